Background: an optimization exercise with open tools, aiming at a short achievable clock period and few clock cycles. Do not read the settings as production practice.
In this exercise RTL edits were held to simulation tests only and were not proved equivalent to the original.
Runs are listed by start time; runs that overlapped did not see each other's results, and the first one shown may already differ from the original design.
Not every run is shown, and edits may drop behaviour that the tests do not exercise.
Power and IR drop assume default switching activity.

--- design/flow/run.sh ---
#!/bin/bash
# synth_recipe.tcl (not shown) runs the flow's synth.tcl, then flattens the netlist and writes it again
# the make line also repeats each setting of config.mk as NAME=value (left out here)
make -C /OpenROAD-flow-scripts/flow DESIGN_CONFIG=/design/flow/config.mk WORK_HOME=/design/flow/orfs CLKGATE_MAP_FILE= SYNTH_SCRIPT=/design/flow/synth_recipe.tcl finish
--- design/flow/config.mk ---
export PLATFORM = sky130hd
export DESIGN_NAME = main
export DESIGN_NICKNAME = main
export VERILOG_FILES = /design/flow/design.v
export SDC_FILE = /design/flow/constraint.sdc
export NUM_CORES = 4
export LEC_CHECK = 0
export CAP_MARGIN = 20
export CORE_MARGIN = 2
export CORE_UTILIZATION = 40
export PLACE_DENSITY = 0.6
export SLEW_MARGIN = 20
--- design/flow/constraint.sdc ---
create_clock -name core_clock -period 10.0 [get_ports {clk}]
set_input_delay 2.0000 -clock core_clock [delete_from_list [all_inputs] [get_ports {clk}]]
set_output_delay 2.0000 -clock core_clock [all_outputs]
set_load 0.01 [all_outputs]
--- design/flow/design.v ---
module fetch_stage(
    input  wire        clk,
    input  wire        rst,
    input  wire        PCWrite,       
    input  wire        branch,        
    input  wire [31:0] branchPC,
    output wire [31:0] PC,
    output wire [31:0] imem_addr,
    input  wire [31:0] imem_rdata,
    output wire [31:0] instruction
);
    reg [31:0] out;
    always @(posedge clk) begin
        if (rst)
            out <= 32'd0;
        else if (branch)
            out <= branchPC;
        else if (PCWrite)
            out <= out + 32'd4;
    end
    assign PC          = out;
    assign imem_addr   = out;
    assign instruction = imem_rdata;
endmodule
module IFIDRegister (
    input  wire        clk,
    input  wire        rst,
    input  wire        IF_flush,
    input  wire        IFIDWrite,
    input  wire [31:0] PC,
    input  wire [31:0] instruction,
    output reg  [31:0] nextinst,
    output reg  [31:0] nextPC,
    output reg         nextvalid
);
    always @(posedge clk) begin
        if (rst || IF_flush) begin
            nextvalid <= 1'b0;
            nextinst  <= 32'h00000013;  
            nextPC    <= 32'd0;
        end else if (IFIDWrite) begin
            nextvalid <= 1'b1;
            nextinst  <= instruction;
            nextPC    <= PC;
        end
    end
endmodule
module register (
    input  wire        clk,
    input  wire        regWrite,
    input  wire [31:0] write_data,
    input  wire [4:0]  rd_data,
    input  wire [4:0]  rs1_data,
    input  wire [4:0]  rs2_data,
    output reg  [31:0] read_data1,
    output reg  [31:0] read_data2
);
    reg [31:0] registerf [1:31];
    always @(posedge clk) begin
        if (regWrite && rd_data != 5'd0)
            registerf[rd_data] <= write_data;
    end
    always @(*) begin
        if (rs1_data == 5'd0)
            read_data1 = 32'b0;
        else if (regWrite && rd_data == rs1_data)
            read_data1 = write_data;
        else
            read_data1 = registerf[rs1_data];
        if (rs2_data == 5'd0)
            read_data2 = 32'b0;
        else if (regWrite && rd_data == rs2_data)
            read_data2 = write_data;
        else
            read_data2 = registerf[rs2_data];
    end
endmodule
module decode_stage(
    input  wire        clk,
    input  wire [31:0] PC,
    input  wire [31:0] instruction,
    input  wire        valid,
    input  wire [31:0] MEMWB_WriteBack_val,
    input  wire        MEMWB_WriteBack,
    input  wire [4:0]  MEMWB_rd,
    input  wire        IDEX_MemoryRead,
    input  wire [4:0]  IDEX_rd,
    output wire [4:0]  IFID_rs1,
    output wire [4:0]  IFID_rs2,
    output reg  [4:0]  IFID_rd,
    output reg  [31:0] IFID_imm,
    output wire [31:0] IFID_read_data1,
    output wire [31:0] IFID_read_data2,
    output reg         WriteBack,
    output reg         MemoryRead,
    output reg         MemoryWrite,
    output reg  [3:0]  aluOP,
    output reg  [2:0]  aluOP_2,      
    output reg         AluSrc,       
    output reg  [1:0]  AsrcSel,      
    output reg         Branch,
    output reg         Jal,
    output reg         Jalr,
    output wire        HDU           
);
    wire [6:0] opcode = instruction[6:0];
    wire [2:0] func3  = instruction[14:12];
    wire [6:0] func7  = instruction[31:25];
    assign IFID_rs1 = instruction[19:15];
    assign IFID_rs2 = instruction[24:20];
    reg uses_rs1, uses_rs2;
    register u_register (
        .clk(clk),
        .regWrite(MEMWB_WriteBack),
        .write_data(MEMWB_WriteBack_val),
        .rd_data(MEMWB_rd),
        .rs1_data(IFID_rs1),
        .rs2_data(IFID_rs2),
        .read_data1(IFID_read_data1),
        .read_data2(IFID_read_data2)
    );
    always @(*) begin
        case (opcode)
            7'd35:         IFID_imm = {{20{instruction[31]}}, instruction[31:25], instruction[11:7]};
            7'd23, 7'd55:  IFID_imm = {instruction[31:12], 12'b0};
            7'd111:        IFID_imm = {{11{instruction[31]}}, instruction[31], instruction[19:12], instruction[20], instruction[30:21], 1'b0};
            7'd99:         IFID_imm = {{19{instruction[31]}}, instruction[31], instruction[7], instruction[30:25], instruction[11:8], 1'b0};
            default:       IFID_imm = {{20{instruction[31]}}, instruction[31:20]};
        endcase
    end
    always @(*) begin
        IFID_rd     = instruction[11:7];
        WriteBack   = 1'b0;
        MemoryRead  = 1'b0;
        MemoryWrite = 1'b0;
        aluOP       = 4'd2;
        aluOP_2     = func3;
        AluSrc      = 1'b0;
        AsrcSel     = 2'd0;
        Branch      = 1'b0;
        Jal         = 1'b0;
        Jalr        = 1'b0;
        uses_rs1    = 1'b0;
        uses_rs2    = 1'b0;
        case (opcode)
            7'd51, 7'd19: begin  
                case (func3)
                    3'd0: aluOP = (opcode == 7'd51 && func7[5]) ? 4'd3 : 4'd2;  
                    3'd1: aluOP = 4'd8;   
                    3'd2: aluOP = 4'd4;   
                    3'd3: aluOP = 4'd5;   
                    3'd4: aluOP = 4'd6;   
                    3'd5: aluOP = func7[5] ? 4'd9 : 4'd10;  
                    3'd6: aluOP = 4'd1;   
                    3'd7: aluOP = 4'd0;   
                endcase
                AluSrc    = (opcode == 7'd19);
                WriteBack = 1'b1;
                uses_rs1  = 1'b1;
                uses_rs2  = (opcode == 7'd51);
            end
            7'd3: begin  
                MemoryRead = 1'b1;
                WriteBack  = 1'b1;
                AluSrc     = 1'b1;
                uses_rs1   = 1'b1;
            end
            7'd35: begin  
                MemoryWrite = 1'b1;
                AluSrc      = 1'b1;
                uses_rs1    = 1'b1;
                uses_rs2    = 1'b1;
            end
            7'd103: begin  
                Jalr      = 1'b1;
                WriteBack = 1'b1;
                uses_rs1  = 1'b1;
            end
            7'd111: begin  
                Jal       = 1'b1;
                WriteBack = 1'b1;
            end
            7'd23: begin  
                AsrcSel   = 2'd1;
                AluSrc    = 1'b1;
                WriteBack = 1'b1;
            end
            7'd55: begin  
                AsrcSel   = 2'd2;
                AluSrc    = 1'b1;
                WriteBack = 1'b1;
            end
            7'd99: begin  
                Branch   = 1'b1;
                uses_rs1 = 1'b1;
                uses_rs2 = 1'b1;
            end
            default: ;
        endcase
        if (!valid) begin
            WriteBack   = 1'b0;
            MemoryRead  = 1'b0;
            MemoryWrite = 1'b0;
            Branch      = 1'b0;
            Jal         = 1'b0;
            Jalr        = 1'b0;
        end
    end
    assign HDU = valid && IDEX_MemoryRead && (IDEX_rd != 5'd0) &&
                 ((uses_rs1 && IDEX_rd == IFID_rs1) || (uses_rs2 && IDEX_rd == IFID_rs2));
endmodule
module IDEXRegister(
    input  wire        clk,
    input  wire        rst,
    input  wire        ID_flush,     
    input  wire [31:0] IFID_PC,
    input  wire [4:0]  IFID_rs1,
    input  wire [4:0]  IFID_rs2,
    input  wire [4:0]  IFID_rd,
    input  wire [31:0] IFID_imm,
    input  wire [31:0] IFID_read_data1,
    input  wire [31:0] IFID_read_data2,
    input  wire        IFID_WriteBack,
    input  wire        IFID_MemoryRead,
    input  wire        IFID_MemoryWrite,
    input  wire [2:0]  IFID_aluOP_2,
    input  wire [3:0]  IFID_aluOP,
    input  wire        IFID_AluSrc,
    input  wire [1:0]  IFID_AsrcSel,
    input  wire        IFID_Branch,
    input  wire        IFID_Jal,
    input  wire        IFID_Jalr,
    output reg  [31:0] IDEX_PC,
    output reg  [4:0]  IDEX_rs1,
    output reg  [4:0]  IDEX_rs2,
    output reg  [4:0]  IDEX_rd,
    output reg  [31:0] IDEX_imm,
    output reg  [31:0] IDEX_read_data1,
    output reg  [31:0] IDEX_read_data2,
    output reg         IDEX_WriteBack,
    output reg         IDEX_MemoryRead,
    output reg         IDEX_MemoryWrite,
    output reg  [2:0]  IDEX_aluOP_2,
    output reg  [3:0]  IDEX_aluOP,
    output reg         IDEX_AluSrc,
    output reg  [1:0]  IDEX_AsrcSel,
    output reg         IDEX_Branch,
    output reg         IDEX_Jal,
    output reg         IDEX_Jalr
);
    always @(posedge clk) begin
        if (rst || ID_flush) begin
            IDEX_WriteBack   <= 1'b0;
            IDEX_MemoryRead  <= 1'b0;
            IDEX_MemoryWrite <= 1'b0;
            IDEX_Branch      <= 1'b0;
            IDEX_Jal         <= 1'b0;
            IDEX_Jalr        <= 1'b0;
        end else begin
            IDEX_WriteBack   <= IFID_WriteBack;
            IDEX_MemoryRead  <= IFID_MemoryRead;
            IDEX_MemoryWrite <= IFID_MemoryWrite;
            IDEX_Branch      <= IFID_Branch;
            IDEX_Jal         <= IFID_Jal;
            IDEX_Jalr        <= IFID_Jalr;
        end
        IDEX_PC         <= IFID_PC;
        IDEX_rs1        <= IFID_rs1;
        IDEX_rs2        <= IFID_rs2;
        IDEX_rd         <= IFID_rd;
        IDEX_imm        <= IFID_imm;
        IDEX_read_data1 <= IFID_read_data1;
        IDEX_read_data2 <= IFID_read_data2;
        IDEX_aluOP      <= IFID_aluOP;
        IDEX_aluOP_2    <= IFID_aluOP_2;
        IDEX_AluSrc     <= IFID_AluSrc;
        IDEX_AsrcSel    <= IFID_AsrcSel;
    end
endmodule
module forwarding_unit(
    input  wire [4:0] IDEX_rs1,
    input  wire [4:0] IDEX_rs2,
    input  wire [4:0] EXMEM_rd,
    input  wire [4:0] MEMWB_rd,
    input  wire       EXMEM_WriteBack,
    input  wire       MEMWB_WriteBack,
    output reg  [1:0] forwardA,
    output reg  [1:0] forwardB
);
    always @(*) begin
        forwardA = 2'b00;
        forwardB = 2'b00;
        if (MEMWB_WriteBack && MEMWB_rd != 5'd0) begin
            if (MEMWB_rd == IDEX_rs1) forwardA = 2'b01;
            if (MEMWB_rd == IDEX_rs2) forwardB = 2'b01;
        end
        if (EXMEM_WriteBack && EXMEM_rd != 5'd0) begin
            if (EXMEM_rd == IDEX_rs1) forwardA = 2'b10;
            if (EXMEM_rd == IDEX_rs2) forwardB = 2'b10;
        end
    end
endmodule
module alu(
    input  wire [31:0] a,
    input  wire [31:0] b,
    input  wire [3:0]  aluOP,
    output reg  [31:0] c
);
    always @(*) begin
        case (aluOP)
            4'd0:  c = a & b;
            4'd1:  c = a | b;
            4'd2:  c = a + b;
            4'd3:  c = a - b;
            4'd4:  c = {31'b0, $signed(a) < $signed(b)};
            4'd5:  c = {31'b0, a < b};
            4'd6:  c = a ^ b;
            4'd8:  c = a << b[4:0];
            4'd9:  c = $signed(a) >>> b[4:0];
            4'd10: c = a >> b[4:0];
            default: c = 32'b0;
        endcase
    end
endmodule
module execution_stage(
    input  wire [31:0] IDEX_PC,
    input  wire [4:0]  IDEX_rs1,
    input  wire [4:0]  IDEX_rs2,
    input  wire [4:0]  EXMEM_rd,
    input  wire [4:0]  MEMWB_rd,
    input  wire [31:0] IDEX_imm,
    input  wire [31:0] IDEX_read_data1,
    input  wire [31:0] IDEX_read_data2,
    input  wire [31:0] EXMEM_AluRES,
    input  wire [31:0] MEMWB_WriteBack_Val,
    input  wire        EXMEM_WriteBack,
    input  wire        MEMWB_WriteBack,
    input  wire [2:0]  IDEX_aluOP_2,
    input  wire [3:0]  IDEX_aluOP,
    input  wire        IDEX_AluSrc,
    input  wire [1:0]  IDEX_AsrcSel,
    input  wire        IDEX_Branch,
    input  wire        IDEX_Jal,
    input  wire        IDEX_Jalr,
    output wire [31:0] c,           
    output wire [31:0] opB,         
    output wire        branch,      
    output wire [31:0] branchPC
);
    reg  [31:0] a, b;
    wire [1:0]  forwardA, forwardB;
    wire [31:0] aluA, aluB, aluC;
    reg         taken;
    forwarding_unit u_forwarding_unit(
        .IDEX_rs1(IDEX_rs1),
        .IDEX_rs2(IDEX_rs2),
        .EXMEM_rd(EXMEM_rd),
        .MEMWB_rd(MEMWB_rd),
        .EXMEM_WriteBack(EXMEM_WriteBack),
        .MEMWB_WriteBack(MEMWB_WriteBack),
        .forwardA(forwardA),
        .forwardB(forwardB)
    );
    always @(*) begin
        case (forwardA)
            2'b01:   a = MEMWB_WriteBack_Val;
            2'b10:   a = EXMEM_AluRES;
            default: a = IDEX_read_data1;
        endcase
        case (forwardB)
            2'b01:   b = MEMWB_WriteBack_Val;
            2'b10:   b = EXMEM_AluRES;
            default: b = IDEX_read_data2;
        endcase
    end
    assign aluA = (IDEX_AsrcSel == 2'd1) ? IDEX_PC :
                  (IDEX_AsrcSel == 2'd2) ? 32'd0 : a;
    assign aluB = IDEX_AluSrc ? IDEX_imm : b;
    assign opB  = b;
    alu u_alu(
        .a(aluA),
        .b(aluB),
        .aluOP(IDEX_aluOP),
        .c(aluC)
    );
    always @(*) begin
        case (IDEX_aluOP_2)
            3'd0:    taken = (a == b);                    
            3'd1:    taken = (a != b);                    
            3'd4:    taken = ($signed(a) <  $signed(b));  
            3'd5:    taken = ($signed(a) >= $signed(b));  
            3'd6:    taken = (a <  b);                    
            3'd7:    taken = (a >= b);                    
            default: taken = 1'b0;
        endcase
    end
    assign branch   = IDEX_Jal || IDEX_Jalr || (IDEX_Branch && taken);
    assign branchPC = IDEX_Jalr ? ((a + IDEX_imm) & 32'hFFFFFFFE) : (IDEX_PC + IDEX_imm);
    assign c        = (IDEX_Jal || IDEX_Jalr) ? (IDEX_PC + 32'd4) : aluC;
endmodule
module EXMEMRegister(
    input  wire        clk,
    input  wire        rst,
    input  wire [31:0] c,
    input  wire [31:0] opB,
    input  wire        IDEX_WriteBack,
    input  wire [2:0]  IDEX_AluOP_2,
    input  wire        IDEX_MemoryRead,
    input  wire        IDEX_MemoryWrite,
    input  wire [4:0]  IDEX_rd,
    output reg  [31:0] EXMEM_AluRES,
    output reg  [31:0] rs2,
    output reg         EXMEM_WriteBack,
    output reg         EXMEM_MemoryRead,
    output reg         EXMEM_MemoryWrite,
    output reg  [4:0]  EXMEM_rd,
    output reg  [2:0]  EXMEM_AluOP_2
);
    always @(posedge clk) begin
        if (rst) begin
            EXMEM_WriteBack   <= 1'b0;
            EXMEM_MemoryRead  <= 1'b0;
            EXMEM_MemoryWrite <= 1'b0;
        end else begin
            EXMEM_WriteBack   <= IDEX_WriteBack;
            EXMEM_MemoryRead  <= IDEX_MemoryRead;
            EXMEM_MemoryWrite <= IDEX_MemoryWrite;
        end
        EXMEM_AluRES  <= c;
        rs2           <= opB;
        EXMEM_rd      <= IDEX_rd;
        EXMEM_AluOP_2 <= IDEX_AluOP_2;
    end
endmodule
module memory_stage(
    input  wire [2:0]  aluOP_2,
    input  wire [31:0] EXMEM_AluRES,
    input  wire [31:0] rs2,
    input  wire        EXMEM_MemoryRead,
    input  wire        EXMEM_MemoryWrite,
    output wire [31:0] dmem_addr,
    output wire        dmem_re,
    output reg  [3:0]  dmem_wstrb,
    output reg  [31:0] dmem_wdata,
    input  wire [31:0] dmem_rdata,
    output reg  [31:0] EXMEM_LoadData
);
    wire [1:0]  off = EXMEM_AluRES[1:0];
    wire [31:0] sh  = dmem_rdata >> {off, 3'b000};
    assign dmem_addr = EXMEM_AluRES;
    assign dmem_re   = EXMEM_MemoryRead;
    always @(*) begin
        dmem_wstrb = 4'b0000;
        dmem_wdata = rs2;
        case (aluOP_2[1:0])
            2'd0: begin  
                dmem_wdata = {4{rs2[7:0]}};
                dmem_wstrb = 4'b0001 << off;
            end
            2'd1: begin  
                dmem_wdata = {2{rs2[15:0]}};
                dmem_wstrb = off[1] ? 4'b1100 : 4'b0011;
            end
            default: begin  
                dmem_wdata = rs2;
                dmem_wstrb = 4'b1111;
            end
        endcase
        if (!EXMEM_MemoryWrite)
            dmem_wstrb = 4'b0000;
    end
    always @(*) begin
        case (aluOP_2)
            3'd0:    EXMEM_LoadData = {{24{sh[7]}}, sh[7:0]};    
            3'd1:    EXMEM_LoadData = {{16{sh[15]}}, sh[15:0]};  
            3'd4:    EXMEM_LoadData = {24'b0, sh[7:0]};          
            3'd5:    EXMEM_LoadData = {16'b0, sh[15:0]};         
            default: EXMEM_LoadData = dmem_rdata;                
        endcase
    end
endmodule
module MEMWBRegister (
    input  wire        clk,
    input  wire        rst,
    input  wire [31:0] EXMEM_LoadData,
    input  wire [31:0] EXMEM_AluRES,
    input  wire [4:0]  EXMEM_rd,
    input  wire        EXMEM_WriteBack,
    input  wire        EXMEM_MemoryRead,
    output reg  [31:0] MEMWB_LoadData,
    output reg  [31:0] MEMWB_AluRES,
    output reg  [4:0]  MEMWB_rd,
    output reg         MEMWB_WriteBack,
    output reg         MEMWB_MemoryRead
);
    always @(posedge clk) begin
        if (rst)
            MEMWB_WriteBack <= 1'b0;
        else
            MEMWB_WriteBack <= EXMEM_WriteBack;
        MEMWB_LoadData   <= EXMEM_LoadData;
        MEMWB_AluRES     <= EXMEM_AluRES;
        MEMWB_rd         <= EXMEM_rd;
        MEMWB_MemoryRead <= EXMEM_MemoryRead;
    end
endmodule
module writeback_stage(
    input  wire [31:0] MEMWB_LoadData,
    input  wire [31:0] MEMWB_AluRES,
    input  wire        MEMWB_MemoryRead,
    output wire [31:0] MEMWB_WriteBack_Val
);
    assign MEMWB_WriteBack_Val = MEMWB_MemoryRead ? MEMWB_LoadData : MEMWB_AluRES;
endmodule
module main(
    input  wire        clk,
    input  wire        rst,
    output wire [31:0] imem_addr,
    input  wire [31:0] imem_rdata,
    output wire [31:0] dmem_addr,
    output wire        dmem_re,
    output wire [3:0]  dmem_wstrb,
    output wire [31:0] dmem_wdata,
    input  wire [31:0] dmem_rdata
);
    wire        branch, HDU;
    wire [31:0] branchPC, PC, instruction, nextinst, nextPC;
    wire        nextvalid;
    wire [4:0]  IFID_rs1, IFID_rs2, IFID_rd;
    wire [31:0] IFID_imm, IFID_read_data1, IFID_read_data2;
    wire        IFID_WriteBack, IFID_MemoryRead, IFID_MemoryWrite, IFID_AluSrc;
    wire        IFID_Branch, IFID_Jal, IFID_Jalr;
    wire [3:0]  IFID_aluOP;
    wire [2:0]  IFID_aluOP_2;
    wire [1:0]  IFID_AsrcSel;
    wire [31:0] IDEX_PC, IDEX_imm, IDEX_read_data1, IDEX_read_data2;
    wire [4:0]  IDEX_rs1, IDEX_rs2, IDEX_rd;
    wire        IDEX_WriteBack, IDEX_MemoryRead, IDEX_MemoryWrite, IDEX_AluSrc;
    wire        IDEX_Branch, IDEX_Jal, IDEX_Jalr;
    wire [3:0]  IDEX_aluOP;
    wire [2:0]  IDEX_aluOP_2;
    wire [1:0]  IDEX_AsrcSel;
    wire [31:0] c, opB;
    wire [31:0] EXMEM_AluRES, rs2, EXMEM_LoadData;
    wire        EXMEM_WriteBack, EXMEM_MemoryRead, EXMEM_MemoryWrite;
    wire [4:0]  EXMEM_rd;
    wire [2:0]  EXMEM_AluOP_2;
    wire [31:0] MEMWB_LoadData, MEMWB_AluRES, MEMWB_WriteBack_Val;
    wire [4:0]  MEMWB_rd;
    wire        MEMWB_WriteBack, MEMWB_MemoryRead;
    wire PCWrite   = ~HDU;
    wire IFIDWrite = ~HDU;
    wire IF_flush  = branch;
    wire ID_flush  = branch | HDU;
    fetch_stage u_fetch_stage(
        .clk(clk),
        .rst(rst),
        .PCWrite(PCWrite),
        .branch(branch),
        .branchPC(branchPC),
        .PC(PC),
        .imem_addr(imem_addr),
        .imem_rdata(imem_rdata),
        .instruction(instruction)
    );
    IFIDRegister u_IFIDRegister(
        .clk(clk),
        .rst(rst),
        .IF_flush(IF_flush),
        .IFIDWrite(IFIDWrite),
        .PC(PC),
        .instruction(instruction),
        .nextinst(nextinst),
        .nextPC(nextPC),
        .nextvalid(nextvalid)
    );
    decode_stage u_decode_stage(
        .clk(clk),
        .PC(nextPC),
        .instruction(nextinst),
        .valid(nextvalid),
        .MEMWB_WriteBack_val(MEMWB_WriteBack_Val),
        .MEMWB_WriteBack(MEMWB_WriteBack),
        .MEMWB_rd(MEMWB_rd),
        .IDEX_MemoryRead(IDEX_MemoryRead),
        .IDEX_rd(IDEX_rd),
        .IFID_rs1(IFID_rs1),
        .IFID_rs2(IFID_rs2),
        .IFID_rd(IFID_rd),
        .IFID_imm(IFID_imm),
        .IFID_read_data1(IFID_read_data1),
        .IFID_read_data2(IFID_read_data2),
        .WriteBack(IFID_WriteBack),
        .MemoryRead(IFID_MemoryRead),
        .MemoryWrite(IFID_MemoryWrite),
        .aluOP(IFID_aluOP),
        .aluOP_2(IFID_aluOP_2),
        .AluSrc(IFID_AluSrc),
        .AsrcSel(IFID_AsrcSel),
        .Branch(IFID_Branch),
        .Jal(IFID_Jal),
        .Jalr(IFID_Jalr),
        .HDU(HDU)
    );
    IDEXRegister u_IDEXRegister(
        .clk(clk),
        .rst(rst),
        .ID_flush(ID_flush),
        .IFID_PC(nextPC),
        .IFID_rs1(IFID_rs1),
        .IFID_rs2(IFID_rs2),
        .IFID_rd(IFID_rd),
        .IFID_imm(IFID_imm),
        .IFID_read_data1(IFID_read_data1),
        .IFID_read_data2(IFID_read_data2),
        .IFID_WriteBack(IFID_WriteBack),
        .IFID_MemoryRead(IFID_MemoryRead),
        .IFID_MemoryWrite(IFID_MemoryWrite),
        .IFID_aluOP_2(IFID_aluOP_2),
        .IFID_aluOP(IFID_aluOP),
        .IFID_AluSrc(IFID_AluSrc),
        .IFID_AsrcSel(IFID_AsrcSel),
        .IFID_Branch(IFID_Branch),
        .IFID_Jal(IFID_Jal),
        .IFID_Jalr(IFID_Jalr),
        .IDEX_PC(IDEX_PC),
        .IDEX_rs1(IDEX_rs1),
        .IDEX_rs2(IDEX_rs2),
        .IDEX_rd(IDEX_rd),
        .IDEX_imm(IDEX_imm),
        .IDEX_read_data1(IDEX_read_data1),
        .IDEX_read_data2(IDEX_read_data2),
        .IDEX_WriteBack(IDEX_WriteBack),
        .IDEX_MemoryRead(IDEX_MemoryRead),
        .IDEX_MemoryWrite(IDEX_MemoryWrite),
        .IDEX_aluOP_2(IDEX_aluOP_2),
        .IDEX_aluOP(IDEX_aluOP),
        .IDEX_AluSrc(IDEX_AluSrc),
        .IDEX_AsrcSel(IDEX_AsrcSel),
        .IDEX_Branch(IDEX_Branch),
        .IDEX_Jal(IDEX_Jal),
        .IDEX_Jalr(IDEX_Jalr)
    );
    execution_stage u_execution_stage(
        .IDEX_PC(IDEX_PC),
        .IDEX_rs1(IDEX_rs1),
        .IDEX_rs2(IDEX_rs2),
        .EXMEM_rd(EXMEM_rd),
        .MEMWB_rd(MEMWB_rd),
        .IDEX_imm(IDEX_imm),
        .IDEX_read_data1(IDEX_read_data1),
        .IDEX_read_data2(IDEX_read_data2),
        .EXMEM_AluRES(EXMEM_AluRES),
        .MEMWB_WriteBack_Val(MEMWB_WriteBack_Val),
        .EXMEM_WriteBack(EXMEM_WriteBack),
        .MEMWB_WriteBack(MEMWB_WriteBack),
        .IDEX_aluOP_2(IDEX_aluOP_2),
        .IDEX_aluOP(IDEX_aluOP),
        .IDEX_AluSrc(IDEX_AluSrc),
        .IDEX_AsrcSel(IDEX_AsrcSel),
        .IDEX_Branch(IDEX_Branch),
        .IDEX_Jal(IDEX_Jal),
        .IDEX_Jalr(IDEX_Jalr),
        .c(c),
        .opB(opB),
        .branch(branch),
        .branchPC(branchPC)
    );
    EXMEMRegister u_EXMEMRegister(
        .clk(clk),
        .rst(rst),
        .c(c),
        .opB(opB),
        .IDEX_WriteBack(IDEX_WriteBack),
        .IDEX_AluOP_2(IDEX_aluOP_2),
        .IDEX_MemoryRead(IDEX_MemoryRead),
        .IDEX_MemoryWrite(IDEX_MemoryWrite),
        .IDEX_rd(IDEX_rd),
        .EXMEM_AluRES(EXMEM_AluRES),
        .rs2(rs2),
        .EXMEM_WriteBack(EXMEM_WriteBack),
        .EXMEM_MemoryRead(EXMEM_MemoryRead),
        .EXMEM_MemoryWrite(EXMEM_MemoryWrite),
        .EXMEM_rd(EXMEM_rd),
        .EXMEM_AluOP_2(EXMEM_AluOP_2)
    );
    memory_stage u_memory_stage(
        .aluOP_2(EXMEM_AluOP_2),
        .EXMEM_AluRES(EXMEM_AluRES),
        .rs2(rs2),
        .EXMEM_MemoryRead(EXMEM_MemoryRead),
        .EXMEM_MemoryWrite(EXMEM_MemoryWrite),
        .dmem_addr(dmem_addr),
        .dmem_re(dmem_re),
        .dmem_wstrb(dmem_wstrb),
        .dmem_wdata(dmem_wdata),
        .dmem_rdata(dmem_rdata),
        .EXMEM_LoadData(EXMEM_LoadData)
    );
    MEMWBRegister u_MEMWBRegister(
        .clk(clk),
        .rst(rst),
        .EXMEM_LoadData(EXMEM_LoadData),
        .EXMEM_AluRES(EXMEM_AluRES),
        .EXMEM_rd(EXMEM_rd),
        .EXMEM_WriteBack(EXMEM_WriteBack),
        .EXMEM_MemoryRead(EXMEM_MemoryRead),
        .MEMWB_LoadData(MEMWB_LoadData),
        .MEMWB_AluRES(MEMWB_AluRES),
        .MEMWB_rd(MEMWB_rd),
        .MEMWB_WriteBack(MEMWB_WriteBack),
        .MEMWB_MemoryRead(MEMWB_MemoryRead)
    );
    writeback_stage u_writeback_stage(
        .MEMWB_LoadData(MEMWB_LoadData),
        .MEMWB_AluRES(MEMWB_AluRES),
        .MEMWB_MemoryRead(MEMWB_MemoryRead),
        .MEMWB_WriteBack_Val(MEMWB_WriteBack_Val)
    );
endmodule
==> impl_metrics.env, run 1 <==
export IMPL_via_per_inst=6.572
export IMPL_arrival_ns=8.72
export IMPL_yosys_top_cells_count="edfxtp_1 (992), a21oi_1 (520), mux4_2 (460), nand2_1 (426), dfxtp_1 (402)"
export IMPL_wl_mm=315.8
export IMPL_synth_flop_cell="edfxtp_1"
export IMPL_grt_max_degree=98
export IMPL_clock_sinks=1394
export IMPL_synth_cell_type_count=92
export IMPL_cts_buffers=150
export IMPL_status="timing/DRC/antenna clean"
export IMPL_slew_violations=0
export IMPL_portBuffers=166
export IMPL_cts_resized_gates=0
export IMPL_synth_area_top_cells="edfxtp_1 (39%), mux4_2 (14%), dfxtp_1 (11%), a21oi_1 (3.4%), mux2i_1 (3.3%)"
export IMPL_wl_per_cell_um=35.42
export IMPL_num_rows=159
export IMPL_worst_slack_ns=1.970
export IMPL_synth_area_leader_cell="edfxtp_1"
export IMPL_synth_compound_area_share_pct=14.28
export IMPL_crit_start="u_MEMWBRegister.MEMWB_rd[3]$_DFF_P_"
export IMPL_clock_path_buffers=3
export IMPL_r2r_slack_ns=1.97
export IMPL_yosys_area_share_simple_pct=7.945
export IMPL_synth_edf_count=992
export IMPL_powerDensity_mw_per_mm2=206.2
export IMPL_ir_drop_uv=139.0
export IMPL_synth_top_cell_area_share_pct=39.29
export IMPL_critical_path_class="flop to flop"
export IMPL_antenna_left=0
export IMPL_fp_dieH_um=439.4
export IMPL_nFillCells=16900
export IMPL_synth_most_common_cell="edfxtp_1"
export IMPL_worstHoldStart="u_IFIDRegister.nextPC[10]$_SDFFE_PP0N_"
export IMPL_start_util_pct=40.33
export IMPL_synthMuxAreaShare_pct=19.22
export IMPL_post_place_ws_ns=2.234
export IMPL_path_clk_slew_ns=0.06
export IMPL_cts_root_buf="clkbuf_16"
export IMPL_fin_crit_sh_pct=80.30
export IMPL_synth_top_family_by_area="multiplexers"
export IMPL_antenna_found_initial=13
export IMPL_grt_pass1_vias=56570
export IMPL_cts_setup_buffers=0
export IMPL_yosys_area_share_adder_pct=3.340
export IMPL_syn_inst=6263
export IMPL_required_ns=10.69
export IMPL_period_minus_slack_ns=8.030
export IMPL_ys_seq_area_share_pct=49.91
export IMPL_critPathMaxFanout=42
export IMPL_cap_violations=0
export IMPL_drc=0
export IMPL_place_hpwl_mm=215.1
export IMPL_grt_pass1_wl_mm=436.9
export IMPL_grt_setup_unrepaired="false"
export IMPL_num_vias=58590
export IMPL_reg2reg_from="u_MEMWBRegister.MEMWB_rd[3]$_DFF_P_"
export IMPL_tightest_slew_ns=1.264
export IMPL_finalHoldViolations=0
export IMPL_grtUsageTotal_pct=32.01
export IMPL_yosys_register_bits=1394
export IMPL_io_pins=167
export IMPL_syn_num_nets=6529
export IMPL_maxSlewHeadroom_pct=14.84
export IMPL_leakage_nw=29.34
export IMPL_grt_overflow=0
export IMPL_cts_tree="yes"
export IMPL_fin_nets=6551
export IMPL_endpoint_kind="flop"
export IMPL_avgSynthCellArea_sq_um=12.11
export IMPL_dr_first_iter_drc_count=7797
export IMPL_skew_ns=0.05867
export IMPL_fmax_mhz=124.5
export IMPL_setup_viol=0
export IMPL_syn2layout_area_growth_pct=12.82
export IMPL_dieWidth_um=439.4
export IMPL_async_flop_share_pct=0
export IMPL_netlist_area_sq_mm=0.07582
export IMPL_globalplace_congestion=1.106
export IMPL_cts_htree_levels=4
export IMPL_coreArea_sq_mm=0.1880
export IMPL_min_path_type="flop to flop"
export IMPL_dieArea_sq_mm=0.1930
export IMPL_yosysWarnings=11
export IMPL_yosys_area_share_xor_xnor_pct=1.744
export IMPL_cts_hold_buf=0
export IMPL_clock_latency_ns=0.84
export IMPL_start_kind="flop"
export IMPL_drtPass1Iterations=8
export IMPL_finalSetupTns_ns=0
export IMPL_layout_drive_gt1_share_pct=17.58
[cells by family after synthesis]
| logic type | after synthesis |
|---|---|
| mux | 861 |
| buf+inv | 684 |
| xor+xnor | 151 |
| simple gates | 1311 |
| compound gates | 1662 |
| flops | 1394 |
| fa+ha+maj | 200 |
[placed cells by master, fill, tap and decap left out, types with 62 or more instances in the layout]
cell             instances
edfxtp_1               992
a21oi_1                520
mux4_2                 460
nand2_1                422
dfxtp_1                386
nor2_1                 357
o21ai_0                292
mux2i_1                250
inv_1                  211
ha_1                   194
clkdlybuf4s50_1        166
buf_4                  163
clkbuf_16              151
mux2_2                 149
a221oi_1               120
xnor2_1                 98
nand3_1                 87
a21o_1                  80
nor3_1                  79
a22oi_1                 71
o211ai_1                71
a31oi_1                 62
[power by group]
| group | switching (mW) | internal, mW | leakage (nW) |
|---|---|---|---|
| Clock | 2.47 | 3.26 | 2.45 |
| Sequential | 0.513 | 7.03 | 12.3 |
| Combinational | 3.07 | 1.29 | 14.6 |
[registers in the layout, summed over array words and instances (netlist names), 2 cells and up]
| signal | count |
|---|---|
| u_IDEXRegister.IDEX_rs1 | 5 |
| u_EXMEMRegister.EXMEM_AluOP_2 | 3 |
| u_MEMWBRegister.MEMWB_AluRES | 32 |
| u_IDEXRegister.IDEX_rs2 | 5 |
| u_IFIDRegister.nextPC | 32 |
| u_IDEXRegister.IDEX_PC | 32 |
| u_IDEXRegister.IDEX_read_data1 | 32 |
| u_EXMEMRegister.EXMEM_rd | 5 |
| u_MEMWBRegister.MEMWB_rd | 5 |
| u_EXMEMRegister.rs2 | 32 |
| u_EXMEMRegister.EXMEM_AluRES | 32 |
| u_MEMWBRegister.MEMWB_LoadData | 32 |
| u_IDEXRegister.IDEX_rd | 5 |
| u_IDEXRegister.IDEX_read_data2 | 32 |
| u_IDEXRegister.IDEX_aluOP_2 | 3 |
| u_IDEXRegister.IDEX_imm | 32 |
| u_IDEXRegister.IDEX_AsrcSel | 2 |
| u_fetch_stage.out | 32 |
| u_IFIDRegister.nextinst | 32 |
| u_IDEXRegister.IDEX_aluOP | 4 |
| u_decode_stage.u_register.registerf | 992 |
[layer usage]
metal,wire (um),track usage (%),part of all wire [%]
met1,118500,40.46,38
met2,141300,48.96,45
met3,30650,7.308,9.7
met4,25200,21.75,8.0
met5,49,0,0.016
[final timing paths]
check	cells after the start	end
setup / recovery	18	u_IFIDRegister.nextinst[0]$_SDFFE_PP1N_
setup reg to reg	18	u_IFIDRegister.nextinst[0]$_SDFFE_PP1N_
hold reg to reg	0	u_IDEXRegister.IDEX_PC[10]$_DFF_P_
hold / removal	0	u_IDEXRegister.IDEX_PC[10]$_DFF_P_
[per-stage QoR]
step / total power, mW / instance area, sq um / hold WS [ns] / util, % / instances
3_3_place_gp: 11.83 / 80460 / 0.3356 / 42.80 / 8628
2_1_floorplan: 9.659 / 75820 / 0.3290 / - / 6263
6_report: 17.64 / 85540 / 0.3501 / 45.50 / 8915
4_1_cts: 17.52 / 85490 / 0.3507 / 45.47 / 8900
3_5_place_dp: 11.84 / 80460 / 0.3370 / 42.80 / 8628
5_1_grt: 18.07 / 85520 / 0.3538 / 45.49 / 8910
[layout make-up]
type,count,area [sq um],share of cell area (%)
antenna,15,37.54,0.04388
clock buffer,185,3948,4.615
clock inverter,87,1076,1.258
inverter,220,825.8,0.9654
multi-input combinational,4185,35660,41.69
sequential,1394,37880,44.29
tap,2495,3122,3.650
timing repair buffer,334,2985,3.490
[worst max-delay path: stages (launching register included)]
cell	delay [ns]
dfxtp_1	0.43
or3_1	0.57
o31ai_1	0.55
nor4_1	0.14
and3_1	0.23
ha_2	0.94
buf_4	0.48
a221oi_1	0.13
a21oi_1	0.26
ha_1	0.40
nand2_1	0.19
nor3_1	0.10
a2111o_1	0.41
a31oi_1	0.67
a2111oi_0	0.27
a31oi_1	0.32
a41o_1	0.74
nand4_1	0.57
or2_2	0.47
Testbench counts, summed over its fixed seeds: cycles 39,136.
==> inputs of run 2 (changes only) <==
==> design/flow/design.v (replaced) <==
module main(
    input  wire        clk,
    input  wire        rst,
    output wire [31:0] imem_addr,
    input  wire [31:0] imem_rdata,
    output wire [31:0] dmem_addr,
    output wire        dmem_re,
    output wire [3:0]  dmem_wstrb,
    output wire [31:0] dmem_wdata,
    input  wire [31:0] dmem_rdata
);
    reg  [31:0] pc;
    reg         d_valid;
    reg  [31:0] d_pc, d_inst, d_imm;
    reg         d_wb, d_mr, d_mw, d_br, d_jal, d_jalr, d_lui, d_urs1, d_urs2;
    reg         d_alusrc, d_pre;
    reg  [9:0]  d_aluop;    
    reg         e_wbe, e_mr, e_mw, e_jal, e_jalr;
    reg         e_teq, e_tne, e_tlt, e_tge, e_tltu, e_tgeu;
    reg  [4:0]  e_rd;
    reg  [2:0]  e_f3;
    reg  [31:0] e_rd1, e_rd2, e_imm, e_tgt, e_prev;
    reg         e_fam, e_faw, e_far, e_fbm, e_fbw, e_fbr;
    reg         e_bm, e_bw, e_br, e_bi;    
    reg  [9:0]  e_aluop;
    reg         e_pre;
    reg  [31:0] m_res, m_wdata;
    reg  [3:0]  m_wstrb;
    reg  [4:0]  m_rd;
    reg         m_wbe, m_mr;
    reg  [2:0]  m_f3;
    reg  [31:0] w_val;
    reg  [4:0]  w_rd;
    reg         w_wbe;
    reg  [31:0] rf [1:31];
    wire branch, hdu;
    wire [31:0] bpc;
    assign imem_addr = pc;
    wire [31:0] fi = imem_rdata;
    wire [6:0]  fop = fi[6:0];
    wire [2:0]  ff3 = fi[14:12];
    wire f_op    = (fop == 7'd51);
    wire f_opimm = (fop == 7'd19);
    wire f_load  = (fop == 7'd3);
    wire f_store = (fop == 7'd35);
    wire f_jalr  = (fop == 7'd103);
    wire f_jal   = (fop == 7'd111);
    wire f_auipc = (fop == 7'd23);
    wire f_lui   = (fop == 7'd55);
    wire f_br    = (fop == 7'd99);
    wire f_alu   = f_op | f_opimm;
    reg [31:0] f_imm;
    always @(*) begin
        if (f_store)              f_imm = {{20{fi[31]}}, fi[31:25], fi[11:7]};
        else if (f_auipc | f_lui) f_imm = {fi[31:12], 12'b0};
        else if (f_jal)           f_imm = {{11{fi[31]}}, fi[31], fi[19:12], fi[20], fi[30:21], 1'b0};
        else if (f_br)            f_imm = {{19{fi[31]}}, fi[31], fi[7], fi[30:25], fi[11:8], 1'b0};
        else                      f_imm = {{20{fi[31]}}, fi[31:20]};
    end
    reg [9:0] f_aluop;
    always @(*) begin
        f_aluop = 10'b0000000001;                       
        if (f_alu) begin
            case (ff3)
                3'd0: f_aluop = (f_op & fi[30]) ? 10'b0000000010 : 10'b0000000001;
                3'd1: f_aluop = 10'b0000000100;
                3'd2: f_aluop = 10'b0000001000;
                3'd3: f_aluop = 10'b0000010000;
                3'd4: f_aluop = 10'b0000100000;
                3'd5: f_aluop = fi[30] ? 10'b0010000000 : 10'b0001000000;
                3'd6: f_aluop = 10'b0100000000;
                3'd7: f_aluop = 10'b1000000000;
            endcase
        end
    end
    always @(posedge clk) begin
        if (rst)
            pc <= 32'd0;
        else if (branch)
            pc <= bpc;
        else if (!hdu)
            pc <= pc + 32'd4;
    end
    always @(posedge clk) begin
        if (rst || branch)
            d_valid <= 1'b0;
        else if (!hdu)
            d_valid <= 1'b1;
        if (!hdu) begin
            d_pc     <= pc;
            d_inst   <= fi;
            d_imm    <= f_imm;
            d_wb     <= f_alu | f_load | f_jalr | f_jal | f_auipc | f_lui;
            d_mr     <= f_load;
            d_mw     <= f_store;
            d_br     <= f_br;
            d_jal    <= f_jal;
            d_jalr   <= f_jalr;
            d_lui    <= f_lui;
            d_urs1   <= f_alu | f_load | f_store | f_jalr | f_br;
            d_urs2   <= f_op | f_store | f_br;
            d_alusrc <= f_opimm | f_load | f_store;
            d_pre    <= f_jal | f_jalr | f_auipc | f_lui;
            d_aluop  <= f_aluop;
        end
    end
    wire [4:0] rs1 = d_inst[19:15];
    wire [4:0] rs2 = d_inst[24:20];
    wire [4:0] rd  = d_inst[11:7];
    wire [2:0] f3  = d_inst[14:12];
    reg [31:0] rd1, rd2;
    always @(*) begin
        if (rs1 == 5'd0)                 rd1 = 32'd0;
        else if (w_wbe && w_rd == rs1)   rd1 = w_val;
        else                             rd1 = rf[rs1];
        if (rs2 == 5'd0)                 rd2 = 32'd0;
        else if (w_wbe && w_rd == rs2)   rd2 = w_val;
        else                             rd2 = rf[rs2];
    end
    wire [31:0] tgt = d_pc + d_imm;
    wire [31:0] pc4 = d_pc + 32'd4;
    wire [31:0] prev = (d_jal | d_jalr) ? pc4 : d_lui ? d_imm : tgt;
    assign hdu = d_valid && e_mr && (e_rd != 5'd0) &&
                 ((d_urs1 && e_rd == rs1) || (d_urs2 && e_rd == rs2));
    wire fam = !rst && e_wbe && e_rd == rs1;
    wire faw = !fam && !rst && m_wbe && m_rd == rs1;
    wire fbm = !rst && e_wbe && e_rd == rs2;
    wire fbw = !fbm && !rst && m_wbe && m_rd == rs2;
    wire kill = rst || branch || hdu;
    wire dv   = d_valid;
    always @(posedge clk) begin
        e_wbe  <= !kill && dv && d_wb && rd != 5'd0;
        e_mr   <= !kill && dv && d_mr;
        e_mw   <= !kill && dv && d_mw;
        e_jal  <= !kill && dv && d_jal;
        e_jalr <= !kill && dv && d_jalr;
        e_teq  <= !kill && dv && d_br && f3 == 3'd0;
        e_tne  <= !kill && dv && d_br && f3 == 3'd1;
        e_tlt  <= !kill && dv && d_br && f3 == 3'd4;
        e_tge  <= !kill && dv && d_br && f3 == 3'd5;
        e_tltu <= !kill && dv && d_br && f3 == 3'd6;
        e_tgeu <= !kill && dv && d_br && f3 == 3'd7;
        e_rd   <= rd;
        e_f3   <= f3;
        e_rd1  <= rd1;
        e_rd2  <= rd2;
        e_imm  <= d_imm;
        e_tgt  <= tgt;
        e_prev <= prev;
        e_fam  <= fam;
        e_faw  <= faw;
        e_far  <= !fam && !faw;
        e_fbm  <= fbm;
        e_fbw  <= fbw;
        e_fbr  <= !fbm && !fbw;
        e_bi   <= d_alusrc;
        e_bm   <= !d_alusrc && fbm;
        e_bw   <= !d_alusrc && fbw;
        e_br   <= !d_alusrc && !fbm && !fbw;
        e_aluop <= d_pre ? 10'd0 : d_aluop;
        e_pre  <= d_pre;
    end
    wire [31:0] a  = ({32{e_fam}} & m_res) | ({32{e_faw}} & w_val) | ({32{e_far}} & e_rd1);
    wire [31:0] b  = ({32{e_fbm}} & m_res) | ({32{e_fbw}} & w_val) | ({32{e_fbr}} & e_rd2);
    wire [31:0] ob = ({32{e_bm}} & m_res) | ({32{e_bw}} & w_val) | ({32{e_br}} & e_rd2) |
                     ({32{e_bi}} & e_imm);
    wire [31:0] sum  = a + ob;
    wire [31:0] diff = a - ob;
    wire        slt  = $signed(a) < $signed(ob);
    wire        sltu = a < ob;
    wire [31:0] sll  = a << ob[4:0];
    wire [31:0] srl  = a >> ob[4:0];
    wire [31:0] sra  = $signed(a) >>> ob[4:0];
    wire [31:0] c = ({32{e_aluop[0]}} & sum) |
                    ({32{e_aluop[1]}} & diff) |
                    ({32{e_aluop[2]}} & sll) |
                    {31'd0, e_aluop[3] & slt} |
                    {31'd0, e_aluop[4] & sltu} |
                    ({32{e_aluop[5]}} & (a ^ ob)) |
                    ({32{e_aluop[6]}} & srl) |
                    ({32{e_aluop[7]}} & sra) |
                    ({32{e_aluop[8]}} & (a | ob)) |
                    ({32{e_aluop[9]}} & (a & ob)) |
                    ({32{e_pre}} & e_prev);
    wire beq  = (a == b);
    wire blt  = $signed(a) < $signed(b);
    wire bltu = a < b;
    assign branch = e_jal | e_jalr |
                    (e_teq & beq) | (e_tne & ~beq) |
                    (e_tlt & blt) | (e_tge & ~blt) |
                    (e_tltu & bltu) | (e_tgeu & ~bltu);
    wire [31:0] jt = a + e_imm;
    assign bpc = e_jalr ? {jt[31:1], 1'b0} : e_tgt;
    always @(posedge clk) begin
        m_res   <= c;
        m_rd    <= e_rd;
        m_f3    <= e_f3;
        m_wbe   <= !rst && e_wbe;
        m_mr    <= !rst && e_mr;
        if (rst || !e_mw)
            m_wstrb <= 4'b0000;
        else case (e_f3[1:0])
            2'd0:    m_wstrb <= 4'b0001 << sum[1:0];
            2'd1:    m_wstrb <= sum[1] ? 4'b1100 : 4'b0011;
            default: m_wstrb <= 4'b1111;
        endcase
        case (e_f3[1:0])
            2'd0:    m_wdata <= {4{b[7:0]}};
            2'd1:    m_wdata <= {2{b[15:0]}};
            default: m_wdata <= b;
        endcase
    end
    assign dmem_addr  = m_res;
    assign dmem_re    = m_mr;
    assign dmem_wstrb = m_wstrb;
    assign dmem_wdata = m_wdata;
    wire [31:0] sh = dmem_rdata >> {m_res[1:0], 3'b000};
    reg  [31:0] ld;
    always @(*) begin
        case (m_f3)
            3'd0:    ld = {{24{sh[7]}}, sh[7:0]};
            3'd1:    ld = {{16{sh[15]}}, sh[15:0]};
            3'd4:    ld = {24'b0, sh[7:0]};
            3'd5:    ld = {16'b0, sh[15:0]};
            default: ld = dmem_rdata;
        endcase
    end
    always @(posedge clk) begin
        w_val <= m_mr ? ld : m_res;
        w_rd  <= m_rd;
        w_wbe <= !rst && m_wbe;
    end
    always @(posedge clk) begin
        if (w_wbe && w_rd != 5'd0)
            rf[w_rd] <= w_val;
    end
endmodule
==> design/flow/flow/run.sh (new file) <==
#!/bin/bash
set -euo pipefail
bash standard.sh SETUP_SLACK_MARGIN=6.8 finish > flow_orfs.log 2>&1
==> design/flow/standard.sh (new file) <==
#!/bin/bash
# synth_recipe.tcl (not shown) runs the flow's synth.tcl, then flattens the netlist and writes it again
# the make line also repeats each setting of config.mk as NAME=value (left out here)
make -C /OpenROAD-flow-scripts/flow DESIGN_CONFIG=/design/flow/config.mk WORK_HOME=/design/flow/orfs CLKGATE_MAP_FILE= SYNTH_SCRIPT=/design/flow/synth_recipe.tcl "${@:-finish}"
--- a/design/flow/config.mk
+++ b/design/flow/config.mk
@@ -5,6 +5,7 @@
 export SDC_FILE = /design/flow/constraint.sdc
 export NUM_CORES = 4
 export LEC_CHECK = 0
+export ABC_CLOCK_PERIOD_IN_PS = 3000
 export CAP_MARGIN = 20
 export CORE_MARGIN = 2
 export CORE_UTILIZATION = 40
removed: design/flow/run.sh
==> run 2 against run 1 <==
Still clean. Global-route usage up 1.6 points. Via count up 0.70%. Total power up 14%. Design area up 8.1%. Sequential share of layout area down 0.83 points. Critical endpoint is now m_res[27]$_DFF_P_. Largest cell class unchanged. Largest power group unchanged. Highest routed layer unchanged.
==> impl_metrics.env, run 2 <==
export IMPL_fmax_mhz=238.4
export IMPL_synth_top_cell_area_share_pct=43.75
export IMPL_final_cells=8917
export IMPL_synth_flop_cell="edfxtp_1"
export IMPL_netlist_area_sq_mm=0.07516
export IMPL_grt_setup_unrepaired="true"
export IMPL_finalSetupTns_ns=0
export IMPL_coreArea_sq_mm=0.1872
export IMPL_path_clk_slew_ns=0.06
export IMPL_synth_most_common_cell="edfxtp_1"
export IMPL_finalHoldViolations=0
export IMPL_via_per_inst=6.617
export IMPL_async_flop_share_pct=0
export IMPL_fin_nets=6541
export IMPL_dr_first_iter_drc_count=9394
export IMPL_syn_num_nets=6111
export IMPL_synth_area_leader_cell="edfxtp_1"
export IMPL_final_cell_mix="edfxtp_1 (1095), mux4_2 (449), buf_4 (369), a21oi_1 (366), nor2_1 (322)"
export IMPL_globalplace_congestion=1.022
export IMPL_ir_drop_uv=224.2
export IMPL_cts_tree="yes"
export IMPL_drc=0
export IMPL_syn2layout_area_growth_pct=23.05
export IMPL_avgSynthCellArea_sq_um=12.84
export IMPL_fp_dieH_um=437.5
export IMPL_grtUsageTotal_pct=33.58
export IMPL_antenna_found_initial=24
export IMPL_clock_path_buffers=3
export IMPL_yosysWarnings=1
export IMPL_skew_ns=0.06020
export IMPL_critical_path_class="flop to flop"
export IMPL_synth_cell_type_count=83
export IMPL_postLayoutCoreUtil_pct=49.40
export IMPL_top_register="rf"
export IMPL_antenna_left=0
export IMPL_wl_per_cell_um=37.15
export IMPL_synth_area_top_cells="edfxtp_1 (44%), mux4_2 (13%), dfxtp_1 (9.3%), mux2i_1 (3.9%), ha_1 (3.2%)"
export IMPL_num_vias=59010
export IMPL_worstRegToRegCells=16
export IMPL_wl_mm=331.3
export IMPL_crit_cells=16
export IMPL_yosys_top_cells_count="edfxtp_1 (1095), mux4_2 (449), a21oi_1 (431), nor2_1 (374), dfxtp_1 (349)"
export IMPL_whs_path_depth=0
export IMPL_clock_latency_ns=0.86
export IMPL_place_hpwl_mm=209.0
export IMPL_powerDensity_mw_per_mm2=217.1
export IMPL_drtPass1Iterations=13
export IMPL_synth_edf_count=1095
export IMPL_dieWidth_um=437.5
export IMPL_slowest_stage="or4_4"
export IMPL_total_power_mw=20.08
export IMPL_fin_crit_sh_pct=41.95
export IMPL_critPathBufInv=4
export IMPL_required_ns=10.74
export IMPL_nFillCells=16200
export IMPL_cts_hold_buf=0
export IMPL_crit_family="compound AO/OA/AOI/OAI gates"
export IMPL_crit_chain="buf_8 > a222oi_1 > buf_4 > clkinvlp_4 > ha_4 > or2_4 > or4_4 > o21ai_4 > a31oi_4 > a2111oi_4 > o31ai_4 > a21oi_2 > o31ai_4 > buf_4 > o211a_1 > o2111ai_1"
export IMPL_layout_drive_gt1_share_pct=30.90
export IMPL_io_pins=167
export IMPL_dieArea_sq_mm=0.1914
export IMPL_yosys_register_bits=1444
export IMPL_period_minus_slack_ns=4.195
export IMPL_clock_sinks=1444
export IMPL_syn_inst=5851
export IMPL_num_rows=159
export IMPL_postLayoutCellArea_sq_mm=0.09248
export IMPL_grt_max_degree=87
export IMPL_placed_cell_area_sq_mm=0.08038
export IMPL_start_util_pct=40.15
export IMPL_arrival_ns=4.94
export IMPL_slew_violations=0
export IMPL_ys_seq_area_share_pct=53.05
export IMPL_critPathMaxFanout=32
export IMPL_portBuffers=166
export IMPL_cpPeakStageDelay_ns=0.53
export IMPL_cts_buffers=155
export IMPL_endpoint_kind="flop"
export IMPL_multi_input_area_sq_mm=0.03601
export IMPL_tightest_slew_ns=1.257
export IMPL_leakage_nw=32.90
export IMPL_regArea_sq_mm=0.04019
export IMPL_maxSlewHeadroom_pct=16.19
export IMPL_layout_commonest_cell="edfxtp_1"
export IMPL_grt_pass1_wl_mm=449.5
export IMPL_start_kind="flop"
export IMPL_min_path_type="flop to flop"
export IMPL_largest_reg_flops=992
export IMPL_setup_viol=0
export IMPL_cts_htree_levels=4
export IMPL_grt_pass1_vias=56810
export IMPL_status="timing/DRC/antenna clean"
export IMPL_grt_overflow=0
export IMPL_dp_cells=8254
export IMPL_cts_root_buf="clkbuf_16"
export IMPL_cap_violations=0
==> run 2: cells by family (layout without fill, tap and decap cells) <==
group           after synthesis  after routing  synth area share, %
compound gates             1410           1411                12.36
simple gates               1232           1237                7.706
xor+xnor                    163            163                1.900
buf+inv                     571           1126                2.912
flops                      1444           1444                53.05
mux                         837            837                18.80
fa+ha+maj                   194            194                3.270
other cells                   0             10                    0
==> run 2: final timing paths <==
check / to / slack [ns] / startpoint
max: m_res[27]$_DFF_P_ / 5.80 / e_far$_DFF_P_
min: m_f3[2]$_DFF_P_ / 0.35 / e_f3[2]$_DFF_P_
max reg2reg: m_res[27]$_DFF_P_ / 5.80 / e_far$_DFF_P_
min reg2reg: m_f3[2]$_DFF_P_ / 0.35 / e_f3[2]$_DFF_P_
==> run 2: layout make-up <==
cell class / count / area share (%)
flip-flops and latches: 1444 / 43.46
well taps: 2495 / 3.376
repair buffers: 686 / 7.808
clock buffers: 201 / 4.526
clock inverters: 87 / 1.157
inverters: 152 / 0.7076
multi-input cells: 3842 / 38.94
diodes: 10 / 0.02706
==> run 2: metrics by stage <==
step / setup WS (ns) / hold WS, ns
6_report: 5.805 / 0.3510
3_5_place_dp: 4.419 / 0.3288
3_3_place_gp: 4.529 / 0.3187
5_1_grt: 5.757 / 0.3651
4_1_cts: 5.964 / 0.3609
2_1_floorplan: 6.117 / 0.3096
==> run 2: where the power goes <==
| part | leakage [nW] | switching, mW | internal [mW] |
|---|---|---|---|
| combinational | 17.3 | 3.42 | 2.30 |
| clock | 2.54 | 2.62 | 3.37 |
| sequential | 13.0 | 0.853 | 7.51 |
==> run 2: repair_timing <==
item / 4_1_cts / 5_1_grt
cloned: 24 / 10
gates resized for setup: 1143 / 173
endpoints found under the setup margin: 507 / 298
buffers inserted: 273 / 58
pin swaps: 158 / 92
==> run 2: routing by layer <==
metal | global-route usage, % | share of wire [%] | vias to the layer above
met5 | 0 | 0.022 | -
met2 | 48.97 | 43 | 4067
li1 | - | - | 23940
met4 | 18.85 | 6.6 | 12
met3 | 7.829 | 11 | 817
met1 | 46.05 | 40 | 30170
Testbench counts for the RTL of run 2, summed over its fixed seeds: cycles 39,136.
==> inputs of run 3 (changes only) <==
==> design/flow/run.sh (new file) <==
#!/bin/bash
# synth_recipe.tcl (not shown) runs the flow's synth.tcl, then flattens the netlist and writes it again
# the make line also repeats each setting of config.mk as NAME=value (left out here)
make -C /OpenROAD-flow-scripts/flow DESIGN_CONFIG=/design/flow/config.mk WORK_HOME=/design/flow/orfs CLKGATE_MAP_FILE= SYNTH_SCRIPT=/design/flow/synth_recipe.tcl finish
--- a/design/flow/config.mk
+++ b/design/flow/config.mk
@@ -10,4 +10,5 @@
 export CORE_MARGIN = 2
 export CORE_UTILIZATION = 40
 export PLACE_DENSITY = 0.6
+export SETUP_SLACK_MARGIN = 5
 export SLEW_MARGIN = 20
removed: design/flow/flow/run.sh
removed: design/flow/standard.sh
==> run 3 against run 2 <==
Fmax down 14%. Wire length down 6.5%. Sequential cell count unchanged. Design area down 7.2%. Critical path type unchanged.
==> impl_metrics.env, run 3 <==
export IMPL_cts_hold_buf=0
export IMPL_drc=0
export IMPL_grtUsageTotal_pct=31.62
export IMPL_maxSlewHeadroom_pct=12.36
export IMPL_grt_overflow=0
export IMPL_r2r_slack_ns=5.12
export IMPL_layout_drive_gt1_share_pct=18.33
export IMPL_setup_viol=0
export IMPL_synth_area_top_cells="edfxtp_1 (44%), mux4_2 (13%), dfxtp_1 (9.3%), mux2i_1 (3.9%), ha_1 (3.2%)"
export IMPL_critPathMaxFanout=49
export IMPL_ys_seq_area_share_pct=53.05
export IMPL_yosys_top_cells_count="edfxtp_1 (1095), mux4_2 (449), a21oi_1 (431), nor2_1 (374), dfxtp_1 (349)"
export IMPL_largest_reg_flops=992
export IMPL_synth_most_common_cell="edfxtp_1"
export IMPL_final_cells=8600
export IMPL_dieArea_sq_mm=0.1914
export IMPL_synth_edf_count=1095
export IMPL_slew_violations=0
export IMPL_endpoint_kind="flop"
export IMPL_cap_violations=0
export IMPL_arrival_ns=5.60
export IMPL_syn2layout_area_growth_pct=14.25
export IMPL_dr_first_iter_drc_count=8877
export IMPL_clock_sinks=1444
export IMPL_grt_pass1_vias=54180
export IMPL_clock_path_buffers=3
export IMPL_yosys_register_bits=1444
export IMPL_drtPass1Iterations=14
export IMPL_skew_ns=0.06949
export IMPL_whs_path_depth=0
export IMPL_start_kind="flop"
export IMPL_period_minus_slack_ns=4.884
export IMPL_synth_flop_cell="edfxtp_1"
export IMPL_globalplace_congestion=1.030
export IMPL_fmax_mhz=204.7
export IMPL_reg2reg_from="e_fam$_DFF_P_"
export IMPL_top_register="rf"
export IMPL_swShare_pct=33.67
export IMPL_min_path_type="flop to flop"
export IMPL_status="timing/DRC/antenna clean"
export IMPL_cts_htree_levels=4
export IMPL_critical_path_class="flop to flop"
export IMPL_tightest_slew_ns=1.315
export IMPL_netlist_area_sq_mm=0.07516
export IMPL_intPower_mw=12.40
export IMPL_num_vias=56680
export IMPL_ir_drop_uv=229.3
export IMPL_synth_cell_type_count=83
export IMPL_num_rows=159
export IMPL_clock_latency_ns=0.84
export IMPL_finalHoldViolations=0
export IMPL_start_util_pct=40.15
export IMPL_layout_commonest_cell="edfxtp_1"
export IMPL_portBuffers=166
export IMPL_syn_inst=5851
export IMPL_avgSynthCellArea_sq_um=12.84
export IMPL_p_seq_share_pct=44.2
export IMPL_rr_endpoint="pc[11]$_SDFFE_PP0P_"
export IMPL_yosysWarnings=1
export IMPL_io_pins=167
export IMPL_dieWidth_um=437.5
export IMPL_power_switching_mw=6.295
export IMPL_synth_area_leader_cell="edfxtp_1"
export IMPL_cts_buffers=155
export IMPL_leakage_nw=30.28
export IMPL_fp_dieH_um=437.5
export IMPL_min_to="m_f3[2]$_DFF_P_"
export IMPL_synth_top_cell_area_share_pct=43.75
export IMPL_wl_per_cell_um=36.03
export IMPL_fin_crit_sh_pct=48.84
export IMPL_clockPowerShare_pct=31.9
export IMPL_antenna_found_initial=24
export IMPL_grt_max_degree=110
export IMPL_required_ns=10.71
export IMPL_worstHoldStart="e_f3[2]$_DFF_P_"
export IMPL_finalSetupTns_ns=0
export IMPL_dp_cells=8280
export IMPL_async_flop_share_pct=0
export IMPL_grt_pass1_wl_mm=425.9
export IMPL_via_per_inst=6.590
export IMPL_powerDensity_mw_per_mm2=217.7
export IMPL_place_hpwl_mm=208.4
export IMPL_cts_tree="yes"
export IMPL_grt_setup_unrepaired="false"
export IMPL_antenna_left=0
export IMPL_wl_mm=309.9
export IMPL_path_clk_slew_ns=0.06
export IMPL_fin_nets=6227
export IMPL_cts_root_buf="clkbuf_16"
export IMPL_coreArea_sq_mm=0.1872
export IMPL_syn_num_nets=6111
export IMPL_worstRegToRegCells=16
export IMPL_final_cell_mix="edfxtp_1 (1095), mux4_2 (449), a21oi_1 (431), nor2_1 (342), dfxtp_1 (334)"
export IMPL_power_frac_comb_pct=23.9
run 3: cell counts after synthesis:
No cell type changed its count.
run 3: power by group through the flow:
stage                     Clock, mW  Sequential, mW  Combinational [mW]
after floorplan                   0            8.14                2.29
after global placement            0            8.32                4.29
after detailed placement          0            8.34                4.29
after CTS                      6.03            8.21                4.33
after global routing           6.24            8.27                4.69
final                          5.97            8.26                4.47
run 3: repair_timing:
item,in CTS,in global routing
pin swaps,13,2
setup endpoints to repair,55,56
cloned,0,0
gates resized for setup,18,24
setup buffers,19,6
run 3: cells by family after synthesis:
family          share of synthesized area [%]
flops                                   53.05
buf+inv                                 2.912
fa+ha+maj                               3.270
simple gates                            7.706
xor+xnor                                1.900
mux                                     18.80
compound gates                          12.36
run 3: layout make-up:
type / instances / area, sq um
tap: 2495 / 3122
multi-input combinational: 3836 / 33550
antenna: 11 / 27.53
inverter: 152 / 576.8
timing repair buffer: 378 / 3387
clock inverter: 79 / 960.9
clock buffer: 205 / 4354
fill: 16590 / 101300
sequential: 1444 / 39890
run 3: metal layers:
layer	vias to the layer above	part of all wire (%)	track usage [%]
li1	23280	-	-
met1	29020	40	44.26
met2	3705	43	45.64
met3	657	11	7.728
met4	10	5.8	15.96
met5	-	0.021	0
run 3: worst max-delay path by stage:
stage | startpoint | to | depth (start not counted)
floorplan | w_val[2]$_DFF_P_ | m_res[28]$_DFF_P_ | 19
global placement | w_val[26]$_DFF_P_ | pc[29]$_SDFFE_PP0P_ | 13
detailed placement | e_fam$_DFF_P_ | pc[29]$_SDFFE_PP0P_ | 14
CTS | w_val[2]$_DFF_P_ | m_res[28]$_DFF_P_ | 17
global route | e_fam$_DFF_P_ | pc[31]$_SDFFE_PP0P_ | 16
finish | e_fam$_DFF_P_ | pc[11]$_SDFFE_PP0P_ | 16
run 3: metrics by stage:
stage               worst slack [ns]  util [%]  power, mW  hold slack (ns)  cell area [sq um]
finish                         5.116     45.87      18.70           0.3276              85860
global route                   5.003     45.86      19.20           0.3330              85850
CTS                            5.014     45.78      18.57           0.3318              85700
detailed placement             4.049     42.82      12.63           0.3179              80170
global placement               4.452     42.82      12.62           0.3183              80160
floorplan                      5.115         -      10.43           0.3096              75160
run 3: worst max-delay path: stages, from the launching register on:
cell and delay [ns]:
dfxtp_1 0.30, buf_4 0.24, a222oi_1 0.71, buf_4 0.26, clkinvlp_4 0.18, ha_1 0.33, nand4_1 0.17, nor4_2 0.43
nand2_1 0.16, nor2_1 0.17, nor4b_4 0.41, mux2_2 0.39, o211ai_1 0.15, and2_2 0.26, buf_12 0.22, nor2_1 0.09
a311oi_1 0.23
==> inputs of run 4 (changes only) <==
--- a/design/flow/design.v
+++ b/design/flow/design.v
@@ -15,13 +15,13 @@
     reg         d_wb, d_mr, d_mw, d_br, d_jal, d_jalr, d_lui, d_urs1, d_urs2;
     reg         d_alusrc, d_pre;
     reg  [9:0]  d_aluop;    
+    reg         e_nb;      
     reg         e_wbe, e_mr, e_mw, e_jal, e_jalr;
-    reg         e_teq, e_tne, e_tlt, e_tge, e_tltu, e_tgeu;
+    reg         e_isbr, e_ceq, e_clt, e_cltu, e_cinv;
     reg  [4:0]  e_rd;
     reg  [2:0]  e_f3;
-    reg  [31:0] e_rd1, e_rd2, e_imm, e_tgt, e_prev;
-    reg         e_fam, e_faw, e_far, e_fbm, e_fbw, e_fbr;
-    reg         e_bm, e_bw, e_br, e_bi;    
+    reg  [31:0] e_imm, e_tgt, e_prev;
+    reg  [31:0] e_a, e_b, e_o;
     reg  [9:0]  e_aluop;
     reg         e_pre;
     reg  [31:0] m_res, m_wdata;
@@ -34,7 +34,7 @@
     reg         w_wbe;
     reg  [31:0] rf [1:31];
     wire branch, hdu;
-    wire [31:0] bpc;
+    wire [31:0] bpc, c, wbval;
     assign imem_addr = pc;
     wire [31:0] fi = imem_rdata;
     wire [6:0]  fop = fi[6:0];
@@ -73,14 +73,9 @@
             endcase
         end
     end
-    always @(posedge clk) begin
-        if (rst)
-            pc <= 32'd0;
-        else if (branch)
-            pc <= bpc;
-        else if (!hdu)
-            pc <= pc + 32'd4;
-    end
+    wire [31:0] pcs = pc + {29'd0, !hdu, 2'b00};
+    always @(posedge clk)
+        pc <= rst ? 32'd0 : branch ? bpc : pcs;
     always @(posedge clk) begin
         if (rst || branch)
             d_valid <= 1'b0;
@@ -120,50 +115,40 @@
     wire [31:0] tgt = d_pc + d_imm;
     wire [31:0] pc4 = d_pc + 32'd4;
     wire [31:0] prev = (d_jal | d_jalr) ? pc4 : d_lui ? d_imm : tgt;
-    assign hdu = d_valid && e_mr && (e_rd != 5'd0) &&
+    assign hdu = d_valid && e_mr && e_nb && (e_rd != 5'd0) &&
                  ((d_urs1 && e_rd == rs1) || (d_urs2 && e_rd == rs2));
-    wire fam = !rst && e_wbe && e_rd == rs1;
+    wire fam = !rst && e_wbe && e_nb && e_rd == rs1;
     wire faw = !fam && !rst && m_wbe && m_rd == rs1;
-    wire fbm = !rst && e_wbe && e_rd == rs2;
+    wire fbm = !rst && e_wbe && e_nb && e_rd == rs2;
     wire fbw = !fbm && !rst && m_wbe && m_rd == rs2;
-    wire kill = rst || branch || hdu;
+    wire kill = rst || hdu;
     wire dv   = d_valid;
     always @(posedge clk) begin
+        e_nb   <= !branch;
         e_wbe  <= !kill && dv && d_wb && rd != 5'd0;
         e_mr   <= !kill && dv && d_mr;
         e_mw   <= !kill && dv && d_mw;
         e_jal  <= !kill && dv && d_jal;
         e_jalr <= !kill && dv && d_jalr;
-        e_teq  <= !kill && dv && d_br && f3 == 3'd0;
-        e_tne  <= !kill && dv && d_br && f3 == 3'd1;
-        e_tlt  <= !kill && dv && d_br && f3 == 3'd4;
-        e_tge  <= !kill && dv && d_br && f3 == 3'd5;
-        e_tltu <= !kill && dv && d_br && f3 == 3'd6;
-        e_tgeu <= !kill && dv && d_br && f3 == 3'd7;
+        e_isbr <= !kill && dv && d_br && f3 != 3'd2 && f3 != 3'd3;
+        e_ceq  <= f3[2:1] == 2'd0;
+        e_clt  <= f3[2:1] == 2'd2;
+        e_cltu <= f3[2:1] == 2'd3;
+        e_cinv <= f3[0];
         e_rd   <= rd;
         e_f3   <= f3;
-        e_rd1  <= rd1;
-        e_rd2  <= rd2;
         e_imm  <= d_imm;
         e_tgt  <= tgt;
         e_prev <= prev;
-        e_fam  <= fam;
-        e_faw  <= faw;
-        e_far  <= !fam && !faw;
-        e_fbm  <= fbm;
-        e_fbw  <= fbw;
-        e_fbr  <= !fbm && !fbw;
-        e_bi   <= d_alusrc;
-        e_bm   <= !d_alusrc && fbm;
-        e_bw   <= !d_alusrc && fbw;
-        e_br   <= !d_alusrc && !fbm && !fbw;
+        e_a    <= fam ? c : faw ? wbval : rd1;
+        e_b    <= fbm ? c : fbw ? wbval : rd2;
+        e_o    <= (fbm && !d_alusrc) ? c : d_alusrc ? d_imm : fbw ? wbval : rd2;
         e_aluop <= d_pre ? 10'd0 : d_aluop;
         e_pre  <= d_pre;
     end
-    wire [31:0] a  = ({32{e_fam}} & m_res) | ({32{e_faw}} & w_val) | ({32{e_far}} & e_rd1);
-    wire [31:0] b  = ({32{e_fbm}} & m_res) | ({32{e_fbw}} & w_val) | ({32{e_fbr}} & e_rd2);
-    wire [31:0] ob = ({32{e_bm}} & m_res) | ({32{e_bw}} & w_val) | ({32{e_br}} & e_rd2) |
-                     ({32{e_bi}} & e_imm);
+    wire [31:0] a  = e_a;
+    wire [31:0] b  = e_b;
+    wire [31:0] ob = e_o;
     wire [31:0] sum  = a + ob;
     wire [31:0] diff = a - ob;
     wire        slt  = $signed(a) < $signed(ob);
@@ -171,7 +156,7 @@
     wire [31:0] sll  = a << ob[4:0];
     wire [31:0] srl  = a >> ob[4:0];
     wire [31:0] sra  = $signed(a) >>> ob[4:0];
-    wire [31:0] c = ({32{e_aluop[0]}} & sum) |
+    assign c = ({32{e_aluop[0]}} & sum) |
                     ({32{e_aluop[1]}} & diff) |
                     ({32{e_aluop[2]}} & sll) |
                     {31'd0, e_aluop[3] & slt} |
@@ -182,22 +167,24 @@
                     ({32{e_aluop[8]}} & (a | ob)) |
                     ({32{e_aluop[9]}} & (a & ob)) |
                     ({32{e_pre}} & e_prev);
-    wire beq  = (a == b);
-    wire blt  = $signed(a) < $signed(b);
-    wire bltu = a < b;
-    assign branch = e_jal | e_jalr |
-                    (e_teq & beq) | (e_tne & ~beq) |
-                    (e_tlt & blt) | (e_tge & ~blt) |
-                    (e_tltu & bltu) | (e_tgeu & ~bltu);
+    wire beq   = (a == b);
+    wire lt31  = a[30:0] < b[30:0];
+    wire samesg = a[31] == b[31];
+    wire blt   = samesg ? lt31 : a[31];
+    wire bltu  = samesg ? lt31 : b[31];
+    wire cmp   = (e_ceq & beq) | (e_clt & blt) | (e_cltu & bltu);
+    wire jj    = e_nb & (e_jal | e_jalr);
+    wire bb    = e_nb & e_isbr;
+    assign branch = jj | (bb & (cmp ^ e_cinv));
     wire [31:0] jt = a + e_imm;
     assign bpc = e_jalr ? {jt[31:1], 1'b0} : e_tgt;
     always @(posedge clk) begin
         m_res   <= c;
         m_rd    <= e_rd;
         m_f3    <= e_f3;
-        m_wbe   <= !rst && e_wbe;
-        m_mr    <= !rst && e_mr;
-        if (rst || !e_mw)
+        m_wbe   <= !rst && e_wbe && e_nb;
+        m_mr    <= !rst && e_mr && e_nb;
+        if (rst || !e_mw || !e_nb)
             m_wstrb <= 4'b0000;
         else case (e_f3[1:0])
             2'd0:    m_wstrb <= 4'b0001 << sum[1:0];
@@ -225,8 +212,9 @@
             default: ld = dmem_rdata;
         endcase
     end
-    always @(posedge clk) begin
-        w_val <= m_mr ? ld : m_res;
+    assign wbval = m_mr ? ld : m_res;
+    always @(posedge clk) begin
+        w_val <= wbval;
         w_rd  <= m_rd;
         w_wbe <= !rst && m_wbe;
     end
==> design/flow/flow/run.sh (new file) <==
#!/bin/bash
set -euo pipefail
bash standard.sh SETUP_SLACK_MARGIN=7 finish > flow_orfs.log 2>&1
==> design/flow/standard.sh (new file) <==
#!/bin/bash
# synth_recipe.tcl (not shown) runs the flow's synth.tcl, then flattens the netlist and writes it again
# the make line also repeats each setting of config.mk as NAME=value (left out here)
make -C /OpenROAD-flow-scripts/flow DESIGN_CONFIG=/design/flow/config.mk WORK_HOME=/design/flow/orfs CLKGATE_MAP_FILE= SYNTH_SCRIPT=/design/flow/synth_recipe.tcl "${@:-finish}"
==> design/flow/config.mk (replaced) <==
export PLATFORM = sky130hd
export DESIGN_NAME = main
export DESIGN_NICKNAME = main
export VERILOG_FILES = /design/flow/design.v
export SDC_FILE = /design/flow/constraint.sdc
export NUM_CORES = 4
export LEC_CHECK = 0
export CAP_MARGIN = 20
export CORE_MARGIN = 2
export CORE_UTILIZATION = 60
export PLACE_DENSITY = 0.7
export SLEW_MARGIN = 20
removed: design/flow/run.sh
==> run 4 against run 3 <==
Highest routed layer unchanged. Fmax is 25% higher. Clock skew decreased by 0.0035 ns. Die area shrank 32%. Largest cell class unchanged. Setup slack improved by 0.97 ns.
==> impl_metrics.env, run 4 <==
export IMPL_status="timing/DRC/antenna clean"
export IMPL_place_hpwl_mm=190.6
export IMPL_path_clk_slew_ns=0.06
export IMPL_num_vias=65290
export IMPL_critical_path_class="flop to flop"
export IMPL_total_power_mw=18.86
export IMPL_finalHoldViolations=0
export IMPL_slowest_stage="buf_4"
export IMPL_synth_area_top_cells="edfxtp_1 (43%), mux4_2 (17%), dfxtp_1 (10%), ha_1 (3.1%), mux2i_1 (3.1%)"
export IMPL_antenna_left=0
export IMPL_grt_pass1_wl_mm=475.1
export IMPL_arrival_ns=4.62
export IMPL_syn2layout_area_growth_pct=26.49
export IMPL_dr_first_iter_drc_count=13120
export IMPL_wl_per_cell_um=44.28
export IMPL_swShare_pct=32.92
export IMPL_powerDensity_mw_per_mm2=195.4
export IMPL_power_frac_comb_pct=24.2
export IMPL_async_flop_share_pct=0
export IMPL_drc=0
export IMPL_synth_flop_cell="edfxtp_1"
export IMPL_io_pins=167
export IMPL_final_cell_mix="edfxtp_1 (1095), mux4_2 (587), buf_4 (430), nor2_1 (369), nand2_1 (308)"
export IMPL_wl_mm=358.8
export IMPL_portBuffers=166
export IMPL_crit_family="multiplexers"
export IMPL_grt_pass1_vias=61110
export IMPL_grt_setup_unrepaired="true"
export IMPL_cpPeakStageDelay_ns=0.71
export IMPL_ys_seq_area_share_pct=53.07
export IMPL_largest_reg_flops=992
export IMPL_power_switching_mw=6.208
export IMPL_fp_dieH_um=360.6
export IMPL_grt_max_degree=65
export IMPL_critPathMaxFanout=40
export IMPL_slew_violations=0
export IMPL_cap_violations=0
export IMPL_required_ns=10.70
export IMPL_fin_crit_sh_pct=39.11
export IMPL_num_rows=130
export IMPL_skew_ns=0.06600
export IMPL_p_seq_share_pct=43.2
export IMPL_layout_commonest_cell="edfxtp_1"
export IMPL_min_path_type="flop to flop"
export IMPL_top_register="rf"
export IMPL_yosys_register_bits=1475
export IMPL_yosys_top_cells_count="edfxtp_1 (1095), mux4_2 (582), nor2_1 (468), dfxtp_1 (380), a21oi_1 (334)"
export IMPL_clock_latency_ns=0.84
export IMPL_dieArea_sq_mm=0.1300
export IMPL_syn_inst=5683
export IMPL_synth_edf_count=1095
export IMPL_finalSetupTns_ns=0
export IMPL_cts_root_buf="clkbuf_16"
export IMPL_grt_overflow=0
export IMPL_grtUsageTotal_pct=52.47
export IMPL_period_minus_slack_ns=3.911
export IMPL_avgSynthCellArea_sq_um=13.43
export IMPL_cts_tree="yes"
export IMPL_intPower_mw=12.65
export IMPL_fin_nets=6562
export IMPL_drtPass1Iterations=18
export IMPL_fmax_mhz=255.7
export IMPL_globalplace_congestion=1.115
export IMPL_critPathBufInv=1
export IMPL_tightest_slew_ns=1.212
export IMPL_layout_drive_gt1_share_pct=38.92
export IMPL_clock_path_buffers=3
export IMPL_start_util_pct=60.60
export IMPL_cts_htree_levels=4
export IMPL_endpoint_kind="flop"
export IMPL_dieWidth_um=360.6
export IMPL_antenna_found_initial=32
export IMPL_synth_area_leader_cell="edfxtp_1"
export IMPL_via_per_inst=8.060
export IMPL_clockPowerShare_pct=32.6
export IMPL_synth_cell_type_count=99
export IMPL_crit_chain="buf_4 > mux4_2 > mux2i_2 > a21oi_1 > a221o_1 > o21a_1 > mux2_4"
export IMPL_hold_ws_ns=0.3414
export IMPL_yosysWarnings=1
export IMPL_setup_viol=0
export IMPL_netlist_area_sq_mm=0.07630
export IMPL_ir_drop_uv=277.0
export IMPL_synth_top_cell_area_share_pct=43.10
export IMPL_coreArea_sq_mm=0.1259
export IMPL_start_kind="flop"
export IMPL_leakage_nw=34.72
export IMPL_clock_sinks=1475
export IMPL_maxSlewHeadroom_pct=19.12
export IMPL_cts_buffers=154
export IMPL_syn_num_nets=5945
export IMPL_synth_most_common_cell="edfxtp_1"
-- run 4: cell count changes in the layout (fill, tap and decap cells not counted), sizes merged, moves of 55 or more --
cell	delta
buf	+534
a211oi	+143
mux4	+139
clkdlybuf4s50	-127
nor2	+96
a21oi	-93
a22oi	-65
mux2i	-57
nor3	-55
-- run 4: cell type report --
type / instances / area, sq um
diodes: 23 / 57.56
multi-input cells: 3644 / 37910
inverters: 193 / 802.0
repair buffers: 832 / 9547
clock inverters: 77 / 937.1
well taps: 1650 / 2064
fillers: 7145 / 29380
clock buffers: 207 / 4302
flip-flops and latches: 1475 / 40900
-- run 4: final timing paths --
kind | from | endpoint | slack, ns | depth (start not counted)
min reg2reg | e_f3[2]$_DFF_P_ | m_f3[2]$_DFF_P_ | 0.34 | 0
max reg2reg | flop | e_o[14]$_DFF_P_ | 6.09 | 7
max | flop | e_o[14]$_DFF_P_ | 6.09 | 7
min | e_f3[2]$_DFF_P_ | m_f3[2]$_DFF_P_ | 0.34 | 0
-- run 4: kinds of logic after synthesis --
group / synth area share, %
buffers and inverters: 3.170
DFF: 53.07
muxes: 21.24
AOI/OAI and AO/OA: 10.81
and+or+nand+nor: 6.794
xor gates and xnor gates: 1.664
adders and majority gates: 3.254
-- run 4: worst reg2reg max path: stages, from the launching register on --
cell     delay [ns]
dfxtp_4        0.67
buf_4          0.74
mux4_2         0.48
mux2i_2        0.64
a21oi_1        0.45
a221o_1        0.43
o21a_1         0.12
mux2_4         0.26
-- run 4: layer usage --
metal	global-route usage [%]	share of wire, %
met5	0.5919	0.11
met4	37.33	10
met3	22.49	17
met2	73.97	41
met1	64.93	32
-- run 4: power by group through the flow --
stage | clock network (mW) | registers, mW | logic [mW]
global route | 6.29 | 8.13 | 4.65
global placement | 0 | 8.18 | 2.98
detailed placement | 0 | 8.19 | 2.99
finish | 6.14 | 8.15 | 4.57
floorplan | 0 | 7.85 | 1.81
CTS | 5.99 | 8.04 | 4.04
-- run 4: repair_timing --
item,in CTS,in global routing
buffers inserted,386,96
hold buffers,0,0
pin swaps,200,157
setup endpoints to repair,436,299
resized for setup,1543,319
cloned,58,4
-- run 4: stage by stage --
step	util (%)	instances	instance area, sq um	worst slack (ns)
global placement	63.65	7249	80130	4.440
detailed placement	63.66	7250	80150	4.359
floorplan	-	5683	77030	5.737
finish	76.66	8101	96510	6.089
CTS	74.84	7978	94220	6.582
global route	76.62	8079	96460	6.245
Testbench counts for the RTL of run 4, summed over its fixed seeds: cycles 39,136.
==> inputs of run 5 (changes only) <==
--- a/design/flow/config.mk
+++ b/design/flow/config.mk
@@ -7,6 +7,6 @@
 export LEC_CHECK = 0
 export CAP_MARGIN = 20
 export CORE_MARGIN = 2
-export CORE_UTILIZATION = 60
-export PLACE_DENSITY = 0.7
+export CORE_UTILIZATION = 40
+export PLACE_DENSITY = 0.6
 export SLEW_MARGIN = 20
==> run 5 against run 4 <==
Still clean on timing, DRC and antenna. Design area barely moved. Sequential cell count did not move. First-iteration DRC count fell by 46%. Register-to-register slack improved by 0.28 ns. Non-clock buffer count fell by 53. Hold slack improved by 0.031 ns. Synthesized cell count did not move. Synthesized area did not move. Clock power fell by 5.0%. Critical path depth rose by 9. Clock skew rose by 0.015 ns. Critical path type unchanged. Largest power group unchanged.
==> impl_metrics.env, run 5 <==
export IMPL_status="timing/DRC/antenna clean"
export IMPL_ir_drop_uv=152.7
export IMPL_start_kind="flop"
export IMPL_synth_flop_cell="edfxtp_1"
export IMPL_setup_viol=0
export IMPL_yosys_top_cells_count="edfxtp_1 (1095), mux4_2 (582), nor2_1 (468), dfxtp_1 (380), a21oi_1 (334)"
export IMPL_cap_violations=0
export IMPL_skew_ns=0.08099
export IMPL_fmax_mhz=275.1
export IMPL_hold_ws_ns=0.3719
export IMPL_grt_overflow=0
export IMPL_fin_nets=6512
export IMPL_period_minus_slack_ns=3.635
export IMPL_drtPass1Iterations=6
export IMPL_postLayoutCellArea_sq_mm=0.09653
export IMPL_clock_latency_ns=0.83
export IMPL_cts_root_buf="clkbuf_16"
export IMPL_syn2layout_area_growth_pct=26.51
export IMPL_drc=0
export IMPL_endpoint_kind="flop"
export IMPL_cts_htree_levels=4
export IMPL_slowest_stage="or4_4"
export IMPL_crit_family="simple AND/OR/NAND/NOR gates"
export IMPL_final_cells=8905
export IMPL_coreArea_sq_mm=0.1898
export IMPL_grt_max_degree=65
export IMPL_cts_tree="yes"
export IMPL_finalSetupTns_ns=0
export IMPL_maxSlewHeadroom_pct=21.84
export IMPL_largest_reg_flops=992
export IMPL_antenna_left=0
export IMPL_placed_cell_area_sq_mm=0.08121
export IMPL_wl_mm=313.7
export IMPL_critPathMaxFanout=4
export IMPL_synth_most_common_cell="edfxtp_1"
export IMPL_grt_use_met2_pct=49.50
export IMPL_synth_area_top_cells="edfxtp_1 (43%), mux4_2 (17%), dfxtp_1 (10%), ha_1 (3.1%), mux2i_1 (3.1%)"
export IMPL_required_ns=10.65
export IMPL_dieWidth_um=440.7
export IMPL_antenna_found_initial=19
export IMPL_yosys_register_bits=1475
export IMPL_layout_drive_gt1_share_pct=37.22
export IMPL_synth_top_cell_area_share_pct=43.10
export IMPL_avgSynthCellArea_sq_um=13.43
export IMPL_wl_per_cell_um=35.23
export IMPL_min_path_type="flop to flop"
export IMPL_dr_first_iter_drc_count=7032
export IMPL_critPathBufInv=4
export IMPL_powerDensity_mw_per_mm2=190.1
export IMPL_grt_pass1_vias=56020
export IMPL_cts_hold_buf=0
export IMPL_dieArea_sq_mm=0.1943
export IMPL_grt_setup_unrepaired="true"
export IMPL_gr_usage_met3_pct=7.398
export IMPL_cts_buffers=159
export IMPL_ys_seq_area_share_pct=53.07
export IMPL_yosysWarnings=1
export IMPL_synth_edf_count=1095
export IMPL_num_rows=160
export IMPL_finalHoldViolations=0
export IMPL_leakage_nw=34.24
export IMPL_fin_crit_sh_pct=36.35
export IMPL_slew_violations=0
export IMPL_dp_cells=8107
export IMPL_arrival_ns=4.28
export IMPL_via_per_inst=6.442
export IMPL_io_pins=167
export IMPL_tightest_slew_ns=1.171
export IMPL_nFillCells=15840
export IMPL_grt_pass1_wl_mm=431.4
export IMPL_num_vias=57360
export IMPL_r2r_slack_ns=6.36
export IMPL_synth_area_leader_cell="edfxtp_1"
export IMPL_critical_path_class="flop to flop"
export IMPL_top_usage_layer="met2"
export IMPL_globalplace_congestion=0.9900
export IMPL_crit_chain="buf_6 > buf_12 > ha_4 > inv_2 > fa_2 > and2b_1 > o21ai_2 > o211a_4 > nor4_4 > buf_4 > nor2_4 > o21ai_4 > a31oi_4 > mux2i_1 > or4_4 > mux2_4"
export IMPL_portBuffers=166
export IMPL_syn_num_nets=5945
export IMPL_place_hpwl_mm=184.5
export IMPL_grtUsageTotal_pct=31.69
export IMPL_synth_cell_type_count=99
export IMPL_final_cell_mix="edfxtp_1 (1095), mux4_2 (587), nor2_1 (385), buf_4 (382), nand2_1 (310)"
export IMPL_cpPeakStageDelay_ns=0.58
export IMPL_grt_use_met1_pct=38.70
export IMPL_layout_commonest_cell="edfxtp_1"
export IMPL_clock_sinks=1475
export IMPL_async_flop_share_pct=0
export IMPL_netlist_area_sq_mm=0.07630
export IMPL_fp_dieH_um=440.7
export IMPL_clock_path_buffers=3
export IMPL_syn_inst=5683
export IMPL_path_clk_slew_ns=0.06
export IMPL_top_register="rf"
export IMPL_start_util_pct=40.20
==> run 5: cell counts after synthesis <==
No cell type changed its count.
==> run 5: metal layers <==
layer  routed length, um  part of all wire, %
met3               30260                  9.6
met4               26900                  8.6
met5                  11               0.0035
met1              112700                   36
met2              143800                   46
==> run 5: cell families after synthesis <==
logic type	Yosys count	share of synthesized area (%)
DFF	1475	53.07
AOI/OAI and AO/OA	1255	10.81
and+or+nand+nor	1164	6.794
muxes	873	21.24
buffers and inverters	575	3.170
adders and majority gates	196	3.254
xor gates and xnor gates	145	1.664
==> run 5: final timing paths <==
check | start | end | cells after the start
worst max-delay path | e_a[0]$_DFF_P_ | e_a[28]$_DFF_P_ | 16
worst min-delay path | d_inst[8]$_DFFE_PN_ | e_rd[1]$_DFF_P_ | 0
worst max register to register | e_a[0]$_DFF_P_ | e_a[28]$_DFF_P_ | 16
worst min register to register | d_inst[8]$_DFFE_PN_ | e_rd[1]$_DFF_P_ | 0
==> run 5: worst register-to-register path: cells and delay by family, from the launching register on <==
| family | cells | cell delay (ns) |
|---|---|---|
| and+or+nand+nor | 4 | 1.01 |
| AOI/OAI and AO/OA | 4 | 0.68 |
| DFF | 1 | 0.37 |
| adders and majority gates | 2 | 0.52 |
| buffers and inverters | 4 | 0.43 |
| muxes | 2 | 0.47 |
==> run 5: metrics by stage <==
stage          setup slack, ns  util, %  power [mW]
3_5_place_dp             4.494    42.79       11.23
4_1_cts                  6.461    49.76       17.94
2_1_floorplan            5.737        -       9.661
5_1_grt                  6.288    50.84       18.80
6_report                 6.365    50.86       18.35
3_3_place_gp             4.486    42.78       11.20
==> run 5: report_power, final <==
part / total [mW] / internal, mW / switching, mW
logic: 4.36 / 1.89 / 2.47
registers: 8.17 / 7.36 / 0.809
clock network: 5.83 / 3.27 / 2.56
==> run 5: layout make-up <==
| cell class | count | area, sq um | share of cell area [%] |
|---|---|---|---|
| Timing Repair Buffer | 779 | 8999 | 9.323 |
| Inverter | 193 | 792.0 | 0.8205 |
| Multi-Input combinational cell | 3641 | 37560 | 38.91 |
| Antenna cell | 16 | 40.04 | 0.04148 |
| Timing Repair inverter | 1 | 5.005 | 0.005185 |
| Sequential cell | 1475 | 40900 | 42.37 |
| Clock inverter | 75 | 688.2 | 0.7129 |
| Tap cell | 2511 | 3142 | 3.255 |
| Clock buffer | 214 | 4408 | 4.567 |
==> run 5: what timing repair did <==
action,in CTS,in global routing
gates resized for setup,1411,292
pin swaps,171,145
setup buffers,341,89
cloned,60,2
setup endpoints to repair,388,339
==> inputs of run 6 (changes only) <==
--- a/design/flow/design.v
+++ b/design/flow/design.v
@@ -1,3 +1,47 @@
+module alu(
+    input  wire [31:0] a,
+    input  wire [31:0] b,
+    input  wire [9:0]  op,
+    input  wire        pre,
+    input  wire [31:0] prev,
+    output wire [31:0] c,
+    output wire [31:0] sum
+);
+    wire [31:0] diff = a - b;
+    wire        slt  = $signed(a) < $signed(b);
+    wire        sltu = a < b;
+    wire [31:0] sll  = a << b[4:0];
+    wire [31:0] srl  = a >> b[4:0];
+    wire [31:0] sra  = $signed(a) >>> b[4:0];
+    assign sum = a + b;
+    assign c = ({32{op[0]}} & sum) |
+               ({32{op[1]}} & diff) |
+               ({32{op[2]}} & sll) |
+               {31'd0, op[3] & slt} |
+               {31'd0, op[4] & sltu} |
+               ({32{op[5]}} & (a ^ b)) |
+               ({32{op[6]}} & srl) |
+               ({32{op[7]}} & sra) |
+               ({32{op[8]}} & (a | b)) |
+               ({32{op[9]}} & (a & b)) |
+               ({32{pre}} & prev);
+endmodule
+module branch_cmp(
+    input  wire [31:0] a,
+    input  wire [31:0] b,
+    input  wire        ceq,
+    input  wire        clt,
+    input  wire        cltu,
+    input  wire        inv,
+    output wire        cond
+);
+    wire beq    = (a == b);
+    wire lt31   = a[30:0] < b[30:0];
+    wire samesg = a[31] == b[31];
+    wire blt    = samesg ? lt31 : a[31];
+    wire bltu   = samesg ? lt31 : b[31];
+    assign cond = ((ceq & beq) | (clt & blt) | (cltu & bltu)) ^ inv;
+endmodule
 module main(
     input  wire        clk,
     input  wire        rst,
@@ -149,33 +193,14 @@
     wire [31:0] a  = e_a;
     wire [31:0] b  = e_b;
     wire [31:0] ob = e_o;
-    wire [31:0] sum  = a + ob;
-    wire [31:0] diff = a - ob;
-    wire        slt  = $signed(a) < $signed(ob);
-    wire        sltu = a < ob;
-    wire [31:0] sll  = a << ob[4:0];
-    wire [31:0] srl  = a >> ob[4:0];
-    wire [31:0] sra  = $signed(a) >>> ob[4:0];
-    assign c = ({32{e_aluop[0]}} & sum) |
-                    ({32{e_aluop[1]}} & diff) |
-                    ({32{e_aluop[2]}} & sll) |
-                    {31'd0, e_aluop[3] & slt} |
-                    {31'd0, e_aluop[4] & sltu} |
-                    ({32{e_aluop[5]}} & (a ^ ob)) |
-                    ({32{e_aluop[6]}} & srl) |
-                    ({32{e_aluop[7]}} & sra) |
-                    ({32{e_aluop[8]}} & (a | ob)) |
-                    ({32{e_aluop[9]}} & (a & ob)) |
-                    ({32{e_pre}} & e_prev);
-    wire beq   = (a == b);
-    wire lt31  = a[30:0] < b[30:0];
-    wire samesg = a[31] == b[31];
-    wire blt   = samesg ? lt31 : a[31];
-    wire bltu  = samesg ? lt31 : b[31];
-    wire cmp   = (e_ceq & beq) | (e_clt & blt) | (e_cltu & bltu);
+    wire [31:0] sum;
+    alu u_alu(.a(a), .b(ob), .op(e_aluop), .pre(e_pre), .prev(e_prev), .c(c), .sum(sum));
+    wire cond;
+    branch_cmp u_cmp(.a(a), .b(b), .ceq(e_ceq), .clt(e_clt), .cltu(e_cltu), .inv(e_cinv),
+                     .cond(cond));
     wire jj    = e_nb & (e_jal | e_jalr);
     wire bb    = e_nb & e_isbr;
-    assign branch = jj | (bb & (cmp ^ e_cinv));
+    assign branch = jj | (bb & cond);
     wire [31:0] jt = a + e_imm;
     assign bpc = e_jalr ? {jt[31:1], 1'b0} : e_tgt;
     always @(posedge clk) begin
--- a/design/flow/config.mk
+++ b/design/flow/config.mk
@@ -10,3 +10,4 @@
 export CORE_UTILIZATION = 40
 export PLACE_DENSITY = 0.6
 export SLEW_MARGIN = 20
+export SYNTH_HIERARCHICAL = 1
==> run 6 against run 5 <==
Via count is 2.1% lower. Total power grew 1.0%. Sequential share of layout area rose by 0.37 points. Largest cell class unchanged.
==> impl_metrics.env, run 6 <==
export IMPL_start_util_pct=40.30
export IMPL_path_clk_slew_ns=0.06
export IMPL_min_to="m_f3[2]$_DFF_P_"
export IMPL_dieArea_sq_mm=0.1927
export IMPL_syn_num_nets=5842
export IMPL_leakage_nw=34.25
export IMPL_yosysWarnings=7
export IMPL_drc=0
export IMPL_wl_mm=304.5
export IMPL_tightest_slew_ns=1.201
export IMPL_reg2reg_from="e_o[0]$_DFF_P_"
export IMPL_status="timing/DRC/antenna clean"
export IMPL_finalSetupTns_ns=0
export IMPL_final_cell_mix="edfxtp_1 (1095), mux4_2 (553), buf_4 (420), nand2_1 (325), nor2_1 (248)"
export IMPL_r2r_slack_ns=6.32
export IMPL_arrival_ns=4.36
export IMPL_dr_first_iter_drc_count=7106
export IMPL_cts_root_buf="clkbuf_16"
export IMPL_grt_pass1_wl_mm=419.6
export IMPL_maxSlewHeadroom_pct=19.68
export IMPL_top_register="rf"
export IMPL_netlist_area_sq_mm=0.07569
export IMPL_io_pins=167
export IMPL_wl_per_cell_um=34.63
export IMPL_largest_reg_flops=992
export IMPL_worstRegToRegCells=13
export IMPL_globalplace_congestion=1.030
export IMPL_grtUsageTotal_pct=30.87
export IMPL_postLayoutCoreUtil_pct=51.03
export IMPL_fin_nets=6421
export IMPL_antenna_found_initial=19
export IMPL_required_ns=10.68
export IMPL_skew_ns=0.06294
export IMPL_cts_tree="yes"
export IMPL_syn2layout_area_growth_pct=26.61
export IMPL_fp_dieH_um=439.0
export IMPL_nFillCells=15650
export IMPL_syn_inst=5580
export IMPL_num_rows=159
export IMPL_slew_violations=0
export IMPL_cts_buffers=159
export IMPL_worst_slack_ns=6.320
export IMPL_grt_pass1_vias=54760
export IMPL_critPathMaxFanout=6
export IMPL_place_hpwl_mm=181.8
export IMPL_grt_setup_unrepaired="true"
export IMPL_worstHoldStart="e_f3[2]$_DFF_P_"
export IMPL_endpoint_kind="flop"
export IMPL_powerDensity_mw_per_mm2=193.4
export IMPL_start_kind="flop"
export IMPL_period_minus_slack_ns=3.680
export IMPL_cts_htree_levels=4
export IMPL_grt_overflow=0
export IMPL_rr_endpoint="e_o[18]$_DFF_P_"
export IMPL_critical_path_class="flop to flop"
export IMPL_finalHoldViolations=0
export IMPL_avgSynthCellArea_sq_um=13.56
export IMPL_clock_latency_ns=0.83
export IMPL_num_vias=56150
export IMPL_ir_drop_uv=202.1
export IMPL_fin_crit_sh_pct=36.80
export IMPL_min_path_type="flop to flop"
export IMPL_via_per_inst=6.386
export IMPL_portBuffers=166
export IMPL_clock_sinks=1475
export IMPL_grt_max_degree=72
export IMPL_post_place_ws_ns=4.983
export IMPL_layout_commonest_cell="edfxtp_1"
export IMPL_fmax_mhz=271.8
export IMPL_coreArea_sq_mm=0.1878
export IMPL_dieWidth_um=439.0
export IMPL_drtPass1Iterations=6
export IMPL_whs_path_depth=0
export IMPL_layout_drive_gt1_share_pct=38.33
export IMPL_setup_viol=0
export IMPL_antenna_left=0
export IMPL_cap_violations=0
export IMPL_clock_path_buffers=3
[run 6: changes by cell type in the layout (fill, tap and decap cells not counted), sizes merged, moves of 19 or more]
cell,delta
a211oi,-32
a21oi,-68
a22oi,+32
mux2,+45
mux4,-36
nand2,+22
nor2,-149
nor3,-19
[run 6: what timing repair did]
item / CTS / global route
setup endpoints to repair: 414 / 381
setup buffers: 323 / 147
hold endpoints to repair: 0 / 0
pin swaps: 145 / 159
gates cloned: 40 / 6
resized for setup: 1407 / 297
hold buffers: 0 / 0
[run 6: metrics by stage]
step           cells  power (mW)  area [sq um]  hold slack (ns)
2_1_floorplan   5580       9.741         76580           0.3096
6_report        8793       18.54         95830           0.3285
3_3_place_gp    7974       11.27         80660           0.3115
5_1_grt         8787       19.00         95810           0.3462
4_1_cts         8629       18.04         93230           0.3286
3_5_place_dp    7976       11.29         80700           0.3224
[run 6: layer usage]
metal | global-route usage [%] | up-vias | part of all wire, %
li1 | - | 23220 | -
met1 | 37.31 | 28630 | 35
met2 | 49.47 | 3412 | 47
met3 | 6.388 | 883 | 9.4
met4 | 21.68 | 8 | 8.5
met5 | 0 | - | 0.013
[run 6: cell type report]
class,instances,area (sq um),area share (%)
Timing Repair inverter,2,16.27,0.01697
Antenna cell,10,25.02,0.02611
Inverter,191,800.8,0.8356
Sequential cell,1475,40950,42.74
Multi-Input combinational cell,3536,37000,38.61
Clock buffer,208,4298,4.485
Tap cell,2495,3122,3.258
Clock inverter,82,988.4,1.031
Timing Repair Buffer,794,8627,9.003
[run 6: how the worst max path moves through the flow]
stage	startpoint	to	slack [ns]	cells past startpoint
finish	e_o[0]$_DFF_P_	e_o[18]$_DFF_P_	6.32	13
global route	e_a[0]$_DFF_P_	e_o[30]$_DFF_P_	6.30	15
CTS	e_o[0]$_DFF_P_	e_o[28]$_DFF_P_	6.35	15
detailed placement	e_a[4]$_DFF_P_	pc[28]$_SDFF_PP0_	4.98	13
global placement	e_a[4]$_DFF_P_	pc[28]$_SDFF_PP0_	5.02	13
floorplan	d_inst[24]$_DFFE_PP_	pc[28]$_SDFF_PP0_	5.61	16
[run 6: worst max-delay path: stages (launching register included)]
cell and delay, ns:
dfxtp_4 0.37, buf_12 0.14, ha_4 0.16, fa_2 0.40
o21ba_4 0.21, or2_4 0.26, a21o_4 0.25, a31oi_4 0.24
or2_4 0.19, o221a_4 0.18, nor2_2 0.03, or4_4 0.56
mux2_4 0.29, mux2_4 0.27
[run 6: report_power, final]
group          total, mW  internal (mW)  switching [mW]  leakage, nW
sequential          8.26           7.40           0.856         13.3
combinational       4.28           1.89            2.39         18.4
clock               6.00           3.38            2.62         2.58
Testbench counts for the RTL of run 6, summed over its fixed seeds: cycles 39,136.
==> inputs of run 7 (changes only) <==
--- a/design/flow/design.v
+++ b/design/flow/design.v
@@ -69,6 +69,8 @@
     reg  [9:0]  e_aluop;
     reg         e_pre;
     reg  [31:0] m_res, m_wdata;
+    reg  [31:0] m_addr;    
+    reg         m_ld;      
     reg  [3:0]  m_wstrb;
     reg  [4:0]  m_rd;
     reg         m_wbe, m_mr;
@@ -166,6 +168,17 @@
     wire fbm = !rst && e_wbe && e_nb && e_rd == rs2;
     wire fbw = !fbm && !rst && m_wbe && m_rd == rs2;
     wire kill = rst || hdu;
+    wire fal = faw && m_ld;
+    wire fax = faw && !m_ld;
+    wire far = !fam && !faw;
+    wire fbl = fbw && m_ld;
+    wire fbx = fbw && !m_ld;
+    wire fbr = !fbm && !fbw;
+    wire oi  = d_alusrc;
+    wire om  = fbm && !d_alusrc;
+    wire ol  = fbl && !d_alusrc;
+    wire ox  = fbx && !d_alusrc;
+    wire orr = fbr && !d_alusrc;
     wire dv   = d_valid;
     always @(posedge clk) begin
         e_nb   <= !branch;
@@ -184,9 +197,10 @@
         e_imm  <= d_imm;
         e_tgt  <= tgt;
         e_prev <= prev;
-        e_a    <= fam ? c : faw ? wbval : rd1;
-        e_b    <= fbm ? c : fbw ? wbval : rd2;
-        e_o    <= (fbm && !d_alusrc) ? c : d_alusrc ? d_imm : fbw ? wbval : rd2;
+        e_a    <= ({32{fam}} & c) | ({32{fal}} & ld) | ({32{fax}} & m_res) | ({32{far}} & rd1);
+        e_b    <= ({32{fbm}} & c) | ({32{fbl}} & ld) | ({32{fbx}} & m_res) | ({32{fbr}} & rd2);
+        e_o    <= ({32{om}} & c) | ({32{ol}} & ld) | ({32{ox}} & m_res) | ({32{oi}} & d_imm) |
+                  ({32{orr}} & rd2);
         e_aluop <= d_pre ? 10'd0 : d_aluop;
         e_pre  <= d_pre;
     end
@@ -205,6 +219,8 @@
     assign bpc = e_jalr ? {jt[31:1], 1'b0} : e_tgt;
     always @(posedge clk) begin
         m_res   <= c;
+        m_addr  <= {32{e_mr | e_mw}} & c;
+        m_ld    <= e_mr;
         m_rd    <= e_rd;
         m_f3    <= e_f3;
         m_wbe   <= !rst && e_wbe && e_nb;
@@ -222,7 +238,7 @@
             default: m_wdata <= b;
         endcase
     end
-    assign dmem_addr  = m_res;
+    assign dmem_addr  = m_addr;
     assign dmem_re    = m_mr;
     assign dmem_wstrb = m_wstrb;
     assign dmem_wdata = m_wdata;
@@ -237,7 +253,7 @@
             default: ld = dmem_rdata;
         endcase
     end
-    assign wbval = m_mr ? ld : m_res;
+    assign wbval = m_ld ? ld : m_res;
     always @(posedge clk) begin
         w_val <= wbval;
         w_rd  <= m_rd;
==> run 7 against run 6 <==
Largest power group unchanged. Clock-buffer cell count decreased by 2. Sequential cell count increased by 33. Die area increased by 2.1%. Critical endpoint is now e_o[26]$_DFF_P_. Highest routed layer unchanged. Register-to-register slack improved by 0.07 ns. Synthesized cell count increased by 5.4%. Design area increased by 2.2%. Total power increased by 0.15%. Combinational power about the same. Sequential power about the same.
==> impl_metrics.env, run 7 <==
export IMPL_syn_inst=5884
export IMPL_clock_path_buffers=3
export IMPL_start_kind="flop"
export IMPL_drc=0
export IMPL_wl_mm=311.4
export IMPL_tightest_slew_ns=1.152
export IMPL_io_pins=167
export IMPL_grtUsageTotal_pct=30.79
export IMPL_grt_max_degree=66
export IMPL_antenna_left=0
export IMPL_path_clk_slew_ns=0.06
export IMPL_regArea_sq_mm=0.04156
export IMPL_critical_path_class="flop to flop"
export IMPL_avgSynthCellArea_sq_um=13.13
export IMPL_final_cell_mix="edfxtp_1 (1095), mux4_2 (561), buf_4 (399), nand2_1 (374), nor2_1 (316)"
export IMPL_leakage_nw=34.96
export IMPL_r2r_slack_ns=6.39
export IMPL_min_path_type="flop to flop"
export IMPL_skew_ns=0.07158
export IMPL_num_rows=161
export IMPL_setup_viol=0
export IMPL_cts_root_buf="clkbuf_16"
export IMPL_hold_ws_ns=0.3276
export IMPL_cts_tree="yes"
export IMPL_netlist_area_sq_mm=0.07726
export IMPL_cts_htree_levels=4
export IMPL_place_hpwl_mm=188.5
export IMPL_multi_input_area_sq_mm=0.03856
export IMPL_post_place_ws_ns=4.766
export IMPL_worst_slack_ns=6.388
export IMPL_drtPass1Iterations=6
export IMPL_antenna_found_initial=24
export IMPL_slew_violations=0
export IMPL_wl_per_cell_um=34.16
export IMPL_via_per_inst=6.404
export IMPL_postLayoutCellArea_sq_mm=0.09798
export IMPL_fin_nets=6707
export IMPL_period_minus_slack_ns=3.612
export IMPL_num_vias=58370
export IMPL_layout_drive_gt1_share_pct=37.67
export IMPL_status="timing/DRC/antenna clean"
export IMPL_dieArea_sq_mm=0.1967
export IMPL_maxSlewHeadroom_pct=23.07
export IMPL_top_register="rf"
export IMPL_largest_reg_flops=992
export IMPL_grt_overflow=0
export IMPL_grt_pass1_vias=56810
export IMPL_cts_buffers=160
export IMPL_fp_dieH_um=443.5
export IMPL_dr_first_iter_drc_count=7806
export IMPL_finalSetupTns_ns=0
export IMPL_fin_crit_sh_pct=36.12
export IMPL_portBuffers=166
export IMPL_endpoint_kind="flop"
export IMPL_nFillCells=16180
export IMPL_start_util_pct=40.20
export IMPL_layout_commonest_cell="edfxtp_1"
export IMPL_syn2layout_area_growth_pct=26.82
export IMPL_grt_pass1_wl_mm=431.8
export IMPL_required_ns=10.68
export IMPL_clock_sinks=1508
export IMPL_arrival_ns=4.29
export IMPL_cap_violations=0
export IMPL_syn_num_nets=6146
export IMPL_fmax_mhz=276.8
export IMPL_ir_drop_uv=135.8
export IMPL_critPathMaxFanout=7
export IMPL_dieWidth_um=443.5
export IMPL_postLayoutCoreUtil_pct=50.98
export IMPL_grt_setup_unrepaired="true"
export IMPL_cts_hold_buf=0
export IMPL_clock_latency_ns=0.83
export IMPL_placed_cell_area_sq_mm=0.08243
export IMPL_powerDensity_mw_per_mm2=189.5
export IMPL_globalplace_congestion=0.9844
export IMPL_coreArea_sq_mm=0.1922
export IMPL_finalHoldViolations=0
export IMPL_yosysWarnings=7
==> run 7: worst max-delay path, cell delays in order, from the launching register on <==
cell	delay (ns)
dfxtp_4	0.41
ha_4	0.19
fa_2	0.35
a21o_4	0.24
a211oi_4	0.30
o31ai_4	0.16
a211oi_4	0.32
o21ai_4	0.15
a31oi_4	0.28
buf_6	0.14
xnor2_1	0.05
a21oi_1	0.14
o21ai_1	0.12
buf_6	0.19
nand2_4	0.08
a21oi_2	0.05
a21oi_1	0.18
o211ai_1	0.14
==> run 7: path summary, 6_finish.rpt <==
kind              cells after the start              end             from
setup / recovery                     17  e_o[26]$_DFF_P_   e_o[0]$_DFF_P_
hold / removal                        0  m_f3[2]$_DFF_P_  e_f3[2]$_DFF_P_
setup reg to reg                     17  e_o[26]$_DFF_P_   e_o[0]$_DFF_P_
hold reg to reg                       0  m_f3[2]$_DFF_P_  e_f3[2]$_DFF_P_
==> run 7: what timing repair did <==
action                     4_1_cts  5_1_grt
hold endpoints to repair         0        0
setup buffers                  348      117
gates cloned                    45        7
setup endpoints to repair      487      342
pin swaps                      172      185
resized for setup             1444      400
==> run 7: cell type report <==
class	count	area share [%]
diodes	16	0.04086
repair buffers	792	8.836
clock buffers	206	4.486
multi-input cells	3797	39.36
flip-flops and latches	1508	42.42
clock inverters	84	0.8211
inverters	183	0.7918
repair inverters	3	0.02299
well taps	2526	3.226
==> run 7: layer usage <==
metal	GRT usage, %	share of wire [%]	wire length (um)	up-vias
met5	0	0.016	49	-
met4	19.72	7.4	23120	10
met3	6.184	9.3	28840	883
met2	48.56	47	145000	3581
met1	38.79	37	114300	29730
li1	-	-	-	24170
==> run 7: where the power goes <==
group          switching [mW]  internal (mW)  leakage, nW
clock network            2.60           3.36         2.53
registers               0.779           7.51         13.6
logic                    2.45           1.86         18.8
==> run 7: stage by stage <==
step	power, mW	instances
2_1_floorplan	9.912	5884
3_3_place_gp	11.30	8292
4_1_cts	18.07	8975
5_1_grt	19.06	9107
3_5_place_dp	11.32	8292
6_report	18.57	9115
Testbench counts for the RTL of run 7, summed over its fixed seeds: cycles 39,136.
==> inputs of run 8 (changes only) <==
--- a/design/flow/design.v
+++ b/design/flow/design.v
@@ -4,8 +4,11 @@
     input  wire [9:0]  op,
     input  wire        pre,
     input  wire [31:0] prev,
+    input  wire        s_a, s_b, s_o, s_m,
+    input  wire [31:0] r_a, r_b, r_o,
     output wire [31:0] c,
-    output wire [31:0] sum
+    output wire [31:0] sum,
+    output wire [31:0] n_a, n_b, n_o, n_m
 );
     wire [31:0] diff = a - b;
     wire        slt  = $signed(a) < $signed(b);
@@ -25,22 +28,38 @@
                ({32{op[8]}} & (a | b)) |
                ({32{op[9]}} & (a & b)) |
                ({32{pre}} & prev);
+    assign n_a = ({32{s_a}} & c) | r_a;
+    assign n_b = ({32{s_b}} & c) | r_b;
+    assign n_o = ({32{s_o}} & c) | r_o;
+    assign n_m = {32{s_m}} & c;
 endmodule
-module branch_cmp(
+module branch_unit(
+    input  wire        rst,
     input  wire [31:0] a,
     input  wire [31:0] b,
     input  wire        ceq,
     input  wire        clt,
     input  wire        cltu,
     input  wire        inv,
-    output wire        cond
+    input  wire        jj,
+    input  wire        bb,
+    input  wire        jalr,
+    input  wire [31:0] imm,
+    input  wire [31:0] tgt,
+    input  wire [31:0] pcs,
+    output wire        branch,
+    output wire [31:0] pc_next
 );
     wire beq    = (a == b);
     wire lt31   = a[30:0] < b[30:0];
     wire samesg = a[31] == b[31];
     wire blt    = samesg ? lt31 : a[31];
     wire bltu   = samesg ? lt31 : b[31];
-    assign cond = ((ceq & beq) | (clt & blt) | (cltu & bltu)) ^ inv;
+    wire cond   = ((ceq & beq) | (clt & blt) | (cltu & bltu)) ^ inv;
+    assign branch = jj | (bb & cond);
+    wire [31:0] jt  = a + imm;
+    wire [31:0] bpc = jalr ? {jt[31:1], 1'b0} : tgt;
+    assign pc_next = rst ? 32'd0 : branch ? bpc : pcs;
 endmodule
 module main(
     input  wire        clk,
@@ -80,7 +99,7 @@
     reg         w_wbe;
     reg  [31:0] rf [1:31];
     wire branch, hdu;
-    wire [31:0] bpc, c, wbval;
+    wire [31:0] pc_next, c, wbval;
     assign imem_addr = pc;
     wire [31:0] fi = imem_rdata;
     wire [6:0]  fop = fi[6:0];
@@ -121,7 +140,7 @@
     end
     wire [31:0] pcs = pc + {29'd0, !hdu, 2'b00};
     always @(posedge clk)
-        pc <= rst ? 32'd0 : branch ? bpc : pcs;
+        pc <= pc_next;
     always @(posedge clk) begin
         if (rst || branch)
             d_valid <= 1'b0;
@@ -180,6 +199,10 @@
     wire ox  = fbx && !d_alusrc;
     wire orr = fbr && !d_alusrc;
     wire dv   = d_valid;
+    wire [31:0] r_a = ({32{fal}} & ld) | ({32{fax}} & m_res) | ({32{far}} & rd1);
+    wire [31:0] r_b = ({32{fbl}} & ld) | ({32{fbx}} & m_res) | ({32{fbr}} & rd2);
+    wire [31:0] r_o = ({32{ol}} & ld) | ({32{ox}} & m_res) | ({32{oi}} & d_imm) |
+                      ({32{orr}} & rd2);
     always @(posedge clk) begin
         e_nb   <= !branch;
         e_wbe  <= !kill && dv && d_wb && rd != 5'd0;
@@ -197,29 +220,28 @@
         e_imm  <= d_imm;
         e_tgt  <= tgt;
         e_prev <= prev;
-        e_a    <= ({32{fam}} & c) | ({32{fal}} & ld) | ({32{fax}} & m_res) | ({32{far}} & rd1);
-        e_b    <= ({32{fbm}} & c) | ({32{fbl}} & ld) | ({32{fbx}} & m_res) | ({32{fbr}} & rd2);
-        e_o    <= ({32{om}} & c) | ({32{ol}} & ld) | ({32{ox}} & m_res) | ({32{oi}} & d_imm) |
-                  ({32{orr}} & rd2);
+        e_a    <= n_a;
+        e_b    <= n_b;
+        e_o    <= n_o;
         e_aluop <= d_pre ? 10'd0 : d_aluop;
         e_pre  <= d_pre;
     end
     wire [31:0] a  = e_a;
     wire [31:0] b  = e_b;
     wire [31:0] ob = e_o;
-    wire [31:0] sum;
-    alu u_alu(.a(a), .b(ob), .op(e_aluop), .pre(e_pre), .prev(e_prev), .c(c), .sum(sum));
-    wire cond;
-    branch_cmp u_cmp(.a(a), .b(b), .ceq(e_ceq), .clt(e_clt), .cltu(e_cltu), .inv(e_cinv),
-                     .cond(cond));
+    wire [31:0] sum, n_a, n_b, n_o, n_m;
+    alu u_alu(.a(a), .b(ob), .op(e_aluop), .pre(e_pre), .prev(e_prev),
+              .s_a(fam), .s_b(fbm), .s_o(om), .s_m(e_mr | e_mw),
+              .r_a(r_a), .r_b(r_b), .r_o(r_o),
+              .c(c), .sum(sum), .n_a(n_a), .n_b(n_b), .n_o(n_o), .n_m(n_m));
     wire jj    = e_nb & (e_jal | e_jalr);
     wire bb    = e_nb & e_isbr;
-    assign branch = jj | (bb & cond);
-    wire [31:0] jt = a + e_imm;
-    assign bpc = e_jalr ? {jt[31:1], 1'b0} : e_tgt;
+    branch_unit u_br(.rst(rst), .a(a), .b(b), .ceq(e_ceq), .clt(e_clt), .cltu(e_cltu),
+                     .inv(e_cinv), .jj(jj), .bb(bb), .jalr(e_jalr), .imm(e_imm), .tgt(e_tgt),
+                     .pcs(pcs), .branch(branch), .pc_next(pc_next));
     always @(posedge clk) begin
         m_res   <= c;
-        m_addr  <= {32{e_mr | e_mw}} & c;
+        m_addr  <= n_m;
         m_ld    <= e_mr;
         m_rd    <= e_rd;
         m_f3    <= e_f3;
==> run 8 against run 7 <==
Wire length rose by 4.5%. Hold slack lost 0.016 ns. Fmax increased by 6.2%. Synthesized cell count rose by 0.29%. First-iteration DRC count is 0.64% lower. Design area grew 1.2%. Still clean. Final cell count grew 0.76%. Largest cell class unchanged. Setup slack better by 0.21 ns.
==> impl_metrics.env, run 8 <==
export IMPL_cts_buffers=162
export IMPL_layout_commonest_cell="edfxtp_1"
export IMPL_crit_family="flip-flops"
export IMPL_wl_per_cell_um=35.43
export IMPL_critPathBufInv=1
export IMPL_netlist_area_sq_mm=0.07821
export IMPL_via_per_inst=6.465
export IMPL_critical_path_class="flop to primary output"
export IMPL_period_minus_slack_ns=3.402
export IMPL_slew_violations=0
export IMPL_final_cell_mix="edfxtp_1 (1095), mux4_2 (530), buf_4 (434), nor2_1 (303), nand2_1 (298)"
export IMPL_syn_inst=5901
export IMPL_avgSynthCellArea_sq_um=13.25
export IMPL_worstRegToRegCells=14
export IMPL_portBuffers=166
export IMPL_dieWidth_um=446.2
export IMPL_num_vias=59380
export IMPL_place_hpwl_mm=190.9
export IMPL_crit_cells=1
export IMPL_clock_path_buffers=3
export IMPL_maxSlewHeadroom_pct=22.01
export IMPL_crit_end="dmem_addr[25]"
export IMPL_cts_htree_levels=4
export IMPL_crit_chain="buf_6"
export IMPL_top_register="rf"
export IMPL_slowest_stage="dfxtp_4"
export IMPL_required_ns=8.00
export IMPL_syn_num_nets=6163
export IMPL_skew_ns=0.07887
export IMPL_powerDensity_mw_per_mm2=187.5
export IMPL_hold_ws_ns=0.3118
export IMPL_fin_nets=6761
export IMPL_cpPeakStageDelay_ns=0.46
export IMPL_cts_tree="yes"
export IMPL_globalplace_congestion=1.012
export IMPL_routed_top_layer="met5"
export IMPL_status="timing/DRC/antenna clean"
export IMPL_fin_crit_sh_pct=34.02
export IMPL_arrival_ns=1.40
export IMPL_start_kind="flop"
export IMPL_grt_overflow=0
export IMPL_grtUsageTotal_pct=31.50
export IMPL_postLayoutCellArea_sq_mm=0.09918
export IMPL_dr_first_iter_drc_count=7756
export IMPL_coreArea_sq_mm=0.1946
export IMPL_wl_met1_mm=115.0
export IMPL_tightest_slew_ns=1.168
export IMPL_placed_cell_area_sq_mm=0.08312
export IMPL_io_pins=167
export IMPL_r2r_slack_ns=6.67
export IMPL_setup_viol=0
export IMPL_drc=0
export IMPL_critPathMaxFanout=1
export IMPL_yosysWarnings=7
export IMPL_ir_drop_uv=142.1
export IMPL_grt_pass1_wl_mm=441.5
export IMPL_clock_latency_ns=0.84
export IMPL_wl_mm=325.4
export IMPL_clock_sinks=1508
export IMPL_path_clk_slew_ns=0.07
export IMPL_fmax_mhz=293.9
export IMPL_wl_met3_mm=31.77
export IMPL_crit_start="m_addr[25]$_DFF_P_"
export IMPL_grt_max_degree=68
export IMPL_fp_dieH_um=446.2
export IMPL_num_rows=162
export IMPL_endpoint_kind="primary output"
export IMPL_finalSetupTns_ns=0
export IMPL_layout_drive_gt1_share_pct=36.62
export IMPL_min_path_type="flop to flop"
export IMPL_grt_pass1_vias=57430
export IMPL_dieArea_sq_mm=0.1991
export IMPL_largest_reg_flops=992
export IMPL_cts_root_buf="clkbuf_16"
export IMPL_cap_violations=0
export IMPL_post_place_ws_ns=4.967
export IMPL_reg2reg_from="e_a[5]$_DFF_P_"
export IMPL_leakage_nw=36.05
export IMPL_antenna_left=0
export IMPL_rr_endpoint="m_addr[30]$_DFF_P_"
export IMPL_grt_setup_unrepaired="true"
export IMPL_met2_length_mm=150.8
export IMPL_worst_slack_ns=6.598
export IMPL_total_power_mw=18.59
export IMPL_drtPass1Iterations=6
export IMPL_finalHoldViolations=0
export IMPL_syn2layout_area_growth_pct=26.81
export IMPL_antenna_found_initial=19
export IMPL_start_util_pct=40.19
run 8: layout make-up:
type | count | area [sq um]
sequential | 1508 | 41510
inverter | 195 | 827.0
fill | 16280 | 95410
timing repair inverter | 5 | 40.04
clock buffer | 209 | 4378
timing repair buffer | 835 | 9557
clock inverter | 89 | 947.2
tap | 2542 | 3181
antenna | 9 | 22.52
multi-input combinational | 3792 | 38710
run 8: what timing repair did:
action                     in CTS  in global routing
setup buffers                 315                154
gates resized for setup      1360                371
cloned                         51                 17
hold buffers                    0                  0
pin swaps                     174                202
setup endpoints to repair     489                344
run 8: through the flow:
step	util, %	std cells
floorplan	-	5901
global placement	42.71	8340
detailed placement	42.72	8340
CTS	49.22	9004
global route	50.96	9176
finish	50.97	9184
run 8: worst min-delay path by stage:
stage	from	endpoint	slack, ns	depth (start not counted)
floorplan	e_f3[2]$_DFF_P_	m_f3[2]$_DFF_P_	0.31	0
global placement	d_inst[12]$_DFFE_PP_	e_f3[0]$_DFF_P_	0.33	0
detailed placement	d_inst[12]$_DFFE_PP_	e_f3[0]$_DFF_P_	0.33	0
CTS	e_f3[2]$_DFF_P_	m_f3[2]$_DFF_P_	0.30	0
global route	e_f3[2]$_DFF_P_	m_f3[2]$_DFF_P_	0.32	0
finish	e_f3[2]$_DFF_P_	m_f3[2]$_DFF_P_	0.31	0
run 8: layer usage:
layer / GRT usage (%) / vias to the layer above
met5: 0 / -
met3: 7.102 / 964
li1: - / 24410
met4: 21.75 / 16
met1: 38.05 / 30340
met2: 50.19 / 3648
run 8: report_power, final:
part / switching [mW] / internal [mW] / total (mW)
clock: 2.67 / 3.38 / 6.05
sequential: 0.711 / 7.51 / 8.22
combinational: 2.52 / 1.81 / 4.33
total: 5.90 / 12.7 / 18.6
Testbench counts for the RTL of run 8, summed over its fixed seeds: cycles 39,136.
==> inputs of run 9 (changes only) <==
--- a/design/flow/config.mk
+++ b/design/flow/config.mk
@@ -7,7 +7,7 @@
 export LEC_CHECK = 0
 export CAP_MARGIN = 20
 export CORE_MARGIN = 2
-export CORE_UTILIZATION = 40
-export PLACE_DENSITY = 0.6
+export CORE_UTILIZATION = 50
+export PLACE_DENSITY = 0.62
 export SLEW_MARGIN = 20
 export SYNTH_HIERARCHICAL = 1
==> run 9 against run 8 <==
Total power grew 0.68%. Wire length shrank 1.7%. Fmax grew 1.4%. Sequential power grew 0.6%. Die area shrank 20%. Sequential cell count is the same. Final cell count shrank 4.8%. Sequential share of layout area shrank 0.11 points. First-iteration DRC count grew 7.1%. Highest routed layer unchanged.
==> impl_metrics.env, run 9 <==
export IMPL_slew_violations=0
export IMPL_clock_sinks=1508
export IMPL_finalSetupTns_ns=0
export IMPL_grt_pass1_vias=57100
export IMPL_cts_htree_levels=4
export IMPL_grt_overflow=0
export IMPL_reg2reg_from="e_o[0]$_DFF_P_"
export IMPL_globalplace_congestion=1.002
export IMPL_drc=0
export IMPL_worst_slack_ns=6.645
export IMPL_coreArea_sq_mm=0.1558
export IMPL_post_place_ws_ns=4.647
export IMPL_io_pins=167
export IMPL_cts_root_buf="clkbuf_16"
export IMPL_skew_ns=0.05994
export IMPL_final_cell_mix="edfxtp_1 (1095), mux4_2 (530), buf_4 (461), nor2_1 (305), nand2_1 (292)"
export IMPL_drtPass1Iterations=9
export IMPL_num_vias=60030
export IMPL_fp_dieH_um=399.5
export IMPL_fin_nets=6809
export IMPL_finalHoldViolations=0
export IMPL_layout_commonest_cell="edfxtp_1"
export IMPL_path_clk_slew_ns=0.06
export IMPL_crit_chain="buf_6 > mux4_2 > nand2b_4 > and2_4 > o31ai_4 > buf_12 > buf_16 > o22ai_4 > o22ai_2 > mux2_4 > a21o_1"
export IMPL_cts_hold_buf=0
export IMPL_status="timing/DRC/antenna clean"
export IMPL_clock_latency_ns=0.82
export IMPL_largest_reg_flops=992
export IMPL_tightest_slew_ns=1.166
export IMPL_cts_tree="yes"
export IMPL_syn_num_nets=6163
export IMPL_grt_use_met1_pct=47.75
export IMPL_avgSynthCellArea_sq_um=13.25
export IMPL_netlist_area_sq_mm=0.07821
export IMPL_antenna_left=0
export IMPL_grt_use_met2_pct=60.87
export IMPL_place_hpwl_mm=186.7
export IMPL_antenna_found_initial=15
export IMPL_yosysWarnings=7
export IMPL_leakage_nw=36.47
export IMPL_start_util_pct=50.18
export IMPL_crit_start="dmem_rdata[31]"
export IMPL_maxSlewHeadroom_pct=22.16
export IMPL_wl_per_cell_um=36.59
export IMPL_fmax_mhz=298.1
export IMPL_fin_crit_sh_pct=33.55
export IMPL_gr_usage_met3_pct=9.692
export IMPL_syn2layout_area_growth_pct=27.13
export IMPL_syn_inst=5901
export IMPL_dr_first_iter_drc_count=8308
export IMPL_grtUsageTotal_pct=38.74
export IMPL_setup_viol=0
export IMPL_endpoint_kind="flop"
export IMPL_top_usage_layer="met2"
export IMPL_critical_path_class="primary input to flop"
export IMPL_wl_mm=319.8
export IMPL_clock_path_buffers=3
export IMPL_via_per_inst=6.867
export IMPL_slowest_stage="mux4_2"
export IMPL_top_register="rf"
export IMPL_total_power_mw=18.72
export IMPL_grt_setup_unrepaired="true"
export IMPL_start_kind="primary input"
export IMPL_r2r_slack_ns=6.71
export IMPL_cap_violations=0
export IMPL_dieWidth_um=399.5
export IMPL_arrival_ns=4.02
export IMPL_cts_buffers=160
export IMPL_cpPeakStageDelay_ns=0.51
export IMPL_num_rows=145
export IMPL_worstHoldStart="e_f3[2]$_DFF_P_"
export IMPL_grt_max_degree=65
export IMPL_postLayoutCoreUtil_pct=63.80
export IMPL_dieArea_sq_mm=0.1596
export IMPL_required_ns=10.66
export IMPL_ir_drop_uv=195.8
export IMPL_portBuffers=166
export IMPL_min_path_type="flop to flop"
export IMPL_critPathMaxFanout=8
export IMPL_hold_ws_ns=0.3283
export IMPL_period_minus_slack_ns=3.355
export IMPL_grt_pass1_wl_mm=432.1
export IMPL_powerDensity_mw_per_mm2=188.3
export IMPL_layout_drive_gt1_share_pct=38.24
==> run 9: repair_timing <==
item / CTS / global route
resized for setup: 1412 / 398
setup buffers: 338 / 185
cloned: 51 / 18
pin swaps: 203 / 222
setup endpoints to repair: 431 / 366
==> run 9: through the flow <==
stage               instances  instance area, sq um
CTS                      8531                 95740
global placement         7850                 82480
floorplan                5901                 78880
finish                   8742                 99430
global route             8736                 99410
detailed placement       7850                 82500
==> run 9: per-layer routing <==
layer	share of wire (%)	wire length, um	vias up
li1	-	-	24510
met1	35	111600	30370
met2	46	146900	4049
met3	11	35340	1095
met4	8.1	25940	6
met5	0.013	40	-
==> run 9: area by class of cell <==
type / instances / area (sq um)
clock inverters: 81 / 832.0
repair inverters: 6 / 50.05
inverters: 195 / 829.5
diodes: 7 / 17.52
multi-input cells: 3791 / 38990
well taps: 2058 / 2575
fillers: 11370 / 56410
clock buffers: 211 / 4400
repair buffers: 885 / 10230
flip-flops and latches: 1508 / 41510
==> run 9: critical path, delay by kind of cell <==
family | cells | cell delay, ns
multiplexers | 2 | 0.81
AO/OA/AOI/OAI | 4 | 0.49
buffers and inverters | 3 | 0.45
AND/OR/NAND/NOR | 2 | 0.25
==> run 9: final timing paths <==
check	endpoint	depth (start not counted)
max	e_o[16]$_DFF_P_	11
min	m_f3[2]$_DFF_P_	0
max reg2reg	m_addr[30]$_DFF_P_	14
min reg2reg	m_f3[2]$_DFF_P_	0
==> run 9: power breakdown <==
group          switching (mW)  leakage, nW  internal [mW]
Combinational            2.56         20.3           1.94
Sequential              0.755         13.6           7.51
Clock                    2.58         2.56           3.38
Total                    5.89         36.5           12.8
==> inputs of run 10 (changes only) <==
--- a/design/flow/design.v
+++ b/design/flow/design.v
@@ -94,6 +94,8 @@
     reg  [4:0]  m_rd;
     reg         m_wbe, m_mr;
     reg  [2:0]  m_f3;
+    reg         m_l00, m_l01, m_l02, m_l03, m_l11, m_l12, m_l13, m_lw, m_byte;
+    reg         m_sb0, m_sb1, m_sb2, m_sb3;
     reg  [31:0] w_val;
     reg  [4:0]  w_rd;
     reg         w_wbe;
@@ -245,6 +247,19 @@
         m_ld    <= e_mr;
         m_rd    <= e_rd;
         m_f3    <= e_f3;
+        m_l00   <= e_f3[1] || sum[1:0] == 2'd0;
+        m_l01   <= !e_f3[1] && sum[1:0] == 2'd1;
+        m_l02   <= !e_f3[1] && sum[1:0] == 2'd2;
+        m_l03   <= !e_f3[1] && sum[1:0] == 2'd3;
+        m_l11   <= e_f3[1] || (e_f3[1:0] == 2'd1 && sum[1:0] == 2'd0);
+        m_l12   <= e_f3[1:0] == 2'd1 && sum[1:0] == 2'd1;
+        m_l13   <= e_f3[1:0] == 2'd1 && sum[1:0] == 2'd2;
+        m_lw    <= e_f3[1];
+        m_byte  <= e_f3[1:0] == 2'd0;
+        m_sb0   <= e_f3[2:0] == 3'd0 && sum[1:0] == 2'd0;
+        m_sb1   <= (e_f3[2:0] == 3'd0 && sum[1:0] == 2'd1) || (e_f3[2:0] == 3'd1 && sum[1:0] == 2'd0);
+        m_sb2   <= (e_f3[2:0] == 3'd0 && sum[1:0] == 2'd2) || (e_f3[2:0] == 3'd1 && sum[1:0] == 2'd1);
+        m_sb3   <= (e_f3[2:0] == 3'd0 && sum[1:0] == 2'd3) || (e_f3[2:0] == 3'd1 && sum[1:0] == 2'd2);
         m_wbe   <= !rst && e_wbe && e_nb;
         m_mr    <= !rst && e_mr && e_nb;
         if (rst || !e_mw || !e_nb)
@@ -264,17 +279,14 @@
     assign dmem_re    = m_mr;
     assign dmem_wstrb = m_wstrb;
     assign dmem_wdata = m_wdata;
-    wire [31:0] sh = dmem_rdata >> {m_res[1:0], 3'b000};
-    reg  [31:0] ld;
-    always @(*) begin
-        case (m_f3)
-            3'd0:    ld = {{24{sh[7]}}, sh[7:0]};
-            3'd1:    ld = {{16{sh[15]}}, sh[15:0]};
-            3'd4:    ld = {24'b0, sh[7:0]};
-            3'd5:    ld = {16'b0, sh[15:0]};
-            default: ld = dmem_rdata;
-        endcase
-    end
+    wire [31:0] r = dmem_rdata;
+    wire sgn = (m_sb0 & r[7]) | (m_sb1 & r[15]) | (m_sb2 & r[23]) | (m_sb3 & r[31]);
+    wire [31:0] ld;
+    assign ld[7:0]   = ({8{m_l00}} & r[7:0]) | ({8{m_l01}} & r[15:8]) |
+                       ({8{m_l02}} & r[23:16]) | ({8{m_l03}} & r[31:24]);
+    assign ld[15:8]  = ({8{m_l11}} & r[15:8]) | ({8{m_l12}} & r[23:16]) |
+                       ({8{m_l13}} & r[31:24]) | {8{m_byte & sgn}};
+    assign ld[31:16] = ({16{m_lw}} & r[31:16]) | {16{sgn}};
     assign wbval = m_ld ? ld : m_res;
     always @(posedge clk) begin
         w_val <= wbval;
--- a/design/flow/config.mk
+++ b/design/flow/config.mk
@@ -7,7 +7,7 @@
 export LEC_CHECK = 0
 export CAP_MARGIN = 20
 export CORE_MARGIN = 2
-export CORE_UTILIZATION = 50
-export PLACE_DENSITY = 0.62
+export CORE_UTILIZATION = 40
+export PLACE_DENSITY = 0.6
 export SLEW_MARGIN = 20
 export SYNTH_HIERARCHICAL = 1
==> run 10 against run 9 <==
Final cell count rose by 6.7%. Sequential power barely moved. Synthesized cell count rose by 1.4%. Fmax fell by 0.62%. Largest power group unchanged. Critical path depth rose by 1. Still clean on timing, DRC and antenna. Critical path type is now flop to flop.
==> impl_metrics.env, run 10 <==
export IMPL_syn_inst=5981
export IMPL_netlist_area_sq_mm=0.07845
export IMPL_avgSynthCellArea_sq_um=13.12
export IMPL_num_vias=60630
export IMPL_maxSlewHeadroom_pct=21.24
export IMPL_fin_nets=6819
export IMPL_skew_ns=0.05546
export IMPL_start_util_pct=40.23
export IMPL_place_hpwl_mm=189.4
export IMPL_cts_hold_buf=0
export IMPL_ir_drop_uv=152.0
export IMPL_setup_viol=0
export IMPL_clock_path_buffers=3
export IMPL_dp_cells=8497
export IMPL_drtPass1Iterations=7
export IMPL_min_path_type="flop to flop"
export IMPL_fin_crit_sh_pct=33.76
export IMPL_cts_root_buf="clkbuf_16"
export IMPL_period_minus_slack_ns=3.376
export IMPL_endpoint_kind="flop"
export IMPL_layout_drive_gt1_share_pct=35.81
export IMPL_powerDensity_mw_per_mm2=187.5
export IMPL_critical_path_class="flop to flop"
export IMPL_grt_pass1_vias=57690
export IMPL_required_ns=10.71
export IMPL_critPathMaxFanout=16
export IMPL_cap_violations=0
export IMPL_cts_htree_levels=4
export IMPL_coreArea_sq_mm=0.1950
export IMPL_postLayoutCoreUtil_pct=51.10
export IMPL_grt_setup_unrepaired="true"
export IMPL_antenna_found_initial=21
export IMPL_leakage_nw=36.27
export IMPL_drc=0
export IMPL_gr_usage_met3_pct=6.951
export IMPL_grtUsageTotal_pct=31.45
export IMPL_status="timing/DRC/antenna clean"
export IMPL_final_cell_mix="edfxtp_1 (1095), mux4_2 (515), buf_4 (418), nand2_1 (355), nor2_1 (335)"
export IMPL_path_clk_slew_ns=0.06
export IMPL_via_per_inst=6.498
export IMPL_largest_reg_flops=992
export IMPL_grt_overflow=0
export IMPL_yosysWarnings=7
export IMPL_final_cells=9331
export IMPL_finalSetupTns_ns=0
export IMPL_grt_use_met2_pct=50.16
export IMPL_dieArea_sq_mm=0.1997
export IMPL_antenna_left=0
export IMPL_wl_mm=327.1
export IMPL_cpPeakStageDelay_ns=0.44
export IMPL_start_kind="flop"
export IMPL_post_place_ws_ns=4.952
export IMPL_grt_use_met1_pct=38.97
export IMPL_io_pins=167
export IMPL_fmax_mhz=296.2
export IMPL_slowest_stage="nand2b_1"
export IMPL_crit_family="simple AND/OR/NAND/NOR gates"
export IMPL_grt_pass1_wl_mm=443.3
export IMPL_critPathBufInv=3
export IMPL_slew_violations=0
export IMPL_hold_ws_ns=0.3283
export IMPL_globalplace_congestion=1.025
export IMPL_syn_num_nets=6243
export IMPL_cts_tree="yes"
export IMPL_dr_first_iter_drc_count=8623
export IMPL_clock_latency_ns=0.84
export IMPL_cts_buffers=161
export IMPL_num_rows=162
export IMPL_dieWidth_um=446.9
export IMPL_fp_dieH_um=446.9
export IMPL_arrival_ns=4.09
export IMPL_portBuffers=166
export IMPL_grt_max_degree=65
export IMPL_top_usage_layer="met2"
export IMPL_finalHoldViolations=0
export IMPL_tightest_slew_ns=1.180
export IMPL_crit_chain="buf_12 > buf_4 > buf_4 > nand2b_1 > nor2_1 > nand3_1 > nand3_1 > a221oi_2 > o21ai_1 > a211o_1 > a221o_2 > and2_4"
export IMPL_syn2layout_area_growth_pct=27.01
export IMPL_worst_slack_ns=6.624
export IMPL_top_register="rf"
export IMPL_nFillCells=16450
export IMPL_layout_commonest_cell="edfxtp_1"
export IMPL_wl_per_cell_um=35.06
export IMPL_clock_sinks=1518
run 10: worst reg2reg max path: stages, from the launching register on:
cell,delay [ns]
dfxtp_4,0.36
buf_12,0.14
buf_4,0.21
buf_4,0.27
nand2b_1,0.45
nor2_1,0.25
nand3_1,0.21
nand3_1,0.11
a221oi_2,0.24
o21ai_1,0.13
a211o_1,0.28
a221o_2,0.41
and2_4,0.22
run 10: layout make-up:
type | count | area [sq um] | area share [%]
antenna | 18 | 45.04 | 0.04521
timing repair buffer | 822 | 9713 | 9.748
inverter | 199 | 820.8 | 0.8238
sequential | 1518 | 41760 | 41.91
clock buffer | 203 | 4443 | 4.459
multi-input combinational | 3852 | 38640 | 38.78
tap | 2624 | 3283 | 3.295
timing repair inverter | 3 | 26.28 | 0.02637
clock inverter | 92 | 904.6 | 0.9079
run 10: path summary, 6_finish.rpt:
kind / from / end / slack [ns] / cells after the start
worst max-delay path: e_o[3]$_DFF_P_ / m_addr[30]$_DFF_P_ / 6.62 / 12
worst min-delay path: d_inst[12]$_DFFE_PP_ / e_f3[0]$_DFF_P_ / 0.33 / 0
worst max register to register: e_o[3]$_DFF_P_ / m_addr[30]$_DFF_P_ / 6.62 / 12
worst min register to register: d_inst[12]$_DFFE_PP_ / e_f3[0]$_DFF_P_ / 0.33 / 0
run 10: what timing repair did:
action / in CTS / in global routing
gates resized for setup: 1355 / 384
cloned: 52 / 26
hold endpoints to repair: 0 / 0
setup buffers: 289 / 154
endpoints found under the setup margin: 580 / 309
pin swaps: 209 / 212
run 10: report_power, final:
group	internal [mW]	leakage [nW]	total, mW	switching, mW
Sequential	7.55	13.7	8.24	0.684
Combinational	1.81	20.0	4.36	2.55
Clock	3.44	2.61	6.08	2.64
Total	12.8	36.3	18.7	5.88
run 10: routing by layer:
layer | share of wire, % | vias to the layer above
met5 | 0.040 | -
met4 | 7.7 | 18
met3 | 11 | 994
met2 | 47 | 4130
met1 | 35 | 30820
li1 | - | 24670
run 10: metrics by stage:
stage,power [mW],area [sq um]
2_1_floorplan,10.01,79000
3_3_place_gp,11.39,83390
3_5_place_dp,11.40,83390
4_1_cts,18.13,96060
5_1_grt,19.16,99590
6_report,18.68,99640
Testbench counts for the RTL of run 10, summed over its fixed seeds: cycles 39,136.
==> inputs of run 11 (changes only) <==
--- a/design/flow/design.v
+++ b/design/flow/design.v
@@ -232,6 +232,7 @@
     wire [31:0] b  = e_b;
     wire [31:0] ob = e_o;
     wire [31:0] sum, n_a, n_b, n_o, n_m;
+    wire [31:0] agu = a + e_imm;
     alu u_alu(.a(a), .b(ob), .op(e_aluop), .pre(e_pre), .prev(e_prev),
               .s_a(fam), .s_b(fbm), .s_o(om), .s_m(e_mr | e_mw),
               .r_a(r_a), .r_b(r_b), .r_o(r_o),
@@ -243,7 +244,7 @@
                      .pcs(pcs), .branch(branch), .pc_next(pc_next));
     always @(posedge clk) begin
         m_res   <= c;
-        m_addr  <= n_m;
+        m_addr  <= {32{e_mr | e_mw}} & agu;
         m_ld    <= e_mr;
         m_rd    <= e_rd;
         m_f3    <= e_f3;
==> design/flow/flow/run.sh (replaced) <==
#!/bin/bash
set -euo pipefail
bash standard.sh SETUP_SLACK_MARGIN=7 place > flow_place.log 2>&1
PLACE_ODB="$PWD/orfs/results/$FLOW_PLATFORM/main/base/3_place.odb" \
  openroad -no_init -exit flow/move_out_ffs.tcl > flow_move.log 2>&1
bash standard.sh SETUP_SLACK_MARGIN=7 finish > flow_orfs.log 2>&1
==> design/flow/flow/move_out_ffs.tcl (new file) <==
# Place each flip-flop that drives a data-port output (through its output
# buffer) next to that buffer, then legalize. The flip-flop's Q wire to the
# pin is then short; its D input has slack to spare.
set odb $::env(PLACE_ODB)
read_db $odb
set block [ord::get_db_block]
set moved 0
foreach bterm [$block getBTerms] {
  if {[$bterm getIoType] != "OUTPUT"} { continue }
  set name [$bterm getName]
  if {![string match "dmem_*" $name]} { continue }
  set net [$bterm getNet]
  set buf ""
  foreach it [$net getITerms] { if {[$it isOutputSignal]} { set buf [$it getInst] } }
  if {$buf == ""} { continue }
  set innet ""
  foreach it [$buf getITerms] { if {[$it isInputSignal]} { set innet [$it getNet] } }
  if {$innet == ""} { continue }
  set drv ""
  set nload 0
  foreach it [$innet getITerms] {
    if {[$it isOutputSignal]} { set drv [$it getInst] } else { incr nload }
  }
  if {$drv == "" || $nload != 1} { continue }
  if {![string match "*dfxtp*" [[$drv getMaster] getName]]} { continue }
  set loc [$buf getLocation]
  $drv setLocation [lindex $loc 0] [lindex $loc 1]
  $drv setPlacementStatus PLACED
  incr moved
}
puts "moved $moved flip-flops"
detailed_placement
check_placement -verbose
write_db $odb
==> run 11 against run 10 <==
Still clean on timing, DRC and antenna. Synthesized area increased by 1.9%. Clock power decreased by 3.9%. Design area decreased by 0.70%. Fmax decreased by 2.5%. Setup slack got worse by 0.087 ns. Synthesized cell count increased by 2.8%. Sequential share of layout area increased by 0.19 points. Global-route usage decreased by 0.19 points. Largest power group unchanged. Highest routed layer unchanged.
==> impl_metrics.env, run 11 <==
export IMPL_cap_violations=0
export IMPL_wl_mm=326.9
export IMPL_finalHoldViolations=0
export IMPL_antenna_found_initial=27
export IMPL_critical_path_class="flop to flop"
export IMPL_largest_reg_flops=992
export IMPL_place_hpwl_mm=200.5
export IMPL_yosysWarnings=7
export IMPL_maxSlewHeadroom_pct=22.78
export IMPL_avgSynthCellArea_sq_um=13.00
export IMPL_critPathMaxFanout=5
export IMPL_num_rows=164
export IMPL_cts_htree_levels=4
export IMPL_drtPass1Iterations=13
export IMPL_status="timing/DRC/antenna clean"
export IMPL_path_clk_slew_ns=0.06
export IMPL_grtUsageTotal_pct=31.27
export IMPL_cts_root_buf="clkbuf_16"
export IMPL_final_cells=9434
export IMPL_skew_ns=0.06938
export IMPL_finalSetupTns_ns=0
export IMPL_hold_ws_ns=0.3503
export IMPL_syn2layout_area_growth_pct=23.75
export IMPL_coreArea_sq_mm=0.1992
export IMPL_worstRegToRegCells=11
export IMPL_layout_drive_gt1_share_pct=33.95
export IMPL_grt_pass1_vias=59070
export IMPL_fin_crit_sh_pct=34.63
export IMPL_cts_buffers=160
export IMPL_syn_num_nets=6442
export IMPL_powerDensity_mw_per_mm2=188.0
export IMPL_start_util_pct=40.13
export IMPL_fmax_mhz=288.7
export IMPL_placed_cell_area_sq_mm=0.08477
export IMPL_grt_max_degree=66
export IMPL_drc=0
export IMPL_top_register="rf"
export IMPL_cts_tree="yes"
export IMPL_postLayoutCellArea_sq_mm=0.09894
export IMPL_via_per_inst=6.498
export IMPL_fin_nets=6937
export IMPL_cts_hold_buf=0
export IMPL_setup_viol=0
export IMPL_fp_dieH_um=451.1
export IMPL_grt_overflow=0
export IMPL_postLayoutCoreUtil_pct=49.66
export IMPL_clock_latency_ns=0.84
export IMPL_dieArea_sq_mm=0.2035
export IMPL_endpoint_kind="flop"
export IMPL_period_minus_slack_ns=3.463
export IMPL_total_power_mw=18.60
export IMPL_final_cell_mix="edfxtp_1 (1095), mux4_2 (514), buf_4 (384), nor2_1 (377), nand2_1 (297)"
export IMPL_layout_commonest_cell="edfxtp_1"
export IMPL_clock_path_buffers=3
export IMPL_worst_slack_ns=6.537
export IMPL_antenna_left=0
export IMPL_post_place_ws_ns=4.906
export IMPL_tightest_slew_ns=1.154
export IMPL_wl_per_cell_um=34.66
export IMPL_arrival_ns=4.18
export IMPL_leakage_nw=35.93
export IMPL_syn_inst=6148
export IMPL_dp_cells=8697
export IMPL_whs_path_depth=0
export IMPL_ir_drop_uv=237.4
export IMPL_io_pins=167
export IMPL_grt_pass1_wl_mm=452.9
export IMPL_slew_violations=0
export IMPL_num_vias=61310
export IMPL_start_kind="flop"
export IMPL_min_path_type="flop to flop"
export IMPL_netlist_area_sq_mm=0.07995
export IMPL_grt_setup_unrepaired="true"
export IMPL_dr_first_iter_drc_count=8649
export IMPL_required_ns=10.71
export IMPL_clock_sinks=1518
export IMPL_dieWidth_um=451.1
export IMPL_portBuffers=166
export IMPL_globalplace_congestion=1.009
## run 11: cell count changes in the layout (fill, tap and decap cells not counted), sizes merged, moves of 17 or more
cell    delta
o221ai    -17
buf       -59
o211ai    -23
o21ai     +45
nand2     -47
a21oi    +100
xnor2     +29
inv       -20
a211oi    -42
ha        +31
nor2      +20
and2      -31
a22o      +35
## run 11: worst paths after layout
path / endpoint / slack [ns] / start
setup / recovery: e_b[30]$_DFF_P_ / 6.54 / e_a[14]$_DFF_P_
hold / removal: e_f3[0]$_DFF_P_ / 0.35 / d_inst[12]$_DFFE_PP_
setup reg to reg: e_b[30]$_DFF_P_ / 6.54 / e_a[14]$_DFF_P_
hold reg to reg: e_f3[0]$_DFF_P_ / 0.35 / d_inst[12]$_DFFE_PP_
## run 11: critical path, cell delays in order, from the launching register on
cell	delay, ns
dfxtp_2	0.34
buf_12	0.15
clkinvlp_4	0.18
ha_4	0.30
buf_4	0.17
nor4_1	0.66
nand2_1	0.22
o2111ai_4	0.31
nand3_2	0.16
mux2i_1	0.15
a221o_2	0.49
a21o_1	0.21
## run 11: layout make-up
cell class	instances	area, sq um
antenna	7	17.52
sequential	1518	41660
inverter	186	747.0
tap	2656	3323
fill	16960	100300
clock buffer	212	4282
timing repair buffer	734	8080
clock inverter	78	803.3
timing repair inverter	2	17.52
multi-input combinational	4041	40010
## run 11: where the power goes
part | total, mW | switching (mW) | internal [mW] | leakage [nW]
sequential | 8.36 | 0.804 | 7.55 | 13.7
combinational | 4.40 | 2.62 | 1.78 | 19.8
clock | 5.84 | 2.61 | 3.23 | 2.46
## run 11: repair_timing
action / in CTS / in global routing
cloned: 40 / 4
pin swaps: 222 / 165
setup endpoints to repair: 516 / 382
gates resized for setup: 1331 / 322
buffers inserted: 257 / 138
## run 11: routing by layer
metal | GRT usage (%) | part of all wire, %
met5 | 0 | 0.039
met4 | 19.77 | 7.3
met3 | 7.901 | 10
met2 | 48.57 | 46
met1 | 38.98 | 37
Testbench counts for the RTL of run 11, summed over its fixed seeds: cycles 39,136.
==> inputs of run 12 (changes only) <==
==> design/flow/design.v: back to that of run 8 <==
==> run 12 against run 11 <==
Still clean. Combinational power decreased by 2%. Synthesized area decreased by 2.2%. Non-clock buffer count increased by 32. Sequential cell count decreased by 10.
==> impl_metrics.env, run 12 <==
export IMPL_wl_met1_mm=114.8
export IMPL_finalHoldViolations=0
export IMPL_yosysWarnings=7
export IMPL_regArea_sq_mm=0.04150
export IMPL_portBuffers=166
export IMPL_grt_overflow=0
export IMPL_antenna_found_initial=16
export IMPL_avgSynthCellArea_sq_um=13.25
export IMPL_endpoint_kind="flop"
export IMPL_required_ns=10.70
export IMPL_antenna_left=0
export IMPL_start_util_pct=40.19
export IMPL_cts_tree="yes"
export IMPL_grt_pass1_vias=57120
export IMPL_met2_length_mm=150.5
export IMPL_skew_ns=0.06050
export IMPL_grt_setup_unrepaired="true"
export IMPL_power_switching_mw=5.833
export IMPL_num_rows=162
export IMPL_clock_latency_ns=0.86
export IMPL_tightest_slew_ns=1.167
export IMPL_syn2layout_area_growth_pct=25.52
export IMPL_grtUsageTotal_pct=31.26
export IMPL_postLayoutCoreUtil_pct=50.45
export IMPL_r2r_slack_ns=6.66
export IMPL_wl_met3_mm=29.90
export IMPL_path_clk_slew_ns=0.06
export IMPL_swShare_pct=31.55
export IMPL_powerDensity_mw_per_mm2=188.3
export IMPL_fin_crit_sh_pct=33.37
export IMPL_wl_per_cell_um=35.22
export IMPL_fp_dieH_um=446.2
export IMPL_worstRegToRegCells=10
export IMPL_start_kind="flop"
export IMPL_leakage_nw=35.50
export IMPL_wl_mm=320.9
export IMPL_power_frac_comb_pct=23.2
export IMPL_clock_path_buffers=3
export IMPL_via_per_inst=6.433
export IMPL_layout_commonest_cell="edfxtp_1"
export IMPL_period_minus_slack_ns=3.337
export IMPL_finalSetupTns_ns=0
export IMPL_critical_path_class="flop to flop"
export IMPL_drc=0
export IMPL_top_register="rf"
export IMPL_final_cell_mix="edfxtp_1 (1095), mux4_2 (530), buf_4 (395), nor2_1 (302), nand2_1 (296)"
export IMPL_dieWidth_um=446.2
export IMPL_p_seq_share_pct=44.5
export IMPL_crit_end="e_prev[28]$_DFF_P_"
export IMPL_globalplace_congestion=1.012
export IMPL_maxSlewHeadroom_pct=22.10
export IMPL_largest_reg_flops=992
export IMPL_status="timing/DRC/antenna clean"
export IMPL_grt_max_degree=68
export IMPL_cts_htree_levels=4
export IMPL_io_pins=167
export IMPL_cts_hold_buf=0
export IMPL_nFillCells=16350
export IMPL_cap_violations=0
export IMPL_cts_buffers=162
export IMPL_syn_num_nets=6163
export IMPL_place_hpwl_mm=190.9
export IMPL_setup_viol=0
export IMPL_reg2reg_from="d_imm[0]$_DFFE_PP_"
export IMPL_ir_drop_uv=192.6
export IMPL_dr_first_iter_drc_count=7335
export IMPL_fin_nets=6690
export IMPL_arrival_ns=4.04
export IMPL_crit_start="d_imm[0]$_DFFE_PP_"
export IMPL_fmax_mhz=299.6
export IMPL_drtPass1Iterations=9
export IMPL_rr_endpoint="e_prev[28]$_DFF_P_"
export IMPL_slew_violations=0
export IMPL_clock_sinks=1508
export IMPL_layout_drive_gt1_share_pct=36.09
export IMPL_min_path_type="flop to flop"
export IMPL_syn_inst=5901
export IMPL_dieArea_sq_mm=0.1991
export IMPL_critPathMaxFanout=3
export IMPL_num_vias=58600
export IMPL_netlist_area_sq_mm=0.07821
export IMPL_intPower_mw=12.65
export IMPL_multi_input_area_sq_mm=0.03864
export IMPL_cts_root_buf="clkbuf_16"
export IMPL_coreArea_sq_mm=0.1946
export IMPL_routed_top_layer="met5"
export IMPL_grt_pass1_wl_mm=438.3
export IMPL_clockPowerShare_pct=32.3
==> run 12: cell type report <==
class                   instances  area share (%)
clock inverters                79          0.8680
repair buffers                766           8.870
flip-flops and latches       1508           42.28
diodes                         10         0.02549
well taps                    2542           3.240
multi-input cells            3791           39.36
repair inverters                4         0.03186
clock buffers                 215           4.488
inverters                     195          0.8412
==> run 12: worst max-delay path: stages, from the launching register on <==
cell	delay (ns)
edfxtp_1	0.56
ha_4	0.26
fa_2	0.34
a21o_1	0.21
a221o_1	0.36
a21oi_2	0.21
o21ai_2	0.13
a211oi_4	0.34
o41ai_2	0.12
or4_1	0.49
o311a_4	0.17
==> run 12: how the worst min path moves through the flow <==
stage / startpoint / endpoint / slack, ns / depth (start not counted)
floorplan: e_f3[2]$_DFF_P_ / m_f3[2]$_DFF_P_ / 0.31 / 0
global placement: d_inst[12]$_DFFE_PP_ / e_f3[0]$_DFF_P_ / 0.33 / 0
detailed placement: d_inst[12]$_DFFE_PP_ / e_f3[0]$_DFF_P_ / 0.33 / 0
CTS: d_inst[12]$_DFFE_PP_ / e_f3[0]$_DFF_P_ / 0.34 / 0
global route: d_inst[12]$_DFFE_PP_ / e_f3[0]$_DFF_P_ / 0.35 / 0
finish: d_inst[12]$_DFFE_PP_ / e_f3[0]$_DFF_P_ / 0.34 / 0
==> run 12: stage by stage <==
stage	instance area [sq um]	total power [mW]	instances	setup slack, ns	hold WS [ns]
global route	98140	19.00	9101	6.634	0.3516
detailed placement	83120	11.39	8340	4.967	0.3269
finish	98170	18.49	9110	6.663	0.3409
global placement	83110	11.36	8340	4.978	0.3253
CTS	95200	18.03	8980	6.641	0.3401
floorplan	78880	9.995	5901	5.593	0.3096
==> run 12: repair_timing <==
item                                     CTS  global route
resized for setup                       1325           386
endpoints found under the setup margin   489           295
gates cloned                              42            11
pin swaps                                173           157
buffers inserted                         304           109
==> run 12: metal layers <==
layer,vias to the layer above,global-route usage [%]
met5,-,0
met4,8,21.00
met3,882,6.836
met2,3429,50.05
met1,30000,37.91
li1,24290,-
==> run 12: power groups by stage <==
stage               sequential, mW  combinational [mW]  clock (mW)
finish                        8.22                4.29        5.98
global route                  8.25                4.47        6.28
CTS                           8.18                3.81        6.03
detailed placement            8.35                3.04           0
global placement              8.33                3.03           0
floorplan                     8.04                1.96           0
Testbench counts for the RTL of run 12, summed over its fixed seeds: cycles 39,136.
==> inputs of run 13 (changes only) <==
==> design/flow/flow/run.sh (replaced) <==
#!/bin/bash
set -euo pipefail
bash standard.sh SETUP_SLACK_MARGIN=7 finish > flow_orfs.log 2>&1
--- a/design/flow/config.mk
+++ b/design/flow/config.mk
@@ -8,6 +8,6 @@
 export CAP_MARGIN = 20
 export CORE_MARGIN = 2
 export CORE_UTILIZATION = 40
-export PLACE_DENSITY = 0.6
+export PLACE_DENSITY = 0.7
 export SLEW_MARGIN = 20
 export SYNTH_HIERARCHICAL = 1
removed: design/flow/flow/move_out_ffs.tcl
==> run 13 against run 12 <==
Fmax is 1.6% lower. Still clean. Synthesized cell count stayed put. Largest cell class unchanged. Utilization is 0.42 points higher.
==> impl_metrics.env, run 13 <==
export IMPL_grt_pass1_vias=58180
export IMPL_nFillCells=15860
export IMPL_drc=0
export IMPL_dieWidth_um=446.2
export IMPL_grtUsageTotal_pct=30.88
export IMPL_power_frac_comb_pct=23.1
export IMPL_endpoint_kind="primary output"
export IMPL_multi_input_area_sq_mm=0.03895
export IMPL_grt_overflow=0
export IMPL_syn_num_nets=6163
export IMPL_power_switching_mw=5.873
export IMPL_arrival_ns=1.39
export IMPL_wl_per_cell_um=35.33
export IMPL_skew_ns=0.04881
export IMPL_cts_root_buf="clkbuf_16"
export IMPL_rr_endpoint="e_prev[28]$_DFF_P_"
export IMPL_fp_dieH_um=446.2
export IMPL_cpPeakStageDelay_ns=0.44
export IMPL_swShare_pct=31.56
export IMPL_r2r_slack_ns=6.67
export IMPL_clock_sinks=1508
export IMPL_fin_crit_sh_pct=33.91
export IMPL_slowest_stage="dfxtp_4"
export IMPL_yosysWarnings=7
export IMPL_start_kind="flop"
export IMPL_hold_ws_ns=0.3295
export IMPL_min_path_type="flop to flop"
export IMPL_cts_tree="yes"
export IMPL_required_ns=8.00
export IMPL_fmax_mhz=294.9
export IMPL_maxSlewHeadroom_pct=20.62
export IMPL_clockPowerShare_pct=32.2
export IMPL_final_cell_mix="edfxtp_1 (1095), mux4_2 (530), buf_4 (394), nor2_1 (302), nand2_1 (295)"
export IMPL_clock_latency_ns=0.83
export IMPL_placed_cell_area_sq_mm=0.08304
export IMPL_num_vias=60640
export IMPL_syn2layout_area_growth_pct=26.57
export IMPL_finalSetupTns_ns=0
export IMPL_cts_htree_levels=4
export IMPL_min_to="m_f3[2]$_DFF_P_"
export IMPL_critPathMaxFanout=1
export IMPL_dieArea_sq_mm=0.1991
export IMPL_netlist_area_sq_mm=0.07821
export IMPL_layout_drive_gt1_share_pct=37.12
export IMPL_leakage_nw=35.86
export IMPL_grt_max_degree=65
export IMPL_avgSynthCellArea_sq_um=13.25
export IMPL_p_seq_share_pct=44.7
export IMPL_antenna_left=0
export IMPL_fin_nets=6715
export IMPL_slew_violations=0
export IMPL_antenna_found_initial=24
export IMPL_postLayoutCellArea_sq_mm=0.09899
export IMPL_worstRegToRegCells=10
export IMPL_crit_family="flip-flops"
export IMPL_cap_violations=0
export IMPL_path_clk_slew_ns=0.06
export IMPL_place_hpwl_mm=186.0
export IMPL_tightest_slew_ns=1.178
export IMPL_grt_pass1_wl_mm=436.2
export IMPL_critical_path_class="flop to primary output"
export IMPL_status="timing/DRC/antenna clean"
export IMPL_num_rows=162
export IMPL_syn_inst=5901
export IMPL_largest_reg_flops=992
export IMPL_drtPass1Iterations=6
export IMPL_setup_viol=0
export IMPL_dr_first_iter_drc_count=8782
export IMPL_whs_path_depth=0
export IMPL_layout_commonest_cell="edfxtp_1"
export IMPL_intPower_mw=12.74
export IMPL_via_per_inst=6.633
export IMPL_cts_buffers=157
export IMPL_globalplace_congestion=1.007
export IMPL_crit_chain="buf_6"
export IMPL_portBuffers=166
export IMPL_wl_mm=323.0
export IMPL_worstHoldStart="e_f3[2]$_DFF_P_"
export IMPL_cts_hold_buf=0
export IMPL_regArea_sq_mm=0.04154
export IMPL_powerDensity_mw_per_mm2=188.0
export IMPL_io_pins=167
export IMPL_critPathBufInv=1
export IMPL_top_register="rf"
export IMPL_start_util_pct=40.19
export IMPL_clock_path_buffers=3
export IMPL_period_minus_slack_ns=3.391
export IMPL_ir_drop_uv=220.5
export IMPL_reg2reg_from="d_imm[0]$_DFFE_PP_"
export IMPL_grt_setup_unrepaired="true"
export IMPL_finalHoldViolations=0
export IMPL_coreArea_sq_mm=0.1946
[run 13: cell count changes in the layout (fill, tap and decap cells not counted), moves of 8 or more]
cell / delta
mux2i_1: -11
buf_6: -9
a21oi_1: -10
a211oi_1: -10
dfxtp_4: +11
a211oi_2: +12
clkinv_1: -8
buf_2: +10
diode_2: +8
buf_12: +11
clkinv_2: +10
[run 13: how the worst max path moves through the flow]
stage                         startpoint               to  slack, ns  cells after the start
floorplan           d_inst[20]$_DFFE_PP_   pc[28]$_DFF_P_       5.59                     16
global placement                     rst  e_o[25]$_DFF_P_       4.94                      8
detailed placement                   rst  e_o[25]$_DFF_P_       4.89                      8
CTS                   m_addr[20]$_DFF_P_    dmem_addr[20]       6.59                      1
global route          m_addr[21]$_DFF_P_    dmem_addr[21]       6.59                      1
finish                m_addr[21]$_DFF_P_    dmem_addr[21]       6.61                      1
[run 13: stage by stage]
step	instances	total power, mW	utilization [%]	setup WS [ns]
after global placement	8332	11.30	42.67	4.943
final	9142	18.61	50.87	6.609
after CTS	8956	18.02	49.04	6.590
after detailed placement	8332	11.35	42.67	4.885
after floorplan	5901	9.995	-	5.593
after global routing	9129	19.05	50.85	6.586
[run 13: timing repair]
action	in CTS	in global routing
pin swaps	200	203
endpoints found under the setup margin	371	318
gates cloned	40	21
gates resized for setup	1401	387
buffers inserted	296	146
[run 13: cell type report]
cell class,instances,area share [%]
flip-flops and latches,1508,41.96
multi-input cells,3792,39.35
repair buffers,797,9.342
clock buffers,200,4.214
well taps,2542,3.213
clock inverters,88,1.048
inverters,195,0.8102
diodes,18,0.04550
repair inverters,2,0.01770
[run 13: power by group through the flow]
stage | clock network [mW] | logic [mW] | registers [mW]
CTS | 6.01 | 3.73 | 8.29
global route | 6.26 | 4.44 | 8.35
floorplan | 0 | 1.96 | 8.04
global placement | 0 | 2.88 | 8.42
finish | 5.98 | 4.30 | 8.33
detailed placement | 0 | 2.89 | 8.46
[run 13: layer usage]
| metal | GRT usage, % | up-vias | part of all wire [%] |
|---|---|---|---|
| li1 | - | 24330 | - |
| met1 | 36.31 | 30470 | 33 |
| met2 | 47.99 | 4554 | 46 |
| met3 | 8.145 | 1277 | 12 |
| met4 | 24.52 | 12 | 9.7 |
| met5 | 0 | - | 0.024 |

-- static timing again, ports no longer ideal --
How much do the figures lean on ideal ports? The routed layouts below were timed once more, with nothing changed but the port constraints. Step 1 (the two cells are an assumption about what drives the block):
set clk [get_ports {clk}]
set_driving_cell -lib_cell sky130_fd_sc_hd__clkbuf_16 $clk
set_driving_cell -lib_cell sky130_fd_sc_hd__buf_2 [delete_from_list [all_inputs] $clk]
Step 2 adds t to the input delays and takes it off the output delays; t is the mean of the earliest and latest rising clock arrival at the registers after step 1. Input paths then give back, and output paths get back, about the clock's delay inside the block. Three values: ideal, step 1, step 2; two values: the first two.
run	t, ns	slack for setup (ns)	hold slack, ns	worst register clock-pin slew, ns	cell pins on the clock port's net
run 1	0.899	1.970 / 1.970 / 1.970	0.350 / 0.350 / 0.350	0.07 / 0.07	1
run 2	0.912	5.805 / 5.805 / 5.805	0.351 / 0.351 / 0.351	0.07 / 0.07	1
run 3	0.884	5.116 / 5.116 / 5.116	0.328 / 0.328 / 0.328	0.08 / 0.08	1
run 4	0.898	6.089 / 6.089 / 5.709	0.341 / 0.341 / 0.341	0.07 / 0.07	1
run 5	0.877	6.365 / 6.365 / 5.736	0.372 / 0.372 / 0.372	0.09 / 0.09	1
run 6	0.891	6.320 / 6.320 / 5.844	0.328 / 0.328 / 0.328	0.08 / 0.08	1
run 7	0.883	6.388 / 6.388 / 5.979	0.328 / 0.328 / 0.328	0.07 / 0.07	1
run 8	0.889	6.598 / 6.506 / 5.900	0.312 / 0.312 / 0.312	0.08 / 0.08	1
run 9	0.879	6.645 / 6.608 / 5.822	0.328 / 0.328 / 0.328	0.07 / 0.07	1
run 10	0.899	6.624 / 6.552 / 6.075	0.328 / 0.328 / 0.328	0.08 / 0.08	1
run 11	0.889	6.537 / 6.537 / 5.862	0.350 / 0.350 / 0.350	0.08 / 0.08	1
run 12	0.909	6.663 / 6.610 / 5.907	0.341 / 0.341 / 0.341	0.09 / 0.09	1
run 13	0.903	6.609 / 6.518 / 5.886	0.329 / 0.329 / 0.329	0.07 / 0.07	1
After both steps every run listed still meets setup and hold. For run 9, which loses most, drivers alone change the setup slack by -0.037 ns; drivers and shift together by -0.823 ns.
